This design comes from an exercise in tuning for small area, a short achievable clock period and few clock cycles on the open sky130 flow, not from production work.
At most, simulation tests tie the RTL to the original design; equivalence was not proved.
Order is by start time. A run may have started before the one above it ended, and the first run may already hold edits.
Not every run is shown, and edits may drop behaviour that the tests do not exercise.
Only the layout flow was run in runs 4 and 5; the RTL was not checked for function there.

[flow/config.mk]
export PLATFORM = sky130hd
export DESIGN_NAME = geofence
export DESIGN_NICKNAME = geofence
export VERILOG_FILES = /design/flow/design.v
export SDC_FILE = /design/flow/constraint.sdc
export NUM_CORES = 4
export LEC_CHECK = 0
export CAP_MARGIN = 20
export CORE_MARGIN = 2
export CORE_UTILIZATION = 40
export SLEW_MARGIN = 20
[flow/run.sh]
#!/bin/bash
# synth_recipe.tcl (not shown) runs the flow's synth.tcl, then flattens the netlist and writes it again
# the make line also repeats each setting of config.mk as NAME=value (left out here)
make -C /OpenROAD-flow-scripts/flow DESIGN_CONFIG=/design/flow/config.mk WORK_HOME=/design/flow/orfs CLKGATE_MAP_FILE= SYNTH_SCRIPT=/design/flow/synth_recipe.tcl finish
[flow/constraint.sdc]
create_clock -name core_clock -period 13.0 [get_ports {clk}]
set_input_delay 2.6000 -clock core_clock [delete_from_list [all_inputs] [get_ports {clk}]]
set_output_delay 2.6000 -clock core_clock [all_outputs]
set_load 0.01 [all_outputs]
[flow/design.v]
module geofence ( clk,reset,X,Y,valid,is_inside);
input clk;
input reset;
input [9:0] X;
input [9:0] Y;
output valid;
output is_inside;
parameter LOAD = 2'd0;
parameter SORT = 2'd1;
parameter CHECK = 2'd2;
reg [9:0] xi [0:6];
reg [9:0] yi [0:6];
reg [1:0] cs,ns;
reg in_reg;
reg [3:0] counter; 
reg [1:0] sorting_counter;
reg [9:0] x0, x1, x2, xb;
reg [9:0] y0, y1, y2, yb;
reg signed [20:0] temp1;
reg signed [20:0] temp2;
reg signed [20:0] cross_result;
wire counter_6 = (counter == 4'd6); 
assign valid = (counter_6 && cs == CHECK) ? 1'b1 : 1'b0;
assign is_inside = in_reg & (~cross_result[20]);  
always @(posedge clk or posedge reset) begin
    if(reset) begin
        cs <= LOAD;
    end
    else begin
        cs <= ns;
    end
end
always @(*) begin
    case (cs)
        LOAD : ns = (counter_6) ? SORT : LOAD;
        SORT : ns = (sorting_counter == 2'd3) ? CHECK : SORT;
        CHECK : ns = (counter_6) ? LOAD : CHECK; 
        default: ns = LOAD;
    endcase
end
always @(posedge clk) begin
    if (!reset) begin
        case (cs)
            LOAD : begin
                xi[counter] <= X;
                yi[counter] <= Y;
            end
            SORT : begin
                if (cross_result[20]) begin
                    xi[counter] <= xi[counter + 4'd1];
                    xi[counter + 4'd1] <= xi[counter];
                    yi[counter] <= yi[counter + 4'd1];
                    yi[counter + 4'd1] <= yi[counter];
                end
            end
        endcase
    end
end
always @(posedge clk or posedge reset) begin
    if (reset) begin
        in_reg <= 1'b1;
    end
    else if (cs == CHECK) begin
        in_reg <= (cross_result[20]) ? 1'b0 : in_reg;
    end
    else begin
        in_reg <= 1'b1;
    end
end
always @(posedge clk or posedge reset) begin
    if (reset) begin
        counter <= 4'd0;
        sorting_counter <= 2'd0;
    end
    else begin
        case (cs)
            LOAD : counter <= (counter_6) ? 4'd2 : counter + 4'd1;
            SORT : begin 
                case (sorting_counter)  
                    2'd0 : begin 
                        counter <= (counter == 4'd5) ? 4'd2 : counter + 4'd1;
                        sorting_counter <= (counter == 4'd5) ? 2'd1 : sorting_counter;   
                    end
                    2'd1 : begin
                        counter <= (counter == 4'd4) ? 4'd2 : counter + 4'd1;
                        sorting_counter <= (counter == 4'd4) ? 2'd2 : sorting_counter;   
                    end
                    2'd2 : begin
                        counter <= (counter == 4'd3) ? 4'd2 : counter + 4'd1;
                        sorting_counter <= (counter == 4'd3) ? 2'd3 : sorting_counter;   
                    end
                    2'd3 : begin
                        counter <= 4'd1;
                        sorting_counter <= 2'd0;   
                    end
                endcase
            end
            CHECK : counter <= (counter_6) ? 4'd0 : counter + 4'd1;
            default : begin 
                counter <= counter;
                sorting_counter <= sorting_counter;
            end
        endcase
    end
end
always @(*) begin
    case (cs)
        SORT : begin
            x0 = xi[1];
            x1 = xi[counter]; 
            x2 = xi[counter + 4'd1];
            xb = x0;                         
            y0 = yi[1];
            y1 = yi[counter];
            y2 = yi[counter + 4'd1];
            yb = y0;
        end
        CHECK : begin
            x0 = xi[0];
            x1 = xi[counter];
            x2 = (counter_6) ? xi[1] : xi[counter + 4'd1];
            xb = x1;                         
            y0 = yi[0];
            y1 = yi[counter];
            y2 = (counter_6) ? yi[1] : yi[counter + 4'd1];
            yb = y1;
        end
        default : begin
            x0 = 10'd0;
            x1 = 10'd0;
            x2 = 10'd0;
            xb = 10'd0;
            y0 = 10'd0;
            y1 = 10'd0;
            y2 = 10'd0;
            yb = 10'd0;
        end 
    endcase
end
always @(*) begin
    temp1 = ({1'b0,x1} - {1'b0,x0}) * ({1'b0,y2} - {1'b0,yb});
    temp2 = ({1'b0,y1} - {1'b0,y0}) * ({1'b0,x2} - {1'b0,xb});
    cross_result = temp1 - temp2;
end
endmodule
==> results of run 1 <==
-- layout by cell type (no fill, tap or decap), types with 14 or more instances in the layout --
master	count
inv_1	320
buf_4	312
nand2_1	262
fa_1	246
o21ai_0	176
a22oi_1	168
edfxtp_1	160
nor2_1	146
ha_1	113
mux2_4	100
mux2_2	62
a21oi_2	34
xnor2_1	33
nor2b_1	32
and2_1	32
nand4_1	31
nand2b_1	23
clkdlybuf4s50_1	22
clkbuf_16	21
buf_12	21
and3_1	20
a21oi_1	18
a22o_1	16
buf_6	16
xor2_1	15
a21o_1	14
-- cell families (layout without fill, tap and decap cells) --
logic type / count (synthesis) / count (layout) / share of synthesized area, %
flip-flops: 169 / 169 / 22.4
AND/OR/NAND/NOR: 625 / 625 / 12.7
XOR/XNOR: 58 / 58 / 2.26
buffers and inverters: 493 / 738 / 8.64
adder cells (fa/ha/maj): 384 / 384 / 29.9
AO/OA/AOI/OAI: 495 / 495 / 14.1
multiplexers: 166 / 166 / 9.97
-- area by class of cell --
cell class              instances  area [µm²]
multi-input cells            1728       16300
inverters                     331        1250
repair buffers                375        3220
fillers                      5134       28000
flip-flops and latches        169        5030
clock inverters                11        78.8
clock buffers                  21         504
well taps                     748         936
-- path summary, 6_finish.rpt --
| kind | endpoint | slack [ns] | depth (start not counted) |
|---|---|---|---|
| worst max-delay path | is_inside | 0.25 | 47 |
| worst min-delay path | in_reg$_DFFE_PP1P_ | 0.52 | 2 |
| worst max register to register | xi[1][8]$_DFFE_PP_ | 1.83 | 49 |
| worst min register to register | in_reg$_DFFE_PP1P_ | 0.52 | 2 |
| max in group asynchronous | counter[2]$_DFFE_PP0P_ | 10.19 | 2 |
| min in group asynchronous | sorting_counter[1]$_DFFE_PP0P_ | 2.46 | 2 |
-- per-layer routing --
metal  routed length (µm)  vias up
met5                   16        -
met4                 2540        2
met3                 5190      174
met2                33600      883
met1                29600     9314
li1                     -     8510
-- through the flow --
stage	TNS [ns]	cell area, µm²	util, %	cells	hold slack [ns]
after detailed placement	-0.336	25500	46.1	3296	0.497
after floorplan	0	22500	-	2390	0.471
after global placement	-0.217	25500	46.1	3296	0.502
after global routing	-0.155	27300	49.4	3383	0.542
final	0	27300	49.4	3383	0.523
after CTS	0	26500	47.9	3351	0.510
-- what timing repair did --
item,CTS,global route
gates cloned,0,1
gates resized for setup,66,138
pin swaps,29,121
setup endpoints to repair,1,1
buffers inserted,23,33
-- worst max-delay path, delay by kind of cell, from the launching register on --
family,cells,cell delay (ns)
compound gates,11,1.85
buf+inv,14,1.62
simple gates,9,1.36
fa+ha+maj,10,3.98
xor+xnor,3,0.38
flops,1,0.48
==> results.ini, run 1 <==
[logic_synthesis]
synth_most_common_cell = inv_1
ys_async_sr_fraction_pct = 5.33
netlist_instances = 2390
synth_common_cells = 328 x inv_1, 265 x nand2_1, 257 x fa_1
syn_avg_cell_area_um2 = 9.41
yosysUniqueCellTypes = 60
synthesis.area_um2 = 22500
ys_ff_latch = 169
synthFlopType = edfxtp_1
yosys.area.top_type = fa_1
synth_area_leaders = fa_1 23%, edfxtp_1 21%, ha_1 7.1%
syn_nets = 2796
synth_top_area_share_pct = 22.9
yosysSeqAreaShare_pct = 22.4
synth_edf_count = 160
ys.warnings.count = 1

[global_route]
grt_pass1_wl_um = 110000
gr-usage-met3_pct = 3.57
top_usage_layer = met2
grt_use_met1_pct = 33.0
grtUsageMet2_pct = 40.5
grt_overflow = 0
grt_max_degree = 68
first_global_vias = 19200
grt_usage_pct = 24.8
antenna_found_initial = 2

[placement]
place_congestion = 0.947
detailed_place_hpwl_um = 54700
pre_cts_ws_ns = -0.336
port_buffers = 23

[clock_network]
path_clk_slew_ns = 0.08
cts_root_buf = clkbuf_16
cts_made_buffers = 17
cts_tree = built
cts_buffer_depth = 2
holdBufCountCts = 0
numClockSinks = 169
cts_htree_levels = 4
clk_latency_ns = 0.46

[sta]
rsz0062_at_grt = yes
period_needed_ns = 12.75
setup_viol = 0
tightest_slew_ns = 1.02
fin_ws_ns = 0.253
fin_crit_sh_pct = 98.1
hold_viol = 0
drv_slew = 0
max_freq_ghz = 0.0784
slew_headroom_pct = 32.1
finClkSkew_ns = 0.0133

[worst_setup_path]
crit_type = flop to output port
cpMaxStageDelayCell = fa_2
crit_start = counter[1]$_DFFE_PP0P_
path_max_fanout = 14
crit_required_ns = 10.40
crit_top_cell = buf_4
cpPeakStageDelay_ns = 0.52
cp-end-kind = output port
setup.worst_path.start_class = flop
reg2reg_from = counter[1]$_DFFE_PP0P_
crit_arrival_ns = 10.15

[floorplan]
ios = 24
rows = 86
dieHeight_um = 241
start_util_pct = 40.7
fp.dieArea_um2 = 58100
die_w_um = 241
core_area_um2 = 55300

[min_path]
hold_path.class = flop to flop
hold_start = in_reg$_DFFE_PP1P_

[cells_and_area]
drive_gt1_share_pct = 27.3
syn2layout_area_growth_pct = 21.5
diodes = 0
reg_top3 = xi x80, yi x80, counter x4
fin_nets = 3028

[drt]
routed_via_density = 5.58
dr.first_iter.drc_count = 1989
drc = 0
wl_per_cell_um = 21.0
dr.pass1.iters = 6
routed_wl_um = 71000
vias = 18900
final_antenna_net_count = 0

[flow_run]
maxCapViolCount = 0

[status]
status = complete, no violations

Testbench counts, summed over its fixed seeds: cycles 55,200.
Power of run 1 is not shown: the default activity estimate is doubtful for this run.
==> run 2: changes to the inputs <==
==> flow/design.v (replaced) <==
module geofence ( clk,reset,X,Y,valid,is_inside);
input clk;
input reset;
input [9:0] X;
input [9:0] Y;
output valid;
output is_inside;
reg [3:0] cnt;
reg [9:0] ox, oy;
reg v_sx, v_sy, a_sx, a_sy, b_sx, b_sy;
reg [9:0] v_mx, v_my, a_mx, a_my, b_mx, b_my;
reg [11:0] v_3x, v_3y;
reg ins_r;
wire lt1, eq1, lt2, eq2;
xcmp u_x1(.am(a_mx), .vm(v_my), .v3m(v_3y), .an(a_my), .vn(v_mx), .v3n(v_3x), .lt(lt1), .eq(eq1));
xcmp u_x2(.am(b_mx), .vm(v_my), .v3m(v_3y), .an(b_my), .vn(v_mx), .v3n(v_3x), .lt(lt2), .eq(eq2));
function [1:0] cross_sign;
    input p_sx, p_sy;
    input [9:0] p_mx, p_my;
    input q_sx, q_sy;
    input [9:0] q_mx, q_my;
    input lt, eq;
    reg sp, sq, zp, zq;
    begin
        sp = p_sx ^ q_sy;
        sq = p_sy ^ q_sx;
        zp = (p_mx == 10'd0) || (q_my == 10'd0);
        zq = (p_my == 10'd0) || (q_mx == 10'd0);
        case ({sp, sq})
            2'b00: cross_sign = {lt, eq};
            2'b11: cross_sign = {!lt && !eq, eq};
            2'b01: cross_sign = {1'b0, zp && zq};
            2'b10: cross_sign = {!(zp && zq), zp && zq};
        endcase
    end
endfunction
wire [1:0] c1 = cross_sign(a_sx, a_sy, a_mx, a_my, v_sx, v_sy, v_mx, v_my, lt1, eq1);
wire [1:0] c2 = cross_sign(b_sx, b_sy, b_mx, b_my, v_sx, v_sy, v_mx, v_my, lt2, eq2);
wire s1n = c1[1], s1z = c1[0];
wire s2n = c2[1], s2z = c2[0];
wire s1p = !s1n && !s1z;
wire s2p = !s2n && !s2z;
wire same = (a_sx == v_sx && a_mx != 10'd0 && v_mx != 10'd0) ||
            (a_sy == v_sy && a_my != 10'd0 && v_my != 10'd0);
wire hit = (s1n && !s2n) || (s1z && s2p) || (s1z && s2z && !same);
wire load = (cnt == 4'd2);
assign valid = (cnt == 4'd8);
assign is_inside = ins_r;
wire [10:0] dx = {1'b0, X} - {1'b0, ox};
wire [10:0] dy = {1'b0, Y} - {1'b0, oy};
wire [9:0] mx = dx[10] ? -dx[9:0] : dx[9:0];
wire [9:0] my = dy[10] ? -dy[9:0] : dy[9:0];
always @(posedge clk or posedge reset) begin
    if (reset)
        cnt <= 4'd0;
    else
        cnt <= (cnt == 4'd8) ? 4'd0 : cnt + 4'd1;
end
always @(posedge clk) begin
    if (cnt == 4'd0) begin
        ox <= X;
        oy <= Y;
    end
    v_sx <= dx[10];
    v_sy <= dy[10];
    v_mx <= mx;
    v_my <= my;
    v_3x <= {2'b0, mx} + {1'b0, mx, 1'b0};
    v_3y <= {2'b0, my} + {1'b0, my, 1'b0};
    if (load || (s1n && s2n)) begin
        a_sx <= v_sx; a_sy <= v_sy; a_mx <= v_mx; a_my <= v_my;
    end
    if (load || (s1p && s2p)) begin
        b_sx <= v_sx; b_sy <= v_sy; b_mx <= v_mx; b_my <= v_my;
    end
    ins_r <= !load && (ins_r || hit);
end
endmodule
module xcmp(am, vm, v3m, an, vn, v3n, lt, eq);
input [9:0] am, vm, an, vn;
input [11:0] v3m, v3n;
output lt, eq;
wire s1;
wire s2;
wire s3;
wire p4;
wire p5;
wire p6;
wire p7;
wire p8;
wire p9;
wire p10;
wire p11;
wire p12;
wire p13;
wire p14;
wire p15;
wire s16;
wire s17;
wire s18;
wire p19;
wire p20;
wire p21;
wire p22;
wire p23;
wire p24;
wire p25;
wire p26;
wire p27;
wire p28;
wire p29;
wire p30;
wire s31;
wire s32;
wire s33;
wire p34;
wire p35;
wire p36;
wire p37;
wire p38;
wire p39;
wire p40;
wire p41;
wire p42;
wire p43;
wire p44;
wire p45;
wire s46;
wire s47;
wire s48;
wire p49;
wire p50;
wire p51;
wire p52;
wire p53;
wire p54;
wire p55;
wire p56;
wire p57;
wire p58;
wire p59;
wire p60;
wire s61;
wire s62;
wire s63;
wire p64;
wire p65;
wire p66;
wire p67;
wire p68;
wire p69;
wire p70;
wire p71;
wire p72;
wire p73;
wire p74;
wire p75;
wire s76;
wire s77;
wire s78;
wire p79;
wire p80;
wire p81;
wire p82;
wire p83;
wire p84;
wire p85;
wire p86;
wire p87;
wire p88;
wire p89;
wire p90;
wire s91;
wire s92;
wire s93;
wire p94;
wire p95;
wire p96;
wire p97;
wire p98;
wire p99;
wire p100;
wire p101;
wire p102;
wire p103;
wire p104;
wire p105;
wire s106;
wire s107;
wire s108;
wire p109;
wire p110;
wire p111;
wire p112;
wire p113;
wire p114;
wire p115;
wire p116;
wire p117;
wire p118;
wire p119;
wire p120;
wire s121;
wire s122;
wire s123;
wire p124;
wire p125;
wire p126;
wire p127;
wire p128;
wire p129;
wire p130;
wire p131;
wire p132;
wire p133;
wire p134;
wire p135;
wire s136;
wire s137;
wire s138;
wire p139;
wire p140;
wire p141;
wire p142;
wire p143;
wire p144;
wire p145;
wire p146;
wire p147;
wire p148;
wire p149;
wire p150;
wire s151;
wire c152;
wire s153;
wire c154;
wire s155;
wire c156;
wire s157;
wire c158;
wire s159;
wire c160;
wire s161;
wire c162;
wire s163;
wire c164;
wire s165;
wire c166;
wire s167;
wire c168;
wire s169;
wire c170;
wire s171;
wire c172;
wire s173;
wire c174;
wire s175;
wire c176;
wire s177;
wire c178;
wire s179;
wire c180;
wire s181;
wire c182;
wire s183;
wire c184;
wire s185;
wire c186;
wire s187;
wire c188;
wire s189;
wire c190;
wire s191;
wire c192;
wire s193;
wire c194;
wire s195;
wire c196;
wire s197;
wire c198;
wire s199;
wire c200;
wire s201;
wire c202;
wire s203;
wire c204;
wire s205;
wire c206;
wire s207;
wire c208;
wire s209;
wire c210;
wire s211;
wire c212;
wire s213;
wire c214;
wire s215;
wire c216;
wire s217;
wire c218;
wire s219;
wire c220;
wire s221;
wire c222;
wire s223;
wire c224;
wire s225;
wire c226;
wire s227;
wire c228;
wire s229;
wire c230;
wire s231;
wire c232;
wire s233;
wire c234;
wire s235;
wire c236;
wire s237;
wire c238;
wire s239;
wire c240;
wire s241;
wire c242;
wire s243;
wire c244;
wire s245;
wire c246;
wire s247;
wire c248;
wire s249;
wire c250;
wire s251;
wire c252;
wire s253;
wire c254;
wire s255;
wire c256;
wire s257;
wire c258;
wire s259;
wire c260;
wire s261;
wire c262;
wire s263;
wire c264;
wire s265;
wire c266;
wire s267;
wire c268;
wire s269;
wire c270;
wire s271;
wire c272;
wire s273;
wire c274;
wire s275;
wire c276;
wire s277;
wire c278;
wire s279;
wire c280;
wire s281;
wire c282;
wire s283;
wire c284;
wire s285;
wire c286;
wire s287;
wire c288;
wire s289;
wire c290;
wire s291;
wire c292;
wire s293;
wire c294;
wire s295;
wire c296;
wire s297;
wire c298;
wire s299;
wire c300;
wire s301;
wire c302;
wire s303;
wire c304;
wire s305;
wire c306;
wire s307;
wire c308;
wire s309;
wire c310;
wire s311;
wire c312;
wire s313;
wire c314;
wire s315;
wire c316;
wire s317;
wire c318;
wire s319;
wire c320;
wire s321;
wire c322;
wire s323;
wire c324;
wire s325;
wire c326;
wire s327;
wire c328;
wire s329;
wire c330;
wire s331;
wire c332;
wire s333;
wire c334;
wire s335;
wire c336;
wire s337;
wire c338;
wire s339;
wire c340;
wire s341;
wire c342;
wire s343;
wire c344;
wire s345;
wire c346;
wire s347;
wire c348;
wire s349;
wire c350;
wire s351;
wire c352;
wire s353;
wire c354;
assign s1 = am[0] & ~am[1];
assign s2 = ~am[0] & am[1];
assign s3 = am[0] & am[1];
assign p4 = (s1 & vm[0]) | (s3 & v3m[0]);
assign p5 = (s1 & vm[1]) | (s2 & vm[0]) | (s3 & v3m[1]);
assign p6 = (s1 & vm[2]) | (s2 & vm[1]) | (s3 & v3m[2]);
assign p7 = (s1 & vm[3]) | (s2 & vm[2]) | (s3 & v3m[3]);
assign p8 = (s1 & vm[4]) | (s2 & vm[3]) | (s3 & v3m[4]);
assign p9 = (s1 & vm[5]) | (s2 & vm[4]) | (s3 & v3m[5]);
assign p10 = (s1 & vm[6]) | (s2 & vm[5]) | (s3 & v3m[6]);
assign p11 = (s1 & vm[7]) | (s2 & vm[6]) | (s3 & v3m[7]);
assign p12 = (s1 & vm[8]) | (s2 & vm[7]) | (s3 & v3m[8]);
assign p13 = (s1 & vm[9]) | (s2 & vm[8]) | (s3 & v3m[9]);
assign p14 = (s2 & vm[9]) | (s3 & v3m[10]);
assign p15 = (s3 & v3m[11]);
assign s16 = am[2] & ~am[3];
assign s17 = ~am[2] & am[3];
assign s18 = am[2] & am[3];
assign p19 = (s16 & vm[0]) | (s18 & v3m[0]);
assign p20 = (s16 & vm[1]) | (s17 & vm[0]) | (s18 & v3m[1]);
assign p21 = (s16 & vm[2]) | (s17 & vm[1]) | (s18 & v3m[2]);
assign p22 = (s16 & vm[3]) | (s17 & vm[2]) | (s18 & v3m[3]);
assign p23 = (s16 & vm[4]) | (s17 & vm[3]) | (s18 & v3m[4]);
assign p24 = (s16 & vm[5]) | (s17 & vm[4]) | (s18 & v3m[5]);
assign p25 = (s16 & vm[6]) | (s17 & vm[5]) | (s18 & v3m[6]);
assign p26 = (s16 & vm[7]) | (s17 & vm[6]) | (s18 & v3m[7]);
assign p27 = (s16 & vm[8]) | (s17 & vm[7]) | (s18 & v3m[8]);
assign p28 = (s16 & vm[9]) | (s17 & vm[8]) | (s18 & v3m[9]);
assign p29 = (s17 & vm[9]) | (s18 & v3m[10]);
assign p30 = (s18 & v3m[11]);
assign s31 = am[4] & ~am[5];
assign s32 = ~am[4] & am[5];
assign s33 = am[4] & am[5];
assign p34 = (s31 & vm[0]) | (s33 & v3m[0]);
assign p35 = (s31 & vm[1]) | (s32 & vm[0]) | (s33 & v3m[1]);
assign p36 = (s31 & vm[2]) | (s32 & vm[1]) | (s33 & v3m[2]);
assign p37 = (s31 & vm[3]) | (s32 & vm[2]) | (s33 & v3m[3]);
assign p38 = (s31 & vm[4]) | (s32 & vm[3]) | (s33 & v3m[4]);
assign p39 = (s31 & vm[5]) | (s32 & vm[4]) | (s33 & v3m[5]);
assign p40 = (s31 & vm[6]) | (s32 & vm[5]) | (s33 & v3m[6]);
assign p41 = (s31 & vm[7]) | (s32 & vm[6]) | (s33 & v3m[7]);
assign p42 = (s31 & vm[8]) | (s32 & vm[7]) | (s33 & v3m[8]);
assign p43 = (s31 & vm[9]) | (s32 & vm[8]) | (s33 & v3m[9]);
assign p44 = (s32 & vm[9]) | (s33 & v3m[10]);
assign p45 = (s33 & v3m[11]);
assign s46 = am[6] & ~am[7];
assign s47 = ~am[6] & am[7];
assign s48 = am[6] & am[7];
assign p49 = (s46 & vm[0]) | (s48 & v3m[0]);
assign p50 = (s46 & vm[1]) | (s47 & vm[0]) | (s48 & v3m[1]);
assign p51 = (s46 & vm[2]) | (s47 & vm[1]) | (s48 & v3m[2]);
assign p52 = (s46 & vm[3]) | (s47 & vm[2]) | (s48 & v3m[3]);
assign p53 = (s46 & vm[4]) | (s47 & vm[3]) | (s48 & v3m[4]);
assign p54 = (s46 & vm[5]) | (s47 & vm[4]) | (s48 & v3m[5]);
assign p55 = (s46 & vm[6]) | (s47 & vm[5]) | (s48 & v3m[6]);
assign p56 = (s46 & vm[7]) | (s47 & vm[6]) | (s48 & v3m[7]);
assign p57 = (s46 & vm[8]) | (s47 & vm[7]) | (s48 & v3m[8]);
assign p58 = (s46 & vm[9]) | (s47 & vm[8]) | (s48 & v3m[9]);
assign p59 = (s47 & vm[9]) | (s48 & v3m[10]);
assign p60 = (s48 & v3m[11]);
assign s61 = am[8] & ~am[9];
assign s62 = ~am[8] & am[9];
assign s63 = am[8] & am[9];
assign p64 = (s61 & vm[0]) | (s63 & v3m[0]);
assign p65 = (s61 & vm[1]) | (s62 & vm[0]) | (s63 & v3m[1]);
assign p66 = (s61 & vm[2]) | (s62 & vm[1]) | (s63 & v3m[2]);
assign p67 = (s61 & vm[3]) | (s62 & vm[2]) | (s63 & v3m[3]);
assign p68 = (s61 & vm[4]) | (s62 & vm[3]) | (s63 & v3m[4]);
assign p69 = (s61 & vm[5]) | (s62 & vm[4]) | (s63 & v3m[5]);
assign p70 = (s61 & vm[6]) | (s62 & vm[5]) | (s63 & v3m[6]);
assign p71 = (s61 & vm[7]) | (s62 & vm[6]) | (s63 & v3m[7]);
assign p72 = (s61 & vm[8]) | (s62 & vm[7]) | (s63 & v3m[8]);
assign p73 = (s61 & vm[9]) | (s62 & vm[8]) | (s63 & v3m[9]);
assign p74 = (s62 & vm[9]) | (s63 & v3m[10]);
assign p75 = (s63 & v3m[11]);
assign s76 = an[0] & ~an[1];
assign s77 = ~an[0] & an[1];
assign s78 = an[0] & an[1];
assign p79 = ~((s76 & vn[0]) | (s78 & v3n[0]));
assign p80 = ~((s76 & vn[1]) | (s77 & vn[0]) | (s78 & v3n[1]));
assign p81 = ~((s76 & vn[2]) | (s77 & vn[1]) | (s78 & v3n[2]));
assign p82 = ~((s76 & vn[3]) | (s77 & vn[2]) | (s78 & v3n[3]));
assign p83 = ~((s76 & vn[4]) | (s77 & vn[3]) | (s78 & v3n[4]));
assign p84 = ~((s76 & vn[5]) | (s77 & vn[4]) | (s78 & v3n[5]));
assign p85 = ~((s76 & vn[6]) | (s77 & vn[5]) | (s78 & v3n[6]));
assign p86 = ~((s76 & vn[7]) | (s77 & vn[6]) | (s78 & v3n[7]));
assign p87 = ~((s76 & vn[8]) | (s77 & vn[7]) | (s78 & v3n[8]));
assign p88 = ~((s76 & vn[9]) | (s77 & vn[8]) | (s78 & v3n[9]));
assign p89 = ~((s77 & vn[9]) | (s78 & v3n[10]));
assign p90 = ~((s78 & v3n[11]));
assign s91 = an[2] & ~an[3];
assign s92 = ~an[2] & an[3];
assign s93 = an[2] & an[3];
assign p94 = ~((s91 & vn[0]) | (s93 & v3n[0]));
assign p95 = ~((s91 & vn[1]) | (s92 & vn[0]) | (s93 & v3n[1]));
assign p96 = ~((s91 & vn[2]) | (s92 & vn[1]) | (s93 & v3n[2]));
assign p97 = ~((s91 & vn[3]) | (s92 & vn[2]) | (s93 & v3n[3]));
assign p98 = ~((s91 & vn[4]) | (s92 & vn[3]) | (s93 & v3n[4]));
assign p99 = ~((s91 & vn[5]) | (s92 & vn[4]) | (s93 & v3n[5]));
assign p100 = ~((s91 & vn[6]) | (s92 & vn[5]) | (s93 & v3n[6]));
assign p101 = ~((s91 & vn[7]) | (s92 & vn[6]) | (s93 & v3n[7]));
assign p102 = ~((s91 & vn[8]) | (s92 & vn[7]) | (s93 & v3n[8]));
assign p103 = ~((s91 & vn[9]) | (s92 & vn[8]) | (s93 & v3n[9]));
assign p104 = ~((s92 & vn[9]) | (s93 & v3n[10]));
assign p105 = ~((s93 & v3n[11]));
assign s106 = an[4] & ~an[5];
assign s107 = ~an[4] & an[5];
assign s108 = an[4] & an[5];
assign p109 = ~((s106 & vn[0]) | (s108 & v3n[0]));
assign p110 = ~((s106 & vn[1]) | (s107 & vn[0]) | (s108 & v3n[1]));
assign p111 = ~((s106 & vn[2]) | (s107 & vn[1]) | (s108 & v3n[2]));
assign p112 = ~((s106 & vn[3]) | (s107 & vn[2]) | (s108 & v3n[3]));
assign p113 = ~((s106 & vn[4]) | (s107 & vn[3]) | (s108 & v3n[4]));
assign p114 = ~((s106 & vn[5]) | (s107 & vn[4]) | (s108 & v3n[5]));
assign p115 = ~((s106 & vn[6]) | (s107 & vn[5]) | (s108 & v3n[6]));
assign p116 = ~((s106 & vn[7]) | (s107 & vn[6]) | (s108 & v3n[7]));
assign p117 = ~((s106 & vn[8]) | (s107 & vn[7]) | (s108 & v3n[8]));
assign p118 = ~((s106 & vn[9]) | (s107 & vn[8]) | (s108 & v3n[9]));
assign p119 = ~((s107 & vn[9]) | (s108 & v3n[10]));
assign p120 = ~((s108 & v3n[11]));
assign s121 = an[6] & ~an[7];
assign s122 = ~an[6] & an[7];
assign s123 = an[6] & an[7];
assign p124 = ~((s121 & vn[0]) | (s123 & v3n[0]));
assign p125 = ~((s121 & vn[1]) | (s122 & vn[0]) | (s123 & v3n[1]));
assign p126 = ~((s121 & vn[2]) | (s122 & vn[1]) | (s123 & v3n[2]));
assign p127 = ~((s121 & vn[3]) | (s122 & vn[2]) | (s123 & v3n[3]));
assign p128 = ~((s121 & vn[4]) | (s122 & vn[3]) | (s123 & v3n[4]));
assign p129 = ~((s121 & vn[5]) | (s122 & vn[4]) | (s123 & v3n[5]));
assign p130 = ~((s121 & vn[6]) | (s122 & vn[5]) | (s123 & v3n[6]));
assign p131 = ~((s121 & vn[7]) | (s122 & vn[6]) | (s123 & v3n[7]));
assign p132 = ~((s121 & vn[8]) | (s122 & vn[7]) | (s123 & v3n[8]));
assign p133 = ~((s121 & vn[9]) | (s122 & vn[8]) | (s123 & v3n[9]));
assign p134 = ~((s122 & vn[9]) | (s123 & v3n[10]));
assign p135 = ~((s123 & v3n[11]));
assign s136 = an[8] & ~an[9];
assign s137 = ~an[8] & an[9];
assign s138 = an[8] & an[9];
assign p139 = ~((s136 & vn[0]) | (s138 & v3n[0]));
assign p140 = ~((s136 & vn[1]) | (s137 & vn[0]) | (s138 & v3n[1]));
assign p141 = ~((s136 & vn[2]) | (s137 & vn[1]) | (s138 & v3n[2]));
assign p142 = ~((s136 & vn[3]) | (s137 & vn[2]) | (s138 & v3n[3]));
assign p143 = ~((s136 & vn[4]) | (s137 & vn[3]) | (s138 & v3n[4]));
assign p144 = ~((s136 & vn[5]) | (s137 & vn[4]) | (s138 & v3n[5]));
assign p145 = ~((s136 & vn[6]) | (s137 & vn[5]) | (s138 & v3n[6]));
assign p146 = ~((s136 & vn[7]) | (s137 & vn[6]) | (s138 & v3n[7]));
assign p147 = ~((s136 & vn[8]) | (s137 & vn[7]) | (s138 & v3n[8]));
assign p148 = ~((s136 & vn[9]) | (s137 & vn[8]) | (s138 & v3n[9]));
assign p149 = ~((s137 & vn[9]) | (s138 & v3n[10]));
assign p150 = ~((s138 & v3n[11]));
assign s151 = ~(p12 ^ p25);
assign c152 = p12 | p25;
fa3 us153(.a(p13), .b(p26), .c(p39), .s(s153), .co(c154));
fa3 us155(.a(p14), .b(p27), .c(p40), .s(s155), .co(c156));
fa3 us157(.a(p15), .b(p28), .c(p41), .s(s157), .co(c158));
assign s159 = ~p29;
assign c160 = p29;
assign s161 = ~p30;
assign c162 = p30;
assign s163 = ~p8;
assign c164 = p8;
ha2 us165(.a(p9), .b(p22), .s(s165), .co(c166));
assign s167 = ~(p10 ^ p23);
assign c168 = p10 | p23;
fa3 us169(.a(p36), .b(p49), .c(p85), .s(s169), .co(c170));
fa3 us171(.a(p11), .b(p24), .c(p37), .s(s171), .co(c172));
fa3 us173(.a(p50), .b(p86), .c(p99), .s(s173), .co(c174));
fa3 us175(.a(p38), .b(p51), .c(p64), .s(s175), .co(c176));
fa3 us177(.a(p87), .b(p100), .c(p113), .s(s177), .co(c178));
ha2 us179(.a(p126), .b(p139), .s(s179), .co(c180));
fa3 us181(.a(p52), .b(p65), .c(p88), .s(s181), .co(c182));
fa3 us183(.a(p101), .b(p114), .c(p127), .s(s183), .co(c184));
fa3 us185(.a(p140), .b(s153), .c(c152), .s(s185), .co(c186));
fa3 us187(.a(p53), .b(p66), .c(p89), .s(s187), .co(c188));
fa3 us189(.a(p102), .b(p115), .c(p128), .s(s189), .co(c190));
fa3 us191(.a(p141), .b(s155), .c(c154), .s(s191), .co(c192));
fa3 us193(.a(p54), .b(p67), .c(p90), .s(s193), .co(c194));
fa3 us195(.a(p103), .b(p116), .c(p129), .s(s195), .co(c196));
fa3 us197(.a(p142), .b(s157), .c(c156), .s(s197), .co(c198));
fa3 us199(.a(p42), .b(p55), .c(p68), .s(s199), .co(c200));
fa3 us201(.a(p104), .b(p117), .c(p130), .s(s201), .co(c202));
fa3 us203(.a(p143), .b(s159), .c(c158), .s(s203), .co(c204));
fa3 us205(.a(p43), .b(p56), .c(p69), .s(s205), .co(c206));
fa3 us207(.a(p105), .b(p118), .c(p131), .s(s207), .co(c208));
fa3 us209(.a(p144), .b(s161), .c(c160), .s(s209), .co(c210));
fa3 us211(.a(p44), .b(p57), .c(p70), .s(s211), .co(c212));
fa3 us213(.a(p119), .b(p132), .c(p145), .s(s213), .co(c214));
assign s215 = ~(p45 ^ p58);
assign c216 = p45 | p58;
ha2 us217(.a(p71), .b(p120), .s(s217), .co(c218));
assign s219 = ~p6;
assign c220 = p6;
ha2 us221(.a(p7), .b(p20), .s(s221), .co(c222));
fa3 us223(.a(p21), .b(p34), .c(p83), .s(s223), .co(c224));
ha2 us225(.a(p96), .b(p109), .s(s225), .co(c226));
fa3 us227(.a(p35), .b(p84), .c(p97), .s(s227), .co(c228));
fa3 us229(.a(p110), .b(s165), .c(c164), .s(s229), .co(c230));
fa3 us231(.a(p98), .b(p111), .c(p124), .s(s231), .co(c232));
fa3 us233(.a(s167), .b(s169), .c(c166), .s(s233), .co(c234));
fa3 us235(.a(p112), .b(p125), .c(s171), .s(s235), .co(c236));
fa3 us237(.a(s173), .b(c168), .c(c170), .s(s237), .co(c238));
fa3 us239(.a(s151), .b(s175), .c(s177), .s(s239), .co(c240));
fa3 us241(.a(s179), .b(c172), .c(c174), .s(s241), .co(c242));
fa3 us243(.a(s181), .b(s183), .c(s185), .s(s243), .co(c244));
fa3 us245(.a(c176), .b(c178), .c(c180), .s(s245), .co(c246));
fa3 us247(.a(s187), .b(s189), .c(s191), .s(s247), .co(c248));
fa3 us249(.a(c182), .b(c184), .c(c186), .s(s249), .co(c250));
fa3 us251(.a(s193), .b(s195), .c(s197), .s(s251), .co(c252));
fa3 us253(.a(c188), .b(c190), .c(c192), .s(s253), .co(c254));
fa3 us255(.a(s199), .b(s201), .c(s203), .s(s255), .co(c256));
fa3 us257(.a(c194), .b(c196), .c(c198), .s(s257), .co(c258));
fa3 us259(.a(s205), .b(s207), .c(s209), .s(s259), .co(c260));
fa3 us261(.a(c200), .b(c202), .c(c204), .s(s261), .co(c262));
fa3 us263(.a(c162), .b(s211), .c(s213), .s(s263), .co(c264));
fa3 us265(.a(c206), .b(c208), .c(c210), .s(s265), .co(c266));
fa3 us267(.a(p133), .b(p146), .c(s215), .s(s267), .co(c268));
fa3 us269(.a(s217), .b(c212), .c(c214), .s(s269), .co(c270));
fa3 us271(.a(p59), .b(p72), .c(p134), .s(s271), .co(c272));
fa3 us273(.a(p147), .b(c216), .c(c218), .s(s273), .co(c274));
assign s275 = ~(p60 ^ p73);
assign c276 = p60 | p73;
ha2 us277(.a(p135), .b(p148), .s(s277), .co(c278));
ha2 us279(.a(p19), .b(p81), .s(s279), .co(c280));
fa3 us281(.a(p82), .b(p95), .c(s221), .s(s281), .co(c282));
fa3 us283(.a(s163), .b(s223), .c(s225), .s(s283), .co(c284));
fa3 us285(.a(s227), .b(s229), .c(c224), .s(s285), .co(c286));
fa3 us287(.a(s231), .b(s233), .c(c228), .s(s287), .co(c288));
fa3 us289(.a(s235), .b(s237), .c(c232), .s(s289), .co(c290));
fa3 us291(.a(s239), .b(s241), .c(c236), .s(s291), .co(c292));
fa3 us293(.a(s243), .b(s245), .c(c240), .s(s293), .co(c294));
fa3 us295(.a(s247), .b(s249), .c(c244), .s(s295), .co(c296));
fa3 us297(.a(s251), .b(s253), .c(c248), .s(s297), .co(c298));
fa3 us299(.a(s255), .b(s257), .c(c252), .s(s299), .co(c300));
fa3 us301(.a(s259), .b(s261), .c(c256), .s(s301), .co(c302));
fa3 us303(.a(s263), .b(s265), .c(c260), .s(s303), .co(c304));
fa3 us305(.a(s267), .b(s269), .c(c264), .s(s305), .co(c306));
fa3 us307(.a(s271), .b(s273), .c(c268), .s(s307), .co(c308));
fa3 us309(.a(s275), .b(s277), .c(c272), .s(s309), .co(c310));
fa3 us311(.a(p74), .b(p149), .c(c276), .s(s311), .co(c312));
assign s313 = ~p75;
assign c314 = p75;
assign s315 = ~p4;
assign c316 = p4;
ha2 us317(.a(p5), .b(p80), .s(s317), .co(c318));
fa3 us319(.a(p94), .b(s219), .c(s279), .s(s319), .co(c320));
fa3 us321(.a(c220), .b(s281), .c(c280), .s(s321), .co(c322));
fa3 us323(.a(c222), .b(s283), .c(c282), .s(s323), .co(c324));
fa3 us325(.a(c226), .b(s285), .c(c284), .s(s325), .co(c326));
fa3 us327(.a(c230), .b(s287), .c(c286), .s(s327), .co(c328));
fa3 us329(.a(c234), .b(s289), .c(c288), .s(s329), .co(c330));
fa3 us331(.a(c238), .b(s291), .c(c290), .s(s331), .co(c332));
fa3 us333(.a(c242), .b(s293), .c(c292), .s(s333), .co(c334));
fa3 us335(.a(c246), .b(s295), .c(c294), .s(s335), .co(c336));
fa3 us337(.a(c250), .b(s297), .c(c296), .s(s337), .co(c338));
fa3 us339(.a(c254), .b(s299), .c(c298), .s(s339), .co(c340));
fa3 us341(.a(c258), .b(s301), .c(c300), .s(s341), .co(c342));
fa3 us343(.a(c262), .b(s303), .c(c302), .s(s343), .co(c344));
fa3 us345(.a(c266), .b(s305), .c(c304), .s(s345), .co(c346));
fa3 us347(.a(c270), .b(s307), .c(c306), .s(s347), .co(c348));
fa3 us349(.a(c274), .b(s309), .c(c308), .s(s349), .co(c350));
fa3 us351(.a(c278), .b(s311), .c(c310), .s(s351), .co(c352));
fa3 us353(.a(p150), .b(s313), .c(c312), .s(s353), .co(c354));
wire [20:0] r1 = {c314, s353, s351, s349, s347, s345, s343, s341, s339, s337, s335, s333, s331, s329, s327, s325, s323, s321, s319, s317, p79};
wire [20:0] r2 = {c354, c352, c350, c348, c346, c344, c342, c340, c338, c336, c334, c332, c330, c328, c326, c324, c322, c320, c318, c316, s315};
csign u_sign(.r1(r1), .r2(r2), .neg(lt));
czero u_zero(.r1(r1), .r2(r2), .zero(eq));
endmodule
module csign(r1, r2, neg);
input [20:0] r1, r2;
output neg;
wire [19:0] g0 = r1[19:0] & r2[19:0];
wire [19:0] p0 = r1[19:0] | r2[19:0];
wire [19:0] g1, p1, g2, p2, g3, p3, g4, p4, g5, p5;
genvar i;
generate for (i = 0; i < 20; i = i + 1) begin : pf
    if (i % 2 == 1) begin
        assign g1[i] = g0[i] | (p0[i] & g0[i - 1]);
        assign p1[i] = p0[i] & p0[i - 1];
    end else begin
        assign g1[i] = g0[i]; assign p1[i] = p0[i];
    end
    if (i % 4 >= 2) begin
        assign g2[i] = g1[i] | (p1[i] & g1[i - i % 4 + 1]);
        assign p2[i] = p1[i] & p1[i - i % 4 + 1];
    end else begin
        assign g2[i] = g1[i]; assign p2[i] = p1[i];
    end
    if (i % 8 >= 4) begin
        assign g3[i] = g2[i] | (p2[i] & g2[i - i % 8 + 3]);
        assign p3[i] = p2[i] & p2[i - i % 8 + 3];
    end else begin
        assign g3[i] = g2[i]; assign p3[i] = p2[i];
    end
    if (i % 16 >= 8) begin
        assign g4[i] = g3[i] | (p3[i] & g3[i - i % 16 + 7]);
        assign p4[i] = p3[i] & p3[i - i % 16 + 7];
    end else begin
        assign g4[i] = g3[i]; assign p4[i] = p3[i];
    end
    if (i % 32 >= 16) begin
        assign g5[i] = g4[i] | (p4[i] & g4[i - i % 32 + 15]);
        assign p5[i] = p4[i] & p4[i - i % 32 + 15];
    end else begin
        assign g5[i] = g4[i]; assign p5[i] = p4[i];
    end
end endgenerate
assign neg = r1[20] ^ r2[20] ^ g5[19];
endmodule
module czero(r1, r2, zero);
input [20:0] r1, r2;
output zero;
wire [20:0] zx = r1 ^ r2;
wire [20:0] zo = {r1[19:0] | r2[19:0], 1'b0};
assign zero = (zx == zo);
endmodule
module fa3(a, b, c, s, co);
input a, b, c;
output s, co;
assign s = a ^ b ^ c;
assign co = (a & b) | (c & (a ^ b));
endmodule
module ha2(a, b, s, co);
input a, b;
output s, co;
assign s = a ^ b;
assign co = a & b;
endmodule
--- a/flow/config.mk
+++ b/flow/config.mk
@@ -11 +11,3 @@
 export SLEW_MARGIN = 20
+export SYNTH_HIERARCHICAL = 1
+export SYNTH_MINIMUM_KEEP_SIZE = 0
==> run 2 against run 1 <==
Against the previous run:
- still clean
- first-iteration DRC count fell by 49%
- cell count decreased by 40%
- design area shrank 37%
- core utilization is 6.2 points lower
- largest cell class unchanged
==> results.ini, run 2 <==
[cells_and_area]
syn2layout_area_growth_pct = 6.43
final_common_cell = fa_1
fill_cells = 3885  ; -24%
reg_top3 = v_3x x12, v_3y x12
seq_area_um2 = 2920  ; -42%
multi_input_area_um2 = 12200  ; -25%
final_cell_mix = 172 x fa_1, 140 x inv_1, 140 x mux2_2
diodes = 0  ; unchanged
drive_gt1_share_pct = 19.1  ; -8.2 points
fin_nets = 1788  ; -41%

[logic_synthesis]
syn_nets = 1823  ; -35%
yosys.area.top_type = fa_1
syn_avg_cell_area_um2 = 10.7  ; +13%
yosysUniqueCellTypes = 68  ; +13%
ys.warnings.count = 7  ; +6
ys_ff_latch = 113  ; -33%
synth_edf_count = 64  ; -60%
ys_async_sr_fraction_pct = 3.54  ; -1.8 points
synth_common_cells = 172 x fa_1, 140 x inv_1, 140 x mux2_2
synth_top_area_share_pct = 21.3  ; -1.6 points
netlist_instances = 1518  ; -36%
yosysSeqAreaShare_pct = 18.1  ; -4.3 points
synthFlopType = edfxtp_1
synth_area_leaders = fa_1 21%, edfxtp_1 12%, mux2_2 9.8%
synthesis.area_um2 = 16200  ; -28%
synth_most_common_cell = fa_1

[drt]
final_antenna_net_count = 0  ; unchanged
drc = 0  ; unchanged
routed_wl_um = 44800  ; -37%
vias = 12100  ; -36%
wl_per_cell_um = 22.2  ; +5.7%
routed_via_density = 5.98  ; +7.2%
dr.first_iter.drc_count = 1023  ; -49%
dr.pass1.iters = 7  ; +1

[worst_setup_path]
crit_type = flop to flop
path_max_fanout = 22  ; +8
cp-end-kind = flop
crit_start = b_mx[2]$_DFFE_PP_
crit_required_ns = 13.02  ; +2.62 ns
setup.worst_path.start_class = flop
reg2reg_from = b_mx[2]$_DFFE_PP_
crit_arrival_ns = 7.28  ; -2.87 ns

[min_path]
hold_path.class = flop to flop
hold_start = cnt[0]$_DFF_PP0_

[global_route]
grt_pass1_wl_um = 71200  ; -35%
first_global_vias = 12600  ; -34%
grt_usage_pct = 21.9  ; -2.9 points
grt_max_degree = 34  ; -50%
antenna_found_initial = 0  ; -2
grt_overflow = 0  ; unchanged

[clock_network]
holdBufCountCts = 0  ; unchanged
cts_htree_levels = 4  ; unchanged
cts_buffer_depth = 2  ; unchanged
path_clk_slew_ns = 0.05  ; -0.03 ns
cts_root_buf = clkbuf_16
cts_tree = built
clk_latency_ns = 0.41  ; -0.05 ns
numClockSinks = 113  ; -33%
cts_made_buffers = 17  ; unchanged
post_cts_resized = 0  ; -100%
post_cts_buffers = 0  ; -100%

[sta]
hold_ws_ns = 0.479  ; -0.0437 ns
setup_tns_ns = 0  ; unchanged
period_needed_ns = 7.26  ; -5.49 ns
rsz0062_at_grt = no
max_freq_ghz = 0.138  ; +76%
tightest_slew_ns = 1.17  ; +0.156 ns
fin_ws_ns = 5.74  ; +5.49 ns
setup_viol = 0  ; unchanged
finClkSkew_ns = 0.0102  ; -0.00302 ns
hold_viol = 0  ; unchanged
fin_crit_sh_pct = 55.8  ; -42 points
drv_slew = 0  ; unchanged
slew_headroom_pct = 21.6  ; -11 points

[status]
status = complete, no violations

[floorplan]
core_area_um2 = 39800  ; -28%
dieHeight_um = 205  ; -15%
fp.dieArea_um2 = 42000  ; -28%
ios = 24  ; unchanged
start_util_pct = 40.6  ; -0.052 points
rows = 73  ; -15%
die_w_um = 205  ; -15%

[placement]
detailed_place_hpwl_um = 32500  ; -41%
pre_cts_ws_ns = 5.76  ; +6.10 ns
port_buffers = 23  ; unchanged
place_congestion = 0.855  ; -9.8%

[flow_run]
maxCapViolCount = 0  ; unchanged

-- run 2: cell families after synthesis --
logic type / after synthesis / share of synthesized area [%]
and+or+nand+nor: 223 / 7.18
AOI/OAI and AO/OA: 334 / 15.7
DFF: 113 / 18.1
muxes: 222 / 16.8
xor gates and xnor gates: 102 / 5.53
buffers and inverters: 241 / 6.79
adders and majority gates: 283 / 29.9
-- run 2: layout make-up --
| class | instances | area share, % |
|---|---|---|
| multi-input combinational | 1164 | 70.6 |
| sequential | 113 | 17.0 |
| tap | 525 | 3.82 |
| inverter | 140 | 3.05 |
| clock buffer | 17 | 2.47 |
| timing repair buffer | 47 | 2.38 |
| clock inverter | 15 | 0.654 |
-- run 2: Yosys stat by module (local to each module, per instance) --
module,cell area (µm²),cells inside
ha2,12.5,1
csign,322,49
xcmp,2690,308
geofence,5310,444
czero,637,88
fa3,20.0,1
-- run 2: per-stage QoR --
stage | cell area, µm² | utilization [%] | cells
global route | 17200 | 43.2 | 2021
detailed placement | 16700 | 41.9 | 1989
global placement | 16700 | 41.9 | 1989
finish | 17200 | 43.2 | 2021
floorplan | 16200 | - | 1518
CTS | 17200 | 43.2 | 2021
-- run 2: path summary, 6_finish.rpt --
kind                                      to  slack (ns)  cells past startpoint
setup / recovery           a_mx[9]$_DFFE_PP_        5.74                     17
hold / removal              cnt[0]$_DFF_PP0_        0.48                      1
setup reg to reg           a_mx[9]$_DFFE_PP_        5.74                     17
hold reg to reg             cnt[0]$_DFF_PP0_        0.48                      1
max in group asynchronous   cnt[1]$_DFF_PP0_       10.48                      2
min in group asynchronous   cnt[3]$_DFF_PP0_        2.37                      2
-- run 2: metal layers --
layer	GRT usage, %	wire (µm)	vias to the layer above
met1	29.4	19100	6028
met5	0	0	-
met3	4.47	3680	112
met2	34.4	20200	546
met4	8.86	1820	0
li1	-	-	5407
-- run 2: worst max-delay path, cell delays in order (launching register included) --
cell      delay [ns]
edfxtp_1        0.83
nor2b_1         0.74
a22o_1          0.30
fa_1            0.45
fa_1            0.56
fa_1            0.45
fa_1            0.51
fa_1            0.60
o2111a_1        0.20
a31oi_1         0.04
a21boi_0        0.47
a211oi_1        0.13
a21oi_1         0.21
a211oi_2        0.13
nor2_1          0.11
o21ai_0         0.07
o21ai_0         0.31
a21o_1          0.75
Testbench counts for the RTL of run 2, summed over its fixed seeds: cycles 21,600.
Power of run 2 is not shown: default switching activity piles up to over one toggle a cycle in this logic, so the estimate is an artifact.
==> run 3: changes to the inputs <==
--- a/flow/design.v
+++ b/flow/design.v
@@ -50,4 +50,8 @@
 wire [10:0] dy = {1'b0, Y} - {1'b0, oy};
-wire [9:0] mx = dx[10] ? -dx[9:0] : dx[9:0];
-wire [9:0] my = dy[10] ? -dy[9:0] : dy[9:0];
+wire [9:0] dxc = dx[9:0] ^ {10{dx[10]}};
+wire [9:0] dyc = dy[9:0] ^ {10{dy[10]}};
+wire [9:0] mx = dxc + {9'd0, dx[10]};
+wire [9:0] my = dyc + {9'd0, dy[10]};
+wire [11:0] m3x = {2'b0, dxc} + {1'b0, dxc, 1'b0} + {10'd0, dx[10], dx[10]};
+wire [11:0] m3y = {2'b0, dyc} + {1'b0, dyc, 1'b0} + {10'd0, dy[10], dy[10]};
 always @(posedge clk or posedge reset) begin
@@ -67,4 +71,4 @@
     v_my <= my;
-    v_3x <= {2'b0, mx} + {1'b0, mx, 1'b0};
-    v_3y <= {2'b0, my} + {1'b0, my, 1'b0};
+    v_3x <= m3x;
+    v_3y <= m3y;
     if (load || (s1n && s2n)) begin
@@ -436,154 +440,134 @@
 wire c354;
-assign s1 = am[0] & ~am[1];
-assign s2 = ~am[0] & am[1];
-assign s3 = am[0] & am[1];
-assign p4 = (s1 & vm[0]) | (s3 & v3m[0]);
-assign p5 = (s1 & vm[1]) | (s2 & vm[0]) | (s3 & v3m[1]);
-assign p6 = (s1 & vm[2]) | (s2 & vm[1]) | (s3 & v3m[2]);
-assign p7 = (s1 & vm[3]) | (s2 & vm[2]) | (s3 & v3m[3]);
-assign p8 = (s1 & vm[4]) | (s2 & vm[3]) | (s3 & v3m[4]);
-assign p9 = (s1 & vm[5]) | (s2 & vm[4]) | (s3 & v3m[5]);
-assign p10 = (s1 & vm[6]) | (s2 & vm[5]) | (s3 & v3m[6]);
-assign p11 = (s1 & vm[7]) | (s2 & vm[6]) | (s3 & v3m[7]);
-assign p12 = (s1 & vm[8]) | (s2 & vm[7]) | (s3 & v3m[8]);
-assign p13 = (s1 & vm[9]) | (s2 & vm[8]) | (s3 & v3m[9]);
-assign p14 = (s2 & vm[9]) | (s3 & v3m[10]);
-assign p15 = (s3 & v3m[11]);
-assign s16 = am[2] & ~am[3];
-assign s17 = ~am[2] & am[3];
-assign s18 = am[2] & am[3];
-assign p19 = (s16 & vm[0]) | (s18 & v3m[0]);
-assign p20 = (s16 & vm[1]) | (s17 & vm[0]) | (s18 & v3m[1]);
-assign p21 = (s16 & vm[2]) | (s17 & vm[1]) | (s18 & v3m[2]);
-assign p22 = (s16 & vm[3]) | (s17 & vm[2]) | (s18 & v3m[3]);
-assign p23 = (s16 & vm[4]) | (s17 & vm[3]) | (s18 & v3m[4]);
-assign p24 = (s16 & vm[5]) | (s17 & vm[4]) | (s18 & v3m[5]);
-assign p25 = (s16 & vm[6]) | (s17 & vm[5]) | (s18 & v3m[6]);
-assign p26 = (s16 & vm[7]) | (s17 & vm[6]) | (s18 & v3m[7]);
-assign p27 = (s16 & vm[8]) | (s17 & vm[7]) | (s18 & v3m[8]);
-assign p28 = (s16 & vm[9]) | (s17 & vm[8]) | (s18 & v3m[9]);
-assign p29 = (s17 & vm[9]) | (s18 & v3m[10]);
-assign p30 = (s18 & v3m[11]);
-assign s31 = am[4] & ~am[5];
-assign s32 = ~am[4] & am[5];
-assign s33 = am[4] & am[5];
-assign p34 = (s31 & vm[0]) | (s33 & v3m[0]);
-assign p35 = (s31 & vm[1]) | (s32 & vm[0]) | (s33 & v3m[1]);
-assign p36 = (s31 & vm[2]) | (s32 & vm[1]) | (s33 & v3m[2]);
-assign p37 = (s31 & vm[3]) | (s32 & vm[2]) | (s33 & v3m[3]);
-assign p38 = (s31 & vm[4]) | (s32 & vm[3]) | (s33 & v3m[4]);
-assign p39 = (s31 & vm[5]) | (s32 & vm[4]) | (s33 & v3m[5]);
-assign p40 = (s31 & vm[6]) | (s32 & vm[5]) | (s33 & v3m[6]);
-assign p41 = (s31 & vm[7]) | (s32 & vm[6]) | (s33 & v3m[7]);
-assign p42 = (s31 & vm[8]) | (s32 & vm[7]) | (s33 & v3m[8]);
-assign p43 = (s31 & vm[9]) | (s32 & vm[8]) | (s33 & v3m[9]);
-assign p44 = (s32 & vm[9]) | (s33 & v3m[10]);
-assign p45 = (s33 & v3m[11]);
-assign s46 = am[6] & ~am[7];
-assign s47 = ~am[6] & am[7];
-assign s48 = am[6] & am[7];
-assign p49 = (s46 & vm[0]) | (s48 & v3m[0]);
-assign p50 = (s46 & vm[1]) | (s47 & vm[0]) | (s48 & v3m[1]);
-assign p51 = (s46 & vm[2]) | (s47 & vm[1]) | (s48 & v3m[2]);
-assign p52 = (s46 & vm[3]) | (s47 & vm[2]) | (s48 & v3m[3]);
-assign p53 = (s46 & vm[4]) | (s47 & vm[3]) | (s48 & v3m[4]);
-assign p54 = (s46 & vm[5]) | (s47 & vm[4]) | (s48 & v3m[5]);
-assign p55 = (s46 & vm[6]) | (s47 & vm[5]) | (s48 & v3m[6]);
-assign p56 = (s46 & vm[7]) | (s47 & vm[6]) | (s48 & v3m[7]);
-assign p57 = (s46 & vm[8]) | (s47 & vm[7]) | (s48 & v3m[8]);
-assign p58 = (s46 & vm[9]) | (s47 & vm[8]) | (s48 & v3m[9]);
-assign p59 = (s47 & vm[9]) | (s48 & v3m[10]);
-assign p60 = (s48 & v3m[11]);
-assign s61 = am[8] & ~am[9];
-assign s62 = ~am[8] & am[9];
-assign s63 = am[8] & am[9];
-assign p64 = (s61 & vm[0]) | (s63 & v3m[0]);
-assign p65 = (s61 & vm[1]) | (s62 & vm[0]) | (s63 & v3m[1]);
-assign p66 = (s61 & vm[2]) | (s62 & vm[1]) | (s63 & v3m[2]);
-assign p67 = (s61 & vm[3]) | (s62 & vm[2]) | (s63 & v3m[3]);
-assign p68 = (s61 & vm[4]) | (s62 & vm[3]) | (s63 & v3m[4]);
-assign p69 = (s61 & vm[5]) | (s62 & vm[4]) | (s63 & v3m[5]);
-assign p70 = (s61 & vm[6]) | (s62 & vm[5]) | (s63 & v3m[6]);
-assign p71 = (s61 & vm[7]) | (s62 & vm[6]) | (s63 & v3m[7]);
-assign p72 = (s61 & vm[8]) | (s62 & vm[7]) | (s63 & v3m[8]);
-assign p73 = (s61 & vm[9]) | (s62 & vm[8]) | (s63 & v3m[9]);
-assign p74 = (s62 & vm[9]) | (s63 & v3m[10]);
-assign p75 = (s63 & v3m[11]);
-assign s76 = an[0] & ~an[1];
-assign s77 = ~an[0] & an[1];
-assign s78 = an[0] & an[1];
-assign p79 = ~((s76 & vn[0]) | (s78 & v3n[0]));
-assign p80 = ~((s76 & vn[1]) | (s77 & vn[0]) | (s78 & v3n[1]));
-assign p81 = ~((s76 & vn[2]) | (s77 & vn[1]) | (s78 & v3n[2]));
-assign p82 = ~((s76 & vn[3]) | (s77 & vn[2]) | (s78 & v3n[3]));
-assign p83 = ~((s76 & vn[4]) | (s77 & vn[3]) | (s78 & v3n[4]));
-assign p84 = ~((s76 & vn[5]) | (s77 & vn[4]) | (s78 & v3n[5]));
-assign p85 = ~((s76 & vn[6]) | (s77 & vn[5]) | (s78 & v3n[6]));
-assign p86 = ~((s76 & vn[7]) | (s77 & vn[6]) | (s78 & v3n[7]));
-assign p87 = ~((s76 & vn[8]) | (s77 & vn[7]) | (s78 & v3n[8]));
-assign p88 = ~((s76 & vn[9]) | (s77 & vn[8]) | (s78 & v3n[9]));
-assign p89 = ~((s77 & vn[9]) | (s78 & v3n[10]));
-assign p90 = ~((s78 & v3n[11]));
-assign s91 = an[2] & ~an[3];
-assign s92 = ~an[2] & an[3];
-assign s93 = an[2] & an[3];
-assign p94 = ~((s91 & vn[0]) | (s93 & v3n[0]));
-assign p95 = ~((s91 & vn[1]) | (s92 & vn[0]) | (s93 & v3n[1]));
-assign p96 = ~((s91 & vn[2]) | (s92 & vn[1]) | (s93 & v3n[2]));
-assign p97 = ~((s91 & vn[3]) | (s92 & vn[2]) | (s93 & v3n[3]));
-assign p98 = ~((s91 & vn[4]) | (s92 & vn[3]) | (s93 & v3n[4]));
-assign p99 = ~((s91 & vn[5]) | (s92 & vn[4]) | (s93 & v3n[5]));
-assign p100 = ~((s91 & vn[6]) | (s92 & vn[5]) | (s93 & v3n[6]));
-assign p101 = ~((s91 & vn[7]) | (s92 & vn[6]) | (s93 & v3n[7]));
-assign p102 = ~((s91 & vn[8]) | (s92 & vn[7]) | (s93 & v3n[8]));
-assign p103 = ~((s91 & vn[9]) | (s92 & vn[8]) | (s93 & v3n[9]));
-assign p104 = ~((s92 & vn[9]) | (s93 & v3n[10]));
-assign p105 = ~((s93 & v3n[11]));
-assign s106 = an[4] & ~an[5];
-assign s107 = ~an[4] & an[5];
-assign s108 = an[4] & an[5];
-assign p109 = ~((s106 & vn[0]) | (s108 & v3n[0]));
-assign p110 = ~((s106 & vn[1]) | (s107 & vn[0]) | (s108 & v3n[1]));
-assign p111 = ~((s106 & vn[2]) | (s107 & vn[1]) | (s108 & v3n[2]));
-assign p112 = ~((s106 & vn[3]) | (s107 & vn[2]) | (s108 & v3n[3]));
-assign p113 = ~((s106 & vn[4]) | (s107 & vn[3]) | (s108 & v3n[4]));
-assign p114 = ~((s106 & vn[5]) | (s107 & vn[4]) | (s108 & v3n[5]));
-assign p115 = ~((s106 & vn[6]) | (s107 & vn[5]) | (s108 & v3n[6]));
-assign p116 = ~((s106 & vn[7]) | (s107 & vn[6]) | (s108 & v3n[7]));
-assign p117 = ~((s106 & vn[8]) | (s107 & vn[7]) | (s108 & v3n[8]));
-assign p118 = ~((s106 & vn[9]) | (s107 & vn[8]) | (s108 & v3n[9]));
-assign p119 = ~((s107 & vn[9]) | (s108 & v3n[10]));
-assign p120 = ~((s108 & v3n[11]));
-assign s121 = an[6] & ~an[7];
-assign s122 = ~an[6] & an[7];
-assign s123 = an[6] & an[7];
-assign p124 = ~((s121 & vn[0]) | (s123 & v3n[0]));
-assign p125 = ~((s121 & vn[1]) | (s122 & vn[0]) | (s123 & v3n[1]));
-assign p126 = ~((s121 & vn[2]) | (s122 & vn[1]) | (s123 & v3n[2]));
-assign p127 = ~((s121 & vn[3]) | (s122 & vn[2]) | (s123 & v3n[3]));
-assign p128 = ~((s121 & vn[4]) | (s122 & vn[3]) | (s123 & v3n[4]));
-assign p129 = ~((s121 & vn[5]) | (s122 & vn[4]) | (s123 & v3n[5]));
-assign p130 = ~((s121 & vn[6]) | (s122 & vn[5]) | (s123 & v3n[6]));
-assign p131 = ~((s121 & vn[7]) | (s122 & vn[6]) | (s123 & v3n[7]));
-assign p132 = ~((s121 & vn[8]) | (s122 & vn[7]) | (s123 & v3n[8]));
-assign p133 = ~((s121 & vn[9]) | (s122 & vn[8]) | (s123 & v3n[9]));
-assign p134 = ~((s122 & vn[9]) | (s123 & v3n[10]));
-assign p135 = ~((s123 & v3n[11]));
-assign s136 = an[8] & ~an[9];
-assign s137 = ~an[8] & an[9];
-assign s138 = an[8] & an[9];
-assign p139 = ~((s136 & vn[0]) | (s138 & v3n[0]));
-assign p140 = ~((s136 & vn[1]) | (s137 & vn[0]) | (s138 & v3n[1]));
-assign p141 = ~((s136 & vn[2]) | (s137 & vn[1]) | (s138 & v3n[2]));
-assign p142 = ~((s136 & vn[3]) | (s137 & vn[2]) | (s138 & v3n[3]));
-assign p143 = ~((s136 & vn[4]) | (s137 & vn[3]) | (s138 & v3n[4]));
-assign p144 = ~((s136 & vn[5]) | (s137 & vn[4]) | (s138 & v3n[5]));
-assign p145 = ~((s136 & vn[6]) | (s137 & vn[5]) | (s138 & v3n[6]));
-assign p146 = ~((s136 & vn[7]) | (s137 & vn[6]) | (s138 & v3n[7]));
-assign p147 = ~((s136 & vn[8]) | (s137 & vn[7]) | (s138 & v3n[8]));
-assign p148 = ~((s136 & vn[9]) | (s137 & vn[8]) | (s138 & v3n[9]));
-assign p149 = ~((s137 & vn[9]) | (s138 & v3n[10]));
-assign p150 = ~((s138 & v3n[11]));
-assign s151 = ~(p12 ^ p25);
-assign c152 = p12 | p25;
+dec4 uds1(.a0(am[0]), .a1(am[1]), .s1(s1), .s2(s2), .s3(s3));
+an2 up4(.a(am[0]), .b(vm[0]), .y(p4));
+pp3 up5(.a1(s1), .a2(vm[1]), .b1(s2), .b2(vm[0]), .c1(s3), .c2(v3m[1]), .y(p5));
+pp3 up6(.a1(s1), .a2(vm[2]), .b1(s2), .b2(vm[1]), .c1(s3), .c2(v3m[2]), .y(p6));
+pp3 up7(.a1(s1), .a2(vm[3]), .b1(s2), .b2(vm[2]), .c1(s3), .c2(v3m[3]), .y(p7));
+pp3 up8(.a1(s1), .a2(vm[4]), .b1(s2), .b2(vm[3]), .c1(s3), .c2(v3m[4]), .y(p8));
+pp3 up9(.a1(s1), .a2(vm[5]), .b1(s2), .b2(vm[4]), .c1(s3), .c2(v3m[5]), .y(p9));
+pp3 up10(.a1(s1), .a2(vm[6]), .b1(s2), .b2(vm[5]), .c1(s3), .c2(v3m[6]), .y(p10));
+pp3 up11(.a1(s1), .a2(vm[7]), .b1(s2), .b2(vm[6]), .c1(s3), .c2(v3m[7]), .y(p11));
+pp3 up12(.a1(s1), .a2(vm[8]), .b1(s2), .b2(vm[7]), .c1(s3), .c2(v3m[8]), .y(p12));
+pp3 up13(.a1(s1), .a2(vm[9]), .b1(s2), .b2(vm[8]), .c1(s3), .c2(v3m[9]), .y(p13));
+pp2 up14(.a1(s2), .a2(vm[9]), .b1(s3), .b2(v3m[10]), .y(p14));
+an2 up15(.a(s3), .b(v3m[11]), .y(p15));
+dec4 uds16(.a0(am[2]), .a1(am[3]), .s1(s16), .s2(s17), .s3(s18));
+an2 up19(.a(am[2]), .b(vm[0]), .y(p19));
+pp3 up20(.a1(s16), .a2(vm[1]), .b1(s17), .b2(vm[0]), .c1(s18), .c2(v3m[1]), .y(p20));
+pp3 up21(.a1(s16), .a2(vm[2]), .b1(s17), .b2(vm[1]), .c1(s18), .c2(v3m[2]), .y(p21));
+pp3 up22(.a1(s16), .a2(vm[3]), .b1(s17), .b2(vm[2]), .c1(s18), .c2(v3m[3]), .y(p22));
+pp3 up23(.a1(s16), .a2(vm[4]), .b1(s17), .b2(vm[3]), .c1(s18), .c2(v3m[4]), .y(p23));
+pp3 up24(.a1(s16), .a2(vm[5]), .b1(s17), .b2(vm[4]), .c1(s18), .c2(v3m[5]), .y(p24));
+pp3 up25(.a1(s16), .a2(vm[6]), .b1(s17), .b2(vm[5]), .c1(s18), .c2(v3m[6]), .y(p25));
+pp3 up26(.a1(s16), .a2(vm[7]), .b1(s17), .b2(vm[6]), .c1(s18), .c2(v3m[7]), .y(p26));
+pp3 up27(.a1(s16), .a2(vm[8]), .b1(s17), .b2(vm[7]), .c1(s18), .c2(v3m[8]), .y(p27));
+pp3 up28(.a1(s16), .a2(vm[9]), .b1(s17), .b2(vm[8]), .c1(s18), .c2(v3m[9]), .y(p28));
+pp2 up29(.a1(s17), .a2(vm[9]), .b1(s18), .b2(v3m[10]), .y(p29));
+an2 up30(.a(s18), .b(v3m[11]), .y(p30));
+dec4 uds31(.a0(am[4]), .a1(am[5]), .s1(s31), .s2(s32), .s3(s33));
+an2 up34(.a(am[4]), .b(vm[0]), .y(p34));
+pp3 up35(.a1(s31), .a2(vm[1]), .b1(s32), .b2(vm[0]), .c1(s33), .c2(v3m[1]), .y(p35));
+pp3 up36(.a1(s31), .a2(vm[2]), .b1(s32), .b2(vm[1]), .c1(s33), .c2(v3m[2]), .y(p36));
+pp3 up37(.a1(s31), .a2(vm[3]), .b1(s32), .b2(vm[2]), .c1(s33), .c2(v3m[3]), .y(p37));
+pp3 up38(.a1(s31), .a2(vm[4]), .b1(s32), .b2(vm[3]), .c1(s33), .c2(v3m[4]), .y(p38));
+pp3 up39(.a1(s31), .a2(vm[5]), .b1(s32), .b2(vm[4]), .c1(s33), .c2(v3m[5]), .y(p39));
+pp3 up40(.a1(s31), .a2(vm[6]), .b1(s32), .b2(vm[5]), .c1(s33), .c2(v3m[6]), .y(p40));
+pp3 up41(.a1(s31), .a2(vm[7]), .b1(s32), .b2(vm[6]), .c1(s33), .c2(v3m[7]), .y(p41));
+pp3 up42(.a1(s31), .a2(vm[8]), .b1(s32), .b2(vm[7]), .c1(s33), .c2(v3m[8]), .y(p42));
+pp3 up43(.a1(s31), .a2(vm[9]), .b1(s32), .b2(vm[8]), .c1(s33), .c2(v3m[9]), .y(p43));
+pp2 up44(.a1(s32), .a2(vm[9]), .b1(s33), .b2(v3m[10]), .y(p44));
+an2 up45(.a(s33), .b(v3m[11]), .y(p45));
+dec4 uds46(.a0(am[6]), .a1(am[7]), .s1(s46), .s2(s47), .s3(s48));
+an2 up49(.a(am[6]), .b(vm[0]), .y(p49));
+pp3 up50(.a1(s46), .a2(vm[1]), .b1(s47), .b2(vm[0]), .c1(s48), .c2(v3m[1]), .y(p50));
+pp3 up51(.a1(s46), .a2(vm[2]), .b1(s47), .b2(vm[1]), .c1(s48), .c2(v3m[2]), .y(p51));
+pp3 up52(.a1(s46), .a2(vm[3]), .b1(s47), .b2(vm[2]), .c1(s48), .c2(v3m[3]), .y(p52));
+pp3 up53(.a1(s46), .a2(vm[4]), .b1(s47), .b2(vm[3]), .c1(s48), .c2(v3m[4]), .y(p53));
+pp3 up54(.a1(s46), .a2(vm[5]), .b1(s47), .b2(vm[4]), .c1(s48), .c2(v3m[5]), .y(p54));
+pp3 up55(.a1(s46), .a2(vm[6]), .b1(s47), .b2(vm[5]), .c1(s48), .c2(v3m[6]), .y(p55));
+pp3 up56(.a1(s46), .a2(vm[7]), .b1(s47), .b2(vm[6]), .c1(s48), .c2(v3m[7]), .y(p56));
+pp3 up57(.a1(s46), .a2(vm[8]), .b1(s47), .b2(vm[7]), .c1(s48), .c2(v3m[8]), .y(p57));
+pp3 up58(.a1(s46), .a2(vm[9]), .b1(s47), .b2(vm[8]), .c1(s48), .c2(v3m[9]), .y(p58));
+pp2 up59(.a1(s47), .a2(vm[9]), .b1(s48), .b2(v3m[10]), .y(p59));
+an2 up60(.a(s48), .b(v3m[11]), .y(p60));
+dec4 uds61(.a0(am[8]), .a1(am[9]), .s1(s61), .s2(s62), .s3(s63));
+an2 up64(.a(am[8]), .b(vm[0]), .y(p64));
+pp3 up65(.a1(s61), .a2(vm[1]), .b1(s62), .b2(vm[0]), .c1(s63), .c2(v3m[1]), .y(p65));
+pp3 up66(.a1(s61), .a2(vm[2]), .b1(s62), .b2(vm[1]), .c1(s63), .c2(v3m[2]), .y(p66));
+pp3 up67(.a1(s61), .a2(vm[3]), .b1(s62), .b2(vm[2]), .c1(s63), .c2(v3m[3]), .y(p67));
+pp3 up68(.a1(s61), .a2(vm[4]), .b1(s62), .b2(vm[3]), .c1(s63), .c2(v3m[4]), .y(p68));
+pp3 up69(.a1(s61), .a2(vm[5]), .b1(s62), .b2(vm[4]), .c1(s63), .c2(v3m[5]), .y(p69));
+pp3 up70(.a1(s61), .a2(vm[6]), .b1(s62), .b2(vm[5]), .c1(s63), .c2(v3m[6]), .y(p70));
+pp3 up71(.a1(s61), .a2(vm[7]), .b1(s62), .b2(vm[6]), .c1(s63), .c2(v3m[7]), .y(p71));
+pp3 up72(.a1(s61), .a2(vm[8]), .b1(s62), .b2(vm[7]), .c1(s63), .c2(v3m[8]), .y(p72));
+pp3 up73(.a1(s61), .a2(vm[9]), .b1(s62), .b2(vm[8]), .c1(s63), .c2(v3m[9]), .y(p73));
+pp2 up74(.a1(s62), .a2(vm[9]), .b1(s63), .b2(v3m[10]), .y(p74));
+an2 up75(.a(s63), .b(v3m[11]), .y(p75));
+dec4 uds76(.a0(an[0]), .a1(an[1]), .s1(s76), .s2(s77), .s3(s78));
+nd2 up79(.a(an[0]), .b(vn[0]), .y(p79));
+pp3n up80(.a1(s76), .a2(vn[1]), .b1(s77), .b2(vn[0]), .c1(s78), .c2(v3n[1]), .y(p80));
+pp3n up81(.a1(s76), .a2(vn[2]), .b1(s77), .b2(vn[1]), .c1(s78), .c2(v3n[2]), .y(p81));
+pp3n up82(.a1(s76), .a2(vn[3]), .b1(s77), .b2(vn[2]), .c1(s78), .c2(v3n[3]), .y(p82));
+pp3n up83(.a1(s76), .a2(vn[4]), .b1(s77), .b2(vn[3]), .c1(s78), .c2(v3n[4]), .y(p83));
+pp3n up84(.a1(s76), .a2(vn[5]), .b1(s77), .b2(vn[4]), .c1(s78), .c2(v3n[5]), .y(p84));
+pp3n up85(.a1(s76), .a2(vn[6]), .b1(s77), .b2(vn[5]), .c1(s78), .c2(v3n[6]), .y(p85));
+pp3n up86(.a1(s76), .a2(vn[7]), .b1(s77), .b2(vn[6]), .c1(s78), .c2(v3n[7]), .y(p86));
+pp3n up87(.a1(s76), .a2(vn[8]), .b1(s77), .b2(vn[7]), .c1(s78), .c2(v3n[8]), .y(p87));
+pp3n up88(.a1(s76), .a2(vn[9]), .b1(s77), .b2(vn[8]), .c1(s78), .c2(v3n[9]), .y(p88));
+pp2n up89(.a1(s77), .a2(vn[9]), .b1(s78), .b2(v3n[10]), .y(p89));
+nd2 up90(.a(s78), .b(v3n[11]), .y(p90));
+dec4 uds91(.a0(an[2]), .a1(an[3]), .s1(s91), .s2(s92), .s3(s93));
+nd2 up94(.a(an[2]), .b(vn[0]), .y(p94));
+pp3n up95(.a1(s91), .a2(vn[1]), .b1(s92), .b2(vn[0]), .c1(s93), .c2(v3n[1]), .y(p95));
+pp3n up96(.a1(s91), .a2(vn[2]), .b1(s92), .b2(vn[1]), .c1(s93), .c2(v3n[2]), .y(p96));
+pp3n up97(.a1(s91), .a2(vn[3]), .b1(s92), .b2(vn[2]), .c1(s93), .c2(v3n[3]), .y(p97));
+pp3n up98(.a1(s91), .a2(vn[4]), .b1(s92), .b2(vn[3]), .c1(s93), .c2(v3n[4]), .y(p98));
+pp3n up99(.a1(s91), .a2(vn[5]), .b1(s92), .b2(vn[4]), .c1(s93), .c2(v3n[5]), .y(p99));
+pp3n up100(.a1(s91), .a2(vn[6]), .b1(s92), .b2(vn[5]), .c1(s93), .c2(v3n[6]), .y(p100));
+pp3n up101(.a1(s91), .a2(vn[7]), .b1(s92), .b2(vn[6]), .c1(s93), .c2(v3n[7]), .y(p101));
+pp3n up102(.a1(s91), .a2(vn[8]), .b1(s92), .b2(vn[7]), .c1(s93), .c2(v3n[8]), .y(p102));
+pp3n up103(.a1(s91), .a2(vn[9]), .b1(s92), .b2(vn[8]), .c1(s93), .c2(v3n[9]), .y(p103));
+pp2n up104(.a1(s92), .a2(vn[9]), .b1(s93), .b2(v3n[10]), .y(p104));
+nd2 up105(.a(s93), .b(v3n[11]), .y(p105));
+dec4 uds106(.a0(an[4]), .a1(an[5]), .s1(s106), .s2(s107), .s3(s108));
+nd2 up109(.a(an[4]), .b(vn[0]), .y(p109));
+pp3n up110(.a1(s106), .a2(vn[1]), .b1(s107), .b2(vn[0]), .c1(s108), .c2(v3n[1]), .y(p110));
+pp3n up111(.a1(s106), .a2(vn[2]), .b1(s107), .b2(vn[1]), .c1(s108), .c2(v3n[2]), .y(p111));
+pp3n up112(.a1(s106), .a2(vn[3]), .b1(s107), .b2(vn[2]), .c1(s108), .c2(v3n[3]), .y(p112));
+pp3n up113(.a1(s106), .a2(vn[4]), .b1(s107), .b2(vn[3]), .c1(s108), .c2(v3n[4]), .y(p113));
+pp3n up114(.a1(s106), .a2(vn[5]), .b1(s107), .b2(vn[4]), .c1(s108), .c2(v3n[5]), .y(p114));
+pp3n up115(.a1(s106), .a2(vn[6]), .b1(s107), .b2(vn[5]), .c1(s108), .c2(v3n[6]), .y(p115));
+pp3n up116(.a1(s106), .a2(vn[7]), .b1(s107), .b2(vn[6]), .c1(s108), .c2(v3n[7]), .y(p116));
+pp3n up117(.a1(s106), .a2(vn[8]), .b1(s107), .b2(vn[7]), .c1(s108), .c2(v3n[8]), .y(p117));
+pp3n up118(.a1(s106), .a2(vn[9]), .b1(s107), .b2(vn[8]), .c1(s108), .c2(v3n[9]), .y(p118));
+pp2n up119(.a1(s107), .a2(vn[9]), .b1(s108), .b2(v3n[10]), .y(p119));
+nd2 up120(.a(s108), .b(v3n[11]), .y(p120));
+dec4 uds121(.a0(an[6]), .a1(an[7]), .s1(s121), .s2(s122), .s3(s123));
+nd2 up124(.a(an[6]), .b(vn[0]), .y(p124));
+pp3n up125(.a1(s121), .a2(vn[1]), .b1(s122), .b2(vn[0]), .c1(s123), .c2(v3n[1]), .y(p125));
+pp3n up126(.a1(s121), .a2(vn[2]), .b1(s122), .b2(vn[1]), .c1(s123), .c2(v3n[2]), .y(p126));
+pp3n up127(.a1(s121), .a2(vn[3]), .b1(s122), .b2(vn[2]), .c1(s123), .c2(v3n[3]), .y(p127));
+pp3n up128(.a1(s121), .a2(vn[4]), .b1(s122), .b2(vn[3]), .c1(s123), .c2(v3n[4]), .y(p128));
+pp3n up129(.a1(s121), .a2(vn[5]), .b1(s122), .b2(vn[4]), .c1(s123), .c2(v3n[5]), .y(p129));
+pp3n up130(.a1(s121), .a2(vn[6]), .b1(s122), .b2(vn[5]), .c1(s123), .c2(v3n[6]), .y(p130));
+pp3n up131(.a1(s121), .a2(vn[7]), .b1(s122), .b2(vn[6]), .c1(s123), .c2(v3n[7]), .y(p131));
+pp3n up132(.a1(s121), .a2(vn[8]), .b1(s122), .b2(vn[7]), .c1(s123), .c2(v3n[8]), .y(p132));
+pp3n up133(.a1(s121), .a2(vn[9]), .b1(s122), .b2(vn[8]), .c1(s123), .c2(v3n[9]), .y(p133));
+pp2n up134(.a1(s122), .a2(vn[9]), .b1(s123), .b2(v3n[10]), .y(p134));
+nd2 up135(.a(s123), .b(v3n[11]), .y(p135));
+dec4 uds136(.a0(an[8]), .a1(an[9]), .s1(s136), .s2(s137), .s3(s138));
+nd2 up139(.a(an[8]), .b(vn[0]), .y(p139));
+pp3n up140(.a1(s136), .a2(vn[1]), .b1(s137), .b2(vn[0]), .c1(s138), .c2(v3n[1]), .y(p140));
+pp3n up141(.a1(s136), .a2(vn[2]), .b1(s137), .b2(vn[1]), .c1(s138), .c2(v3n[2]), .y(p141));
+pp3n up142(.a1(s136), .a2(vn[3]), .b1(s137), .b2(vn[2]), .c1(s138), .c2(v3n[3]), .y(p142));
+pp3n up143(.a1(s136), .a2(vn[4]), .b1(s137), .b2(vn[3]), .c1(s138), .c2(v3n[4]), .y(p143));
+pp3n up144(.a1(s136), .a2(vn[5]), .b1(s137), .b2(vn[4]), .c1(s138), .c2(v3n[5]), .y(p144));
+pp3n up145(.a1(s136), .a2(vn[6]), .b1(s137), .b2(vn[5]), .c1(s138), .c2(v3n[6]), .y(p145));
+pp3n up146(.a1(s136), .a2(vn[7]), .b1(s137), .b2(vn[6]), .c1(s138), .c2(v3n[7]), .y(p146));
+pp3n up147(.a1(s136), .a2(vn[8]), .b1(s137), .b2(vn[7]), .c1(s138), .c2(v3n[8]), .y(p147));
+pp3n up148(.a1(s136), .a2(vn[9]), .b1(s137), .b2(vn[8]), .c1(s138), .c2(v3n[9]), .y(p148));
+pp2n up149(.a1(s137), .a2(vn[9]), .b1(s138), .b2(v3n[10]), .y(p149));
+nd2 up150(.a(s138), .b(v3n[11]), .y(p150));
+xn2 us151(.a(p12), .b(p25), .y(s151));
+or2 uc152(.a(p12), .b(p25), .y(c152));
 fa3 us153(.a(p13), .b(p26), .c(p39), .s(s153), .co(c154));
@@ -598,4 +582,4 @@
 ha2 us165(.a(p9), .b(p22), .s(s165), .co(c166));
-assign s167 = ~(p10 ^ p23);
-assign c168 = p10 | p23;
+xn2 us167(.a(p10), .b(p23), .y(s167));
+or2 uc168(.a(p10), .b(p23), .y(c168));
 fa3 us169(.a(p36), .b(p49), .c(p85), .s(s169), .co(c170));
@@ -623,4 +607,4 @@
 fa3 us213(.a(p119), .b(p132), .c(p145), .s(s213), .co(c214));
-assign s215 = ~(p45 ^ p58);
-assign c216 = p45 | p58;
+xn2 us215(.a(p45), .b(p58), .y(s215));
+or2 uc216(.a(p45), .b(p58), .y(c216));
 ha2 us217(.a(p71), .b(p120), .s(s217), .co(c218));
@@ -655,4 +639,4 @@
 fa3 us273(.a(p147), .b(c216), .c(c218), .s(s273), .co(c274));
-assign s275 = ~(p60 ^ p73);
-assign c276 = p60 | p73;
+xn2 us275(.a(p60), .b(p73), .y(s275));
+or2 uc276(.a(p60), .b(p73), .y(c276));
 ha2 us277(.a(p135), .b(p148), .s(s277), .co(c278));
@@ -751,2 +735,49 @@
 endmodule
+module dec4(a0, a1, s1, s2, s3);
+input a0, a1;
+output s1, s2, s3;
+assign s1 = a0 & ~a1;
+assign s2 = ~a0 & a1;
+assign s3 = a0 & a1;
+endmodule
+module pp3(a1, a2, b1, b2, c1, c2, y);
+input a1, a2, b1, b2, c1, c2;
+output y;
+assign y = (a1 & a2) | (b1 & b2) | (c1 & c2);
+endmodule
+module pp3n(a1, a2, b1, b2, c1, c2, y);
+input a1, a2, b1, b2, c1, c2;
+output y;
+assign y = ~((a1 & a2) | (b1 & b2) | (c1 & c2));
+endmodule
+module pp2(a1, a2, b1, b2, y);
+input a1, a2, b1, b2;
+output y;
+assign y = (a1 & a2) | (b1 & b2);
+endmodule
+module pp2n(a1, a2, b1, b2, y);
+input a1, a2, b1, b2;
+output y;
+assign y = ~((a1 & a2) | (b1 & b2));
+endmodule
+module an2(a, b, y);
+input a, b;
+output y;
+assign y = a & b;
+endmodule
+module nd2(a, b, y);
+input a, b;
+output y;
+assign y = ~(a & b);
+endmodule
+module xn2(a, b, y);
+input a, b;
+output y;
+assign y = ~(a ^ b);
+endmodule
+module or2(a, b, y);
+input a, b;
+output y;
+assign y = a | b;
+endmodule
 module fa3(a, b, c, s, co);
==> run 3 against run 2 <==
Against the previous run:
- register-to-register slack improved by 0.27 ns
- maximum frequency rose by 3.9%
- hold slack improved by 0.0055 ns
- first-iteration DRC count grew to 3.2 times the previous value
- flip-flop and latch count is the same
- global-route usage is 2.4 points higher
- setup slack better by 0.27 ns
- clock-buffer cell count grew 8
- largest cell class unchanged
- highest routed layer is now met5
==> results.ini, run 3 <==
[logic_synthesis]
synth_fa_ha_area_share_pct = 32.6  ; +2.7 points
synth_top_area_share_pct = 23.6  ; +2.3 points
syn_nets = 1703  ; -6.6%
synth_top_family_by_area = adder cells
syn_avg_cell_area_um2 = 10.4  ; -2.4%
ys_ff_latch = 113  ; unchanged
synth_common_cells = 230 x inv_1, 182 x a222oi_1, 172 x fa_1
synthSimpleGateAreaFrac_pct = 10.7  ; +3.6 points
synthFlopType = edfxtp_1
ys.warnings.count = 7  ; unchanged
synth_most_common_cell = inv_1
yosysUniqueCellTypes = 72  ; +5.9%
ys_async_sr_fraction_pct = 3.54  ; unchanged
yosysSeqAreaShare_pct = 20.0  ; +1.9 points
synth_compound_area_share_pct = 21.5  ; +5.8 points
yosys.area.top_type = fa_1
synthesis.area_um2 = 14600  ; -9.7%
synth_area_leaders = fa_1 24%, edfxtp_1 13%, a222oi_1 12%
synth_xor_area_share_pct = 8.90  ; +3.4 points
netlist_instances = 1404  ; -7.5%
muxShareOfSynthArea_pct = 0.146  ; -17 points
synth_edf_count = 64  ; unchanged

[drt]
final_antenna_net_count = 0  ; unchanged
drc = 0  ; unchanged
vias = 12500  ; +3.3%
wl_per_cell_um = 24.0  ; +8.0%
routed_wl_um = 46200  ; +3.0%
dr.first_iter.drc_count = 3318  ; +220%
dr.pass1.iters = 17  ; +10
routed_via_density = 6.48  ; +8.3%

[sta]
rsz0062_at_grt = no
max_freq_ghz = 0.143  ; +3.9%
hold_viol = 0  ; unchanged
finClkSkew_ns = 0.0187  ; +0.00850 ns
setup_viol = 0  ; unchanged
slew_headroom_pct = 15.9  ; -5.7 points
period_needed_ns = 6.98  ; -0.274 ns
tightest_slew_ns = 1.26  ; +0.0855 ns
setup_tns_ns = 0  ; unchanged
fin_crit_sh_pct = 53.7  ; -2.1 points
drv_slew = 0  ; unchanged

[min_path]
hold_path.class = flop to flop
whs_path_depth = 1  ; unchanged

[worst_setup_path]
path_max_fanout = 23  ; +4.5%
rr_worst_depth = 16  ; -1
cp-end-kind = flop
crit_required_ns = 13.04  ; +0.02 ns
crit_arrival_ns = 7.02  ; -0.26 ns
crit_type = flop to flop
setup.worst_path.start_class = flop

[clock_network]
path_clk_slew_ns = 0.06  ; about the same
cts_made_buffers = 17  ; unchanged
cts_root_buf = clkbuf_16
cts_buffer_depth = 2  ; unchanged
holdBufCountCts = 0  ; unchanged
numClockSinks = 113  ; unchanged
post_cts_buffers = 0  ; unchanged
post_cts_resized = 0  ; unchanged
clk_latency_ns = 0.42  ; about the same
cts_htree_levels = 4  ; unchanged
cts_tree = built

[cells_and_area]
syn2layout_area_growth_pct = 9.97
fin_nets = 1752  ; -2.0%
reg_top3 = v_3x x12, v_3y x12
drive_gt1_share_pct = 8.12  ; -11 points
final_common_cell = inv_1
fill_cells = 3423  ; -12%
diodes = 0  ; unchanged
final_cell_mix = 230 x inv_1, 182 x a222oi_1, 172 x fa_1

[global_route]
grt_usage_pct = 24.3  ; +2.4 points
grt_pass1_wl_um = 71600  ; +0.57%
first_global_vias = 12600  ; +0.13%
antenna_found_initial = 2  ; +2
grt_max_degree = 24  ; -29%
grt_overflow = 0  ; unchanged

[floorplan]
core_area_um2 = 35700  ; -10%
ios = 24  ; unchanged
fp.dieArea_um2 = 38000  ; -9.5%
start_util_pct = 40.8  ; +0.24 points
die_w_um = 195  ; -4.9%
rows = 69  ; -5.5%
dieHeight_um = 195  ; -4.9%

[status]
status = complete, no violations

[placement]
port_buffers = 23  ; unchanged
place_congestion = 0.932  ; +9.0%
detailed_place_hpwl_um = 33600  ; +3.3%

[flow_run]
maxCapViolCount = 0  ; unchanged

run 3: cell type report:
class | instances | area, µm² | share of cell area [%]
multi-input cells | 1055 | 10800 | 67.3
flip-flops and latches | 113 | 2920 | 18.2
clock buffers | 25 | 508 | 3.16
inverters | 232 | 871 | 5.42
clock inverters | 7 | 47.5 | 0.296
well taps | 461 | 577 | 3.59
repair buffers | 34 | 320 | 2.00
run 3: critical path, stage by stage (launching register included):
cell      delay [ns]
dfxtp_1         0.99
a222oi_1        0.29
inv_1           0.15
fa_1            0.46
fa_1            0.45
fa_1            0.54
fa_1            0.44
fa_1            0.60
inv_1           0.07
ha_1            0.32
xnor2_1         0.14
nor4_1          0.35
nand4_1         0.15
nor3_2          0.52
nor3_1          0.11
a22oi_1         0.41
a31o_2          0.60
run 3: worst paths after layout:
kind	startpoint	end	slack, ns
min	cnt[0]$_DFF_PP0_	cnt[0]$_DFF_PP0_	0.48
max	v_my[8]$_DFF_P_	b_mx[6]$_DFFE_PP_	6.02
max reg2reg	v_my[8]$_DFF_P_	b_mx[6]$_DFFE_PP_	6.02
max in group asynchronous	reset	cnt[3]$_DFF_PP0_	10.48
min reg2reg	cnt[0]$_DFF_PP0_	cnt[0]$_DFF_PP0_	0.48
min in group asynchronous	reset	cnt[0]$_DFF_PP0_	2.37
run 3: logic make-up after synthesis:
family,Yosys count
compound gates,357
simple gates,280
fa+ha+maj,277
buf+inv,236
xor+xnor,139
flops,113
mux,2
run 3: per-module statistics from Yosys, one instance, submodules excluded, excerpt:
| module | times used | flip-flops and latches | cells |
|---|---|---|---|
| pp3n | 90 | 0 | 1 |
| xcmp | 2 | 0 | 6 |
| ha2 | 16 | 0 | 1 |
| or2 | 8 | 0 | 1 |
| pp2n | 10 | 0 | 1 |
| geofence | 1 | 113 | 528 |
| an2 | 20 | 0 | 1 |
| pp3 | 90 | 0 | 2 |
| nd2 | 20 | 0 | 1 |
| xn2 | 8 | 0 | 1 |
| czero | 2 | 0 | 88 |
| csign | 2 | 0 | 49 |
run 3: per-stage QoR:
step,setup slack [ns],hold slack (ns),instances,utilization [%],instance area (µm²)
finish,6.02,0.485,1927,44.9,16100
global route,5.77,0.528,1927,44.9,16100
CTS,6.04,0.490,1926,44.9,16000
detailed placement,5.93,0.482,1894,43.3,15500
global placement,6.03,0.479,1894,43.3,15500
floorplan,6.61,0.454,1404,-,14600
run 3: layer usage:
metal	wire (µm)	GRT usage (%)
met1	18200	31.8
met2	19600	36.4
met3	6040	8.29
met4	2340	10.8
met5	13	0
Testbench counts for the RTL of run 3, summed over its fixed seeds: cycles 21,600.
Power of run 3 is left out for the same reason.
==> run 4: changes to the inputs <==
--- a/flow/design.v
+++ b/flow/design.v
@@ -13,5 +13,5 @@
 reg ins_r;
-wire lt1, eq1, lt2, eq2;
-xcmp u_x1(.am(a_mx), .vm(v_my), .v3m(v_3y), .an(a_my), .vn(v_mx), .v3n(v_3x), .lt(lt1), .eq(eq1));
-xcmp u_x2(.am(b_mx), .vm(v_my), .v3m(v_3y), .an(b_my), .vn(v_mx), .v3n(v_3x), .lt(lt2), .eq(eq2));
+wire le1, eq1, le2, eq2;
+xcmp u_x1(.am(a_mx), .vm(v_my), .v3m(v_3y), .an(a_my), .vn(v_mx), .v3n(v_3x), .le(le1), .eq(eq1));
+xcmp u_x2(.am(b_mx), .vm(v_my), .v3m(v_3y), .an(b_my), .vn(v_mx), .v3n(v_3x), .le(le2), .eq(eq2));
 function [1:0] cross_sign;
@@ -21,3 +21,3 @@
     input [9:0] q_mx, q_my;
-    input lt, eq;
+    input le, eq;
     reg sp, sq, zp, zq;
@@ -29,4 +29,4 @@
         case ({sp, sq})
-            2'b00: cross_sign = {lt, eq};
-            2'b11: cross_sign = {!lt && !eq, eq};
+            2'b00: cross_sign = {le && !eq, eq};
+            2'b11: cross_sign = {!le, eq};
             2'b01: cross_sign = {1'b0, zp && zq};
@@ -36,4 +36,4 @@
 endfunction
-wire [1:0] c1 = cross_sign(a_sx, a_sy, a_mx, a_my, v_sx, v_sy, v_mx, v_my, lt1, eq1);
-wire [1:0] c2 = cross_sign(b_sx, b_sy, b_mx, b_my, v_sx, v_sy, v_mx, v_my, lt2, eq2);
+wire [1:0] c1 = cross_sign(a_sx, a_sy, a_mx, a_my, v_sx, v_sy, v_mx, v_my, le1, eq1);
+wire [1:0] c2 = cross_sign(b_sx, b_sy, b_mx, b_my, v_sx, v_sy, v_mx, v_my, le2, eq2);
 wire s1n = c1[1], s1z = c1[0];
@@ -54,4 +54,4 @@
 wire [9:0] my = dyc + {9'd0, dy[10]};
-wire [11:0] m3x = {2'b0, dxc} + {1'b0, dxc, 1'b0} + {10'd0, dx[10], dx[10]};
-wire [11:0] m3y = {2'b0, dyc} + {1'b0, dyc, 1'b0} + {10'd0, dy[10], dy[10]};
+wire [11:0] m3x = {2'b0, mx} + {1'b0, mx, 1'b0};
+wire [11:0] m3y = {2'b0, my} + {1'b0, my, 1'b0};
 always @(posedge clk or posedge reset) begin
@@ -82,6 +82,6 @@
 endmodule
-module xcmp(am, vm, v3m, an, vn, v3n, lt, eq);
+module xcmp(am, vm, v3m, an, vn, v3n, le, eq);
 input [9:0] am, vm, an, vn;
 input [11:0] v3m, v3n;
-output lt, eq;
+output le, eq;
 wire s1;
@@ -436,6 +436,2 @@
 wire c350;
-wire s351;
-wire c352;
-wire s353;
-wire c354;
 dec4 uds1(.a0(am[0]), .a1(am[1]), .s1(s1), .s2(s2), .s3(s3));
@@ -661,35 +657,33 @@
 assign c314 = p75;
-assign s315 = ~p4;
-assign c316 = p4;
-ha2 us317(.a(p5), .b(p80), .s(s317), .co(c318));
-fa3 us319(.a(p94), .b(s219), .c(s279), .s(s319), .co(c320));
-fa3 us321(.a(c220), .b(s281), .c(c280), .s(s321), .co(c322));
-fa3 us323(.a(c222), .b(s283), .c(c282), .s(s323), .co(c324));
-fa3 us325(.a(c226), .b(s285), .c(c284), .s(s325), .co(c326));
-fa3 us327(.a(c230), .b(s287), .c(c286), .s(s327), .co(c328));
-fa3 us329(.a(c234), .b(s289), .c(c288), .s(s329), .co(c330));
-fa3 us331(.a(c238), .b(s291), .c(c290), .s(s331), .co(c332));
-fa3 us333(.a(c242), .b(s293), .c(c292), .s(s333), .co(c334));
-fa3 us335(.a(c246), .b(s295), .c(c294), .s(s335), .co(c336));
-fa3 us337(.a(c250), .b(s297), .c(c296), .s(s337), .co(c338));
-fa3 us339(.a(c254), .b(s299), .c(c298), .s(s339), .co(c340));
-fa3 us341(.a(c258), .b(s301), .c(c300), .s(s341), .co(c342));
-fa3 us343(.a(c262), .b(s303), .c(c302), .s(s343), .co(c344));
-fa3 us345(.a(c266), .b(s305), .c(c304), .s(s345), .co(c346));
-fa3 us347(.a(c270), .b(s307), .c(c306), .s(s347), .co(c348));
-fa3 us349(.a(c274), .b(s309), .c(c308), .s(s349), .co(c350));
-fa3 us351(.a(c278), .b(s311), .c(c310), .s(s351), .co(c352));
-fa3 us353(.a(p150), .b(s313), .c(c312), .s(s353), .co(c354));
-wire [20:0] r1 = {c314, s353, s351, s349, s347, s345, s343, s341, s339, s337, s335, s333, s331, s329, s327, s325, s323, s321, s319, s317, p79};
-wire [20:0] r2 = {c354, c352, c350, c348, c346, c344, c342, c340, c338, c336, c334, c332, c330, c328, c326, c324, c322, c320, c318, c316, s315};
-csign u_sign(.r1(r1), .r2(r2), .neg(lt));
-czero u_zero(.r1(r1), .r2(r2), .zero(eq));
+ha2 us315(.a(p94), .b(s219), .s(s315), .co(c316));
+fa3 us317(.a(c220), .b(s281), .c(c280), .s(s317), .co(c318));
+fa3 us319(.a(c222), .b(s283), .c(c282), .s(s319), .co(c320));
+fa3 us321(.a(c226), .b(s285), .c(c284), .s(s321), .co(c322));
+fa3 us323(.a(c230), .b(s287), .c(c286), .s(s323), .co(c324));
+fa3 us325(.a(c234), .b(s289), .c(c288), .s(s325), .co(c326));
+fa3 us327(.a(c238), .b(s291), .c(c290), .s(s327), .co(c328));
+fa3 us329(.a(c242), .b(s293), .c(c292), .s(s329), .co(c330));
+fa3 us331(.a(c246), .b(s295), .c(c294), .s(s331), .co(c332));
+fa3 us333(.a(c250), .b(s297), .c(c296), .s(s333), .co(c334));
+fa3 us335(.a(c254), .b(s299), .c(c298), .s(s335), .co(c336));
+fa3 us337(.a(c258), .b(s301), .c(c300), .s(s337), .co(c338));
+fa3 us339(.a(c262), .b(s303), .c(c302), .s(s339), .co(c340));
+fa3 us341(.a(c266), .b(s305), .c(c304), .s(s341), .co(c342));
+fa3 us343(.a(c270), .b(s307), .c(c306), .s(s343), .co(c344));
+fa3 us345(.a(c274), .b(s309), .c(c308), .s(s345), .co(c346));
+fa3 us347(.a(c278), .b(s311), .c(c310), .s(s347), .co(c348));
+fa3 us349(.a(p150), .b(s313), .c(c312), .s(s349), .co(c350));
+wire [20:0] r1 = {c314, s349, s347, s345, s343, s341, s339, s337, s335, s333, s331, s329, s327, s325, s323, s321, s319, s317, s279, p5, p4};
+wire [20:0] r2 = {c350, c348, c346, c344, c342, c340, c338, c336, c334, c332, c330, c328, c326, c324, c322, c320, c318, c316, s315, p80, p79};
+csz u_sz(.r1(r1), .r2(r2), .le(le), .eq(eq));
 endmodule
-module csign(r1, r2, neg);
+module csz(r1, r2, le, eq);
 input [20:0] r1, r2;
-output neg;
-wire [19:0] g0 = r1[19:0] & r2[19:0];
-wire [19:0] p0 = r1[19:0] | r2[19:0];
+output le, eq;
+wire [20:0] g0, p0;
 wire [19:0] g1, p1, g2, p2, g3, p3, g4, p4, g5, p5;
 genvar i;
+generate for (i = 0; i < 21; i = i + 1) begin : hb
+    ha2 u(.a(r1[i]), .b(r2[i]), .s(p0[i]), .co(g0[i]));
+end endgenerate
 generate for (i = 0; i < 20; i = i + 1) begin : pf
@@ -726,10 +720,4 @@
 end endgenerate
-assign neg = r1[20] ^ r2[20] ^ g5[19];
-endmodule
-module czero(r1, r2, zero);
-input [20:0] r1, r2;
-output zero;
-wire [20:0] zx = r1 ^ r2;
-wire [20:0] zo = {r1[19:0] | r2[19:0], 1'b0};
-assign zero = (zx == zo);
+assign le = p0[20] ^ g5[19];
+assign eq = &p0;
 endmodule
==> flow/flow/run.sh (new file) <==
#!/bin/bash
# The standard layout, with ORFS's timing repair aiming for a setup slack of
# $MARGIN ns (a shorter period than the constraint's) instead of the default.
set -euo pipefail
MARGIN=$(cat flow/margin.txt)
bash standard.sh SETUP_SLACK_MARGIN=$MARGIN finish > make_finish.log 2>&1
==> flow/flow/margin.txt (new file) <==
7
==> flow/standard.sh (new file) <==
#!/bin/bash
# synth_recipe.tcl (not shown) runs the flow's synth.tcl, then flattens the netlist and writes it again
# the make line also repeats each setting of config.mk as NAME=value (left out here)
make -C /OpenROAD-flow-scripts/flow DESIGN_CONFIG=/design/flow/config.mk WORK_HOME=/design/flow/orfs CLKGATE_MAP_FILE= SYNTH_SCRIPT=/design/flow/synth_recipe.tcl "${@:-finish}"
removed: flow/run.sh
==> run 4 against run 3 <==
Against the previous run:
- global-route usage decreased by 1.2 points
- clock skew decreased by 0.0079 ns
- clock-buffer cell count fell by 4
- core utilization up 4.2 points
- critical path depth grew 5
- flip-flop and latch count stayed put
- design area rose by 2.6%
- wire length down 10%
- synthesized cell count decreased by 11%
- critical endpoint is now v_3y[10]$_DFF_P_
==> results.ini, run 4 <==
[status]
status = complete, no violations

[clock_network]
cts_buffer_depth = 2  ; unchanged
path_clk_slew_ns = 0.06  ; about the same
cts_htree_levels = 4  ; unchanged
cts_made_buffers = 17  ; unchanged
numClockSinks = 113  ; unchanged
cts_root_buf = clkbuf_16
clk_latency_ns = 0.43  ; about the same
cts_tree = built

[global_route]
antenna_found_initial = 0  ; -2
first_global_vias = 11900  ; -5.7%
grt_pass1_wl_um = 64500  ; -10%
grt_max_degree = 24  ; unchanged
grt_usage_pct = 23.1  ; -1.2 points
grt_overflow = 0  ; unchanged

[logic_synthesis]
synth_area_leaders = fa_1 25%, edfxtp_1 14%, a222oi_1 13%
synthesis.area_um2 = 13600  ; -6.5%
netlist_instances = 1243  ; -11%
synthFlopType = edfxtp_1
yosysUniqueCellTypes = 89  ; +24%
synth_edf_count = 64  ; unchanged
synth_most_common_cell = a222oi_1
syn_avg_cell_area_um2 = 11.0  ; +5.6%
ys.warnings.count = 7  ; unchanged
ys_async_sr_fraction_pct = 3.54  ; unchanged
ys_ff_latch = 113  ; unchanged
yosysSeqAreaShare_pct = 21.4  ; +1.4 points
synth_common_cells = 180 x a222oi_1, 170 x fa_1, 142 x inv_1
syn_nets = 1534  ; -9.9%
synth_top_area_share_pct = 24.9  ; +1.4 points
yosys.area.top_type = fa_1

[worst_setup_path]
crit_required_ns = 13.29  ; +0.25 ns
path_max_fanout = 4  ; -83%
crit_arrival_ns = 6.42  ; -0.60 ns
cp-end-kind = flop
setup.worst_path.start_class = primary input
crit_type = primary input to flop

[drt]
dr.pass1.iters = 27  ; +10
dr.first_iter.drc_count = 2580  ; -22%
wl_per_cell_um = 22.8  ; -5.0%
vias = 11800  ; -5.4%
routed_wl_um = 41600  ; -10%
routed_via_density = 6.48  ; -0.12%
final_antenna_net_count = 0  ; unchanged
drc = 0  ; unchanged

[floorplan]
core_area_um2 = 33500  ; -6.2%
start_util_pct = 40.7  ; -0.15 points
rows = 67  ; -2.9%
die_w_um = 189  ; -3.3%
ios = 24  ; unchanged
fp.dieArea_um2 = 35600  ; -6.4%
dieHeight_um = 189  ; -3.3%

[cells_and_area]
utilization_pct = 49.1  ; +4.2 points
final_common_cell = a222oi_1
fin_cells = 1825  ; -5.3%
final_cell_mix = 180 x a222oi_1, 165 x fa_1, 138 x inv_1
reg_top3 = v_3x x12, v_3y x12
fin_nets = 1655  ; -5.5%
fill_cells = 3098  ; -9.5%
diodes = 0  ; unchanged
multi_input_area_um2 = 10900  ; +0.86%
syn2layout_area_growth_pct = 20.7
drive_gt1_share_pct = 21.0  ; +13 points
seq_area_um2 = 2930  ; +0.17%

[sta]
finClkSkew_ns = 0.0108  ; -0.00795 ns
setup_tns_ns = 0  ; unchanged
hold_viol = 0  ; unchanged
fin_crit_sh_pct = 47.1  ; -6.6 points
setup_viol = 0  ; unchanged
max_freq_ghz = 0.163  ; +14%
period_needed_ns = 6.12  ; -0.861 ns
tightest_slew_ns = 1.25  ; -0.0104 ns
drv_slew = 0  ; unchanged
rsz0062_at_grt = yes
slew_headroom_pct = 16.6  ; +0.69 points
hold_ws_ns = 0.481  ; -0.00345 ns

[placement]
detailed_place_hpwl_um = 28700  ; -15%
port_buffers = 23  ; unchanged
dp.cells = 1720  ; -9.2%
place_congestion = 0.888  ; -4.8%

[min_path]
hold_path.class = flop to flop

[flow_run]
maxCapViolCount = 0  ; unchanged

==> run 4: cell types whose count changed after synthesis, moves of 8 or more <==
| cell | delta |
|---|---|
| a31oi_1 | -8 |
| inv_1 | -88 |
| nand2_1 | +8 |
| nor2_1 | -24 |
| nor3_1 | +14 |
| o22ai_1 | -12 |
| xnor2_1 | -54 |
==> run 4: kinds of logic (layout without fill, tap and decap cells) <==
logic type      after synthesis  count (layout)  share of synthesized area [%]
compound gates              352             353                           22.7
simple gates                278             283                           11.9
fa+ha+maj                   269             269                           34.0
buf+inv                     147             275                           4.23
flops                       113             113                           21.4
xor+xnor                     78              78                           5.26
mux                           6               6                          0.440
==> run 4: modules after synthesis (local to each module, per instance) <==
module,area [µm²],times used,cells
csz,223,2,42
xn2,8.76,8,1
fa3,20.0,166,1
pp2,8.76,10,1
pp3,13.8,90,2
geofence,5990,1,519
nd2,3.75,20,1
pp2n,12.5,10,1
pp3n,10.0,90,1
an2,6.26,20,1
ha2,12.5,58,1
dec4,22.5,20,3
xcmp,18.8,2,5
or2,6.26,8,1
==> run 4: layer usage <==
layer	wire length (µm)	track usage (%)	vias up
met5	0	0	-
met4	1810	9.41	0
met3	4800	5.49	127
met2	18800	35.8	824
met1	16200	31.1	5731
li1	-	-	5135
==> run 4: timing repair <==
action	CTS	global route
gates cloned	2	5
hold buffers	0	0
setup buffers	28	38
pin swaps	30	80
hold endpoints to repair	0	0
endpoints found under the setup margin	62	55
gates resized for setup	67	72
==> run 4: worst paths after layout <==
check	to	start	depth (start not counted)	slack, ns
worst min register to register	cnt[0]$_DFF_PP0_	cnt[0]$_DFF_PP0_	1	0.48
max in group asynchronous	cnt[2]$_DFF_PP0_	reset	2	10.50
worst max-delay path	v_3y[10]$_DFF_P_	Y[0]	21	6.88
worst min-delay path	cnt[0]$_DFF_PP0_	cnt[0]$_DFF_PP0_	1	0.48
worst max register to register	a_mx[0]$_DFFE_PP_	v_mx[4]$_DFF_P_	16	6.94
min in group asynchronous	cnt[0]$_DFF_PP0_	reset	2	2.35
==> run 4: critical path: stages <==
cell and delay, ns:
buf_12 0.11, inv_12 0.04, ha_4 0.12, inv_2 0.03, fa_2 0.36, a211oi_2 0.22, o21a_2 0.19, o32ai_4 0.10
or2_4 0.28, xnor2_4 0.14, ha_4 0.19, xnor2_2 0.14, xnor2_2 0.26, ha_1 0.28, a21o_1 0.17, a21oi_2 0.20
o32a_1 0.18, o21bai_2 0.08, a31o_2 0.30, a2111oi_4 0.31, nor3_1 0.10
==> run 4: area by class of cell <==
type / count / share of cell area [%]
clock inverter: 11 / 1.12
tap: 448 / 3.40
clock buffer: 21 / 2.73
inverter: 143 / 3.38
multi-input combinational: 989 / 66.2
sequential: 113 / 17.8
timing repair buffer: 100 / 5.42
==> run 4: stage by stage <==
step | area [µm²] | setup WS (ns)
final | 16500 | 6.88
after global routing | 16500 | 6.69
after CTS | 15800 | 6.85
after detailed placement | 14600 | 5.54
after global placement | 14600 | 5.68
after floorplan | 13800 | 6.72
Power of run 4 is left out for the same reason.
==> run 5: changes to the inputs <==
--- a/flow/design.v
+++ b/flow/design.v
@@ -48,10 +48,7 @@
 assign is_inside = ins_r;
-wire [10:0] dx = {1'b0, X} - {1'b0, ox};
-wire [10:0] dy = {1'b0, Y} - {1'b0, oy};
-wire [9:0] dxc = dx[9:0] ^ {10{dx[10]}};
-wire [9:0] dyc = dy[9:0] ^ {10{dy[10]}};
-wire [9:0] mx = dxc + {9'd0, dx[10]};
-wire [9:0] my = dyc + {9'd0, dy[10]};
-wire [11:0] m3x = {2'b0, mx} + {1'b0, mx, 1'b0};
-wire [11:0] m3y = {2'b0, my} + {1'b0, my, 1'b0};
+wire [9:0] mx, my;
+wire [11:0] m3x, m3y;
+wire nx, ny;    
+absx u_ax(.x(X), .o(ox), .m(mx), .m3(m3x), .neg(nx));
+absx u_ay(.x(Y), .o(oy), .m(my), .m3(m3y), .neg(ny));
 always @(posedge clk or posedge reset) begin
@@ -67,4 +64,4 @@
     end
-    v_sx <= dx[10];
-    v_sy <= dy[10];
+    v_sx <= nx;
+    v_sy <= ny;
     v_mx <= mx;
@@ -782 +779,49 @@
 endmodule
+module absx(x, o, m, m3, neg);
+input [9:0] x, o;
+output neg;
+output [9:0] m;
+output [11:0] m3;
+wire [9:0] g = x & ~o;
+wire [9:0] p = ~(x ^ o);
+wire [9:0] G1, P1, G2, P2, G3, P3, G4, P4;
+genvar i;
+generate for (i = 0; i < 10; i = i + 1) begin : pf
+    if (i % 2 == 1) begin
+        assign G1[i] = g[i] | (p[i] & g[i-1]); assign P1[i] = p[i] & p[i-1];
+    end else begin assign G1[i] = g[i]; assign P1[i] = p[i]; end
+    if (i % 4 >= 2) begin
+        assign G2[i] = G1[i] | (P1[i] & G1[i - i%4 + 1]); assign P2[i] = P1[i] & P1[i - i%4 + 1];
+    end else begin assign G2[i] = G1[i]; assign P2[i] = P1[i]; end
+    if (i % 8 >= 4) begin
+        assign G3[i] = G2[i] | (P2[i] & G2[i - i%8 + 3]); assign P3[i] = P2[i] & P2[i - i%8 + 3];
+    end else begin assign G3[i] = G2[i]; assign P3[i] = P2[i]; end
+    if (i % 16 >= 8) begin
+        assign G4[i] = G3[i] | (P3[i] & G3[i - i%16 + 7]); assign P4[i] = P3[i] & P3[i - i%16 + 7];
+    end else begin assign G4[i] = G3[i]; assign P4[i] = P3[i]; end
+end endgenerate
+wire co = G4[9];            
+assign neg = ~co;
+wire [9:0] c = {G4[8:0] | (P4[8:0] & {9{co}}), co};
+assign m = p ^ c ^ {10{~co}};
+wire [10:0] a3 = {1'b0, m};
+wire [10:0] b3 = {m, 1'b0};
+wire [10:0] h = a3 ^ b3;
+wire [10:0] k = a3 & b3;
+wire [10:0] K1, Q1, K2, Q2, K3, Q3, K4, Q4;
+generate for (i = 0; i < 11; i = i + 1) begin : pf3
+    if (i % 2 == 1) begin
+        assign K1[i] = k[i] | (h[i] & k[i-1]); assign Q1[i] = h[i] & h[i-1];
+    end else begin assign K1[i] = k[i]; assign Q1[i] = h[i]; end
+    if (i % 4 >= 2) begin
+        assign K2[i] = K1[i] | (Q1[i] & K1[i - i%4 + 1]); assign Q2[i] = Q1[i] & Q1[i - i%4 + 1];
+    end else begin assign K2[i] = K1[i]; assign Q2[i] = Q1[i]; end
+    if (i % 8 >= 4) begin
+        assign K3[i] = K2[i] | (Q2[i] & K2[i - i%8 + 3]); assign Q3[i] = Q2[i] & Q2[i - i%8 + 3];
+    end else begin assign K3[i] = K2[i]; assign Q3[i] = Q2[i]; end
+    if (i % 16 >= 8) begin
+        assign K4[i] = K3[i] | (Q3[i] & K3[i - i%16 + 7]); assign Q4[i] = Q3[i] & Q3[i - i%16 + 7];
+    end else begin assign K4[i] = K3[i]; assign Q4[i] = Q3[i]; end
+end endgenerate
+assign m3 = {K4[10], h ^ {K4[9:0], 1'b0}};
+endmodule
==> flow/flow/margin.txt (replaced) <==
7.5
==> run 5 against run 4 <==
Against the previous run:
- hold slack better by 0.010 ns
- flip-flop and latch count stayed put
- highest routed layer unchanged
- setup slack better by 0.26 ns
- core utilization is 0.75 points higher
- design area is 0.98% lower
- wire length is 2.6% higher
- cell count is 0.11% higher
- first-iteration DRC count is 13% higher
==> results.ini, run 5 <==
[floorplan]
ios = 24  ; unchanged
start_util_pct = 40.7  ; about the same
rows = 66  ; -1.5%
core_area_um2 = 32700  ; -2.5%
die_w_um = 186  ; -1.2%
dieHeight_um = 186  ; -1.2%
fp.dieArea_um2 = 34800  ; -2.3%

[placement]
detailed_place_hpwl_um = 29000  ; +1.1%
dp.cells = 1710  ; -0.58%
port_buffers = 23  ; unchanged
place_congestion = 0.880  ; -0.81%

[cells_and_area]
reg_top3 = v_3x x11, v_3y x11
final_common_cell = a222oi_1
fin_nets = 1657  ; +0.12%
drive_gt1_share_pct = 24.6  ; +3.6 points
utilization_pct = 49.9  ; +0.75 points
fin_cells = 1827  ; +0.11%
syn2layout_area_growth_pct = 22.5
final_cell_mix = 180 x a222oi_1, 160 x fa_1, 146 x inv_1
fill_cells = 2971  ; -4.1%
diodes = 0  ; unchanged

[sta]
slew_headroom_pct = 35.3  ; +19 points
hold_ws_ns = 0.492  ; +0.0105 ns
fin_crit_sh_pct = 45.1  ; -2.0 points
hold_viol = 0  ; unchanged
max_freq_ghz = 0.171  ; +4.5%
period_needed_ns = 5.86  ; -0.264 ns
drv_slew = 0  ; unchanged
finClkSkew_ns = 0.0142  ; +0.00337 ns
tightest_slew_ns = 0.969  ; -0.280 ns
rsz0062_at_grt = yes
setup_viol = 0  ; unchanged
setup_tns_ns = 0  ; unchanged

[worst_setup_path]
critPathBufInv = 1  ; -2
cpMaxStageDelayCell = fa_2
crit_arrival_ns = 6.02  ; -0.40 ns
r2r-end = b_sx$_DFFE_PP_
reg2reg_from = a_mx[0]$_DFFE_PP_
path_max_fanout = 6  ; +2
cp_cell_sequence = and2b_2, buf_4, a22o_1, fa_2, fa_1, fa_2, fa_1, fa_2, ha_1, nand2_4, nor3_4, a211oi_2, a21oi_2, nor4_4, nor2b_2, a31oi_1, o21ai_2, nor2_4, a21o_4
crit_type = flop to flop
regToRegSetupSlack_ns = 7.14  ; +0.20 ns
crit_required_ns = 13.16  ; -0.13 ns
critPathTopFamily = adder cells
cpPeakStageDelay_ns = 0.58  ; +0.22 ns
setup.worst_path.start_class = flop
cp-end-kind = flop
crit_top_cell = fa_2
rr_worst_depth = 19  ; +3

[drt]
final_antenna_net_count = 0  ; unchanged
routed_wl_um = 42600  ; +2.6%
wl_per_cell_um = 23.3  ; +2.5%
dr.pass1.iters = 13  ; -52%
drc = 0  ; unchanged
vias = 11700  ; -0.61%
dr.first_iter.drc_count = 2915  ; +13%
routed_via_density = 6.43  ; -0.72%

[min_path]
hold_start = cnt[0]$_DFF_PP0_
whs_path_depth = 1  ; unchanged
hold_path.class = flop to flop
holdPathEnd = cnt[0]$_DFF_PP0_

[logic_synthesis]
ys.warnings.count = 7  ; unchanged
syn_avg_cell_area_um2 = 10.8  ; -1.3%
syn_nets = 1514  ; -1.3%
synthesis.area_um2 = 13300  ; -2.4%
netlist_instances = 1229  ; -1.1%

[global_route]
top_usage_layer = met2
grt_overflow = 0  ; unchanged
gr-usage-met3_pct = 7.79  ; +2.3 points
grt_usage_pct = 24.2  ; +1.1 points
first_global_vias = 11900  ; +0.54%
grt_pass1_wl_um = 66200  ; +2.7%
grt_use_met1_pct = 31.2  ; +0.091 points
antenna_found_initial = 0  ; unchanged
grtUsageMet2_pct = 38.2  ; +2.4 points
grt_max_degree = 24  ; unchanged

[clock_network]
numClockSinks = 113  ; unchanged
path_clk_slew_ns = 0.05  ; about the same
cts_tree = built
clk_latency_ns = 0.41  ; -0.02 ns
cts_buffer_depth = 2  ; unchanged
cts_htree_levels = 4  ; unchanged
cts_made_buffers = 17  ; unchanged
holdBufCountCts = 0  ; unchanged
cts_root_buf = clkbuf_16

[flow_run]
maxCapViolCount = 0  ; unchanged

[status]
status = complete, no violations

==> run 5: worst max path at each step <==
stage	from	endpoint	slack (ns)	cells past startpoint
global placement	Y[5]	v_3y[8]$_DFF_P_	6.60	15
floorplan	X[1]	v_3x[8]$_DFF_P_	7.31	15
finish	a_mx[0]$_DFFE_PP_	b_sx$_DFFE_PP_	7.14	19
CTS	a_mx[0]$_DFFE_PP_	b_my[8]$_DFFE_PP_	7.25	19
detailed placement	X[5]	v_3x[8]$_DFF_P_	6.50	15
global route	a_mx[2]$_DFFE_PP_	b_my[8]$_DFFE_PP_	6.93	19
==> run 5: area by class of cell <==
class	instances	area, µm²	area share (%)
multi-input combinational	966	10700	65.6
sequential	113	2930	18.0
timing repair buffer	120	931	5.71
inverter	154	583	3.57
tap	442	553	3.39
clock buffer	23	478	2.93
clock inverter	9	131	0.805
==> run 5: metal layers <==
layer | wire length (µm) | share of wire [%] | vias up
met5 | 0 | 0 | -
met4 | 1840 | 4.3 | 0
met3 | 5210 | 12 | 112
met2 | 19200 | 45 | 812
met1 | 16400 | 38 | 5724
li1 | - | - | 5097
==> run 5: stage by stage <==
| stage | instance area, µm² | worst slack [ns] |
|---|---|---|
| 2_1_floorplan | 13600 | 7.31 |
| 3_3_place_gp | 14500 | 6.60 |
| 3_5_place_dp | 14500 | 6.50 |
| 4_1_cts | 16100 | 7.25 |
| 5_1_grt | 16300 | 6.93 |
| 6_report | 16300 | 7.14 |
==> run 5: timing repair <==
item,in CTS,in global routing
gates resized for setup,128,37
endpoints found under the setup margin,61,54
pin swaps,93,44
cloned,6,0
setup buffers,57,22
==> run 5: worst register-to-register path: stages (launching register included) <==
cell and delay [ns]:
edfxtp_1 0.42, and2b_2 0.28, buf_4 0.16, a22o_1 0.25, fa_2 0.58, fa_1 0.45
fa_2 0.55, fa_1 0.43, fa_2 0.53, ha_1 0.25, nand2_4 0.09, nor3_4 0.05
a211oi_2 0.24, a21oi_2 0.11, nor4_4 0.35, nor2b_2 0.22, a31oi_1 0.11, o21ai_2 0.17
nor2_4 0.11, a21o_4 0.27
Power of run 5 is left out for the same reason.
==> run 6: changes to the inputs <==
--- a/flow/design.v
+++ b/flow/design.v
@@ -433,2 +433,44 @@
 wire c350;
+wire p351;
+wire g352;
+wire p353;
+wire g354;
+wire p355;
+wire g356;
+wire p357;
+wire g358;
+wire p359;
+wire g360;
+wire p361;
+wire g362;
+wire p363;
+wire g364;
+wire p365;
+wire g366;
+wire p367;
+wire g368;
+wire p369;
+wire g370;
+wire p371;
+wire g372;
+wire p373;
+wire g374;
+wire p375;
+wire g376;
+wire p377;
+wire g378;
+wire p379;
+wire g380;
+wire p381;
+wire g382;
+wire p383;
+wire g384;
+wire p385;
+wire g386;
+wire p387;
+wire g388;
+wire p389;
+wire g390;
+wire p391;
+wire g392;
 dec4 uds1(.a0(am[0]), .a1(am[1]), .s1(s1), .s2(s2), .s3(s3));
@@ -563,7 +605,7 @@
 nd2 up150(.a(s138), .b(v3n[11]), .y(p150));
-xn2 us151(.a(p12), .b(p25), .y(s151));
-or2 uc152(.a(p12), .b(p25), .y(c152));
-fa3 us153(.a(p13), .b(p26), .c(p39), .s(s153), .co(c154));
-fa3 us155(.a(p14), .b(p27), .c(p40), .s(s155), .co(c156));
-fa3 us157(.a(p15), .b(p28), .c(p41), .s(s157), .co(c158));
+xn2 us151(.a(p64), .b(p87), .y(s151));
+or2 uc152(.a(p64), .b(p87), .y(c152));
+fa3 us153(.a(p88), .b(p101), .c(p114), .s(s153), .co(c154));
+fa3 us155(.a(p14), .b(p89), .c(p102), .s(s155), .co(c156));
+fa3 us157(.a(p15), .b(p90), .c(p103), .s(s157), .co(c158));
 assign s159 = ~p29;
@@ -572,81 +614,81 @@
 assign c162 = p30;
-assign s163 = ~p8;
-assign c164 = p8;
-ha2 us165(.a(p9), .b(p22), .s(s165), .co(c166));
-xn2 us167(.a(p10), .b(p23), .y(s167));
-or2 uc168(.a(p10), .b(p23), .y(c168));
-fa3 us169(.a(p36), .b(p49), .c(p85), .s(s169), .co(c170));
-fa3 us171(.a(p11), .b(p24), .c(p37), .s(s171), .co(c172));
-fa3 us173(.a(p50), .b(p86), .c(p99), .s(s173), .co(c174));
-fa3 us175(.a(p38), .b(p51), .c(p64), .s(s175), .co(c176));
-fa3 us177(.a(p87), .b(p100), .c(p113), .s(s177), .co(c178));
-ha2 us179(.a(p126), .b(p139), .s(s179), .co(c180));
-fa3 us181(.a(p52), .b(p65), .c(p88), .s(s181), .co(c182));
-fa3 us183(.a(p101), .b(p114), .c(p127), .s(s183), .co(c184));
-fa3 us185(.a(p140), .b(s153), .c(c152), .s(s185), .co(c186));
-fa3 us187(.a(p53), .b(p66), .c(p89), .s(s187), .co(c188));
-fa3 us189(.a(p102), .b(p115), .c(p128), .s(s189), .co(c190));
-fa3 us191(.a(p141), .b(s155), .c(c154), .s(s191), .co(c192));
-fa3 us193(.a(p54), .b(p67), .c(p90), .s(s193), .co(c194));
-fa3 us195(.a(p103), .b(p116), .c(p129), .s(s195), .co(c196));
-fa3 us197(.a(p142), .b(s157), .c(c156), .s(s197), .co(c198));
-fa3 us199(.a(p42), .b(p55), .c(p68), .s(s199), .co(c200));
-fa3 us201(.a(p104), .b(p117), .c(p130), .s(s201), .co(c202));
-fa3 us203(.a(p143), .b(s159), .c(c158), .s(s203), .co(c204));
-fa3 us205(.a(p43), .b(p56), .c(p69), .s(s205), .co(c206));
-fa3 us207(.a(p105), .b(p118), .c(p131), .s(s207), .co(c208));
-fa3 us209(.a(p144), .b(s161), .c(c160), .s(s209), .co(c210));
-fa3 us211(.a(p44), .b(p57), .c(p70), .s(s211), .co(c212));
-fa3 us213(.a(p119), .b(p132), .c(p145), .s(s213), .co(c214));
-xn2 us215(.a(p45), .b(p58), .y(s215));
-or2 uc216(.a(p45), .b(p58), .y(c216));
-ha2 us217(.a(p71), .b(p120), .s(s217), .co(c218));
-assign s219 = ~p6;
-assign c220 = p6;
-ha2 us221(.a(p7), .b(p20), .s(s221), .co(c222));
-fa3 us223(.a(p21), .b(p34), .c(p83), .s(s223), .co(c224));
-ha2 us225(.a(p96), .b(p109), .s(s225), .co(c226));
-fa3 us227(.a(p35), .b(p84), .c(p97), .s(s227), .co(c228));
-fa3 us229(.a(p110), .b(s165), .c(c164), .s(s229), .co(c230));
-fa3 us231(.a(p98), .b(p111), .c(p124), .s(s231), .co(c232));
-fa3 us233(.a(s167), .b(s169), .c(c166), .s(s233), .co(c234));
-fa3 us235(.a(p112), .b(p125), .c(s171), .s(s235), .co(c236));
-fa3 us237(.a(s173), .b(c168), .c(c170), .s(s237), .co(c238));
-fa3 us239(.a(s151), .b(s175), .c(s177), .s(s239), .co(c240));
-fa3 us241(.a(s179), .b(c172), .c(c174), .s(s241), .co(c242));
-fa3 us243(.a(s181), .b(s183), .c(s185), .s(s243), .co(c244));
-fa3 us245(.a(c176), .b(c178), .c(c180), .s(s245), .co(c246));
-fa3 us247(.a(s187), .b(s189), .c(s191), .s(s247), .co(c248));
-fa3 us249(.a(c182), .b(c184), .c(c186), .s(s249), .co(c250));
-fa3 us251(.a(s193), .b(s195), .c(s197), .s(s251), .co(c252));
-fa3 us253(.a(c188), .b(c190), .c(c192), .s(s253), .co(c254));
-fa3 us255(.a(s199), .b(s201), .c(s203), .s(s255), .co(c256));
-fa3 us257(.a(c194), .b(c196), .c(c198), .s(s257), .co(c258));
-fa3 us259(.a(s205), .b(s207), .c(s209), .s(s259), .co(c260));
-fa3 us261(.a(c200), .b(c202), .c(c204), .s(s261), .co(c262));
-fa3 us263(.a(c162), .b(s211), .c(s213), .s(s263), .co(c264));
-fa3 us265(.a(c206), .b(c208), .c(c210), .s(s265), .co(c266));
-fa3 us267(.a(p133), .b(p146), .c(s215), .s(s267), .co(c268));
+assign s163 = ~p34;
+assign c164 = p34;
+ha2 us165(.a(p84), .b(p97), .s(s165), .co(c166));
+xn2 us167(.a(p49), .b(p85), .y(s167));
+or2 uc168(.a(p49), .b(p85), .y(c168));
+fa3 us169(.a(p98), .b(p111), .c(p124), .s(s169), .co(c170));
+fa3 us171(.a(p86), .b(p99), .c(p112), .s(s171), .co(c172));
+fa3 us173(.a(p125), .b(p11), .c(p24), .s(s173), .co(c174));
+fa3 us175(.a(p100), .b(p113), .c(p126), .s(s175), .co(c176));
+fa3 us177(.a(p139), .b(p12), .c(p25), .s(s177), .co(c178));
+ha2 us179(.a(p38), .b(p51), .s(s179), .co(c180));
+fa3 us181(.a(p127), .b(p140), .c(p13), .s(s181), .co(c182));
+fa3 us183(.a(p26), .b(p39), .c(p52), .s(s183), .co(c184));
+fa3 us185(.a(p65), .b(c152), .c(s153), .s(s185), .co(c186));
+fa3 us187(.a(p115), .b(p128), .c(p141), .s(s187), .co(c188));
+fa3 us189(.a(p27), .b(p40), .c(p53), .s(s189), .co(c190));
+fa3 us191(.a(p66), .b(c154), .c(s155), .s(s191), .co(c192));
+fa3 us193(.a(p116), .b(p129), .c(p142), .s(s193), .co(c194));
+fa3 us195(.a(p28), .b(p41), .c(p54), .s(s195), .co(c196));
+fa3 us197(.a(p67), .b(c156), .c(s157), .s(s197), .co(c198));
+fa3 us199(.a(p104), .b(p117), .c(p130), .s(s199), .co(c200));
+fa3 us201(.a(p143), .b(p42), .c(p55), .s(s201), .co(c202));
+fa3 us203(.a(p68), .b(s159), .c(c158), .s(s203), .co(c204));
+fa3 us205(.a(p105), .b(p118), .c(p131), .s(s205), .co(c206));
+fa3 us207(.a(p144), .b(p43), .c(p56), .s(s207), .co(c208));
+fa3 us209(.a(p69), .b(c160), .c(s161), .s(s209), .co(c210));
+fa3 us211(.a(p44), .b(p119), .c(p132), .s(s211), .co(c212));
+fa3 us213(.a(p145), .b(p57), .c(p70), .s(s213), .co(c214));
+xn2 us215(.a(p45), .b(p120), .y(s215));
+or2 uc216(.a(p45), .b(p120), .y(c216));
+ha2 us217(.a(p133), .b(p146), .s(s217), .co(c218));
+assign s219 = ~p19;
+assign c220 = p19;
+ha2 us221(.a(p82), .b(p95), .s(s221), .co(c222));
+fa3 us223(.a(p83), .b(p96), .c(p109), .s(s223), .co(c224));
+ha2 us225(.a(p8), .b(p21), .s(s225), .co(c226));
+fa3 us227(.a(p110), .b(p9), .c(p22), .s(s227), .co(c228));
+fa3 us229(.a(p35), .b(c164), .c(s165), .s(s229), .co(c230));
+fa3 us231(.a(p10), .b(p23), .c(p36), .s(s231), .co(c232));
+fa3 us233(.a(s167), .b(c166), .c(s169), .s(s233), .co(c234));
+fa3 us235(.a(p37), .b(p50), .c(c168), .s(s235), .co(c236));
+fa3 us237(.a(c170), .b(s171), .c(s173), .s(s237), .co(c238));
+fa3 us239(.a(s151), .b(c172), .c(s175), .s(s239), .co(c240));
+fa3 us241(.a(s179), .b(c174), .c(s177), .s(s241), .co(c242));
+fa3 us243(.a(c180), .b(c176), .c(c178), .s(s243), .co(c244));
+fa3 us245(.a(s181), .b(s183), .c(s185), .s(s245), .co(c246));
+fa3 us247(.a(s187), .b(c182), .c(c184), .s(s247), .co(c248));
+fa3 us249(.a(s189), .b(c186), .c(s191), .s(s249), .co(c250));
+fa3 us251(.a(c188), .b(s193), .c(c190), .s(s251), .co(c252));
+fa3 us253(.a(s195), .b(c192), .c(s197), .s(s253), .co(c254));
+fa3 us255(.a(c194), .b(s199), .c(c196), .s(s255), .co(c256));
+fa3 us257(.a(s201), .b(s203), .c(c198), .s(s257), .co(c258));
+fa3 us259(.a(c200), .b(s205), .c(c202), .s(s259), .co(c260));
+fa3 us261(.a(s207), .b(s209), .c(c204), .s(s261), .co(c262));
+fa3 us263(.a(c162), .b(c206), .c(s211), .s(s263), .co(c264));
+fa3 us265(.a(c208), .b(s213), .c(c210), .s(s265), .co(c266));
+fa3 us267(.a(p58), .b(p71), .c(s215), .s(s267), .co(c268));
 fa3 us269(.a(s217), .b(c212), .c(c214), .s(s269), .co(c270));
-fa3 us271(.a(p59), .b(p72), .c(p134), .s(s271), .co(c272));
-fa3 us273(.a(p147), .b(c216), .c(c218), .s(s273), .co(c274));
-xn2 us275(.a(p60), .b(p73), .y(s275));
-or2 uc276(.a(p60), .b(p73), .y(c276));
-ha2 us277(.a(p135), .b(p148), .s(s277), .co(c278));
-ha2 us279(.a(p19), .b(p81), .s(s279), .co(c280));
-fa3 us281(.a(p82), .b(p95), .c(s221), .s(s281), .co(c282));
-fa3 us283(.a(s163), .b(s223), .c(s225), .s(s283), .co(c284));
-fa3 us285(.a(s227), .b(s229), .c(c224), .s(s285), .co(c286));
-fa3 us287(.a(s231), .b(s233), .c(c228), .s(s287), .co(c288));
-fa3 us289(.a(s235), .b(s237), .c(c232), .s(s289), .co(c290));
-fa3 us291(.a(s239), .b(s241), .c(c236), .s(s291), .co(c292));
-fa3 us293(.a(s243), .b(s245), .c(c240), .s(s293), .co(c294));
-fa3 us295(.a(s247), .b(s249), .c(c244), .s(s295), .co(c296));
-fa3 us297(.a(s251), .b(s253), .c(c248), .s(s297), .co(c298));
-fa3 us299(.a(s255), .b(s257), .c(c252), .s(s299), .co(c300));
-fa3 us301(.a(s259), .b(s261), .c(c256), .s(s301), .co(c302));
-fa3 us303(.a(s263), .b(s265), .c(c260), .s(s303), .co(c304));
-fa3 us305(.a(s267), .b(s269), .c(c264), .s(s305), .co(c306));
-fa3 us307(.a(s271), .b(s273), .c(c268), .s(s307), .co(c308));
-fa3 us309(.a(s275), .b(s277), .c(c272), .s(s309), .co(c310));
+fa3 us271(.a(p59), .b(p134), .c(p147), .s(s271), .co(c272));
+fa3 us273(.a(p72), .b(c216), .c(c218), .s(s273), .co(c274));
+xn2 us275(.a(p60), .b(p135), .y(s275));
+or2 uc276(.a(p60), .b(p135), .y(c276));
+ha2 us277(.a(p148), .b(p73), .s(s277), .co(c278));
+ha2 us279(.a(p81), .b(p94), .s(s279), .co(c280));
+fa3 us281(.a(p7), .b(p20), .c(c220), .s(s281), .co(c282));
+fa3 us283(.a(c222), .b(s163), .c(s223), .s(s283), .co(c284));
+fa3 us285(.a(c226), .b(c224), .c(s227), .s(s285), .co(c286));
+fa3 us287(.a(c228), .b(s231), .c(c230), .s(s287), .co(c288));
+fa3 us289(.a(c232), .b(s235), .c(c234), .s(s289), .co(c290));
+fa3 us291(.a(c236), .b(s239), .c(c238), .s(s291), .co(c292));
+fa3 us293(.a(c240), .b(s243), .c(c242), .s(s293), .co(c294));
+fa3 us295(.a(c244), .b(s247), .c(c246), .s(s295), .co(c296));
+fa3 us297(.a(c248), .b(s251), .c(c250), .s(s297), .co(c298));
+fa3 us299(.a(c252), .b(s255), .c(s257), .s(s299), .co(c300));
+fa3 us301(.a(c256), .b(s259), .c(s261), .s(s301), .co(c302));
+fa3 us303(.a(c260), .b(s263), .c(s265), .s(s303), .co(c304));
+fa3 us305(.a(s267), .b(c264), .c(s269), .s(s305), .co(c306));
+fa3 us307(.a(s271), .b(c268), .c(s273), .s(s307), .co(c308));
+fa3 us309(.a(s275), .b(c272), .c(s277), .s(s309), .co(c310));
 fa3 us311(.a(p74), .b(p149), .c(c276), .s(s311), .co(c312));
@@ -654,13 +696,13 @@
 assign c314 = p75;
-ha2 us315(.a(p94), .b(s219), .s(s315), .co(c316));
-fa3 us317(.a(c220), .b(s281), .c(c280), .s(s317), .co(c318));
-fa3 us319(.a(c222), .b(s283), .c(c282), .s(s319), .co(c320));
-fa3 us321(.a(c226), .b(s285), .c(c284), .s(s321), .co(c322));
-fa3 us323(.a(c230), .b(s287), .c(c286), .s(s323), .co(c324));
-fa3 us325(.a(c234), .b(s289), .c(c288), .s(s325), .co(c326));
-fa3 us327(.a(c238), .b(s291), .c(c290), .s(s327), .co(c328));
-fa3 us329(.a(c242), .b(s293), .c(c292), .s(s329), .co(c330));
-fa3 us331(.a(c246), .b(s295), .c(c294), .s(s331), .co(c332));
-fa3 us333(.a(c250), .b(s297), .c(c296), .s(s333), .co(c334));
-fa3 us335(.a(c254), .b(s299), .c(c298), .s(s335), .co(c336));
+ha2 us315(.a(p6), .b(s219), .s(s315), .co(c316));
+fa3 us317(.a(c280), .b(s221), .c(s281), .s(s317), .co(c318));
+fa3 us319(.a(s225), .b(c282), .c(s283), .s(s319), .co(c320));
+fa3 us321(.a(s229), .b(c284), .c(s285), .s(s321), .co(c322));
+fa3 us323(.a(s233), .b(c286), .c(s287), .s(s323), .co(c324));
+fa3 us325(.a(c288), .b(s237), .c(s289), .s(s325), .co(c326));
+fa3 us327(.a(s241), .b(c290), .c(s291), .s(s327), .co(c328));
+fa3 us329(.a(s245), .b(c292), .c(s293), .s(s329), .co(c330));
+fa3 us331(.a(s249), .b(c294), .c(s295), .s(s331), .co(c332));
+fa3 us333(.a(s253), .b(c296), .c(s297), .s(s333), .co(c334));
+fa3 us335(.a(c254), .b(c298), .c(s299), .s(s335), .co(c336));
 fa3 us337(.a(c258), .b(s301), .c(c300), .s(s337), .co(c338));
@@ -672,15 +714,32 @@
 fa3 us349(.a(p150), .b(s313), .c(c312), .s(s349), .co(c350));
-wire [20:0] r1 = {c314, s349, s347, s345, s343, s341, s339, s337, s335, s333, s331, s329, s327, s325, s323, s321, s319, s317, s279, p5, p4};
-wire [20:0] r2 = {c350, c348, c346, c344, c342, c340, c338, c336, c334, c332, c330, c328, c326, c324, c322, c320, c318, c316, s315, p80, p79};
-csz u_sz(.r1(r1), .r2(r2), .le(le), .eq(eq));
+ha2 up351(.a(p4), .b(p79), .s(p351), .co(g352));
+ha2 up353(.a(p80), .b(p5), .s(p353), .co(g354));
+ha2 up355(.a(s279), .b(s315), .s(p355), .co(g356));
+ha2 up357(.a(s317), .b(c316), .s(p357), .co(g358));
+ha2 up359(.a(s319), .b(c318), .s(p359), .co(g360));
+ha2 up361(.a(s321), .b(c320), .s(p361), .co(g362));
+ha2 up363(.a(s323), .b(c322), .s(p363), .co(g364));
+ha2 up365(.a(s325), .b(c324), .s(p365), .co(g366));
+ha2 up367(.a(s327), .b(c326), .s(p367), .co(g368));
+ha2 up369(.a(s329), .b(c328), .s(p369), .co(g370));
+ha2 up371(.a(s331), .b(c330), .s(p371), .co(g372));
+ha2 up373(.a(s333), .b(c332), .s(p373), .co(g374));
+ha2 up375(.a(s335), .b(c334), .s(p375), .co(g376));
+ha2 up377(.a(s337), .b(c336), .s(p377), .co(g378));
+ha2 up379(.a(s339), .b(c338), .s(p379), .co(g380));
+ha2 up381(.a(s341), .b(c340), .s(p381), .co(g382));
+ha2 up383(.a(s343), .b(c342), .s(p383), .co(g384));
+ha2 up385(.a(s345), .b(c344), .s(p385), .co(g386));
+ha2 up387(.a(s347), .b(c346), .s(p387), .co(g388));
+ha2 up389(.a(s349), .b(c348), .s(p389), .co(g390));
+ha2 up391(.a(c314), .b(c350), .s(p391), .co(g392));
+wire [20:0] g0 = {g392, g390, g388, g386, g384, g382, g380, g378, g376, g374, g372, g370, g368, g366, g364, g362, g360, g358, g356, g354, g352};
+wire [20:0] p0 = {p391, p389, p387, p385, p383, p381, p379, p377, p375, p373, p371, p369, p367, p365, p363, p361, p359, p357, p355, p353, p351};
+csz u_sz(.g0(g0), .p0(p0), .le(le), .eq(eq));
 endmodule
-module csz(r1, r2, le, eq);
-input [20:0] r1, r2;
+module csz(g0, p0, le, eq);
+input [20:0] g0, p0;
 output le, eq;
-wire [20:0] g0, p0;
 wire [19:0] g1, p1, g2, p2, g3, p3, g4, p4, g5, p5;
 genvar i;
-generate for (i = 0; i < 21; i = i + 1) begin : hb
-    ha2 u(.a(r1[i]), .b(r2[i]), .s(p0[i]), .co(g0[i]));
-end endgenerate
 generate for (i = 0; i < 20; i = i + 1) begin : pf
==> run 6 against run 5 <==
Against the previous run:
- setup slack improved by 0.15 ns
- synthesized area stayed put
- sequential share of layout area about the same
- clock-buffer cell count decreased by 6
- maximum frequency is 2.6% higher
- flip-flop and latch count is the same
- critical path depth stayed put
- largest cell class unchanged
- register-to-register slack better by 0.15 ns
- still clean on timing, DRC and antenna
- non-clock buffer count down 3
- cell count fell by 0.16%
- clock skew rose by 0.0011 ns
==> results.ini, run 6 <==
[worst_setup_path]
regToRegSetupSlack_ns = 7.29  ; +0.15 ns
crit_arrival_ns = 5.83  ; -0.19 ns
crit_required_ns = 13.12  ; -0.04 ns
setup.worst_path.start_class = flop
crit_type = flop to flop
path_max_fanout = 9  ; +3
r2r-end = a_my[1]$_DFFE_PP_
reg2reg_from = a_my[5]$_DFFE_PP_
cp-end-kind = flop
rr_worst_depth = 19  ; unchanged

[drt]
vias = 11900  ; +1.3%
wl_per_cell_um = 23.6  ; +1.2%
routed_wl_um = 43100  ; +1.0%
final_antenna_net_count = 0  ; unchanged
dr.first_iter.drc_count = 2876  ; -1.3%
routed_via_density = 6.52  ; +1.5%
drc = 0  ; unchanged
dr.pass1.iters = 14  ; +1

[sta]
fin_crit_sh_pct = 43.9  ; -1.1 points
setup_tns_ns = 0  ; unchanged
period_needed_ns = 5.71  ; -0.148 ns
setup_viol = 0  ; unchanged
max_freq_ghz = 0.175  ; +2.6%
rsz0062_at_grt = yes
slew_headroom_pct = 38.6  ; +3.3 points
finClkSkew_ns = 0.0152  ; +0.00108 ns
hold_ws_ns = 0.485  ; -0.00622 ns
hold_viol = 0  ; unchanged
drv_slew = 0  ; unchanged
tightest_slew_ns = 0.920  ; -0.0490 ns

[logic_synthesis]
netlist_instances = 1229  ; unchanged
synthesis.area_um2 = 13300  ; unchanged
syn_avg_cell_area_um2 = 10.8  ; unchanged
ys.warnings.count = 7  ; unchanged
syn_nets = 1514  ; unchanged

[cells_and_area]
fill_cells = 2984  ; +0.44%
fin_nets = 1654  ; -0.18%
multi_input_area_um2 = 10700  ; -0.32%
seq_area_um2 = 2940  ; +0.30%
syn2layout_area_growth_pct = 22.6  ; about the same
drive_gt1_share_pct = 24.6  ; about the same
final_common_cell = a222oi_1
final_cell_mix = 180 x a222oi_1, 156 x fa_1, 146 x inv_1
utilization_pct = 49.9  ; about the same
diodes = 0  ; unchanged
reg_top3 = v_3x x11, v_3y x11

[placement]
place_congestion = 0.887  ; +0.74%
detailed_place_hpwl_um = 29500  ; +1.9%
port_buffers = 23  ; unchanged

[floorplan]
start_util_pct = 40.7  ; unchanged
fp.dieArea_um2 = 34800  ; unchanged
die_w_um = 186  ; unchanged
ios = 24  ; unchanged
dieHeight_um = 186  ; unchanged
rows = 66  ; unchanged
core_area_um2 = 32700  ; unchanged

[min_path]
whs_path_depth = 1  ; unchanged
hold_start = cnt[0]$_DFF_PP0_
holdPathEnd = cnt[0]$_DFF_PP0_
hold_path.class = flop to flop

[clock_network]
cts_root_buf = clkbuf_16
holdBufCountCts = 0  ; unchanged
numClockSinks = 113  ; unchanged
cts_htree_levels = 4  ; unchanged
cts_made_buffers = 17  ; unchanged
cts_tree = built
path_clk_slew_ns = 0.06  ; about the same
clk_latency_ns = 0.42  ; about the same
cts_buffer_depth = 2  ; unchanged

[global_route]
grt_usage_pct = 24.5  ; +0.27 points
grt_pass1_wl_um = 66600  ; +0.61%
grt_overflow = 0  ; unchanged
grt_max_degree = 24  ; unchanged
antenna_found_initial = 1  ; +1
first_global_vias = 12100  ; +1.8%

[status]
status = complete, no violations

[flow_run]
maxCapViolCount = 0  ; unchanged

## run 6: timing repair
action                     CTS  global route
setup endpoints to repair   61            53
buffers inserted            58            19
cloned                       6             0
resized for setup          125            46
pin swaps                   63            39
## run 6: worst max-delay path by stage
stage,start,to,slack (ns),depth (start not counted)
global route,a_my[1]$_DFFE_PP_,a_mx[1]$_DFFE_PP_,7.06,19
CTS,a_my[2]$_DFFE_PP_,b_mx[9]$_DFFE_PP_,7.39,18
floorplan,Y[1],v_3y[8]$_DFF_P_,7.31,15
finish,a_my[5]$_DFFE_PP_,a_my[1]$_DFFE_PP_,7.29,19
global placement,X[2],v_3x[9]$_DFF_P_,6.58,15
detailed placement,X[5],v_3x[8]$_DFF_P_,6.52,15
## run 6: area by class of cell
cell class                 instances  area share, %
clock buffer                      17           2.61
clock inverter                    15           1.26
inverter                         154           3.57
multi-input combinational        966           65.4
sequential                       113           18.0
tap                              442           3.39
timing repair buffer             117           5.82
## run 6: layer usage
| metal | global-route usage [%] | vias to the layer above | part of all wire [%] |
|---|---|---|---|
| li1 | - | 5094 | - |
| met5 | 0.412 | - | 0 |
| met4 | 9.74 | 0 | 4.6 |
| met2 | 37.8 | 892 | 44 |
| met3 | 7.67 | 150 | 13 |
| met1 | 32.1 | 5762 | 38 |
## run 6: per-stage QoR
step | instance area, µm² | setup slack [ns] | std cells
after global routing | 16300 | 7.06 | 1824
after CTS | 16000 | 7.39 | 1805
after global placement | 14400 | 6.58 | 1709
final | 16300 | 7.29 | 1824
after detailed placement | 14400 | 6.52 | 1709
after floorplan | 13600 | 7.31 | 1229
## run 6: worst max-delay path, cell delays in order (launching register included)
cell and delay (ns):
edfxtp_1 0.49, nor2b_4 0.32, a222oi_1 0.19, fa_1 0.60, fa_2 0.44, fa_2 0.35, fa_1 0.50, fa_1 0.41
ha_1 0.31, nand2_2 0.11, nor3_4 0.06, a211oi_2 0.28, a21oi_2 0.11, nor4_4 0.34, nor2b_1 0.20, a31oi_1 0.11
o21ai_2 0.15, buf_4 0.17, nand2b_4 0.12, nand2_4 0.14
Testbench counts for the RTL of run 6, summed over its fixed seeds: cycles 21,600.
Power of run 6 is left out for the same reason.
==> run 7: changes to the inputs <==
--- a/flow/flow/run.sh
+++ b/flow/flow/run.sh
@@ -5,2 +5,2 @@
 MARGIN=$(cat flow/margin.txt)
-bash standard.sh SETUP_SLACK_MARGIN=$MARGIN finish > make_finish.log 2>&1
+bash standard.sh SETUP_SLACK_MARGIN=$MARGIN PLACE_DENSITY=0.5 finish > make_finish.log 2>&1
==> run 7 against run 6 <==
Against the previous run:
- still clean on timing, DRC and antenna
- maximum frequency grew 0.48%
- synthesized cell count unchanged
- first-iteration DRC count decreased by 23%
- critical path type unchanged
- critical endpoint is now a_mx[3]$_DFFE_PP_
- highest routed layer unchanged
==> results.ini, run 7 <==
[sta]
max_freq_ghz = 0.176  ; +0.48%
period_needed_ns = 5.68  ; -0.0275 ns
drv_slew = 0  ; unchanged
setup_tns_ns = 0  ; unchanged
slew_headroom_pct = 42.4  ; +3.8 points
rsz0062_at_grt = yes
hold_viol = 0  ; unchanged
setup_viol = 0  ; unchanged
finClkSkew_ns = 0.0135  ; -0.00177 ns
tightest_slew_ns = 0.863  ; -0.0569 ns
fin_crit_sh_pct = 43.7  ; -0.21 points

[min_path]
hold_path.class = flop to flop

[logic_synthesis]
synthesis.area_um2 = 13300  ; unchanged
syn_nets = 1514  ; unchanged
ys.warnings.count = 7  ; unchanged
netlist_instances = 1229  ; unchanged
syn_avg_cell_area_um2 = 10.8  ; unchanged

[clock_network]
clk_latency_ns = 0.42  ; about the same
path_clk_slew_ns = 0.06  ; about the same
cts_htree_levels = 4  ; unchanged
cts_made_buffers = 17  ; unchanged
numClockSinks = 113  ; unchanged
cts_root_buf = clkbuf_16
cts_tree = built
holdBufCountCts = 0  ; unchanged
cts_buffer_depth = 2  ; unchanged

[drt]
routed_via_density = 6.36  ; -2.5%
drc = 0  ; unchanged
vias = 11600  ; -2.7%
dr.pass1.iters = 15  ; +1
wl_per_cell_um = 24.4  ; +3.3%
dr.first_iter.drc_count = 2216  ; -23%
routed_wl_um = 44300  ; +3.0%
final_antenna_net_count = 0  ; unchanged

[status]
status = complete, no violations

[global_route]
grt_overflow = 0  ; unchanged
grt_pass1_wl_um = 68400  ; +2.6%
grt_max_degree = 24  ; unchanged
grt_usage_pct = 25.6  ; +1.1 points
antenna_found_initial = 0  ; -1
first_global_vias = 11800  ; -2.6%

[cells_and_area]
seq_area_um2 = 2930  ; -0.38%
syn2layout_area_growth_pct = 22.2
final_cell_mix = 180 x a222oi_1, 157 x fa_1, 147 x inv_1
diodes = 0  ; unchanged
fill_cells = 3083  ; +3.3%
final_common_cell = a222oi_1
fin_nets = 1649  ; -0.30%
multi_input_area_um2 = 10700  ; +0.11%
drive_gt1_share_pct = 23.4  ; -1.2 points
final_area_um2 = 16300  ; -0.36%
reg_top3 = v_3x x11, v_3y x11

[worst_setup_path]
crit_type = flop to flop
cpMaxStageDelayCell = dfxtp_1
path_max_fanout = 10  ; +1
cpPeakStageDelay_ns = 0.81  ; +0.21 ns
cp_cell_sequence = a222oi_1, fa_1, fa_1, fa_2, fa_2, fa_1, ha_4, a21oi_1, o21bai_1, a211oi_2, a21oi_2, nor4_4, nor2b_1, a31oi_1, o21ai_2, buf_4, nand2b_4, nand2_4
cp-end-kind = flop
crit_required_ns = 13.11  ; about the same
crit_top_cell = fa_1
crit_arrival_ns = 5.79  ; -0.04 ns
setup.worst_path.start_class = flop

[placement]
place_congestion = 0.839  ; -5.4%
detailed_place_hpwl_um = 30800  ; +4.2%
port_buffers = 23  ; unchanged
dpl_cell_area_um2 = 14500  ; about the same

[floorplan]
ios = 24  ; unchanged
core_area_um2 = 32700  ; unchanged
start_util_pct = 40.7  ; unchanged
die_w_um = 186  ; unchanged
fp.dieArea_um2 = 34800  ; unchanged
rows = 66  ; unchanged
dieHeight_um = 186  ; unchanged

[flow_run]
maxCapViolCount = 0  ; unchanged

[run 7: cell type report]
type	instances	area share, %
Sequential cell	113	18.0
Tap cell	442	3.40
Multi-Input combinational cell	968	65.7
Timing Repair Buffer	110	5.31
Inverter	154	3.58
Clock inverter	10	0.784
Clock buffer	22	3.25
[run 7: path summary, 6_finish.rpt]
kind / start / end / slack [ns] / cells past startpoint
worst max-delay path: v_3x[5]$_DFF_P_ / a_mx[3]$_DFFE_PP_ / 7.32 / 18
worst min-delay path: cnt[0]$_DFF_PP0_ / cnt[0]$_DFF_PP0_ / 0.48 / 1
worst max register to register: v_3x[5]$_DFF_P_ / a_mx[3]$_DFFE_PP_ / 7.32 / 18
worst min register to register: cnt[0]$_DFF_PP0_ / cnt[0]$_DFF_PP0_ / 0.48 / 1
max in group asynchronous: reset / cnt[3]$_DFF_PP0_ / 10.48 / 2
min in group asynchronous: reset / cnt[1]$_DFF_PP0_ / 2.36 / 2
[run 7: critical path: cells and delay by family, from the launching register on]
family	cells	cell delay (ns)
flip-flops	1	0.81
AO/OA/AOI/OAI	7	1.03
buffers and inverters	1	0.15
AND/OR/NAND/NOR	4	0.78
adder cells (fa/ha/maj)	6	2.59
[run 7: through the flow]
stage	utilization, %	hold WS (ns)	setup WS [ns]	cells
final	49.8	0.482	7.32	1819
after global routing	49.8	0.515	7.10	1819
after CTS	48.5	0.485	7.34	1790
after detailed placement	44.2	0.475	6.39	1710
after global placement	44.2	0.479	6.42	1710
after floorplan	-	0.454	7.31	1229
[run 7: per-layer routing]
| metal | part of all wire, % | global-route usage (%) | vias up |
|---|---|---|---|
| li1 | - | - | 5099 |
| met1 | 40 | 34.2 | 5654 |
| met2 | 45 | 40.7 | 736 |
| met3 | 11 | 6.30 | 84 |
| met4 | 3.4 | 8.27 | 0 |
| met5 | 0 | 0.962 | - |
[run 7: what timing repair did]
action | CTS | global route
pin swaps | 61 | 58
setup endpoints to repair | 61 | 52
cloned | 7 | 1
gates resized for setup | 111 | 49
buffers inserted | 41 | 28
Power of run 7 is left out for the same reason.
==> run 8: changes to the inputs <==
==> flow/flow/margin.txt (replaced) <==
8.0
==> run 8 against run 7 <==
Against the previous run:
- still clean
- die area unchanged
- clock skew is 0.00079 ns higher
- design area increased by 2.1%
- register-to-register slack got worse by 0.03 ns
- cell count grew 1.6%
- critical endpoint is now a_mx[6]$_DFFE_PP_
- core utilization up 1.0 points
==> results.ini, run 8 <==
[floorplan]
dieHeight_um = 186  ; unchanged
start_util_pct = 40.7  ; unchanged
fp.dieArea_um2 = 34800  ; unchanged
core_area_um2 = 32700  ; unchanged
ios = 24  ; unchanged
rows = 66  ; unchanged
die_w_um = 186  ; unchanged

[flow_run]
maxCapViolCount = 0  ; unchanged

[sta]
setup_viol = 0  ; unchanged
drv_slew = 0  ; unchanged
fin_ws_ns = 7.28  ; -0.0328 ns
hold_viol = 0  ; unchanged
slew_headroom_pct = 37.9  ; -4.5 points
setup_tns_ns = 0  ; unchanged
tightest_slew_ns = 0.930  ; +0.0665 ns
max_freq_ghz = 0.175  ; -0.57%
finClkSkew_ns = 0.0143  ; +0.000795 ns
period_needed_ns = 5.72  ; +0.0328 ns
rsz0062_at_grt = yes
fin_crit_sh_pct = 44.0  ; +0.25 points

[logic_synthesis]
netlist_instances = 1229  ; unchanged
syn_avg_cell_area_um2 = 10.8  ; unchanged
ys.warnings.count = 7  ; unchanged
synthesis.area_um2 = 13300  ; unchanged
syn_nets = 1514  ; unchanged

[cells_and_area]
fin_nets = 1678  ; +1.8%
drive_gt1_share_pct = 28.5  ; +5.1 points
seq_area_um2 = 2930  ; +0.17%
final_area_um2 = 16600  ; +2.1%
fill_cells = 3009  ; -2.4%
multi_input_area_um2 = 10900  ; +1.7%
diodes = 0  ; unchanged
final_cell_mix = 180 x a222oi_1, 158 x fa_1, 143 x inv_1
utilization_pct = 50.8  ; +1.0 points
syn2layout_area_growth_pct = 24.7
reg_top3 = v_3x x11, v_3y x11
final_common_cell = a222oi_1

[drt]
routed_wl_um = 44900  ; +1.2%
routed_via_density = 6.43  ; +1.0%
dr.pass1.iters = 10  ; -5
vias = 11900  ; +2.6%
wl_per_cell_um = 24.3  ; -0.38%
drc = 0  ; unchanged
final_antenna_net_count = 0  ; unchanged
dr.first_iter.drc_count = 2475  ; +12%

[worst_setup_path]
cp-endpoint = a_mx[6]$_DFFE_PP_
cpPeakStageDelay_ns = 0.77  ; -0.04 ns
crit_top_cell = fa_1
crit_arrival_ns = 5.87  ; +0.08 ns
critPathBufInv = 2  ; +1
crit_start = b_mx[0]$_DFFE_PP_
cp_num_cells = 18  ; unchanged
cpMaxStageDelayCell = nor2b_1
setup.worst_path.start_class = flop
crit_type = flop to flop
r2r-end = a_mx[6]$_DFFE_PP_
regToRegSetupSlack_ns = 7.28  ; -0.03 ns
path_max_fanout = 9  ; -1
cp_cell_sequence = nor2b_1, a222oi_1, inv_1, fa_1, fa_1, fa_1, fa_1, ha_1, nand2_1, nor3_4, a211oi_2, a21oi_2, nor4_4, buf_4, o22ai_1, a31oi_2, nand2b_4, nand2_4
reg2reg_from = b_mx[0]$_DFFE_PP_
crit_required_ns = 13.16  ; +0.05 ns
critPathTopFamily = adder cells
cp-end-kind = flop
rr_worst_depth = 18  ; unchanged

[clock_network]
cts_root_buf = clkbuf_16
cts_buffer_depth = 2  ; unchanged
numClockSinks = 113  ; unchanged
cts_made_buffers = 17  ; unchanged
holdBufCountCts = 0  ; unchanged
cts_htree_levels = 4  ; unchanged
clk_latency_ns = 0.42  ; about the same
path_clk_slew_ns = 0.06  ; about the same
cts_tree = built

[placement]
detailed_place_hpwl_um = 30700  ; -0.40%
place_congestion = 0.842  ; +0.31%
port_buffers = 23  ; unchanged
pre_cts_ws_ns = 6.51  ; +0.116 ns
dpl_cell_area_um2 = 14600  ; +0.94%

[min_path]
hold_path.class = flop to flop
whs_path_depth = 1  ; unchanged

[global_route]
grt_max_degree = 24  ; unchanged
grt_usage_pct = 25.6  ; +0.030 points
grt_pass1_wl_um = 68400  ; about the same
first_global_vias = 12000  ; +1.3%
grt_overflow = 0  ; unchanged
antenna_found_initial = 0  ; unchanged

[status]
status = complete, no violations

## run 8: cell types whose count changed in the layout (fill, tap and decap cells not counted), moves of 7 or more
cell	previous run	this run
buf_4	84	113
buf_6	2	12
dlygate4sd2_1	19	0
ha_1	69	60
o21ai_0	26	18
buf_2	0	10
ha_4	25	32
## run 8: per-stage QoR
stage / instances / hold slack (ns)
2_1_floorplan: 1229 / 0.454
3_3_place_gp: 1708 / 0.477
3_5_place_dp: 1708 / 0.478
4_1_cts: 1822 / 0.486
5_1_grt: 1848 / 0.496
6_report: 1848 / 0.480
## run 8: what timing repair did
| action | in CTS | in global routing |
|---|---|---|
| gates resized for setup | 191 | 55 |
| cloned | 4 | 2 |
| setup buffers | 78 | 24 |
| pin swaps | 104 | 59 |
| endpoints found under the setup margin | 61 | 59 |
## run 8: cell type report
class,instances,area share [%]
inverters,154,3.51
repair buffers,141,6.71
clock buffers,18,2.58
flip-flops and latches,113,17.7
well taps,442,3.33
clock inverters,14,0.799
multi-input cells,966,65.4
## run 8: layer usage
metal / track usage (%) / share of wire [%] / vias up
met5: 0 / 0 / -
met4: 9.16 / 3.7 / 0
met3: 6.73 / 11 / 105
met2: 39.8 / 44 / 761
met1: 34.5 / 41 / 5862
li1: - / - / 5149
## run 8: worst min-delay path by stage
stage	start	endpoint
global route	cnt[0]$_DFF_PP0_	cnt[0]$_DFF_PP0_
detailed placement	cnt[0]$_DFF_PP0_	cnt[0]$_DFF_PP0_
floorplan	cnt[0]$_DFF_PP0_	cnt[0]$_DFF_PP0_
CTS	cnt[0]$_DFF_PP0_	cnt[0]$_DFF_PP0_
finish	cnt[0]$_DFF_PP0_	cnt[0]$_DFF_PP0_
global placement	cnt[0]$_DFF_PP0_	cnt[0]$_DFF_PP0_
Power of run 8 is left out for the same reason.
==> run 9: changes to the inputs <==
==> flow/flow/margin.txt (replaced) <==
7.0
==> run 9 against run 8 <==
Against the previous run:
- via count decreased by 3.8%
- non-clock buffer count decreased by 76
- highest routed layer unchanged
- synthesized cell count unchanged
==> results.ini, run 9 <==
[worst_setup_path]
crit_arrival_ns = 5.98  ; +0.11 ns
crit_top_cell = fa_1
setup.worst_path.start_class = flop
crit_required_ns = 13.16  ; about the same
cp_cell_sequence = and2_4, a222oi_1, fa_1, fa_1, fa_1, fa_1, fa_1, ha_1, nand2_1, nor3_4, nand3_2, and3_4, nor4_4, o21ai_0, a32o_2, a21o_4
critPathTopFamily = adder cells
rr_worst_depth = 16  ; -2
cpMaxStageDelayCell = fa_1
crit_type = flop to flop
reg2reg_from = b_my[3]$_DFFE_PP_
regToRegSetupSlack_ns = 7.18  ; -0.11 ns
critPathBufInv = 0  ; -2
path_max_fanout = 11  ; +2
cp_num_cells = 16  ; -2
r2r-end = b_sx$_DFFE_PP_
cp-end-kind = flop
cpPeakStageDelay_ns = 0.51  ; -0.26 ns

[cells_and_area]
final_area_um2 = 15600  ; -6.3%
fin_cells = 1771  ; -4.2%
final_cell_mix = 180 x a222oi_1, 168 x fa_1, 150 x inv_1
syn2layout_area_growth_pct = 16.9
drive_gt1_share_pct = 17.6  ; -11 points
final_common_cell = a222oi_1
diodes = 0  ; unchanged
fin_nets = 1601  ; -4.6%
reg_top3 = v_3x x11, v_3y x11

[sta]
max_freq_ghz = 0.172  ; -1.8%
fin_crit_sh_pct = 44.8  ; +0.81 points
fin_ws_ns = 7.18  ; -0.105 ns
period_needed_ns = 5.82  ; +0.105 ns
hold_viol = 0  ; unchanged
setup_viol = 0  ; unchanged
drv_slew = 0  ; unchanged
slew_headroom_pct = 37.7  ; -0.24 points
tightest_slew_ns = 0.934  ; +0.00419 ns
setup_tns_ns = 0  ; unchanged
rsz0062_at_grt = no
finClkSkew_ns = 0.0120  ; -0.00225 ns

[drt]
routed_via_density = 6.45  ; +0.41%
routed_wl_um = 43800  ; -2.3%
drc = 0  ; unchanged
final_antenna_net_count = 0  ; unchanged
dr.first_iter.drc_count = 2588  ; +4.6%
vias = 11400  ; -3.8%
dr.pass1.iters = 12  ; +2
wl_per_cell_um = 24.8  ; +2.0%

[global_route]
first_global_vias = 11200  ; -6.1%
grt_usage_pct = 24.7  ; -0.89 points
grt_max_degree = 24  ; unchanged
grt_overflow = 0  ; unchanged
antenna_found_initial = 0  ; unchanged
grt_pass1_wl_um = 66100  ; -3.4%

[floorplan]
core_area_um2 = 32700  ; unchanged
die_w_um = 186  ; unchanged
ios = 24  ; unchanged
fp.dieArea_um2 = 34800  ; unchanged
start_util_pct = 40.7  ; unchanged
rows = 66  ; unchanged
dieHeight_um = 186  ; unchanged

[clock_network]
path_clk_slew_ns = 0.06  ; about the same
cts_tree = built
cts_htree_levels = 4  ; unchanged
cts_made_buffers = 17  ; unchanged
cts_root_buf = clkbuf_16
holdBufCountCts = 0  ; unchanged
numClockSinks = 113  ; unchanged
cts_buffer_depth = 2  ; unchanged
clk_latency_ns = 0.41  ; about the same

[logic_synthesis]
syn_avg_cell_area_um2 = 10.8  ; unchanged
synthesis.area_um2 = 13300  ; unchanged
syn_nets = 1514  ; unchanged
ys.warnings.count = 7  ; unchanged
netlist_instances = 1229  ; unchanged

[flow_run]
maxCapViolCount = 0  ; unchanged

[placement]
place_congestion = 0.820  ; -2.5%
dpl_cell_area_um2 = 14200  ; -2.5%
dp.cells = 1710  ; +0.12%
port_buffers = 23  ; unchanged
pre_cts_ws_ns = 6.19  ; -0.315 ns
detailed_place_hpwl_um = 30700  ; about the same

[min_path]
whs_path_depth = 1  ; unchanged
hold_start = cnt[0]$_DFF_PP0_
holdPathEnd = cnt[0]$_DFF_PP0_
hold_path.class = flop to flop

[status]
status = complete, no violations

[run 9: cell count changes in the layout (fill, tap and decap cells not counted), moves of 7 or more]
cell | before | now
buf_4 | 113 | 42
inv_1 | 143 | 150
clkdlybuf4s50_1 | 3 | 23
buf_6 | 12 | 0
a21oi_1 | 30 | 37
ha_1 | 60 | 79
o21ai_1 | 9 | 2
fa_1 | 158 | 168
o21ai_0 | 18 | 32
a21oi_2 | 7 | 0
ha_4 | 32 | 13
fa_2 | 10 | 0
buf_2 | 10 | 0
[run 9: worst max path at each step]
stage               slack [ns]                 to         startpoint
floorplan                 7.19    v_3x[9]$_DFF_P_               X[2]
detailed placement        6.19    v_3x[9]$_DFF_P_               X[2]
finish                    7.18     b_sx$_DFFE_PP_  b_my[3]$_DFFE_PP_
global placement          6.26    v_3y[9]$_DFF_P_               Y[2]
CTS                       7.00  b_mx[4]$_DFFE_PP_  a_my[1]$_DFFE_PP_
global route              6.95  b_mx[3]$_DFFE_PP_  a_my[5]$_DFFE_PP_
[run 9: repair_timing]
action / CTS / global route
cloned: 0 / 5
endpoints found under the hold margin: 0 / 0
setup buffers: 4 / 20
gates resized for setup: 21 / 90
endpoints found under the setup margin: 56 / 52
pin swaps: 3 / 37
[run 9: per-layer routing]
| layer | track usage [%] | vias up | share of wire (%) |
|---|---|---|---|
| li1 | - | 4990 | - |
| met5 | 0 | - | 0 |
| met3 | 5.76 | 70 | 12 |
| met1 | 34.6 | 5583 | 41 |
| met4 | 6.32 | 0 | 2.2 |
| met2 | 38.6 | 786 | 45 |
[run 9: final cells by class]
type / instances / area [µm²]
fill: 3091 / 17100
multi-input combinational: 965 / 10300
sequential: 113 / 2930
inverter: 154 / 578
tap: 442 / 553
timing repair buffer: 65 / 546
clock buffer: 20 / 500
clock inverter: 12 / 111
[run 9: worst reg2reg max path, cell delays in order, from the launching register on]
cell and delay (ns):
edfxtp_1 0.45, and2_4 0.25, a222oi_1 0.44, fa_1 0.51, fa_1 0.45, fa_1 0.41
fa_1 0.51, fa_1 0.42, ha_1 0.31, nand2_1 0.13, nor3_4 0.23, nand3_2 0.12
and3_4 0.20, nor4_4 0.37, o21ai_0 0.17, a32o_2 0.32, a21o_4 0.27
[run 9: metrics by stage]
| stage | hold WS (ns) | util [%] |
|---|---|---|
| global placement | 0.475 | 43.5 |
| CTS | 0.490 | 45.7 |
| global route | 0.521 | 47.6 |
| detailed placement | 0.480 | 43.5 |
| finish | 0.488 | 47.6 |
| floorplan | 0.454 | - |
Power of run 9 is left out for the same reason.
==> run 10: changes to the inputs <==
==> flow/flow/margin.txt (replaced) <==
6.5
==> run 10 against run 9 <==
Against the previous run:
- design area decreased by 4.3%
- cell count decreased by 1.6%
- register-to-register slack got worse by 0.39 ns
- sequential share of layout area increased by 0.83 points
- maximum frequency decreased by 6.3%
- core utilization decreased by 2.0 points
- synthesized cell count unchanged
- global-route usage decreased by 0.15 points
- critical path depth unchanged
- via count decreased by 2.1%
- critical path type unchanged
- setup slack got worse by 0.39 ns
- critical endpoint is now b_my[0]$_DFFE_PP_
- die area unchanged
==> results.ini, run 10 <==
[sta]
hold_ws_ns = 0.490  ; +0.00190 ns
finClkSkew_ns = 0.0103  ; -0.00169 ns
max_freq_ghz = 0.161  ; -6.3%
setup_viol = 0  ; unchanged
fin_crit_sh_pct = 47.8  ; +3.0 points
setup_tns_ns = 0  ; unchanged
drv_slew = 0  ; unchanged
tightest_slew_ns = 1.22  ; +0.288 ns
rsz0062_at_grt = no
hold_viol = 0  ; unchanged
period_needed_ns = 6.21  ; +0.388 ns
slew_headroom_pct = 18.5  ; -19 points

[worst_setup_path]
cp_cell_sequence = a222oi_1, inv_1, fa_1, fa_1, fa_1, fa_1, ha_1, nand4_2, nor2_1, nand4_1, nor4_1, nor2b_1, a31oi_1, o21ai_1, nor2_1, a21o_4
critPathTopFamily = adder cells
reg2reg_from = v_my[8]$_DFF_P_
crit_arrival_ns = 6.29  ; +0.31 ns
crit_required_ns = 13.08  ; -0.08 ns
path_max_fanout = 23  ; +12
setup.worst_path.start_class = flop
crit_type = flop to flop
critPathBufInv = 1  ; +1
cpMaxStageDelayCell = dfxtp_1
crit_start = v_my[8]$_DFF_P_
cp-end-kind = flop
crit_top_cell = fa_1
cpPeakStageDelay_ns = 1.13  ; +0.62 ns

[drt]
vias = 11200  ; -2.1%
routed_via_density = 6.43  ; -0.43%
dr.first_iter.drc_count = 2461  ; -4.9%
drc = 0  ; unchanged
routed_wl_um = 42700  ; -2.6%
dr.pass1.iters = 15  ; +3
final_antenna_net_count = 0  ; unchanged
wl_per_cell_um = 24.5  ; -0.96%

[cells_and_area]
diodes = 0  ; unchanged
reg_top3 = v_3x x11, v_3y x11
fin_nets = 1572  ; -1.8%
utilization_pct = 45.6  ; -2.0 points
final_area_um2 = 14900  ; -4.3%
final_common_cell = a222oi_1
final_cell_mix = 180 x a222oi_1, 168 x fa_1, 152 x inv_1
fill_cells = 3125  ; +1.1%
syn2layout_area_growth_pct = 11.9
drive_gt1_share_pct = 11.7  ; -5.9 points

[global_route]
grt_max_degree = 24  ; unchanged
grt_usage_pct = 24.6  ; -0.15 points
grt_pass1_wl_um = 65700  ; -0.63%
antenna_found_initial = 0  ; unchanged
first_global_vias = 11100  ; -0.93%
grt_overflow = 0  ; unchanged

[clock_network]
path_clk_slew_ns = 0.06  ; about the same
cts_made_buffers = 17  ; unchanged
post_cts_buffers = 0  ; -4
cts_root_buf = clkbuf_16
cts_htree_levels = 4  ; unchanged
holdBufCountCts = 0  ; unchanged
cts_tree = built
post_cts_resized = 1  ; -95%
clk_latency_ns = 0.41  ; about the same
numClockSinks = 113  ; unchanged
cts_buffer_depth = 2  ; unchanged

[min_path]
hold_path.class = flop to flop
hold_start = cnt[0]$_DFF_PP0_

[placement]
port_buffers = 23  ; unchanged
detailed_place_hpwl_um = 30700  ; unchanged
dpl_cell_area_um2 = 14200  ; unchanged
place_congestion = 0.820  ; unchanged

[floorplan]
dieHeight_um = 186  ; unchanged
die_w_um = 186  ; unchanged
rows = 66  ; unchanged
core_area_um2 = 32700  ; unchanged
fp.dieArea_um2 = 34800  ; unchanged
start_util_pct = 40.7  ; unchanged
ios = 24  ; unchanged

[logic_synthesis]
syn_avg_cell_area_um2 = 10.8  ; unchanged
ys.warnings.count = 7  ; unchanged
syn_nets = 1514  ; unchanged
netlist_instances = 1229  ; unchanged
synthesis.area_um2 = 13300  ; unchanged

[status]
status = complete, no violations

[flow_run]
maxCapViolCount = 0  ; unchanged

run 10: final cells by class:
class	instances	area [µm²]	share of cell area, %
clock inverter	12	111	0.747
clock buffer	20	500	3.36
tap	442	553	3.71
inverter	154	578	3.88
timing repair buffer	41	365	2.45
sequential	113	2930	19.6
multi-input combinational	960	9870	66.2
run 10: routing by layer:
metal / track usage, % / vias to the layer above / wire [µm]
met5: 0 / - / 0
li1: - / 4917 / -
met1: 34.5 / 5439 / 17700
met3: 5.70 / 74 / 5200
met4: 6.59 / 0 / 1090
met2: 38.2 / 763 / 18700
run 10: path summary, 6_finish.rpt:
check                                     to  slack (ns)  cells past startpoint
setup / recovery           b_my[0]$_DFFE_PP_        6.79                     16
hold / removal              cnt[0]$_DFF_PP0_        0.49                      1
setup reg to reg           b_my[0]$_DFFE_PP_        6.79                     16
hold reg to reg             cnt[0]$_DFF_PP0_        0.49                      1
max in group asynchronous   cnt[0]$_DFF_PP0_       10.48                      2
min in group asynchronous   cnt[3]$_DFF_PP0_        2.37                      2
run 10: metrics by stage:
stage,std cells,setup WS (ns)
finish,1742,6.79
detailed placement,1710,6.19
global route,1742,6.47
floorplan,1229,7.19
global placement,1710,6.26
CTS,1742,6.61
Power of run 10 is left out for the same reason.
==> run 11: changes to the inputs <==
==> flow/flow/margin.txt (replaced) <==
7.0
--- a/flow/config.mk
+++ b/flow/config.mk
@@ -10,2 +10,3 @@
 export CORE_UTILIZATION = 40
+export CTS_BUF_LIST = sky130_fd_sc_hd__clkbuf_4 sky130_fd_sc_hd__clkbuf_8
 export SLEW_MARGIN = 20
==> run 11 against run 10 <==
Against the previous run:
- clock-buffer cell count is 3 lower
- non-clock buffer count is 26 higher
- synthesized area stayed put
- highest routed layer unchanged
- largest cell class unchanged
==> results.ini, run 11 <==
[drt]
vias = 11400  ; +1.8%
wl_per_cell_um = 24.7  ; +0.72%
routed_wl_um = 43800  ; +2.5%
dr.pass1.iters = 15  ; unchanged
final_antenna_net_count = 0  ; unchanged
dr.first_iter.drc_count = 2597  ; +5.5%
routed_via_density = 6.43  ; about the same
drc = 0  ; unchanged

[worst_setup_path]
cp-end-kind = flop
crit_top_cell = fa_1
cpMaxStageDelayCell = fa_1
path_max_fanout = 10  ; -57%
regToRegSetupSlack_ns = 7.18  ; +0.39 ns
rr_worst_depth = 16  ; unchanged
crit_required_ns = 13.18  ; +0.10 ns
crit_type = flop to flop
cpPeakStageDelay_ns = 0.51  ; -0.62 ns
setup.worst_path.start_class = flop
crit_start = b_my[5]$_DFFE_PP_
reg2reg_from = b_my[5]$_DFFE_PP_
crit_arrival_ns = 6.00  ; -0.29 ns
cp-endpoint = b_mx[9]$_DFFE_PP_
r2r-end = b_mx[9]$_DFFE_PP_
cp_cell_sequence = and2b_2, a222oi_1, fa_1, fa_1, fa_1, fa_1, fa_1, ha_1, nand2_1, nor3_4, nand3_2, and3_4, nor4_4, o21ai_0, a32o_2, a21o_4

[placement]
detailed_place_hpwl_um = 30700  ; unchanged
port_buffers = 23  ; unchanged
place_congestion = 0.820  ; unchanged
dpl_cell_area_um2 = 14200  ; unchanged

[sta]
drv_slew = 0  ; unchanged
fin_crit_sh_pct = 44.7  ; -3.0 points
finClkSkew_ns = 0.0148  ; +0.00451 ns
rsz0062_at_grt = no
setup_viol = 0  ; unchanged
max_freq_ghz = 0.172  ; +6.7%
hold_viol = 0  ; unchanged
slew_headroom_pct = 37.9  ; +19 points
period_needed_ns = 5.82  ; -0.392 ns
setup_tns_ns = 0  ; unchanged
tightest_slew_ns = 0.930  ; -0.291 ns

[status]
status = complete, no violations

[logic_synthesis]
syn_nets = 1514  ; unchanged
syn_avg_cell_area_um2 = 10.8  ; unchanged
synthesis.area_um2 = 13300  ; unchanged
ys.warnings.count = 7  ; unchanged
netlist_instances = 1229  ; unchanged

[clock_network]
cts_tree = built
cts_root_buf = clkbuf_8
cts_htree_levels = 4  ; unchanged
cts_made_buffers = 17  ; unchanged
cts_buffer_depth = 2  ; unchanged
holdBufCountCts = 0  ; unchanged
clk_latency_ns = 0.43  ; +0.02 ns
numClockSinks = 113  ; unchanged
path_clk_slew_ns = 0.08  ; +0.02 ns

[global_route]
grt_pass1_wl_um = 66200  ; +0.72%
grt_usage_pct = 24.7  ; +0.18 points
grt_max_degree = 24  ; unchanged
antenna_found_initial = 0  ; unchanged
first_global_vias = 11300  ; +1.3%
grt_overflow = 0  ; unchanged

[floorplan]
die_w_um = 186  ; unchanged
core_area_um2 = 32700  ; unchanged
fp.dieArea_um2 = 34800  ; unchanged
dieHeight_um = 186  ; unchanged
rows = 66  ; unchanged
start_util_pct = 40.7  ; unchanged
ios = 24  ; unchanged

[cells_and_area]
drive_gt1_share_pct = 17.4  ; +5.7 points
diodes = 0  ; unchanged
fill_cells = 3128  ; +0.096%
final_cell_mix = 180 x a222oi_1, 168 x fa_1, 152 x inv_1
fin_nets = 1603  ; +2.0%
final_area_um2 = 15400  ; +3.3%
reg_top3 = v_3x x11, v_3y x11
final_common_cell = a222oi_1
syn2layout_area_growth_pct = 15.5

[flow_run]
maxCapViolCount = 0  ; unchanged

[min_path]
hold_path.class = flop to flop

## run 11: layout make-up
cell class,instances,area [µm²],share of cell area [%]
Multi-Input combinational cell,965,10300,67.2
Sequential cell,113,2930,19.0
Inverter,154,578,3.76
Timing Repair Buffer,67,561,3.64
Tap cell,442,553,3.59
Clock buffer,17,234,1.52
Clock inverter,15,201,1.31
## run 11: layer usage
metal / wire length (µm) / up-vias / global-route usage [%]
met5: 0 / - / 0
met4: 1120 / 0 / 6.72
met3: 5030 / 69 / 5.77
met2: 19300 / 791 / 38.5
met1: 18300 / 5547 / 34.6
li1: - / 4993 / -
## run 11: how the worst min path moves through the flow
stage                           from  depth (start not counted)          endpoint  slack (ns)
floorplan           cnt[0]$_DFF_PP0_                          1  cnt[0]$_DFF_PP0_        0.45
global placement    cnt[0]$_DFF_PP0_                          1  cnt[0]$_DFF_PP0_        0.48
detailed placement  cnt[0]$_DFF_PP0_                          1  cnt[0]$_DFF_PP0_        0.48
CTS                 cnt[0]$_DFF_PP0_                          1  cnt[0]$_DFF_PP0_        0.49
global route        cnt[0]$_DFF_PP0_                          1  cnt[0]$_DFF_PP0_        0.53
finish              cnt[0]$_DFF_PP0_                          1  cnt[0]$_DFF_PP0_        0.49
## run 11: worst max-delay path, delay by kind of cell (launching register included)
kind                     cells  cell delay, ns
flip-flops                   1            0.46
AO/OA/AOI/OAI                4            1.16
adder cells (fa/ha/maj)      6            2.56
AND/OR/NAND/NOR              6            1.37
## run 11: timing repair
action	CTS	global route
pin swaps	3	34
resized for setup	22	88
setup endpoints to repair	55	51
setup buffers	4	22
cloned	0	5
## run 11: metrics by stage
step	std cells	hold slack (ns)	setup slack [ns]	utilization, %
floorplan	1229	0.454	7.19	-
global placement	1710	0.475	6.26	43.5
detailed placement	1710	0.480	6.19	43.5
CTS	1746	0.494	7.04	45.2
global route	1773	0.525	6.96	47.1
finish	1773	0.493	7.18	47.1
Power of run 11 is left out for the same reason.
==> run 12: changes to the inputs <==
--- a/flow/config.mk
+++ b/flow/config.mk
@@ -10,3 +10,5 @@
 export CORE_UTILIZATION = 40
-export CTS_BUF_LIST = sky130_fd_sc_hd__clkbuf_4 sky130_fd_sc_hd__clkbuf_8
+export CTS_BUF_LIST = sky130_fd_sc_hd__clkbuf_4
+export CTS_CLUSTER_DIAMETER = 60
+export CTS_CLUSTER_SIZE = 30
 export SLEW_MARGIN = 20
==> run 12 against run 11 <==
Against the previous run:
- clock-buffer cell count stayed put
- core utilization decreased by 0.77 points
- global-route usage shrank 0.075 points
- register-to-register slack about the same
- via count grew 0.19%
- design area is 1.6% lower
- wire length shrank 0.56%
- non-clock buffer count shrank 3
- largest cell class unchanged
- die area stayed put
- flip-flop and latch count unchanged
==> results.ini, run 12 <==
[sta]
rsz0062_at_grt = yes
setup_viol = 0  ; unchanged
slew_headroom_pct = 36.9  ; -0.98 points
period_needed_ns = 5.85  ; +0.0318 ns
drv_slew = 0  ; unchanged
hold_ws_ns = 0.497  ; +0.00473 ns
tightest_slew_ns = 0.945  ; +0.0147 ns
fin_crit_sh_pct = 45.0  ; +0.24 points
setup_tns_ns = 0  ; unchanged
finClkSkew_ns = 0.0251  ; +0.0102 ns
hold_viol = 0  ; unchanged
max_freq_ghz = 0.171  ; -0.54%

[drt]
routed_wl_um = 43500  ; -0.56%
drc = 0  ; unchanged
dr.pass1.iters = 14  ; -1
dr.first_iter.drc_count = 2506  ; -3.5%
vias = 11400  ; +0.19%
final_antenna_net_count = 0  ; unchanged
routed_via_density = 6.43  ; about the same
wl_per_cell_um = 24.5  ; -0.67%

[worst_setup_path]
reg2reg_from = a_my[9]$_DFFE_PP_
r2r-end = b_mx[0]$_DFFE_PP_
cp-endpoint = v_3x[9]$_DFF_P_
cp-end-kind = flop
crit_type = primary input to flop
rr_worst_depth = 16  ; unchanged
regToRegSetupSlack_ns = 7.19  ; about the same
crit_start = X[1]
path_max_fanout = 8  ; -2
crit_arrival_ns = 6.25  ; +0.25 ns
crit_required_ns = 13.40  ; +0.22 ns
setup.worst_path.start_class = primary input

[placement]
detailed_place_hpwl_um = 30700  ; unchanged
port_buffers = 23  ; unchanged
dp.cells = 1710  ; unchanged
place_congestion = 0.820  ; unchanged

[floorplan]
rows = 66  ; unchanged
core_area_um2 = 32700  ; unchanged
ios = 24  ; unchanged
dieHeight_um = 186  ; unchanged
die_w_um = 186  ; unchanged
start_util_pct = 40.7  ; unchanged
fp.dieArea_um2 = 34800  ; unchanged

[global_route]
grt_usage_pct = 24.7  ; -0.075 points
grt_overflow = 0  ; unchanged
antenna_found_initial = 1  ; +1
grt_pass1_wl_um = 66000  ; -0.19%
first_global_vias = 11300  ; unchanged
grt_max_degree = 24  ; unchanged

[logic_synthesis]
ys.warnings.count = 7  ; unchanged
syn_avg_cell_area_um2 = 10.8  ; unchanged
synthesis.area_um2 = 13300  ; unchanged
syn_nets = 1514  ; unchanged
netlist_instances = 1229  ; unchanged

[cells_and_area]
syn2layout_area_growth_pct = 13.6
utilization_pct = 46.3  ; -0.77 points
final_cell_mix = 180 x a222oi_1, 168 x fa_1, 152 x inv_1
fill_cells = 3144  ; +0.51%
reg_top3 = v_3x x11, v_3y x11
final_common_cell = a222oi_1
drive_gt1_share_pct = 16.3  ; -1.1 points
fin_nets = 1600  ; -0.19%
fin_cells = 1775  ; +0.11%

[clock_network]
cts_buffer_depth = 2  ; unchanged
path_clk_slew_ns = 0.13  ; +0.05 ns
numClockSinks = 113  ; unchanged
cts_made_buffers = 17  ; unchanged
cts_htree_levels = 4  ; unchanged
clk_latency_ns = 0.53  ; +0.10 ns
cts_root_buf = clkbuf_4
cts_tree = built

[status]
status = complete, no violations

[flow_run]
maxCapViolCount = 0  ; unchanged

[min_path]
hold_path.class = flop to flop

run 12: cell type report:
type	instances	area, µm²	share of cell area, %
Antenna cell	5	12.5	0.0827
Clock buffer	17	128	0.843
Clock inverter	15	201	1.33
Inverter	154	578	3.82
Multi-Input combinational cell	965	10200	67.4
Sequential cell	113	2930	19.3
Tap cell	442	553	3.65
Timing Repair Buffer	64	538	3.55
run 12: worst min path at each step:
stage / from / endpoint / slack [ns] / cells after the start
after detailed placement: cnt[0]$_DFF_PP0_ / cnt[0]$_DFF_PP0_ / 0.48 / 1
after global placement: cnt[0]$_DFF_PP0_ / cnt[0]$_DFF_PP0_ / 0.48 / 1
after global routing: cnt[0]$_DFF_PP0_ / cnt[0]$_DFF_PP0_ / 0.53 / 1
final: cnt[0]$_DFF_PP0_ / cnt[0]$_DFF_PP0_ / 0.50 / 1
after CTS: cnt[0]$_DFF_PP0_ / cnt[0]$_DFF_PP0_ / 0.50 / 1
after floorplan: cnt[0]$_DFF_PP0_ / cnt[0]$_DFF_PP0_ / 0.45 / 1
run 12: metrics by stage:
step / setup WS (ns) / area, µm²
2_1_floorplan: 7.19 / 13300
3_3_place_gp: 6.26 / 14200
3_5_place_dp: 6.19 / 14200
4_1_cts: 7.00 / 14700
5_1_grt: 6.97 / 15100
6_report: 7.15 / 15100
run 12: worst max-delay path, stage by stage:
cell and delay (ns):
clkdlybuf4s50_1 0.44, ha_2 0.44, a211oi_4 0.10, o21ba_2 0.27, o22ai_4 0.27, mux2i_4 0.32, xor2_2 0.17, inv_1 0.11
ha_1 0.34, inv_1 0.08, a211oi_4 0.21, o21a_1 0.24, o22ai_1 0.14, fa_1 0.39, xnor2_1 0.14
run 12: per-layer routing:
| layer | share of wire, % | vias to the layer above | global-route usage, % |
|---|---|---|---|
| met5 | 0 | - | 0 |
| met4 | 3.1 | 0 | 6.56 |
| met3 | 12 | 82 | 5.87 |
| met2 | 44 | 787 | 38.2 |
| met1 | 41 | 5554 | 34.6 |
| li1 | - | 4999 | - |
run 12: timing repair:
item	in CTS	in global routing
endpoints found under the setup margin	49	51
gates cloned	0	5
hold buffers	0	0
resized for setup	22	65
endpoints found under the hold margin	0	0
pin swaps	1	30
buffers inserted	1	22
Power of run 12 is left out for the same reason.
==> run 13: changes to the inputs <==
==> flow/flow/run.sh (replaced) <==
#!/bin/bash
# The standard layout (standard.sh, ORFS's own steps), with two changes made
# through make variables, one per line in flow/make_args.txt:
#  - ORFS's timing repair aims for a setup slack of SETUP_SLACK_MARGIN ns,
#    i.e. a shorter period than the constraint's, instead of the default 0;
#  - the port buffers that ORFS inserts are a plain buffer cell instead of the
#    delay cell buffer_ports picks by itself.
set -euo pipefail
mapfile -t ARGS < flow/make_args.txt
bash standard.sh "${ARGS[@]}" finish > make_finish.log 2>&1
==> flow/flow/make_args.txt (new file) <==
SETUP_SLACK_MARGIN=7.0
PLACE_DENSITY=0.5
BUFFER_PORTS_ARGS=-buffer_cell sky130_fd_sc_hd__buf_2
--- a/flow/config.mk
+++ b/flow/config.mk
@@ -10,5 +10,3 @@
 export CORE_UTILIZATION = 40
-export CTS_BUF_LIST = sky130_fd_sc_hd__clkbuf_4
-export CTS_CLUSTER_DIAMETER = 60
-export CTS_CLUSTER_SIZE = 30
+export CTS_BUF_LIST = sky130_fd_sc_hd__clkbuf_4 sky130_fd_sc_hd__clkbuf_8
 export SLEW_MARGIN = 20
removed: flow/flow/margin.txt
==> run 13 against run 12 <==
Against the previous run:
- clock-buffer cell count grew 3
- largest cell class unchanged
- design area shrank 1.3%
- global-route usage grew 0.30 points
==> results.ini, run 13 <==
[floorplan]
rows = 66  ; unchanged
core_area_um2 = 32700  ; unchanged
die_w_um = 186  ; unchanged
dieHeight_um = 186  ; unchanged
start_util_pct = 40.7  ; unchanged
ios = 24  ; unchanged
fp.dieArea_um2 = 34800  ; unchanged

[min_path]
whs_path_depth = 1  ; unchanged
hold_path.class = flop to flop

[sta]
max_freq_ghz = 0.171  ; +0.29%
finClkSkew_ns = 0.0211  ; -0.00396 ns
setup_tns_ns = 0  ; unchanged
hold_viol = 0  ; unchanged
rsz0062_at_grt = yes
drv_slew = 0  ; unchanged
fin_crit_sh_pct = 44.9  ; -0.13 points
setup_viol = 0  ; unchanged
period_needed_ns = 5.83  ; -0.0166 ns
tightest_slew_ns = 0.887  ; -0.0575 ns
slew_headroom_pct = 40.8  ; +3.8 points

[global_route]
first_global_vias = 11300  ; +0.35%
antenna_found_initial = 0  ; -1
grt_usage_pct = 25.0  ; +0.30 points
grt_pass1_wl_um = 67100  ; +1.7%
grt_max_degree = 24  ; unchanged
grt_overflow = 0  ; unchanged

[clock_network]
cts_htree_levels = 4  ; unchanged
path_clk_slew_ns = 0.08  ; -0.05 ns
cts_made_buffers = 17  ; unchanged
numClockSinks = 113  ; unchanged
cts_root_buf = clkbuf_8
cts_buffer_depth = 2  ; unchanged
cts_tree = built
clk_latency_ns = 0.44  ; -0.09 ns
holdBufCountCts = 0  ; unchanged

[cells_and_area]
final_cell_mix = 180 x a222oi_1, 167 x fa_1, 152 x inv_1
fin_nets = 1592  ; -0.50%
syn2layout_area_growth_pct = 12.1
final_common_cell = a222oi_1
reg_top3 = v_3x x11, v_3y x11
drive_gt1_share_pct = 16.3  ; +0.023 points
diodes = 0  ; -5

[logic_synthesis]
synthesis.area_um2 = 13300  ; unchanged
syn_nets = 1514  ; unchanged
netlist_instances = 1229  ; unchanged
ys.warnings.count = 7  ; unchanged
syn_avg_cell_area_um2 = 10.8  ; unchanged

[placement]
detailed_place_hpwl_um = 30700  ; +0.24%
place_congestion = 0.858  ; +4.5%
port_buffers = 23  ; unchanged

[drt]
vias = 11300  ; -1.1%
wl_per_cell_um = 24.8  ; +0.95%
final_antenna_net_count = 0  ; unchanged
routed_wl_um = 43600  ; +0.21%
drc = 0  ; unchanged
routed_via_density = 6.41  ; -0.39%
dr.first_iter.drc_count = 2403  ; -4.1%
dr.pass1.iters = 15  ; +1

[worst_setup_path]
cp-end-kind = flop
setup.worst_path.start_class = flop
crit_type = flop to flop
path_max_fanout = 11  ; +3
rr_worst_depth = 18  ; +2
crit_arrival_ns = 5.96  ; -0.29 ns
crit_required_ns = 13.13  ; -0.27 ns

[flow_run]
maxCapViolCount = 0  ; unchanged

[status]
status = complete, no violations

-- run 13: final timing paths --
| path | start | to | slack, ns |
|---|---|---|---|
| min in group asynchronous | reset | cnt[2]$_DFF_PP0_ | 2.03 |
| worst max-delay path | a_my[1]$_DFFE_PP_ | b_mx[8]$_DFFE_PP_ | 7.17 |
| max in group asynchronous | reset | cnt[0]$_DFF_PP0_ | 10.81 |
| worst max register to register | a_my[1]$_DFFE_PP_ | b_mx[8]$_DFFE_PP_ | 7.17 |
| worst min-delay path | cnt[0]$_DFF_PP0_ | cnt[0]$_DFF_PP0_ | 0.49 |
| worst min register to register | cnt[0]$_DFF_PP0_ | cnt[0]$_DFF_PP0_ | 0.49 |
-- run 13: metrics by stage --
step	hold slack, ns	cell area [µm²]	util (%)	instances	setup slack, ns
detailed placement	0.476	14100	43.1	1710	6.39
global route	0.520	14900	45.7	1762	6.97
finish	0.486	14900	45.7	1762	7.17
CTS	0.492	14600	44.6	1743	7.00
global placement	0.478	14100	43.1	1710	6.43
floorplan	0.454	13300	-	1229	7.19
-- run 13: repair_timing --
action | 4_1_cts | 5_1_grt
buffers inserted | 0 | 12
gates cloned | 1 | 7
pin swaps | 0 | 23
setup endpoints to repair | 44 | 50
resized for setup | 12 | 49
-- run 13: critical path, stage by stage, from the launching register on --
cell	delay, ns
edfxtp_1	0.44
and2_2	0.32
a222oi_1	0.45
fa_1	0.48
fa_1	0.45
fa_1	0.39
fa_1	0.51
fa_1	0.42
ha_1	0.30
nand2_1	0.11
nor3_2	0.06
a211oi_1	0.27
a21oi_1	0.15
nor4_4	0.32
nor3_1	0.10
a31oi_1	0.19
o21ai_2	0.14
nor2_4	0.21
a21o_4	0.22
-- run 13: routing by layer --
layer | routed length (µm) | up-vias | global-route usage [%]
met5 | 0 | - | 0
met4 | 1220 | 0 | 7.20
met3 | 5250 | 80 | 5.53
met2 | 19400 | 740 | 38.8
met1 | 17700 | 5496 | 35.0
li1 | - | 4978 | -
-- run 13: final cells by class --
class / count / area (µm²)
well taps: 442 / 553
repair buffers: 53 / 340
flip-flops and latches: 113 / 2930
clock buffers: 20 / 256
multi-input cells: 968 / 10100
clock inverters: 12 / 158
fillers: 3174 / 17800
inverters: 154 / 578
Power of run 13 is left out for the same reason.
==> run 14: changes to the inputs <==
==> flow/flow/make_args.txt (replaced) <==
SETUP_SLACK_MARGIN=7.25
PLACE_DENSITY=0.5
BUFFER_PORTS_ARGS=-buffer_cell sky130_fd_sc_hd__buf_2
==> run 14 against run 13 <==
Against the previous run:
- still clean
- die area stayed put
- via count is 2.4% higher
- critical path depth stayed put
- maximum frequency is 1.1% higher
- critical path type unchanged
- largest cell class unchanged
==> results.ini, run 14 <==
[drt]
routed_via_density = 6.41  ; about the same
dr.first_iter.drc_count = 2444  ; +1.7%
dr.pass1.iters = 12  ; -3
vias = 11600  ; +2.4%
final_antenna_net_count = 0  ; unchanged
routed_wl_um = 43600  ; about the same
drc = 0  ; unchanged
wl_per_cell_um = 24.2  ; -2.4%

[clock_network]
cts_made_buffers = 17  ; unchanged
clk_latency_ns = 0.45  ; about the same
cts_tree = built
path_clk_slew_ns = 0.09  ; about the same
cts_buffer_depth = 2  ; unchanged
cts_htree_levels = 4  ; unchanged
numClockSinks = 113  ; unchanged
cts_root_buf = clkbuf_8

[global_route]
first_global_vias = 11700  ; +3.4%
grt_overflow = 0  ; unchanged
grt_max_degree = 24  ; unchanged
antenna_found_initial = 0  ; unchanged
grt_usage_pct = 25.0  ; +0.079 points
grt_pass1_wl_um = 67000  ; -0.28%

[cells_and_area]
reg_top3 = v_3x x11, v_3y x11
syn2layout_area_growth_pct = 16.7
final_cell_mix = 180 x a222oi_1, 161 x fa_1, 151 x inv_1
fin_cells = 1803  ; +2.3%
fill_cells = 3122  ; -1.6%
final_area_um2 = 15500  ; +4.0%
drive_gt1_share_pct = 21.9  ; +5.6 points
diodes = 0  ; unchanged
fin_nets = 1633  ; +2.6%
seq_area_um2 = 2930  ; +0.13%
final_common_cell = a222oi_1
multi_input_area_um2 = 10400  ; +2.5%

[floorplan]
dieHeight_um = 186  ; unchanged
die_w_um = 186  ; unchanged
core_area_um2 = 32700  ; unchanged
rows = 66  ; unchanged
fp.dieArea_um2 = 34800  ; unchanged
start_util_pct = 40.7  ; unchanged
ios = 24  ; unchanged

[worst_setup_path]
setup.worst_path.start_class = flop
crit_arrival_ns = 5.92  ; -0.04 ns
critPathTopFamily = adder cells
path_max_fanout = 6  ; -5
critPathBufInv = 1  ; +1
regToRegSetupSlack_ns = 7.23  ; +0.06 ns
cpMaxStageDelayCell = fa_1
cp_cell_sequence = nor2b_4, buf_4, a222oi_1, fa_1, fa_1, fa_1, fa_1, ha_1, nand2_1, o21ai_0, a211oi_2, and3_4, nor4_4, nor3_1, a31oi_1, o21ai_2, nor2_4, a21o_4
reg2reg_from = a_my[4]$_DFFE_PP_
cp-end-kind = flop
crit_top_cell = fa_1
crit_required_ns = 13.15  ; +0.02 ns
cpPeakStageDelay_ns = 0.53  ; +0.02 ns
rr_worst_depth = 18  ; unchanged
r2r-end = b_mx[9]$_DFFE_PP_
crit_type = flop to flop

[flow_run]
maxCapViolCount = 0  ; unchanged

[sta]
slew_headroom_pct = 42.3  ; +1.5 points
hold_ws_ns = 0.490  ; +0.00306 ns
setup_tns_ns = 0  ; unchanged
rsz0062_at_grt = yes
period_needed_ns = 5.77  ; -0.0639 ns
hold_viol = 0  ; unchanged
tightest_slew_ns = 0.865  ; -0.0221 ns
setup_viol = 0  ; unchanged
max_freq_ghz = 0.173  ; +1.1%
drv_slew = 0  ; unchanged
fin_crit_sh_pct = 44.4  ; -0.49 points
finClkSkew_ns = 0.0219  ; +0.000781 ns

[logic_synthesis]
syn_nets = 1514  ; unchanged
ys.warnings.count = 7  ; unchanged
netlist_instances = 1229  ; unchanged
synthesis.area_um2 = 13300  ; unchanged
syn_avg_cell_area_um2 = 10.8  ; unchanged

[placement]
port_buffers = 23  ; unchanged
dp.cells = 1708  ; -0.12%
place_congestion = 0.868  ; +1.2%
detailed_place_hpwl_um = 30900  ; +0.41%
dpl_cell_area_um2 = 14100  ; about the same

[status]
status = complete, no violations

[min_path]
holdPathEnd = cnt[0]$_DFF_PP0_
whs_path_depth = 1  ; unchanged
hold_path.class = flop to flop
hold_start = cnt[0]$_DFF_PP0_

## run 14: routing by layer
metal	share of wire, %	track usage, %	routed length (µm)
met1	41	33.9	17800
met2	44	38.5	19200
met3	12	7.65	5210
met4	3.2	7.57	1380
met5	0	0.412	0
## run 14: final cells by class
| class | count | area share (%) |
|---|---|---|
| clock buffer | 17 | 1.51 |
| sequential | 113 | 18.9 |
| timing repair buffer | 96 | 4.35 |
| inverter | 154 | 3.72 |
| multi-input combinational | 966 | 66.8 |
| clock inverter | 15 | 1.25 |
| tap | 442 | 3.56 |
## run 14: worst max path at each step
| stage | end | slack (ns) | cells after the start | from |
|---|---|---|---|---|
| 3_5_place_dp | a_my[8]$_DFFE_PP_ | 6.33 | 18 | b_my[2]$_DFFE_PP_ |
| 6_report | b_mx[9]$_DFFE_PP_ | 7.23 | 18 | a_my[4]$_DFFE_PP_ |
| 5_1_grt | a_my[3]$_DFFE_PP_ | 7.09 | 19 | a_my[2]$_DFFE_PP_ |
| 3_3_place_gp | a_my[6]$_DFFE_PP_ | 6.34 | 18 | b_my[2]$_DFFE_PP_ |
| 2_1_floorplan | v_3x[9]$_DFF_P_ | 7.28 | 14 | X[2] |
| 4_1_cts | a_mx[9]$_DFFE_PP_ | 7.25 | 17 | b_my[2]$_DFFE_PP_ |
## run 14: what timing repair did
item	4_1_cts	5_1_grt
endpoints found under the setup margin	49	53
resized for setup	56	78
buffers inserted	17	40
gates cloned	6	0
endpoints found under the hold margin	0	0
pin swaps	28	59
hold buffers	0	0
## run 14: through the flow
stage,utilization [%],worst slack [ns]
final,47.5,7.23
after global routing,47.5,7.09
after CTS,45.6,7.25
after detailed placement,43.1,6.33
after global placement,43.1,6.34
after floorplan,-,7.28
Power of run 14 is left out for the same reason.
==> run 15: changes to the inputs <==
==> flow/flow/make_args.txt (replaced) <==
SETUP_SLACK_MARGIN=6.75
PLACE_DENSITY=0.5
BUFFER_PORTS_ARGS=-buffer_cell sky130_fd_sc_hd__buf_2
==> run 15 against run 14 <==
Against the previous run:
- sequential share of layout area grew 1.1 points
- global-route usage down 0.22 points
- clock-buffer cell count rose by 3
- critical path type is now primary input to flop
- critical endpoint is now v_3x[9]$_DFF_P_
==> results.ini, run 15 <==
[placement]
place_congestion = 0.858  ; -1.2%
dpl_cell_area_um2 = 14100  ; about the same
dp.cells = 1710  ; +0.12%
port_buffers = 23  ; unchanged
detailed_place_hpwl_um = 30700  ; -0.41%

[logic_synthesis]
syn_nets = 1514  ; unchanged
ys.warnings.count = 7  ; unchanged
synthesis.area_um2 = 13300  ; unchanged
syn_avg_cell_area_um2 = 10.8  ; unchanged
netlist_instances = 1229  ; unchanged

[sta]
max_freq_ghz = 0.169  ; -2.3%
fin_crit_sh_pct = 45.4  ; +1.0 points
period_needed_ns = 5.90  ; +0.134 ns
drv_slew = 0  ; unchanged
setup_viol = 0  ; unchanged
tightest_slew_ns = 1.11  ; +0.241 ns
setup_tns_ns = 0  ; unchanged
finClkSkew_ns = 0.0201  ; -0.00181 ns
rsz0062_at_grt = yes
slew_headroom_pct = 26.2  ; -16 points
hold_viol = 0  ; unchanged

[floorplan]
fp.dieArea_um2 = 34800  ; unchanged
dieHeight_um = 186  ; unchanged
core_area_um2 = 32700  ; unchanged
start_util_pct = 40.7  ; unchanged
rows = 66  ; unchanged
ios = 24  ; unchanged
die_w_um = 186  ; unchanged

[worst_setup_path]
crit_required_ns = 13.31  ; +0.16 ns
crit_type = primary input to flop
cp-end-kind = flop
reg2reg_from = b_my[7]$_DFFE_PP_
path_max_fanout = 8  ; +2
crit_arrival_ns = 6.21  ; +0.29 ns
cpMaxStageDelayCell = ha_1
critPathBufInv = 3  ; +2
cp_cell_sequence = buf_2, ha_1, o21ai_0, o21ba_2, o22ai_4, mux2i_1, xor2_1, inv_1, ha_1, inv_1, a211oi_1, o21a_1, o22ai_1, fa_1, xnor2_1
cpPeakStageDelay_ns = 0.39  ; -0.14 ns
crit_start = X[2]
critPathTopFamily = compound AO/OA/AOI/OAI gates
setup.worst_path.start_class = primary input

[clock_network]
cts_buffer_depth = 2  ; unchanged
post_cts_buffers = 0  ; -17
cts_root_buf = clkbuf_8
path_clk_slew_ns = 0.08  ; about the same
cts_htree_levels = 4  ; unchanged
cts_tree = built
numClockSinks = 113  ; unchanged
clk_latency_ns = 0.44  ; about the same
cts_made_buffers = 17  ; unchanged

[cells_and_area]
final_area_um2 = 14600  ; -5.9%
fin_nets = 1573  ; -3.7%
fin_cells = 1743  ; -3.3%
reg_top3 = v_3x x11, v_3y x11
final_cell_mix = 180 x a222oi_1, 168 x fa_1, 152 x inv_1
drive_gt1_share_pct = 13.8  ; -8.1 points
diodes = 0  ; unchanged
fill_cells = 3194  ; +2.3%
final_common_cell = a222oi_1
syn2layout_area_growth_pct = 9.79

[drt]
routed_via_density = 6.40  ; -0.21%
drc = 0  ; unchanged
wl_per_cell_um = 24.5  ; +1.5%
dr.pass1.iters = 15  ; +3
vias = 11200  ; -3.5%
final_antenna_net_count = 0  ; unchanged
dr.first_iter.drc_count = 2368  ; -3.1%
routed_wl_um = 42800  ; -1.9%

[flow_run]
maxCapViolCount = 0  ; unchanged

[min_path]
hold_path.class = flop to flop
hold_start = cnt[0]$_DFF_PP0_

[global_route]
grt_pass1_wl_um = 66800  ; -0.22%
first_global_vias = 11300  ; -3.5%
antenna_found_initial = 0  ; unchanged
grt_overflow = 0  ; unchanged
grt_usage_pct = 24.8  ; -0.22 points
grt_max_degree = 24  ; unchanged

[status]
status = complete, no violations

## run 15: cell type report
cell class,instances,area [µm²],share of cell area (%)
inverter,154,578,3.95
tap,442,553,3.78
sequential,113,2930,20.0
clock buffer,20,256,1.75
multi-input combinational,961,9900,67.7
timing repair buffer,41,250,1.71
clock inverter,12,158,1.08
## run 15: worst reg2reg max path: stages (launching register included)
cell      delay (ns)
edfxtp_1        0.44
and2_2          0.32
a222oi_1        0.61
fa_1            0.55
fa_1            0.48
fa_1            0.56
fa_1            0.43
ha_1            0.33
nand4_2         0.19
nor3_2          0.27
nand3_1         0.16
and3_1          0.23
nor4_4          0.24
nand2_1         0.09
o22ai_1         0.14
a31oi_1         0.07
nand2b_1        0.25
nand2_8         0.22
## run 15: timing repair
| action | 4_1_cts | 5_1_grt |
|---|---|---|
| pin swaps | 0 | 3 |
| gates cloned | 0 | 1 |
| setup endpoints to repair | 44 | 46 |
| hold buffers | 0 | 0 |
| gates resized for setup | 7 | 16 |
| hold endpoints to repair | 0 | 0 |
## run 15: layer usage
layer / vias to the layer above / track usage [%] / wire length [µm] / part of all wire, %
met2: 700 / 38.6 / 19200 / 45
met3: 58 / 5.53 / 4840 / 11
met1: 5467 / 34.8 / 17700 / 41
li1: 4931 / - / - / -
met4: 0 / 7.11 / 1020 / 2.4
met5: - / 0 / 0 / 0
## run 15: final timing paths
kind / cells after the start / end / slack, ns
max: 15 / v_3x[9]$_DFF_P_ / 7.10
max in group asynchronous: 2 / cnt[0]$_DFF_PP0_ / 10.81
max reg2reg: 17 / a_my[4]$_DFFE_PP_ / 7.13
min: 1 / cnt[0]$_DFF_PP0_ / 0.49
min in group asynchronous: 2 / cnt[2]$_DFF_PP0_ / 2.03
min reg2reg: 1 / cnt[0]$_DFF_PP0_ / 0.49
## run 15: metrics by stage
step / worst slack [ns] / hold WS (ns) / utilization [%]
global placement: 6.43 / 0.478 / 43.1
detailed placement: 6.39 / 0.476 / 43.1
CTS: 6.76 / 0.492 / 44.5
global route: 6.75 / 0.520 / 44.7
finish: 7.10 / 0.485 / 44.7
floorplan: 7.19 / 0.454 / -
Power of run 15 is left out for the same reason.
==> run 16: changes to the inputs <==
==> flow/flow/make_args.txt (replaced) <==
SETUP_SLACK_MARGIN=7.0
PLACE_DENSITY=0.62
BUFFER_PORTS_ARGS=-buffer_cell sky130_fd_sc_hd__buf_2
--- a/flow/config.mk
+++ b/flow/config.mk
@@ -9,3 +9,3 @@
 export CORE_MARGIN = 2
-export CORE_UTILIZATION = 40
+export CORE_UTILIZATION = 55
 export CTS_BUF_LIST = sky130_fd_sc_hd__clkbuf_4 sky130_fd_sc_hd__clkbuf_8
==> run 16 against run 15 <==
Against the previous run:
- clock skew is 0.0075 ns lower
- die area shrank 27%
- maximum frequency increased by 1.9%
- synthesized area stayed put
- highest routed layer unchanged
- setup slack better by 0.11 ns
- global-route usage increased by 7.5 points
==> results.ini, run 16 <==
[global_route]
grt_usage_pct = 32.3  ; +7.5 points
first_global_vias = 11600  ; +2.9%
antenna_found_initial = 1  ; +1
grt_pass1_wl_um = 63400  ; -5.1%
grt_overflow = 0  ; unchanged
grt_max_degree = 24  ; unchanged

[clock_network]
numClockSinks = 113  ; unchanged
cts_htree_levels = 4  ; unchanged
holdBufCountCts = 0  ; unchanged
cts_made_buffers = 17  ; unchanged
clk_latency_ns = 0.44  ; about the same
cts_tree = built
cts_root_buf = clkbuf_8
cts_buffer_depth = 2  ; unchanged
path_clk_slew_ns = 0.08  ; about the same

[logic_synthesis]
synthesis.area_um2 = 13300  ; unchanged
syn_avg_cell_area_um2 = 10.8  ; unchanged
syn_nets = 1514  ; unchanged
ys.warnings.count = 7  ; unchanged
netlist_instances = 1229  ; unchanged

[floorplan]
start_util_pct = 56.4  ; +16 points
rows = 56  ; -15%
die_w_um = 160  ; -14%
fp.dieArea_um2 = 25500  ; -27%
dieHeight_um = 160  ; -14%
ios = 24  ; unchanged
core_area_um2 = 23600  ; -28%

[flow_run]
maxCapViolCount = 0  ; unchanged

[min_path]
hold_path.class = flop to flop

[worst_setup_path]
crit_type = flop to flop
crit_required_ns = 13.15  ; -0.16 ns
setup.worst_path.start_class = flop
cp-end-kind = flop
crit_arrival_ns = 5.94  ; -0.27 ns
path_max_fanout = 23  ; +15

[sta]
drv_slew = 0  ; unchanged
finClkSkew_ns = 0.0126  ; -0.00750 ns
rsz0062_at_grt = no
fin_crit_sh_pct = 44.5  ; -0.85 points
fin_ws_ns = 7.21  ; +0.111 ns
period_needed_ns = 5.79  ; -0.111 ns
setup_tns_ns = 0  ; unchanged
setup_viol = 0  ; unchanged
hold_viol = 0  ; unchanged
tightest_slew_ns = 1.27  ; +0.167 ns
max_freq_ghz = 0.173  ; +1.9%
slew_headroom_pct = 15.0  ; -11 points

[placement]
detailed_place_hpwl_um = 28900  ; -5.9%
pre_cts_ws_ns = 6.54  ; +0.141 ns
port_buffers = 23  ; unchanged
place_congestion = 0.890  ; +3.8%

[cells_and_area]
drive_gt1_share_pct = 15.1  ; +1.3 points
final_cell_mix = 180 x a222oi_1, 168 x fa_1, 152 x inv_1
diodes = 0  ; unchanged
syn2layout_area_growth_pct = 9.88  ; about the same
fill_cells = 2008  ; -37%
reg_top3 = v_3x x11, v_3y x11
fin_nets = 1585  ; +0.76%
final_common_cell = a222oi_1

[drt]
wl_per_cell_um = 25.2  ; +2.7%
final_antenna_net_count = 0  ; unchanged
dr.pass1.iters = 15  ; unchanged
drc = 0  ; unchanged
routed_wl_um = 41100  ; -3.9%
vias = 11500  ; +3.0%
routed_via_density = 7.04  ; +10%
dr.first_iter.drc_count = 2592  ; +9.5%

[status]
status = complete, no violations

-- run 16: area by class of cell --
cell class	instances	area [µm²]	share of cell area [%]
Multi-Input combinational cell	965	10000	68.5
Sequential cell	113	2930	20.0
Inverter	154	578	3.95
Tap cell	319	399	2.73
Timing Repair Buffer	49	310	2.12
Clock buffer	18	248	1.69
Clock inverter	14	155	1.06
-- run 16: routing by layer --
metal,global-route usage (%),wire (µm),up-vias
li1,-,-,4965
met1,41.7,15200,5501
met2,47.7,17700,879
met3,12.6,6190,147
met4,15.5,2010,0
met5,0,0,-
-- run 16: final timing paths --
kind | start | endpoint | slack [ns] | cells after the start
min in group asynchronous | reset | cnt[2]$_DFF_PP0_ | 2.02 | 2
worst max-delay path | v_my[2]$_DFF_P_ | b_mx[4]$_DFFE_PP_ | 7.21 | 17
worst min-delay path | cnt[0]$_DFF_PP0_ | cnt[0]$_DFF_PP0_ | 0.50 | 1
max in group asynchronous | reset | cnt[0]$_DFF_PP0_ | 10.84 | 2
worst min register to register | cnt[0]$_DFF_PP0_ | cnt[0]$_DFF_PP0_ | 0.50 | 1
worst max register to register | v_my[2]$_DFF_P_ | b_mx[4]$_DFFE_PP_ | 7.21 | 17
-- run 16: critical path: stages (launching register included) --
cell	delay (ns)
dfxtp_1	1.17
a222oi_1	0.29
inv_1	0.23
fa_1	0.43
fa_1	0.39
fa_1	0.50
fa_1	0.42
ha_1	0.31
nand2_1	0.09
nor3_2	0.19
nand3_1	0.11
and3_1	0.22
nor4_4	0.29
nor3_1	0.10
a31oi_1	0.20
o21ai_2	0.14
nor2_4	0.19
a21o_4	0.21
-- run 16: through the flow --
step                      cells  utilization, %  hold slack [ns]  instance area (µm²)
after detailed placement   1586            59.1            0.490                13900
after global routing       1632            62.0            0.546                14600
after floorplan            1229               -            0.454                13300
after CTS                  1618            60.9            0.497                14400
final                      1632            62.0            0.496                14600
after global placement     1586            59.1            0.477                13900
-- run 16: timing repair --
item,in CTS,in global routing
resized for setup,8,34
cloned,0,5
pin swaps,0,16
setup endpoints to repair,44,50
setup buffers,0,9
Power of run 16 is left out for the same reason.
==> run 17: changes to the inputs <==
==> flow/flow/make_args.txt (replaced) <==
SETUP_SLACK_MARGIN=6.5
PLACE_DENSITY=0.5
BUFFER_PORTS_ARGS=-buffer_cell sky130_fd_sc_hd__buf_2
--- a/flow/config.mk
+++ b/flow/config.mk
@@ -9,3 +9,3 @@
 export CORE_MARGIN = 2
-export CORE_UTILIZATION = 55
+export CORE_UTILIZATION = 40
 export CTS_BUF_LIST = sky130_fd_sc_hd__clkbuf_4 sky130_fd_sc_hd__clkbuf_8
==> run 17 against run 16 <==
Against the previous run:
- still clean
- via count down 3.4%
- design area down 0.56%
- clock-buffer cell count up 2
- critical path type unchanged
- critical endpoint is now a_mx[2]$_DFFE_PP_
==> results.ini, run 17 <==
[min_path]
whs_path_depth = 1  ; unchanged
holdPathEnd = cnt[0]$_DFF_PP0_
hold_start = cnt[0]$_DFF_PP0_
hold_path.class = flop to flop

[sta]
fin_crit_sh_pct = 47.3  ; +2.7 points
slew_headroom_pct = 16.5  ; +1.5 points
hold_viol = 0  ; unchanged
drv_slew = 0  ; unchanged
rsz0062_at_grt = no
finClkSkew_ns = 0.0212  ; +0.00865 ns
period_needed_ns = 6.15  ; +0.357 ns
setup_viol = 0  ; unchanged
tightest_slew_ns = 1.25  ; -0.0217 ns
max_freq_ghz = 0.163  ; -5.8%
setup_tns_ns = 0  ; unchanged

[placement]
place_congestion = 0.858  ; -3.6%
dpl_cell_area_um2 = 14100  ; +1.2%
detailed_place_hpwl_um = 30700  ; +6.3%
dp.cells = 1710  ; +7.8%
port_buffers = 23  ; unchanged

[worst_setup_path]
cpMaxStageDelayCell = dfxtp_1
cp-end-kind = flop
crit_type = flop to flop
critPathTopFamily = adder cells
cp_cell_sequence = a222oi_1, inv_1, fa_1, fa_1, fa_1, fa_1, ha_1, nand4_2, nor2_1, nand4_1, nor4_1, inv_1, nand2_1, o22ai_1, a31oi_1, nand2b_1, nand2_4
crit_required_ns = 13.11  ; -0.04 ns
regToRegSetupSlack_ns = 6.85  ; -0.36 ns
path_max_fanout = 23  ; unchanged
crit_top_cell = fa_1
critPathBufInv = 2  ; +1
reg2reg_from = v_my[7]$_DFF_P_
crit_arrival_ns = 6.26  ; +0.32 ns
r2r-end = a_mx[2]$_DFFE_PP_
cpPeakStageDelay_ns = 1.15  ; -0.02 ns
rr_worst_depth = 17  ; unchanged
setup.worst_path.start_class = flop

[cells_and_area]
final_cell_mix = 180 x a222oi_1, 168 x fa_1, 152 x inv_1
fin_nets = 1572  ; -0.82%
fin_cells = 1742  ; +6.7%
syn2layout_area_growth_pct = 9.26
final_common_cell = a222oi_1
diodes = 0  ; unchanged
drive_gt1_share_pct = 12.8  ; -2.2 points
reg_top3 = v_3x x11, v_3y x11
final_area_um2 = 14600  ; -0.56%

[floorplan]
core_area_um2 = 32700  ; +38%
fp.dieArea_um2 = 34800  ; +36%
start_util_pct = 40.7  ; -16 points
dieHeight_um = 186  ; +17%
rows = 66  ; +18%
ios = 24  ; unchanged
die_w_um = 186  ; +17%

[global_route]
grt_overflow = 0  ; unchanged
antenna_found_initial = 0  ; -1
grt_usage_pct = 24.8  ; -7.5 points
grt_pass1_wl_um = 66700  ; +5.3%
grt_max_degree = 24  ; unchanged
first_global_vias = 11300  ; -2.9%

[clock_network]
post_cts_buffers = 0  ; unchanged
cts_htree_levels = 4  ; unchanged
path_clk_slew_ns = 0.08  ; about the same
clk_latency_ns = 0.44  ; about the same
holdBufCountCts = 0  ; unchanged
cts_tree = built
cts_buffer_depth = 2  ; unchanged
cts_root_buf = clkbuf_8
numClockSinks = 113  ; unchanged
cts_made_buffers = 17  ; unchanged

[drt]
wl_per_cell_um = 24.4  ; -3.0%
vias = 11100  ; -3.4%
routed_wl_um = 42600  ; +3.5%
dr.pass1.iters = 13  ; -2
dr.first_iter.drc_count = 2262  ; -13%
routed_via_density = 6.37  ; -9.5%
drc = 0  ; unchanged
final_antenna_net_count = 0  ; unchanged

[logic_synthesis]
syn_avg_cell_area_um2 = 10.8  ; unchanged
synthesis.area_um2 = 13300  ; unchanged
netlist_instances = 1229  ; unchanged
syn_nets = 1514  ; unchanged
ys.warnings.count = 7  ; unchanged

[status]
status = complete, no violations

[flow_run]
maxCapViolCount = 0  ; unchanged

==> run 17: cell types whose count changed in the layout (fill, tap and decap cells not counted), sizes merged <==
cell / before / now
buf: 49 / 41
a21o: 7 / 4
clkinv: 8 / 5
clkbuf: 18 / 20
nand2: 74 / 72
bufinv: 2 / 3
clkinvlp: 0 / 1
inv: 158 / 157
==> run 17: timing repair <==
item,4_1_cts,5_1_grt
gates resized for setup,1,7
gates cloned,0,0
endpoints found under the hold margin,0,0
setup endpoints to repair,22,44
==> run 17: how the worst max path moves through the flow <==
| stage | slack (ns) | start | cells after the start | end |
|---|---|---|---|---|
| global route | 6.56 | b_my[0]$_DFFE_PP_ | 18 | a_my[7]$_DFFE_PP_ |
| finish | 6.85 | v_my[7]$_DFF_P_ | 17 | a_mx[2]$_DFFE_PP_ |
| global placement | 6.43 | b_my[3]$_DFFE_PP_ | 18 | a_my[7]$_DFFE_PP_ |
| CTS | 6.64 | b_my[3]$_DFFE_PP_ | 18 | a_my[4]$_DFFE_PP_ |
| detailed placement | 6.39 | b_my[3]$_DFFE_PP_ | 18 | a_my[7]$_DFFE_PP_ |
| floorplan | 7.19 | X[2] | 14 | v_3x[9]$_DFF_P_ |
==> run 17: cell type report <==
class	instances	area, µm²
multi-input combinational	960	9830
timing repair buffer	41	250
clock inverter	12	158
fill	3199	18100
sequential	113	2920
clock buffer	20	256
inverter	154	578
tap	442	553
==> run 17: stage by stage <==
| step | worst slack, ns | hold WS [ns] | util (%) |
|---|---|---|---|
| after floorplan | 7.19 | 0.454 | - |
| after global placement | 6.43 | 0.478 | 43.1 |
| after detailed placement | 6.39 | 0.476 | 43.1 |
| after CTS | 6.64 | 0.492 | 44.4 |
| after global routing | 6.56 | 0.520 | 44.5 |
| final | 6.85 | 0.485 | 44.5 |
==> run 17: routing by layer <==
metal,global-route usage (%),routed length [µm],vias up
met3,5.53,4690,61
met2,38.5,19000,712
li1,-,-,4932
met5,0,0,-
met1,34.8,17800,5394
met4,7.11,1130,0
Power of run 17 is left out for the same reason.
==> run 18: changes to the inputs <==
==> flow/flow/make_args.txt (replaced) <==
SETUP_SLACK_MARGIN=7.0
PLACE_DENSITY=0.72
BUFFER_PORTS_ARGS=-buffer_cell sky130_fd_sc_hd__buf_2
--- a/flow/config.mk
+++ b/flow/config.mk
@@ -9,3 +9,3 @@
 export CORE_MARGIN = 2
-export CORE_UTILIZATION = 40
+export CORE_UTILIZATION = 65
 export CTS_BUF_LIST = sky130_fd_sc_hd__clkbuf_4 sky130_fd_sc_hd__clkbuf_8
==> run 18 against run 17 <==
Against the previous run:
- largest cell class unchanged
- cell count shrank 9.4%
- register-to-register slack gained 0.22 ns
- maximum frequency grew 3.7%
==> results.ini, run 18 <==
[placement]
place_congestion = 0.926  ; +8.0%
port_buffers = 23  ; unchanged
dp.cells = 1531  ; -10%
detailed_place_hpwl_um = 27600  ; -10%

[cells_and_area]
fill_cells = 1487  ; -54%
syn2layout_area_growth_pct = 9.70
fin_nets = 1580  ; +0.51%
diodes = 0  ; unchanged
reg_top3 = v_3x x11, v_3y x11
fin_cells = 1578  ; -9.4%
final_cell_mix = 180 x a222oi_1, 168 x fa_1, 152 x inv_1
drive_gt1_share_pct = 15.4  ; +2.5 points
final_common_cell = a222oi_1

[worst_setup_path]
crit_type = flop to flop
cp-end-kind = flop
cpPeakStageDelay_ns = 1.19  ; +0.04 ns
critPathBufInv = 1  ; -1
crit_top_cell = fa_1
cp_cell_sequence = a222oi_1, inv_1, fa_1, fa_1, fa_1, fa_1, ha_1, nand4_4, nor3_4, nand3_2, and3_1, nor4_4, nor3_1, a31oi_1, o21ai_2, nor2_4, a21o_4
cpMaxStageDelayCell = dfxtp_1
critPathTopFamily = adder cells
crit_arrival_ns = 6.07  ; -0.19 ns
crit_required_ns = 13.14  ; +0.03 ns
path_max_fanout = 23  ; unchanged
setup.worst_path.start_class = flop

[sta]
setup_viol = 0  ; unchanged
finClkSkew_ns = 0.0159  ; -0.00533 ns
max_freq_ghz = 0.169  ; +3.7%
slew_headroom_pct = 12.9  ; -3.6 points
rsz0062_at_grt = no
hold_viol = 0  ; unchanged
tightest_slew_ns = 1.30  ; +0.0540 ns
period_needed_ns = 5.93  ; -0.217 ns
setup_tns_ns = 0  ; unchanged
fin_crit_sh_pct = 45.6  ; -1.7 points
drv_slew = 0  ; unchanged
hold_ws_ns = 0.492  ; +0.00663 ns

[clock_network]
numClockSinks = 113  ; unchanged
cts_htree_levels = 4  ; unchanged
holdBufCountCts = 0  ; unchanged
cts_root_buf = clkbuf_8
cts_made_buffers = 17  ; unchanged
clk_latency_ns = 0.43  ; about the same
path_clk_slew_ns = 0.08  ; about the same
cts_buffer_depth = 2  ; unchanged
cts_tree = built

[drt]
final_antenna_net_count = 0  ; unchanged
vias = 11700  ; +5.3%
routed_via_density = 7.41  ; +16%
wl_per_cell_um = 25.2  ; +3.0%
routed_wl_um = 39700  ; -6.7%
drc = 0  ; unchanged
dr.first_iter.drc_count = 2875  ; +27%
dr.pass1.iters = 15  ; +2

[global_route]
grt_max_degree = 24  ; unchanged
first_global_vias = 11800  ; +4.6%
grt_overflow = 0  ; unchanged
grt_usage_pct = 36.7  ; +12 points
antenna_found_initial = 0  ; unchanged
grt_pass1_wl_um = 61400  ; -8.0%

[floorplan]
die_w_um = 147  ; -21%
rows = 52  ; -21%
ios = 24  ; unchanged
dieHeight_um = 147  ; -21%
fp.dieArea_um2 = 21700  ; -38%
start_util_pct = 66.0  ; +25 points
core_area_um2 = 20200  ; -38%

[logic_synthesis]
syn_avg_cell_area_um2 = 10.8  ; unchanged
ys.warnings.count = 7  ; unchanged
syn_nets = 1514  ; unchanged
netlist_instances = 1229  ; unchanged
synthesis.area_um2 = 13300  ; unchanged

[status]
status = complete, no violations

[min_path]
hold_path.class = flop to flop

[flow_run]
maxCapViolCount = 0  ; unchanged

-- run 18: layer usage --
metal  vias to the layer above  GRT usage [%]  routed length, µm
met5                         -          0.909                  0
met4                         0           17.3               2250
met3                       210           14.3               6390
met2                      1015           55.1              17200
met1                      5513           46.8              13900
li1                       4952              -                  -
-- run 18: area by class of cell --
cell class                      instances  area [µm²]  area share (%)
Clock buffer                           17         234            1.60
Clock inverter                         15         203            1.39
Inverter                              154         578            3.96
Multi-Input combinational cell        965       10100            68.8
Sequential cell                       113        2930            20.1
Tap cell                              270         338            2.31
Timing Repair Buffer                   44         273            1.87
-- run 18: path summary, 6_finish.rpt --
check	start	end	cells past startpoint	slack, ns
max	v_my[3]$_DFF_P_	b_my[8]$_DFFE_PP_	17	7.07
min	cnt[0]$_DFF_PP0_	cnt[0]$_DFF_PP0_	1	0.49
max reg2reg	v_my[3]$_DFF_P_	b_my[8]$_DFFE_PP_	17	7.07
min reg2reg	cnt[0]$_DFF_PP0_	cnt[0]$_DFF_PP0_	1	0.49
max in group asynchronous	reset	cnt[3]$_DFF_PP0_	2	10.82
min in group asynchronous	reset	cnt[0]$_DFF_PP0_	2	2.03
-- run 18: repair_timing --
| action | CTS | global route |
|---|---|---|
| gates resized for setup | 10 | 46 |
| setup buffers | 0 | 10 |
| gates cloned | 0 | 5 |
| pin swaps | 0 | 19 |
| setup endpoints to repair | 44 | 51 |
-- run 18: worst reg2reg max path, delay by kind of cell, from the launching register on --
kind	cells	cell delay [ns]
fa+ha+maj	5	2.16
compound gates	4	0.79
flops	1	1.19
simple gates	7	1.32
buf+inv	1	0.19
-- run 18: per-stage QoR --
step / area (µm²) / worst slack (ns) / util (%)
global placement: 13800 / 6.65 / 68.6
detailed placement: 13800 / 6.47 / 68.6
CTS: 14300 / 7.01 / 70.9
finish: 14600 / 7.07 / 72.4
floorplan: 13300 / 7.19 / -
global route: 14600 / 6.97 / 72.4
Power of run 18 is left out for the same reason.
==> run 19: changes to the inputs <==
==> flow/flow/make_args.txt (replaced) <==
SETUP_SLACK_MARGIN=6.75
PLACE_DENSITY=0.62
BUFFER_PORTS_ARGS=-buffer_cell sky130_fd_sc_hd__buf_2
--- a/flow/config.mk
+++ b/flow/config.mk
@@ -9,3 +9,3 @@
 export CORE_MARGIN = 2
-export CORE_UTILIZATION = 65
+export CORE_UTILIZATION = 55
 export CTS_BUF_LIST = sky130_fd_sc_hd__clkbuf_4 sky130_fd_sc_hd__clkbuf_8
==> run 19 against run 18 <==
Against the previous run:
- critical path type unchanged
- flip-flop and latch count did not move
- sequential share of layout area is 0.20 points higher
- clock-buffer cell count increased by 1
- die area increased by 18%
- critical endpoint is now b_mx[4]$_DFFE_PP_
- wire length increased by 2.1%
- critical path depth unchanged
- first-iteration DRC count down 11%
- core utilization down 11 points
- synthesized area unchanged
- hold slack improved by 0.0039 ns
==> results.ini, run 19 <==
[status]
status = complete, no violations

[worst_setup_path]
cpPeakStageDelay_ns = 1.13  ; -0.06 ns
cp-end-kind = flop
cp_cell_sequence = a222oi_1, inv_1, fa_1, fa_1, fa_1, fa_1, ha_1, nand4_2, nor3_2, nand3_1, and3_1, nor4_4, nor3_1, a31oi_1, o21ai_1, nor2_1, a21o_4
cpMaxStageDelayCell = dfxtp_1
crit_required_ns = 13.13  ; about the same
setup.worst_path.start_class = flop
reg2reg_from = v_my[6]$_DFF_P_
rr_worst_depth = 17  ; unchanged
regToRegSetupSlack_ns = 6.94  ; -0.13 ns
cp_num_cells = 17  ; unchanged
crit_arrival_ns = 6.20  ; +0.13 ns
crit_type = flop to flop
crit_start = v_my[6]$_DFF_P_
path_max_fanout = 23  ; unchanged
r2r-end = b_mx[4]$_DFFE_PP_
crit_top_cell = fa_1
critPathBufInv = 1  ; unchanged
critPathTopFamily = adder cells
cp-endpoint = b_mx[4]$_DFFE_PP_

[sta]
setup_viol = 0  ; unchanged
max_freq_ghz = 0.165  ; -2.2%
drv_slew = 0  ; unchanged
hold_viol = 0  ; unchanged
rsz0062_at_grt = yes
slew_headroom_pct = 8.00  ; -4.9 points
finClkSkew_ns = 0.0135  ; -0.00238 ns
tightest_slew_ns = 1.38  ; +0.0733 ns
period_needed_ns = 6.06  ; +0.134 ns
setup_tns_ns = 0  ; unchanged
fin_ws_ns = 6.94  ; -0.134 ns
fin_crit_sh_pct = 46.7  ; +1.0 points

[clock_network]
clk_latency_ns = 0.44  ; about the same
cts_buffer_depth = 2  ; unchanged
cts_made_buffers = 17  ; unchanged
cts_root_buf = clkbuf_8
cts_htree_levels = 4  ; unchanged
cts_tree = built
numClockSinks = 113  ; unchanged
path_clk_slew_ns = 0.08  ; about the same

[global_route]
grt_max_degree = 24  ; unchanged
first_global_vias = 11600  ; -1.8%
antenna_found_initial = 1  ; +1
grt_pass1_wl_um = 63200  ; +3.0%
grt_overflow = 0  ; unchanged
grt_usage_pct = 32.2  ; -4.5 points

[min_path]
hold_start = cnt[0]$_DFF_PP0_
hold_path.class = flop to flop
whs_path_depth = 1  ; unchanged

[placement]
port_buffers = 23  ; unchanged
pre_cts_ws_ns = 6.54  ; +0.0668 ns
place_congestion = 0.890  ; -3.9%
detailed_place_hpwl_um = 28900  ; +4.6%

[logic_synthesis]
netlist_instances = 1229  ; unchanged
syn_nets = 1514  ; unchanged
ys.warnings.count = 7  ; unchanged
syn_avg_cell_area_um2 = 10.8  ; unchanged
synthesis.area_um2 = 13300  ; unchanged

[floorplan]
die_w_um = 160  ; +8.5%
ios = 24  ; unchanged
core_area_um2 = 23600  ; +17%
fp.dieArea_um2 = 25500  ; +18%
dieHeight_um = 160  ; +8.5%
rows = 56  ; +7.7%
start_util_pct = 56.4  ; -9.6 points

[drt]
met1_length_um = 15000  ; +8.6%
vias = 11400  ; -2.9%
wl_per_cell_um = 25.0  ; -0.49%
routed_via_density = 7.01  ; -5.3%
wl_met2_um = 17500  ; +1.6%
final_antenna_net_count = 0  ; unchanged
met3_length_um = 6060  ; -5.2%
dr.first_iter.drc_count = 2546  ; -11%
drc = 0  ; unchanged
top_layer = met4
dr.pass1.iters = 15  ; unchanged
routed_wl_um = 40500  ; +2.1%

[cells_and_area]
final_cell_mix = 180 x a222oi_1, 168 x fa_1, 152 x inv_1
fin_nets = 1572  ; -0.51%
reg_top3 = v_3x x11, v_3y x11
fill_cells = 2037  ; +37%
final_common_cell = a222oi_1
syn2layout_area_growth_pct = 8.37
diodes = 0  ; unchanged
drive_gt1_share_pct = 13.2  ; -2.2 points

[flow_run]
maxCapViolCount = 0  ; unchanged

-- run 19: layout make-up --
class	count	area (µm²)	share of cell area, %
Clock buffer	18	248	1.72
Clock inverter	14	155	1.07
Inverter	154	578	4.00
Multi-Input combinational cell	961	9890	68.5
Sequential cell	113	2920	20.3
Tap cell	319	399	2.77
Timing Repair Buffer	40	243	1.68
-- run 19: how the worst min path moves through the flow --
| stage | end | slack (ns) |
|---|---|---|
| 5_1_grt | cnt[0]$_DFF_PP0_ | 0.55 |
| 6_report | cnt[0]$_DFF_PP0_ | 0.50 |
| 3_3_place_gp | cnt[0]$_DFF_PP0_ | 0.48 |
| 2_1_floorplan | cnt[0]$_DFF_PP0_ | 0.45 |
| 3_5_place_dp | cnt[0]$_DFF_PP0_ | 0.49 |
| 4_1_cts | cnt[0]$_DFF_PP0_ | 0.50 |
-- run 19: timing repair --
action / in CTS / in global routing
hold buffers: 0 / 0
cloned: 0 / 1
endpoints found under the setup margin: 22 / 46
buffers inserted: 0 / 0
pin swaps: 0 / 3
gates resized for setup: 1 / 14
endpoints found under the hold margin: 0 / 0
-- run 19: worst register-to-register path: stages (launching register included) --
cell      delay [ns]
dfxtp_1         1.13
a222oi_1        0.31
inv_1           0.14
fa_1            0.48
fa_1            0.54
fa_1            0.44
fa_1            0.48
ha_1            0.32
nand4_2         0.17
nor3_2          0.24
nand3_1         0.11
and3_1          0.22
nor4_4          0.29
nor3_1          0.10
a31oi_1         0.15
o21ai_1         0.12
nor2_1          0.26
a21o_4          0.28
-- run 19: per-stage QoR --
step / util [%] / cells / hold WS, ns / area, µm²
after floorplan: - / 1229 / 0.454 / 13300
after global placement: 59.1 / 1586 / 0.477 / 13900
after detailed placement: 59.1 / 1586 / 0.490 / 13900
after CTS: 60.8 / 1618 / 0.497 / 14300
after global routing: 61.1 / 1619 / 0.546 / 14400
final: 61.1 / 1619 / 0.496 / 14400
-- run 19: layer usage --
layer,up-vias,global-route usage (%)
li1,4930,-
met2,849,47.5
met1,5431,41.7
met3,143,12.6
met4,0,15.4
met5,-,0
Power of run 19 is left out for the same reason.
==> run 20: changes to the inputs <==
==> flow/flow/make_args.txt (replaced) <==
SETUP_SLACK_MARGIN=7.0
BUFFER_PORTS_ARGS=-buffer_cell sky130_fd_sc_hd__buf_2
--- a/flow/config.mk
+++ b/flow/config.mk
@@ -11,2 +11,3 @@
 export CTS_BUF_LIST = sky130_fd_sc_hd__clkbuf_4 sky130_fd_sc_hd__clkbuf_8
+export PLACE_DENSITY = 0.62
 export SLEW_MARGIN = 20
==> run 20 against run 19 <==
Against the previous run:
- synthesized cell count is the same
- cell count grew 0.80%
- core utilization grew 0.85 points
- wire length grew 1.5%
- via count grew 1.2%
- setup slack gained 0.27 ns
- synthesized area is the same
- register-to-register slack gained 0.27 ns
- sequential share of layout area shrank 0.26 points
- largest cell class unchanged
==> results.ini, run 20 <==
[min_path]
holdPathEnd = cnt[0]$_DFF_PP0_
hold_path.class = flop to flop
hold_start = cnt[0]$_DFF_PP0_
whs_path_depth = 1  ; unchanged

[sta]
setup_viol = 0  ; unchanged
drv_slew = 0  ; unchanged
tightest_slew_ns = 1.27  ; -0.106 ns
rsz0062_at_grt = no
setup_tns_ns = 0  ; unchanged
fin_crit_sh_pct = 44.5  ; -2.1 points
max_freq_ghz = 0.173  ; +4.7%
slew_headroom_pct = 15.0  ; +7.0 points
finClkSkew_ns = 0.0126  ; -0.000937 ns
period_needed_ns = 5.79  ; -0.274 ns
hold_viol = 0  ; unchanged

[logic_synthesis]
ys.warnings.count = 7  ; unchanged
netlist_instances = 1229  ; unchanged
syn_nets = 1514  ; unchanged
syn_avg_cell_area_um2 = 10.8  ; unchanged
synthesis.area_um2 = 13300  ; unchanged

[cells_and_area]
syn2layout_area_growth_pct = 9.88
reg_top3 = v_3x x11, v_3y x11
drive_gt1_share_pct = 15.1  ; +1.9 points
final_common_cell = a222oi_1
diodes = 0  ; unchanged
final_cell_mix = 180 x a222oi_1, 168 x fa_1, 152 x inv_1
fin_nets = 1585  ; +0.83%
fin_cells = 1632  ; +0.80%

[drt]
drc = 0  ; unchanged
final_antenna_net_count = 0  ; unchanged
dr.pass1.iters = 15  ; unchanged
routed_via_density = 7.04  ; +0.42%
vias = 11500  ; +1.2%
dr.first_iter.drc_count = 2592  ; +1.8%
routed_wl_um = 41100  ; +1.5%
wl_per_cell_um = 25.2  ; +0.64%

[flow_run]
maxCapViolCount = 0  ; unchanged

[global_route]
grt_usage_pct = 32.3  ; +0.090 points
grt_pass1_wl_um = 63400  ; +0.28%
grt_max_degree = 24  ; unchanged
first_global_vias = 11600  ; +0.28%
antenna_found_initial = 1  ; unchanged
grt_overflow = 0  ; unchanged

[floorplan]
core_area_um2 = 23600  ; unchanged
rows = 56  ; unchanged
ios = 24  ; unchanged
dieHeight_um = 160  ; unchanged
fp.dieArea_um2 = 25500  ; unchanged
start_util_pct = 56.4  ; unchanged
die_w_um = 160  ; unchanged

[worst_setup_path]
crit_arrival_ns = 5.94  ; -0.26 ns
crit_required_ns = 13.15  ; +0.02 ns
cp-end-kind = flop
setup.worst_path.start_class = flop
rr_worst_depth = 17  ; unchanged
reg2reg_from = v_my[2]$_DFF_P_
path_max_fanout = 23  ; unchanged
crit_type = flop to flop
regToRegSetupSlack_ns = 7.21  ; +0.27 ns
r2r-end = b_mx[4]$_DFFE_PP_

[clock_network]
cts_made_buffers = 17  ; unchanged
cts_htree_levels = 4  ; unchanged
clk_latency_ns = 0.44  ; about the same
cts_tree = built
numClockSinks = 113  ; unchanged
path_clk_slew_ns = 0.08  ; about the same
cts_root_buf = clkbuf_8
cts_buffer_depth = 2  ; unchanged

[placement]
detailed_place_hpwl_um = 28900  ; unchanged
place_congestion = 0.890  ; unchanged
dp.cells = 1586  ; unchanged
port_buffers = 23  ; unchanged

[status]
status = complete, no violations

==> run 20: per-stage QoR <==
step	utilization [%]	instance area, µm²	hold WS, ns	setup slack [ns]
finish	62.0	14600	0.496	7.21
detailed placement	59.1	13900	0.490	6.54
global route	62.0	14600	0.546	6.95
floorplan	-	13300	0.454	7.19
CTS	60.9	14400	0.497	7.05
global placement	59.1	13900	0.477	6.59
==> run 20: metal layers <==
layer  global-route usage (%)  part of all wire, %  vias up  routed length (µm)
met3                     12.6                   15      147                6190
met5                        0                    0        -                   0
met1                     41.7                   37     5501               15200
met2                     47.7                   43      879               17700
met4                     15.5                  4.9        0                2010
li1                         -                    -     4965                   -
==> run 20: how the worst max path moves through the flow <==
stage / startpoint / end / slack [ns]
2_1_floorplan: X[2] / v_3x[9]$_DFF_P_ / 7.19
3_3_place_gp: b_my[2]$_DFFE_PP_ / a_my[6]$_DFFE_PP_ / 6.59
3_5_place_dp: b_my[3]$_DFFE_PP_ / a_my[1]$_DFFE_PP_ / 6.54
4_1_cts: b_my[3]$_DFFE_PP_ / a_my[8]$_DFFE_PP_ / 7.05
5_1_grt: a_my[0]$_DFFE_PP_ / b_mx[4]$_DFFE_PP_ / 6.95
6_report: v_my[2]$_DFF_P_ / b_mx[4]$_DFFE_PP_ / 7.21
==> run 20: repair_timing <==
| item | in CTS | in global routing |
|---|---|---|
| hold buffers | 0 | 0 |
| pin swaps | 0 | 16 |
| endpoints found under the setup margin | 44 | 50 |
| setup buffers | 0 | 9 |
| cloned | 0 | 5 |
| resized for setup | 8 | 34 |
==> run 20: final cells by class <==
cell class / instances / area (µm²)
multi-input cells: 965 / 10000
fillers: 2008 / 8980
flip-flops and latches: 113 / 2930
inverters: 154 / 578
well taps: 319 / 399
repair buffers: 49 / 310
clock buffers: 18 / 248
clock inverters: 14 / 155
==> run 20: critical path: stages (launching register included) <==
cell	delay (ns)
dfxtp_1	1.17
a222oi_1	0.29
inv_1	0.23
fa_1	0.43
fa_1	0.39
fa_1	0.50
fa_1	0.42
ha_1	0.31
nand2_1	0.09
nor3_2	0.19
nand3_1	0.11
and3_1	0.22
nor4_4	0.29
nor3_1	0.10
a31oi_1	0.20
o21ai_2	0.14
nor2_4	0.19
a21o_4	0.21
Power of run 20 is left out for the same reason.

==> what the ideal ports hide <==
The flow's constraints put no driver on any port. The routed layouts listed below were extracted and timed again, unchanged, in two steps. Step 1, drivers: a clkbuf_16 drives clk and a buf_2 each remaining input, both assumed. Step 2 moves the port delays by t, midway between the first and last clock arrival at a register: inputs arrive t later, outputs are due t later. That takes back most of the time a late clock gives input paths. Three values: no drivers, after step 1, after step 2; two values: the first two.
run | shift t [ns] | setup slack, ns | worst setup path after step 2
run 1 | 0.508 | 0.253 / 0.203 / 0.711 | register to output
run 2 | 0.442 | 5.743 / 5.743 / 5.743 | register to register
run 3 | 0.452 | 6.017 / 6.017 / 5.906 | input to register
run 4 | 0.471 | 6.878 / 6.882 / 6.411 | input to register
run 5 | 0.447 | 7.142 / 7.142 / 7.142 | register to register
run 6 | 0.455 | 7.290 / 7.290 / 7.185 | input to register
run 7 | 0.467 | 7.317 / 7.317 / 7.177 | input to register
run 8 | 0.463 | 7.284 / 7.284 / 7.284 | register to register
run 9 | 0.451 | 7.179 / 7.179 / 6.784 | input to register
run 10 | 0.449 | 6.791 / 6.791 / 6.392 | input to register
run 11 | 0.468 | 7.183 / 7.183 / 6.748 | input to register
run 12 | 0.558 | 7.151 / 7.177 / 6.618 | input to register
run 13 | 0.471 | 7.168 / 7.168 / 6.825 | input to register
run 14 | 0.489 | 7.232 / 7.232 / 7.027 | input to register
run 15 | 0.471 | 7.098 / 7.124 / 6.654 | input to register
run 16 | 0.480 | 7.209 / 7.209 / 6.796 | input to register
run 17 | 0.471 | 6.852 / 6.852 / 6.638 | input to register
run 18 | 0.463 | 7.069 / 7.069 / 6.742 | input to register
run 19 | 0.475 | 6.935 / 6.935 / 6.672 | input to register
run 20 | 0.480 | 7.209 / 7.209 / 6.796 | input to register
After both steps setup and hold are still met in every run listed. The setup slack of run 12, which loses most, moves by +0.026 ns with the drivers and by -0.533 ns with both steps.
